What follows belongs to an exercise in optimizing a design on an open flow for small area; a production flow would make more cautious choices.
Only simulation tests tie the RTL to the original design; equivalence was not proved.
Runs are listed by start time; runs that overlapped did not see each other's results, and the first one shown may already differ from the original design.
Not every run is shown, and edits may drop behaviour that the tests do not exercise.
Power is estimated from default activity; no workload was simulated.

**flow/config.mk**
```make
export PLATFORM = sky130hd
export DESIGN_NAME = piano
export DESIGN_NICKNAME = piano
export VERILOG_FILES = /design/flow/design.v
export SDC_FILE = /design/flow/constraint.sdc
export NUM_CORES = 4
export LEC_CHECK = 0
export CAP_MARGIN = 20
export CORE_MARGIN = 2
export CORE_UTILIZATION = 40
export SLEW_MARGIN = 20
export SYNTH_MEMORY_MAX_BITS = 65536
```
**flow/run.sh**
```bash
#!/bin/bash
# synth_recipe.tcl (not shown) runs the flow's synth.tcl, then flattens the netlist and writes it again
# the make line also repeats each setting of config.mk as NAME=value (left out here)
make -C /OpenROAD-flow-scripts/flow DESIGN_CONFIG=/design/flow/config.mk WORK_HOME=/design/flow/orfs CLKGATE_MAP_FILE= SYNTH_SCRIPT=/design/flow/synth_recipe.tcl finish
```
**flow/music.mem**
```
00BC
00C1
3A41
003C
06C5
3F45
41BC
00C1
3F41
003C
01C5
3F45
41BC
00C1
3F41
003C
01C5
3F45
01B9
00BC
00C1
7341
003C
0039
0DC1
1D41
03C3
1D43
03C5
1D45
03C1
1D41
03C8
5648
0AC5
1D45
03C3
3F43
01C8
3F48
01C3
3F43
01C1
2041
00BE
203E
00C5
5F45
01C1
2041
00C0
7F40
01C0
3F40
01BE
3F3E
01C0
3F40
01C1
1D41
03C3
1D43
03BC
3A3C
06C1
3A41
06C3
1D43
03C5
1D45
03C6
3A46
06C6
1D46
03C5
1D45
03C3
1D43
03C1
1D41
03C3
7343
0DC1
1D41
03C3
2043
00C5
2045
00C1
2041
00C8
5F48
01C5
2045
00C0
00C3
3F43
0040
01C8
3A48
06C3
3A43
06C1
1D41
03BE
1D3E
03BE
3A3E
06C0
1D40
03C1
1D41
03BC
733C
2DBC
203C
00BE
3F3E
01C0
3F40
01C1
2041
00C3
2043
00BC
3F3C
01C1
3F41
01C3
2043
00C5
2045
00BE
00C1
00C6
3A46
0041
003E
06C6
1D46
03C5
1D45
03C3
1D43
03C1
1D41
03C1
FA41
46C5
1D45
03C6
2046
00C5
00C8
3F48
0045
01C3
00C8
3F48
0043
01C1
00C8
3F48
0041
01C0
00C8
3F48
0040
01C8
2048
00CA
204A
00C8
2048
00C6
2046
00C1
00C5
3A45
0041
06C0
00C5
3A45
0040
06BE
00C5
3A45
003E
06BC
00C5
3A45
003C
06C5
1D45
03C6
2046
00C5
2045
00C3
2043
00C1
3F41
01C1
3F41
01C1
2041
00C0
2040
00BE
3F3E
01C0
3A40
06C0
1D40
03C1
1D41
03C3
3A43
06C3
1D43
03C5
1D45
03C3
1D43
03C5
1D45
03C0
00C3
7343
0040
0DC1
00C5
1D45
0041
03C3
00C6
1D46
0043
03C5
00C8
3A48
0045
06C3
00C8
3A48
0043
06C1
00C8
3A48
0041
06C0
00C8
3A48
0040
06C8
1D48
03CA
1D4A
03C8
1D48
03C6
1D46
03C1
00C5
3A45
0041
06C0
00C5
3A45
0040
06BE
00C5
3A45
003E
06BC
00C5
1D45
003C
03C6
1D46
03C5
1D45
03C3
1D43
03C1
1D41
03C0
1D40
03BE
3A3E
06BE
1D3E
03C0
1D40
03C1
1D41
03C3
1D43
03BC
3A3C
06C1
3A41
06C3
1D43
03C5
1D45
03C3
5643
0AC3
1D43
03C3
1D43
03C1
1D41
03C1
FF41
8DCD
204D
00CF
204F
00D1
2051
00CD
204D
00D4
5F54
01D1
2051
00CF
3F4F
01D4
3A54
06CF
3A4F
06CD
074D
01CF
084F
00CD
104D
00CA
204A
00D1
5F51
01CD
204D
00C8
00CC
7F4C
0048
01CD
204D
00CC
204C
00CA
3F4A
01CC
3F4C
01CD
1D4D
03CF
1D4F
03C8
3A48
06CD
3A4D
06CF
1D4F
03D1
1D51
03D2
3A52
06D2
1D52
03D1
1D51
03CF
1D4F
03CD
1D4D
03CC
00CF
734F
004C
0DCD
204D
00CF
204F
00D1
2051
00CD
204D
00D4
5F54
01D1
1D51
03CF
3A4F
06D4
3A54
06CF
3A4F
06CD
074D
01CF
084F
00CD
0E4D
02CA
1D4A
03CA
3A4A
06CC
1D4C
03CD
1D4D
03C8
7348
0DC8
3F48
01C6
00CA
3F4A
0046
01CC
3F4C
01CD
204D
00CF
204F
00C8
3F48
01CD
3F4D
01CF
204F
00D1
2051
08D2
39D2
0752
1952
00D1
2051
00CF
204F
00CD
204D
00CD
FF4D
8DC5
2045
00C6
2046
00C8
2048
20C8
2048
20C8
3A48
06C8
2048
20C8
1048
10CA
104A
10C8
2048
00C6
2046
00C5
2045
20C5
2045
20C5
3A45
06C5
2045
20C5
1045
10C6
1046
10C5
2045
00C3
2043
00C1
2041
20C1
2041
20C1
2041
00C0
2040
00BE
3A3E
06C0
2040
20C0
2040
00C1
2041
00C3
2043
20C3
2043
00C5
2045
00C3
2043
00C5
2045
00C3
3A43
46C5
2045
00C6
2046
00C8
2048
20C8
2048
20C8
2048
20C8
2048
20C8
1048
10CA
104A
10C8
20C6
1D46
0348
00C5
2045
20C5
2045
20C5
3A45
06C5
1045
10C6
1046
10C5
1045
10C3
1043
10C1
1041
10C0
1040
50BE
1D3E
03C0
1D40
03C1
1D41
03C3
1D43
03BC
3A3C
06C1
3A41
06C3
1D43
03C5
1D45
03C3
7343
0DC3
1D43
03C1
1D41
03C1
FF41
CDC1
2041
00C3
2043
00C5
2045
00C8
2048
00CD
1D4D
03CF
1D4F
03D1
2051
00CD
204D
00D4
5F54
01D1
2051
00CF
3F4F
01D4
3A54
06CF
3A4F
06C5
00CD
1D4D
0045
03CA
1D4A
03D1
5651
0ACD
1D4D
03CC
734C
0DCC
3F4C
01CA
3F4A
01CC
3F4C
01CD
204D
00CF
204F
00C8
3F48
01CD
3F4D
01CF
204F
00D1
2051
00CA
02CD
02D2
3C4A
01D2
014D
0252
1D52
00D1
2051
00CF
204F
00CD
204D
00C8
00CC
00CF
7F4F
004C
0048
01CD
204D
00CF
204F
00D1
2051
00CD
204D
00D4
5F54
01D1
2051
00CF
3F4F
01D4
3F54
01CF
3F4F
01CD
074D
01CF
084F
00CD
104D
00CA
204A
00CA
3F4A
01CC
204C
00CD
204D
00C8
7F48
21C8
2048
00CA
3F4A
01CC
3F4C
01CD
1D4D
03CF
1D4F
03C8
3A48
06CD
3A4D
06CF
1D4F
03D1
1D51
03CA
02CD
02D2
364A
024D
0252
03D2
1D52
03D1
1D51
03CF
1D4F
03CD
1D4D
03CD
FA4D
46D1
2051
00D2
2052
00D1
00D4
3F54
0051
01CF
00D4
3F54
004F
01CD
00D4
3A54
004D
06CC
00D4
3A54
004C
06CC
00D4
1D54
004C
03CD
00D6
1D56
004D
03CC
00D4
1D54
004C
03CA
00D2
1D52
004A
03CD
00D1
3A51
004D
06CC
00D1
3A51
004C
06CA
00D1
3A51
004A
06C8
00CC
00D1
3A51
004C
0048
06C8
00CC
00D1
2051
004C
0048
00CA
00D2
2052
004A
00C8
00D1
2051
0048
00C6
00CF
204F
0046
00CD
3F4D
01CD
3A4D
06CD
1D4D
03CC
1D4C
03CA
3A4A
06CC
3A4C
06CC
1D4C
03CD
1D4D
07CF
3A4F
03CF
1D4F
03D1
1D51
03CF
1D4F
03D1
1D51
03C8
00CC
00CF
734F
004C
0048
0DD1
1D51
03D2
1D52
03D1
00D4
3F54
0051
01CF
00D4
3F54
004F
01CD
00D4
3F54
004D
01CC
00D4
3F54
004C
01D4
2054
00D6
1D56
03D4
1D54
03D2
1D52
03CD
00D1
3A51
004D
06CC
00D1
3A51
004C
06CA
00D1
3A51
004A
06D1
1D51
03D2
1D52
03D1
1D51
03CF
1D4F
03CD
1D4D
03CC
1D4C
03CA
3F4A
01CA
204A
00CC
204C
00CD
204D
00CF
204F
00C8
3F48
01CD
3F4D
01CF
1D4F
03D1
1D51
03CA
02CD
02D2
534A
024D
0252
06D1
1D51
03CF
1D4F
03CD
1D4D
03C5
02C8
02CD
B045
0248
024D
09C1
2041
00C3
2043
00C5
2045
00C8
2048
00CD
204D
00CF
204F
00D1
5F51
01D4
2054
00D9
2059
00DB
205B
00E0
7360
0DC1
2041
00C3
2043
00C5
2045
00C1
2041
00C8
5F48
01C5
1D45
03C3
3A43
06C8
3A48
06C3
3A43
0AC1
1CBE
0141
1C3E
03C5
5645
0AC1
1D41
03BC
00C0
7340
003C
0DC1
1D41
03C0
1D40
03BE
3F3E
01C0
3F40
01C1
1D41
03C3
1D43
03BC
3A3C
06C1
3A41
06C3
1D43
03C5
1D45
07C6
3A46
02C6
1D46
03C5
1D45
03C3
1D43
03C1
1D41
03BC
02C0
02C3
703C
0240
0243
09C1
1D41
03C3
2043
00C5
2045
00C1
2041
00C8
5F48
01C5
1D45
03C3
3F43
01C8
3F48
01C3
3F43
01C1
2041
00BE
203E
00BE
3F3E
01C0
2040
00C1
2041
00BC
7F3C
01BC
3F3C
01BA
00BE
3F3E
003A
01C0
3F40
01C1
2041
00C3
2043
00BC
3F3C
01C1
3F41
21C0
1D40
03BA
00BE
3F3E
003A
01C0
3F40
01C1
2041
00C3
2043
00BC
7F3C
01C1
2041
00C0
2040
00BA
00BE
3F3E
003A
01C0
3F40
01C1
1D41
03C3
1D43
03BC
3A3C
06C1
3A41
06C3
1D43
03C5
1D45
03BE
02C1
02C6
353E
0241
0246
02C6
1D46
03C5
1D45
03C3
1D43
03C1
1D41
03C1
B341
0DC1
1D41
03C3
1D43
03C5
1D45
03C8
1D48
03CD
1D4D
03CF
1D4F
03CF
02D1
02D4
6F4F
0251
0254
49C1
2041
00C3
2043
00C5
2045
00C8
2048
00CD
00D1
2051
004D
00CF
00D2
2052
004F
00D1
00D4
3F54
0051
01CF
00D4
3F54
004F
01CD
00D4
3F54
004D
01CC
00CF
00D4
3F54
004F
004C
01CC
00D4
2054
004C
00CD
00D6
2056
004D
00D4
2054
00D2
2052
00CD
00D1
3F51
004D
01CC
00D1
3F51
004C
01CA
00D1
3F51
004A
01C8
00D1
3F51
0048
01C8
00D1
2051
0048
00CA
00D2
2052
004A
00C8
00D1
2051
0048
00C6
00CF
204F
0046
00CA
00CD
3F4D
004A
01CA
00CD
3F4D
004A
01CA
00CD
204D
004A
00C8
00CC
204C
0048
00C6
00CA
3F4A
0046
01C8
00CC
3F4C
0048
01C8
00CC
204C
0048
00CA
00CD
204D
004A
00C6
00CA
00CF
3A4F
004A
0046
06CF
1D4F
03D1
1D51
03CF
1D4F
03D1
1D51
03C8
00CC
00CF
734F
004C
0048
0DCD
00D1
2051
004D
00CF
00D2
2052
004F
00D1
00D4
3F54
0051
01CF
00D4
3A54
004F
06CD
00D4
3A54
004D
06CC
00CF
00D4
3A54
004F
004C
06CC
00CF
00D4
1D54
004F
004C
03CD
00D6
1D56
004D
03CC
00D4
1D54
004C
03CA
00D2
1D52
004A
03CD
00D1
3A51
004D
06CC
00D1
3A51
004C
06D1
3A51
06C8
00D1
2051
0048
00CA
00D2
2052
004A
00C8
00D1
2051
0048
00C6
00CF
204F
0046
00C5
00CD
204D
0045
00C3
00CC
204C
0043
00C1
00CA
3F4A
0041
01CA
204A
00CC
204C
00CD
1D4D
03CF
1D4F
03C8
3A48
06CD
3A4D
06CF
1D4F
03D1
1D51
03C6
03CA
02CF
6E46
034A
024F
08C6
03CF
1A46
034F
00CD
1D4D
03C5
03C8
02CD
AE45
0348
024D
08C1
1D41
03C3
2043
00C5
2045
00C8
2048
00CD
204D
00CF
204F
C0C1
1D41
03C3
2043
00C5
2045
00C8
2048
00CD
204D
00D4
2054
00CF
03D1
02D4
02D9
AC4F
0351
0254
0259
```
**flow/design.v**
```verilog
module clkdiv (input wire clk,              
               input wire rst,              
               input wire [31:0] divx,
               output reg clk_out,          
               output wire rise);           
    reg [31:0] cnt;
    wire wrap = (cnt >= (divx >> 1));
    assign rise = wrap & ~clk_out;
    always @(posedge clk or posedge rst) begin
        if (rst) begin
            cnt     <= 32'd0;
            clk_out <= 1'b0;
        end
        else if (wrap) begin
            cnt     <= 32'd0;
            clk_out <= ~clk_out;
        end
        else begin
            cnt <= cnt + 1'b1;
        end
    end
endmodule
module div (input wire clk,
            input wire rst,
            input wire [31:0] m,
            input wire [31:0] n,
            output reg [31:0] ans);
    reg [31:0] last_m;
    reg [31:0] last_n;
    reg [31:0] m_cache;
    reg [31:0] n_cache;
    reg [31:0] ans_cache;
    always @(posedge clk or posedge rst) begin
        if (rst) begin
            last_m    <= 0;
            last_n    <= 0;
            m_cache   <= 0;
            n_cache   <= 0;
            ans_cache <= 0;
            ans       <= 0;
        end
        else if (m_cache != 0) begin
            if (m_cache > n_cache) begin
                m_cache   <= m_cache - n_cache;
                ans_cache <= ans_cache + 1;
            end
            else begin
                m_cache <= 0;
                ans     <= ans_cache;
            end
        end
        else if (m != last_m || n != last_n) begin
            ans_cache <= 0;
            m_cache   <= m;
            n_cache   <= n;
            last_m    <= m;
            last_n    <= n;
        end
    end
endmodule
module dac #(parameter CLK_FREQ = 120_000_000,
             parameter AM_WIDTH = 8,
             parameter PWM_FREQ = 500_000)
            (input wire clk,                    
             input wire rst,                    
             input wire [AM_WIDTH-1:0] am,      
             output reg pwm);                   
    localparam ARR = CLK_FREQ / PWM_FREQ - 1;
    reg [31:0] cnt;
    reg [31:0] ccr;
    always @(posedge clk or posedge rst) begin
        if (rst) begin
            cnt <= 1'b0;
            ccr <= 1'b0;
        end
        else begin
            if (cnt >= ARR) begin
                cnt <= 1'b0;
                ccr <= (am * ARR) >> AM_WIDTH;
            end
            else
                cnt <= cnt + 1'b1;
        end
    end
    always @(posedge clk or posedge rst) begin
        if (rst)
            pwm <= 1'b0;
        else
            pwm <= cnt > ccr;
    end
endmodule
module dds #(parameter PLAYER_NUM = 3,
             parameter THETA_WIDTH = 8,
             parameter AM_WIDTH = 8)
            (input wire [THETA_WIDTH*PLAYER_NUM-1:0] theta,
             output wire [AM_WIDTH*PLAYER_NUM-1:0] am);
    reg [AM_WIDTH-1:0] wave_rom [0:(1<<THETA_WIDTH)-1];
    initial $readmemh("dds.mem", wave_rom);
    genvar i;
    generate
    for (i=0; i<PLAYER_NUM; i=i+1)
        assign am[AM_WIDTH*i+:AM_WIDTH] = wave_rom[theta[THETA_WIDTH*i+:THETA_WIDTH]];
    endgenerate
endmodule
module noteid2freq(input wire clk,
                   input wire rst,
                   input wire [7:0] noteid,
                   output reg [15:0] freq);
    localparam C0X1024    = 8372;
    localparam RATIOX1024 = 1085;
    reg [7:0] last_noteid;
    reg [7:0] noteid_cache;
    reg [31:0] freq_cache;
    reg [15:0] i;
    always @(posedge clk or posedge rst) begin
        if (rst) begin
            freq         <= 1'b0;
            last_noteid  <= 1'b0;
            noteid_cache <= 1'b0;
            freq_cache   <= 1'b0;
            i            <= 1'b0;
        end
        else begin
            if (i == 1'b0) begin
                if (noteid != last_noteid) begin
                    if (noteid == 0)
                        freq <= 1'b0;
                    else begin
                        noteid_cache <= noteid;
                        freq_cache   <= C0X1024;
                        i            <= 1'b1;
                    end
                    last_noteid <= noteid;
                end
            end
            else begin
                if (i <= noteid_cache) begin
                    freq_cache <= (freq_cache * RATIOX1024) >> 10;
                    i          <= i + 1'b1;
                end
                else begin
                    freq <= freq_cache >> 10;
                    i    <= 1'b0;
                end
            end
        end
    end
endmodule
module note #(parameter CLK_FREQ = 120_000_000,
              parameter THETA_WIDTH = 8,
              parameter AM_WIDTH = 8)
             (input wire clk,
              input wire rst,
              input wire [7:0] noteid,
              input wire signed [AM_WIDTH-1:0] dds_am,
              output reg [THETA_WIDTH-1:0] theta,
              output reg signed [AM_WIDTH-1:0] am);
    wire [15:0] freq;
    wire [31:0] div_n = (noteid == 0 || freq == 0) ? (CLK_FREQ + 1) : (freq << THETA_WIDTH);
    wire [31:0] clk_theta_divx;
    wire clk_theta_level;
    wire theta_en;
    reg [7:0] last_noteid;
    noteid2freq noteid2freq_u (clk, rst, noteid, freq);
    div div_u (clk, rst, CLK_FREQ, div_n, clk_theta_divx);
    clkdiv clkdiv_u (clk, rst, clk_theta_divx, clk_theta_level, theta_en);
    always @(posedge clk or posedge rst) begin
        if (rst)
            theta <= 1'b0;
        else if (theta_en) begin
            if (theta == (1<<AM_WIDTH)-1)
                theta <= 1'b0;
            else
                theta <= theta + 1'b1;
        end
    end
    always @(posedge clk or posedge rst) begin
        if (rst) begin
            am          <= 1'b0;
            last_noteid <= 1'b0;
        end
        else if (theta_en) begin
            if (noteid != last_noteid)
                last_noteid <= noteid;
            else if (noteid != 0 && freq != 0 && clk_theta_divx != 0)
                am <= dds_am;
            else
                am <= 1'b0;
        end
    end
endmodule
module player #(parameter CLK_FREQ = 120_000_000,
                parameter PLAYER_NUM = 3,
                parameter PWM_FREQ = 500_000,
                parameter THETA_WIDTH = 8,
                parameter AM_WIDTH = 8)
               (input wire clk,                    
                input wire rst,                    
                input wire clk_msg,                
                input wire [7:0] msg,              
                output wire wave);                 
    integer i;
    wire [THETA_WIDTH*PLAYER_NUM-1:0] dds_theta;
    wire [AM_WIDTH*PLAYER_NUM-1:0] dds_am;
    wire signed [AM_WIDTH-1:0] ams [PLAYER_NUM-1:0];
    reg signed [31:0] am_sum;
    wire [31:0] am_div;
    wire [7:0] am = am_div[7:0];
    reg clk_msg_last;
    reg [1:0] sta;
    reg [7:0] handle_note;
    reg [PLAYER_NUM-1:0] handle_i;
    reg [7:0] noteids [PLAYER_NUM-1:0];
    dds dds_u (dds_theta, dds_am);
    genvar g;
    generate
    for(g=0; g<PLAYER_NUM; g=g+1) begin : voice
        note #(.CLK_FREQ(CLK_FREQ)) note_u (clk, rst, noteids[g], dds_am[AM_WIDTH*g+:AM_WIDTH], dds_theta[THETA_WIDTH*g+:THETA_WIDTH], ams[g]);
    end
    endgenerate
    div div_u (clk, rst, am_sum, PLAYER_NUM, am_div);
    dac #(.CLK_FREQ(CLK_FREQ), .PWM_FREQ(PWM_FREQ)) dac_u (clk, rst, am, wave);
    always @(*) begin
        am_sum = ams[0];
        for(i = 1; i<PLAYER_NUM; i = i+1) begin
            am_sum = am_sum + ams[i];
        end
        am_sum = am_sum + (1<<(AM_WIDTH-1)) * PLAYER_NUM;
    end
    always @(posedge clk or posedge rst) begin
        if (rst) begin
            clk_msg_last <= 1'b0;
            sta          <= 2'b00;
            handle_note  <= 1'b0;
            handle_i     <= 1'b0;
            for (i = 0; i<PLAYER_NUM; i = i+1)
                noteids[i] <= 8'b0;
        end
        else begin
            case (sta)
                2'b00: begin
                    if (~clk_msg_last & clk_msg) begin
                        handle_note <= msg[6:0];
                        handle_i    <= 1'b0;
                        if (msg[7:7])
                            sta <= 2'b01;
                        else
                            sta <= 2'b10;
                    end
                    clk_msg_last <= clk_msg;
                end
                2'b01: begin  
                    if (noteids[handle_i] == 8'b0) begin
                        noteids[handle_i] <= handle_note;
                        sta               <= 2'b00;
                    end
                    else if (handle_i == PLAYER_NUM-1)
                        sta <= 2'b00;
                    else
                        handle_i <= handle_i + 1'b1;
                end
                2'b10: begin  
                    if (noteids[handle_i] == handle_note) begin
                        noteids[handle_i] <= 8'b0;
                        sta               <= 2'b00;
                    end
                    else if (handle_i == PLAYER_NUM-1)
                        sta <= 2'b00;
                    else
                        handle_i <= handle_i + 1'b1;
                end
                default: ;
            endcase
        end
    end
endmodule
module keyboard #(parameter CLK_FREQ = 120_000_000,
                  parameter MIN_SHIFT = 3,
                  parameter MAX_SHIFT = 6,
                  parameter SCAN_FREQ = 100)
                 (input wire clk,                    
                  input wire rst,                    
                  input wire [12:0] key,             
                  input wire [1:0] pitch,            
                  output reg clk_msg,                
                  output reg [7:0] msg);             
    wire clk_scan_level, scan_en;
    wire clk_scan_13x_level, scan13_en;
    reg [1:0] sta;
    reg [7:0] scan_i;
    reg [12:0] key_last_sta;
    reg [4:0] shift;
    reg [1:0] pitch_last_sta;
    clkdiv clkdiv_u1 (clk, rst, CLK_FREQ / SCAN_FREQ, clk_scan_level, scan_en);
    clkdiv clkdiv_u2 (clk, rst, CLK_FREQ / (SCAN_FREQ*13), clk_scan_13x_level, scan13_en);
    wire [7:0] msg_num = (shift+1)*12+scan_i;
    wire [7:0] msg_n   = {~key[scan_i], msg_num[6:0]};
    wire [4:0] shift_dn = ((pitch_last_sta[0] & ~pitch[0]) && shift > MIN_SHIFT) ? shift - 1'b1 : shift;
    wire [4:0] shift_n  = ((pitch_last_sta[1] & ~pitch[1]) && shift_dn < MAX_SHIFT) ? shift_dn + 1'b1 : shift_dn;
    always @(posedge clk or posedge rst) begin
        if (rst) begin
            clk_msg      <= 1'b0;
            msg          <= 1'b0;
            sta          <= 0;
            scan_i       <= 1'b0;
            key_last_sta <= 13'b1_111_111_111_111;
        end
        else if (scan13_en) begin
            case (sta)
                2'b00: begin
                    if (key_last_sta[scan_i] != key[scan_i]) begin
                        msg                  <= msg_n;
                        key_last_sta[scan_i] <= key[scan_i];
                        sta                  <= 2'b01;
                    end
                    if (scan_i == 12)
                        scan_i <= 1'b0;
                    else
                        scan_i <= scan_i + 1'b1;
                end
                2'b01: begin
                    clk_msg <= 1'b1;
                    sta     <= 2'b10;
                end
                2'b10: begin
                    clk_msg <= 1'b0;
                    sta     <= 2'b00;
                end
                default: ;
            endcase
        end
    end
    always @(posedge clk or posedge rst) begin
        if (rst) begin
            shift          <= 5'd4;
            pitch_last_sta <= 2'b11;
        end
        else if (scan_en) begin
            shift          <= shift_n;
            pitch_last_sta <= pitch;
        end
    end
endmodule
module autoplay #(parameter CLK_FREQ = 120_000_000,
                  parameter TICK_FREQ = 1000,
                  parameter MUSIC_LEN = 1394,
                  parameter MS_PER_BEATX64 = 9)
                 (input wire clk,
                  input wire rst,
                  input wire en,
                  output reg clk_msg,
                  output reg [7:0] msg);
    wire clk_tick_level, tick_rise;
    wire play_en = en & tick_rise;
    reg [15:0] music [0:MUSIC_LEN-1];
    initial $readmemh("music.mem", music);
    reg [1:0] sta;
    reg [15:0] ms;
    reg [15:0] i;
    clkdiv clkdiv_u (clk, rst, CLK_FREQ / TICK_FREQ, clk_tick_level, tick_rise);
    wire [15:0] entry  = music[i];
    wire [15:0] ms_inc = ms + 1'b1;
    always @(posedge clk or posedge rst) begin
        if (rst) begin
            clk_msg <= 1'b0;
            msg     <= 1'b0;
            sta     <= 2'b00;
            ms      <= 1'b0;
            i       <= 1'b0;
        end
        else if (play_en) begin
            ms <= ms_inc;
            case (sta)
                2'b00: begin
                    if (ms_inc > entry[15:8] * MS_PER_BEATX64) begin
                        msg <= entry[7:0];
                        i   <= (i == MUSIC_LEN-1) ? 1'b0 : i + 1'b1;
                        ms  <= 1'b0;
                        sta <= 2'b01;
                    end
                end
                2'b01: begin
                    clk_msg <= 1'b1;
                    sta     <= 2'b11;
                end
                2'b11: begin
                    clk_msg <= 1'b0;
                    sta     <= 2'b00;
                end
                default: ;
            endcase
        end
    end
endmodule
module segment (input wire [7:0] noteid,
                output wire [8:0] seg1,
                output wire [8:0] seg2);
    function [8:0] mask;
        input [31:0] d;
        begin
            case (d)
                0: mask = 9'h3f;
                1: mask = 9'h06;
                2: mask = 9'h5b;
                3: mask = 9'h4f;
                4: mask = 9'h66;
                5: mask = 9'h6d;
                6: mask = 9'h7d;
                7: mask = 9'h07;
                8: mask = 9'h7f;
                9: mask = 9'h6f;
                default: mask = 9'h00;
            endcase
        end
    endfunction
    assign seg1 = (noteid == 0) ? 9'b0 : mask((noteid*103)>>10);  
    assign seg2 = (noteid == 0) ? 9'b0 : mask(noteid%10);         
endmodule
module piano #(parameter CLK_FREQ  = 120_000_000,
               parameter SCAN_FREQ = 10_000,
               parameter TICK_FREQ = 6_000_000)
              (input wire clk,                       
               input wire rst_n,                     
               input wire [12:0] key,                
               input wire [1:0] pitch,               
               input wire switch_sel,                    
               input wire autoplay_n,                
               output wire buzzer,                   
               output wire speaker,                  
               output wire [8:0] seg1,               
               output wire [8:0] seg2);              
    wire rst = ~rst_n;
    wire wave;
    assign buzzer  = ~switch_sel ? wave : 1'b0;
    assign speaker = switch_sel ? wave : 1'b0;
    reg mode;
    wire clk_msg1;
    wire [7:0] msg1;
    keyboard #(.CLK_FREQ(CLK_FREQ), .SCAN_FREQ(SCAN_FREQ)) keyboard_u (clk, rst, key, pitch, clk_msg1, msg1);
    wire clk_msg2;
    wire [7:0] msg2;
    autoplay #(.CLK_FREQ(CLK_FREQ), .TICK_FREQ(TICK_FREQ)) autoplay_u (clk, rst, mode, clk_msg2, msg2);
    wire clk_msg   = mode ? clk_msg2 : clk_msg1;
    wire [7:0] msg = mode ? msg2 : msg1;
    player #(.CLK_FREQ(CLK_FREQ)) player_u (clk, rst, clk_msg, msg, wave);
    always @(posedge clk or posedge rst) begin
        if (rst)
            mode <= 1'b0;
        else if (~autoplay_n)
            mode <= 1'b1;
    end
    reg [7:0] noteid;
    reg clk_msg_q;
    segment segment_u (noteid, seg1, seg2);
    always @(posedge clk or posedge rst) begin
        if (rst) begin
            noteid    <= 1'b0;
            clk_msg_q <= 1'b0;
        end
        else begin
            clk_msg_q <= clk_msg;
            if (clk_msg & ~clk_msg_q & msg[7])
                noteid <= msg[6:0];
        end
    end
endmodule
```
**flow/dds.mem**
```
00
0E
1C
28
34
3F
48
4F
55
59
5C
5E
60
60
61
61
61
62
63
64
65
66
67
69
6A
6B
6C
6D
6E
6F
70
72
73
74
76
77
79
7B
7C
7D
7E
7F
7F
7F
7E
7D
7C
7B
79
78
77
75
74
73
73
72
72
71
71
70
70
6F
6E
6D
6C
6B
6A
69
68
66
65
64
62
60
5F
5C
5A
58
55
52
4F
4C
49
46
43
40
3D
3B
39
37
35
34
33
32
31
31
30
30
2F
2F
2F
2E
2D
2C
2B
2A
28
26
23
21
1E
1A
17
13
10
0C
09
05
03
00
FE
FD
FC
FC
FC
FD
FE
FF
00
01
02
03
04
04
04
03
02
00
FD
FB
F7
F4
F0
ED
E9
E6
E2
DF
DD
DA
D8
D6
D5
D4
D3
D2
D1
D1
D1
D0
D0
CF
CF
CE
CD
CC
CB
C9
C7
C5
C3
C0
BD
BA
B7
B4
B1
AE
AB
A8
A6
A4
A1
A0
9E
9C
9B
9A
98
97
96
95
94
93
92
91
90
90
8F
8F
8E
8E
8D
8D
8C
8B
89
88
87
85
84
83
82
81
81
81
82
83
84
85
87
89
8A
8C
8D
8E
90
91
92
93
94
95
96
97
99
9A
9B
9C
9D
9E
9F
9F
9F
A0
A0
A2
A4
A7
AB
B1
B8
C1
CC
D8
E4
F2
```
**flow/constraint.sdc**
```tcl
create_clock -name core_clock -period 10.0 [get_ports {clk}]
set_input_delay 2.0000 -clock core_clock [delete_from_list [all_inputs] [get_ports {clk}]]
set_output_delay 2.0000 -clock core_clock [all_outputs]
set_load 0.01 [all_outputs]
```
==> notes.md, run 1 <==
Run status
The run finished with no timing, DRC or antenna violations.

Critical path
The master of the slowest instance on the critical path is sky130_fd_sc_hd__dfrtp_2. The largest single stage delay on the critical path is 0.77 ns. The worst register-to-register path has a depth of 31. The critical path start-end classification is reg2reg.

Tracing the worst setup path back leads to its startpoint at autoplay_u.i[0]. The biggest fanout along the worst timing path is 21. For the worst setup path, the data arrival time is 9.61 ns. The register-to-register setup slack is 1.01 ns.

STA classifies the critical path startpoint as a flop. The startpoint identified for the worst register-to-register timing path is autoplay_u.i[0]. The critical path ends at autoplay_u.i[14]. The endpoint of the lowest-slack register-to-register path is autoplay_u.i[14]. Among the stages of the critical path, the cell type that occurs most often is sky130_fd_sc_hd__o21ai_0. STA classifies the critical path endpoint as a flop. For the worst setup path, the data required time is 10.62 ns.

Global route
The initial antenna violation count is 24. The total overflow reported by the global router is 0. Across every metal layer, demand over resource in global routing totals 31.38%. The number of global-route vias before repair is 78,767. The maximum number of pins on one net before global-route repair is 142. The global-route wire length before repair is 518,300 um.

Floorplanning
For this configuration, the core starts out at a cell density of 40.27%. The number of placed I/O pins is 39. The die covers 0.2174 sq mm.

Measured along the y axis, the die boundary spans 466.3 um. The core region area is 0.2123 sq mm. From left edge to right edge, the die measures 466.3 um.

The placement row count is 169.

Power
The leakage power is 42.65 nW. IR analysis of the VDD net gives a maximum drop of 0.6435 mV. Power spread over the standard cell area amounts to 291.0 mW/mm^2.

STA
The worst pin sits at a relative slew slack of 13.99%. Counting I/O delays and the setup requirement, the final critical path takes 8.987 ns. The slew at the pin closest to its max-slew limit is 1.280 ns.

The final count of pins violating max slew was 0. Dividing the final minimum period by the clock period gives 89.87%. The clock skew is 0.09693 ns.

Setup violations remaining at the end of the flow were counted as 0. The setup total negative slack is 0 ns. Derived from the worst setup path, the maximum achievable clock frequency is 0.1113 GHz. The worst slack on hold paths is 0.4497 ns.

Setup repair after global routing left no endpoint under its margin. The final hold violation count is 0.

Routing
The post-detailed-route via-to-cell ratio is 6.194. The routed wire length is 346,600 um. The remaining routing DRC violations is 0.

The total vias in the final route is 79,955. Before antenna repair, the detailed router went through 7 iterations. The count of nets left with antenna violations once routing finished came out at 0. The routed length per placed instance is 26.85 um. The count of routing violations after the opening detailed-route iteration is 9,027.

CTS
The tree is rooted in a sky130_fd_sc_hd__clkbuf_16. Clock-pin slew was measured on the worst setup and hold paths at 0.06 ns. The clock net sink count is 1,028. The clock network latency to the later pin of the worst-skew pair is 0.79 ns. For this design, the CTS-stage hold fixing added 0 buffers. The number of levels in the clock H-tree is 3. TritonCTS built the clock tree. The post-CTS repair timing setup buffer count is 0.

The number of instances resized during post-cts repair is 0. The clock tree buffer depth is 3. The number of clock buffers added by TritonCTS is 119.

Placement
The placed wire-length estimate after detailed placement is 247,000 um. The count of buffers added on input and output ports is 34. The global placement routability congestion is 1.088.

Yosys
In this run the mean area of a mapped cell was 8.521 sq um. The async set-reset flop share out of synthesis is 100.0%. The sequential element share of the synthesized area is 30.12%. Synthesis instantiated 119 different standard cells from the library. The most used flip-flop cell after synthesis is sky130_fd_sc_hd__dfrtp_1. The number of warning messages in the yosys log is 13. The count of state elements after synthesis is 1,028. The number of synthesized flops with an enable pin is 0. The synthesized netlist occupies a cell area of 0.08548 sq mm. The post-synthesis instance total is 10,032.

Run
Max-cap violations in this run came to 0.

Finish
The number of nets at the end of the flow is 11,067. In the layout the commonest cells are 1,004 x sky130_fd_sc_hd__nand2_1, 1,000 x sky130_fd_sc_hd__dfrtp_1, 936 x sky130_fd_sc_hd__nor2_1. The ratio of cells with drive above 1 in the final layout is 8.067%. The area growth from synthesis to layout is 10.32%.

The most common library cell in the layout ignoring fill and taps is sky130_fd_sc_hd__nand2_1.

Min path
The worst min-delay path category is reg2reg.
## report_power, final
group / switching (W) / internal, W / leakage [nW] / total, W
Sequential: 0.000865 / 0.00485 / 13.3 / 0.00571
Clock: 0.00194 / 0.00272 / 2.02 / 0.00466
Combinational: 0.0109 / 0.00618 / 27.3 / 0.0171
## synth_stat cells, types with 44 or more instances
| library cell | n | area (sq um) |
|---|---|---|
| sky130_fd_sc_hd__a211oi_1 | 131 | 983.4 |
| sky130_fd_sc_hd__a21o_1 | 132 | 991.0 |
| sky130_fd_sc_hd__a21oi_1 | 646 | 3233 |
| sky130_fd_sc_hd__a221oi_1 | 55 | 481.7 |
| sky130_fd_sc_hd__a22o_1 | 61 | 534.3 |
| sky130_fd_sc_hd__a311oi_1 | 53 | 464.2 |
| sky130_fd_sc_hd__a31oi_1 | 130 | 813.3 |
| sky130_fd_sc_hd__and2_1 | 49 | 306.5 |
| sky130_fd_sc_hd__and3_1 | 102 | 638.1 |
| sky130_fd_sc_hd__buf_1 | 99 | 371.6 |
| sky130_fd_sc_hd__clkbuf_1 | 507 | 1903 |
| sky130_fd_sc_hd__dfrtp_1 | 1012 | 25320 |
| sky130_fd_sc_hd__fa_1 | 267 | 5345 |
| sky130_fd_sc_hd__ha_1 | 806 | 10080 |
| sky130_fd_sc_hd__inv_1 | 570 | 2140 |
| sky130_fd_sc_hd__mux2_2 | 129 | 1453 |
| sky130_fd_sc_hd__nand2_1 | 1009 | 3787 |
| sky130_fd_sc_hd__nand2b_1 | 79 | 494.2 |
| sky130_fd_sc_hd__nand3_1 | 246 | 1231 |
| sky130_fd_sc_hd__nand4_1 | 118 | 738.2 |
| sky130_fd_sc_hd__nor2_1 | 952 | 3573 |
| sky130_fd_sc_hd__nor2b_1 | 80 | 500.5 |
| sky130_fd_sc_hd__nor3_1 | 229 | 1146 |
| sky130_fd_sc_hd__nor4_1 | 130 | 813.3 |
| sky130_fd_sc_hd__o211ai_1 | 95 | 713.2 |
| sky130_fd_sc_hd__o21a_1 | 58 | 435.4 |
| sky130_fd_sc_hd__o21ai_0 | 861 | 4309 |
| sky130_fd_sc_hd__o221ai_1 | 51 | 446.7 |
| sky130_fd_sc_hd__o22ai_1 | 68 | 425.4 |
| sky130_fd_sc_hd__o311ai_0 | 44 | 385.4 |
| sky130_fd_sc_hd__o31ai_1 | 68 | 510.5 |
| sky130_fd_sc_hd__or3_1 | 56 | 350.3 |
| sky130_fd_sc_hd__xnor2_1 | 279 | 2444 |
| sky130_fd_sc_hd__xor2_1 | 216 | 1892 |
## area by class of cell
cell class | instances | area (sq um)
Fill cell | 20974 | 118000
Multi-Input combinational cell | 7917 | 55800
Sequential cell | 1028 | 25770
Tap cell | 2821 | 3530
Clock buffer | 159 | 3329
Timing Repair Buffer | 328 | 2769
Inverter | 581 | 2182
Clock inverter | 65 | 898.4
Antenna cell | 9 | 22.52
## critical path, delay by kind of cell, from the launching register on
kind	cells	cell delay, ns
XOR/XNOR	2	0.27
flip-flops	1	0.77
buffers and inverters	3	1.18
AND/OR/NAND/NOR	7	1.79
adder cells (fa/ha/maj)	4	1.58
multiplexers	1	0.27
AO/OA/AOI/OAI	14	2.89
## per-layer routing
| layer | global-route usage (%) | part of all wire, % | vias to the layer above | wire length, um |
|---|---|---|---|---|
| li1 | - | - | 35664 | - |
| met1 | 39.92 | 40 | 39424 | 139300 |
| met2 | 47.93 | 43 | 3724 | 150600 |
| met3 | 7.522 | 8.9 | 1119 | 30830 |
| met4 | 19.57 | 7.4 | 24 | 25710 |
| met5 | 0 | 0.045 | - | 156 |
## per-stage QoR
stage          setup slack, ns  cell area [sq um]  instances  power [W]  utilization (%)
4_1_cts                  1.183              94220      12896    0.02707            44.38
5_1_grt                 0.6864              94300      12903    0.02913            44.42
6_report                 1.013              94310      12908    0.02744            44.42
2_1_floorplan            2.621              85940      10153    0.01613                -
3_5_place_dp             1.415              89990      12672    0.02222            42.39
3_3_place_gp             1.172              89980      12672    0.02220            42.38
## kinds of logic (layout without fill, tap and decap cells)
| logic type | count (synthesis) | count (layout) | share of synthesized area (%) |
|---|---|---|---|
| mux | 191 | 191 | 2.879 |
| flops | 1028 | 1028 | 30.12 |
| xor+xnor | 499 | 499 | 5.162 |
| other cells | 1 | 131 | 0.004387 |
| simple gates | 3207 | 3207 | 17.34 |
| compound gates | 2824 | 2824 | 21.06 |
| fa+ha+maj | 1074 | 1074 | 18.06 |
| buf+inv | 1208 | 1133 | 5.369 |
## worst min-delay path by stage
stage	from	endpoint	slack, ns	cells past startpoint
detailed placement	keyboard_u.clkdiv_u1.clk_out	keyboard_u.clkdiv_u1.clk_out	0.46	1
floorplan	player_u.voice[0].note_u.div_u.last_m[9]	player_u.voice[0].note_u.div_u.last_m[9]	0.44	1
global placement	keyboard_u.clkdiv_u1.clk_out	keyboard_u.clkdiv_u1.clk_out	0.46	1
global route	autoplay_u.sta[1]	autoplay_u.sta[0]	0.45	1
CTS	autoplay_u.sta[1]	autoplay_u.sta[0]	0.44	1
finish	autoplay_u.sta[1]	autoplay_u.sta[0]	0.45	1
## registers in the layout, summed over array words and instances, names as in the netlist, 21 cells and up
signal,count
player_u.voice.note_u.div_u.n_cache,39
player_u.voice.note_u.noteid2freq_u.i,48
player_u.voice.note_u.theta,24
player_u.voice.note_u.div_u.m_cache,96
player_u.voice.note_u.noteid2freq_u.last_noteid,21
player_u.voice.note_u.noteid2freq_u.freq_cache,66
player_u.voice.note_u.div_u.ans_cache,96
player_u.voice.note_u.div_u.ans,96
player_u.div_u.m_cache,32
player_u.voice.note_u.clkdiv_u.cnt,96
player_u.dac_u.cnt,32
player_u.voice.note_u.noteid2freq_u.freq,36
keyboard_u.clkdiv_u1.cnt,32
player_u.voice.note_u.noteid2freq_u.noteid_cache,21
autoplay_u.clkdiv_u.cnt,32
player_u.div_u.last_m,24
keyboard_u.clkdiv_u2.cnt,32
player_u.voice.note_u.last_noteid,21
player_u.noteids,21
player_u.voice.note_u.am,24
==> run 2: changes to the inputs <==
==> flow/design.v (replaced) <==
module timebase (input wire clk,
                 input wire rst,
                 output wire tick_en,
                 output wire scan13_en,
                 output wire scan_en);
    reg [4:0] c22;
    reg [5:0] c42;
    reg [12:0] c6001;
    assign tick_en   = (c22 == 5'd10);
    assign scan13_en = (c22 == 5'd21) && (c42 == 6'd20);
    assign scan_en   = (c6001 == 13'd6000) && !c22[0];
    always @(posedge clk or posedge rst) begin
        if (rst) begin
            c22   <= 5'd0;
            c42   <= 6'd0;
            c6001 <= 13'd0;
        end
        else begin
            if (c22 == 5'd21) begin
                c22 <= 5'd0;
                c42 <= (c42 == 6'd41) ? 6'd0 : c42 + 1'b1;
            end
            else
                c22 <= c22 + 1'b1;
            c6001 <= (c6001 == 13'd6000) ? 13'd0 : c6001 + 1'b1;
        end
    end
endmodule
module div3 (input wire clk,
             input wire rst,
             input wire [9:0] m,
             output reg [7:0] ans);
    reg [9:0] lastm;
    reg [9:0] mc;
    reg [7:0] ac;
    always @(posedge clk or posedge rst) begin
        if (rst) begin
            lastm <= 10'd0;
            mc    <= 10'd0;
            ans   <= 8'd0;
        end
        else if (mc != 10'd0) begin
            if (mc > 10'd3)
                mc <= mc - 10'd3;
            else begin
                mc  <= 10'd0;
                ans <= ac;
            end
        end
        else if (m != lastm) begin
            mc    <= m;
            lastm <= m;
        end
    end
    always @(posedge clk) begin
        if (mc != 10'd0)
            ac <= ac + 1'b1;
        else
            ac <= 8'd0;
    end
endmodule
module dac (input wire clk,
            input wire rst,
            input wire [7:0] am,
            output reg pwm);
    reg [7:0] cnt;
    reg [7:0] ccr;
    wire [15:0] prod = am * 8'd239;
    always @(posedge clk or posedge rst) begin
        if (rst) begin
            cnt <= 8'd0;
            ccr <= 8'd0;
            pwm <= 1'b0;
        end
        else begin
            if (cnt == 8'd239) begin
                cnt <= 8'd0;
                ccr <= prod[15:8];
            end
            else
                cnt <= cnt + 1'b1;
            pwm <= cnt > ccr;
        end
    end
endmodule
module wrom (input wire [6:0] a, output reg [7:0] d);
    always @(*) begin
        case (a)
            7'd0: d = 8'd0;
            7'd1: d = 8'd14;
            7'd2: d = 8'd28;
            7'd3: d = 8'd40;
            7'd4: d = 8'd52;
            7'd5: d = 8'd63;
            7'd6: d = 8'd72;
            7'd7: d = 8'd79;
            7'd8: d = 8'd85;
            7'd9: d = 8'd89;
            7'd10: d = 8'd92;
            7'd11: d = 8'd94;
            7'd12: d = 8'd96;
            7'd13: d = 8'd96;
            7'd14: d = 8'd97;
            7'd15: d = 8'd97;
            7'd16: d = 8'd97;
            7'd17: d = 8'd98;
            7'd18: d = 8'd99;
            7'd19: d = 8'd100;
            7'd20: d = 8'd101;
            7'd21: d = 8'd102;
            7'd22: d = 8'd103;
            7'd23: d = 8'd105;
            7'd24: d = 8'd106;
            7'd25: d = 8'd107;
            7'd26: d = 8'd108;
            7'd27: d = 8'd109;
            7'd28: d = 8'd110;
            7'd29: d = 8'd111;
            7'd30: d = 8'd112;
            7'd31: d = 8'd114;
            7'd32: d = 8'd115;
            7'd33: d = 8'd116;
            7'd34: d = 8'd118;
            7'd35: d = 8'd119;
            7'd36: d = 8'd121;
            7'd37: d = 8'd123;
            7'd38: d = 8'd124;
            7'd39: d = 8'd125;
            7'd40: d = 8'd126;
            7'd41: d = 8'd127;
            7'd42: d = 8'd127;
            7'd43: d = 8'd127;
            7'd44: d = 8'd126;
            7'd45: d = 8'd125;
            7'd46: d = 8'd124;
            7'd47: d = 8'd123;
            7'd48: d = 8'd121;
            7'd49: d = 8'd120;
            7'd50: d = 8'd119;
            7'd51: d = 8'd117;
            7'd52: d = 8'd116;
            7'd53: d = 8'd115;
            7'd54: d = 8'd115;
            7'd55: d = 8'd114;
            7'd56: d = 8'd114;
            7'd57: d = 8'd113;
            7'd58: d = 8'd113;
            7'd59: d = 8'd112;
            7'd60: d = 8'd112;
            7'd61: d = 8'd111;
            7'd62: d = 8'd110;
            7'd63: d = 8'd109;
            7'd64: d = 8'd108;
            7'd65: d = 8'd107;
            7'd66: d = 8'd106;
            7'd67: d = 8'd105;
            7'd68: d = 8'd104;
            7'd69: d = 8'd102;
            7'd70: d = 8'd101;
            7'd71: d = 8'd100;
            7'd72: d = 8'd98;
            7'd73: d = 8'd96;
            7'd74: d = 8'd95;
            7'd75: d = 8'd92;
            7'd76: d = 8'd90;
            7'd77: d = 8'd88;
            7'd78: d = 8'd85;
            7'd79: d = 8'd82;
            7'd80: d = 8'd79;
            7'd81: d = 8'd76;
            7'd82: d = 8'd73;
            7'd83: d = 8'd70;
            7'd84: d = 8'd67;
            7'd85: d = 8'd64;
            7'd86: d = 8'd61;
            7'd87: d = 8'd59;
            7'd88: d = 8'd57;
            7'd89: d = 8'd55;
            7'd90: d = 8'd53;
            7'd91: d = 8'd52;
            7'd92: d = 8'd51;
            7'd93: d = 8'd50;
            7'd94: d = 8'd49;
            7'd95: d = 8'd49;
            7'd96: d = 8'd48;
            7'd97: d = 8'd48;
            7'd98: d = 8'd47;
            7'd99: d = 8'd47;
            7'd100: d = 8'd47;
            7'd101: d = 8'd46;
            7'd102: d = 8'd45;
            7'd103: d = 8'd44;
            7'd104: d = 8'd43;
            7'd105: d = 8'd42;
            7'd106: d = 8'd40;
            7'd107: d = 8'd38;
            7'd108: d = 8'd35;
            7'd109: d = 8'd33;
            7'd110: d = 8'd30;
            7'd111: d = 8'd26;
            7'd112: d = 8'd23;
            7'd113: d = 8'd19;
            7'd114: d = 8'd16;
            7'd115: d = 8'd12;
            7'd116: d = 8'd9;
            7'd117: d = 8'd5;
            7'd118: d = 8'd3;
            7'd119: d = 8'd0;
            7'd120: d = 8'd254;
            7'd121: d = 8'd253;
            7'd122: d = 8'd252;
            7'd123: d = 8'd252;
            7'd124: d = 8'd252;
            7'd125: d = 8'd253;
            7'd126: d = 8'd254;
            7'd127: d = 8'd255;
            default: d = 8'd0;
        endcase
    end
endmodule
module qrom (input wire [5:0] a, output reg [11:0] d);
    always @(*) begin
        case (a)
            6'd1: d = 12'd3578;
            6'd2: d = 12'd3372;
            6'd3: d = 12'd3188;
            6'd4: d = 12'd3004;
            6'd5: d = 12'd2840;
            6'd6: d = 12'd2678;
            6'd7: d = 12'd2533;
            6'd8: d = 12'd2391;
            6'd9: d = 12'd2253;
            6'd10: d = 12'd2121;
            6'd11: d = 12'd2003;
            6'd12: d = 12'd1890;
            6'd13: d = 12'd1789;
            6'd14: d = 12'd1686;
            6'd15: d = 12'd1588;
            6'd16: d = 12'd1502;
            6'd17: d = 12'd1416;
            6'd18: d = 12'd1335;
            6'd19: d = 12'd1260;
            6'd20: d = 12'd1189;
            6'd21: d = 12'd1124;
            6'd22: d = 12'd1060;
            6'd23: d = 12'd999;
            6'd24: d = 12'd945;
            6'd25: d = 12'd891;
            6'd26: d = 12'd841;
            6'd27: d = 12'd793;
            6'd28: d = 12'd748;
            6'd29: d = 12'd707;
            6'd30: d = 12'd666;
            6'd31: d = 12'd629;
            6'd32: d = 12'd594;
            6'd33: d = 12'd560;
            6'd34: d = 12'd529;
            6'd35: d = 12'd499;
            6'd36: d = 12'd471;
            6'd37: d = 12'd444;
            6'd38: d = 12'd419;
            6'd39: d = 12'd396;
            6'd40: d = 12'd373;
            6'd41: d = 12'd352;
            6'd42: d = 12'd332;
            6'd43: d = 12'd314;
            6'd44: d = 12'd296;
            6'd45: d = 12'd279;
            6'd46: d = 12'd264;
            6'd47: d = 12'd249;
            6'd48: d = 12'd235;
            6'd49: d = 12'd222;
            default: d = 12'd0;
        endcase
    end
endmodule
module note (input wire clk,
             input wire rst,
             input wire [5:0] nid,
             output reg signed [7:0] am);
    reg [5:0] lastn;
    reg [5:0] fcode;
    reg [6:0] k;
    always @(posedge clk or posedge rst) begin
        if (rst) begin
            lastn <= 6'd0;
            fcode <= 6'd0;
            k     <= 7'd0;
        end
        else if (k == 7'd0) begin
            if (nid != lastn) begin
                if (nid == 6'd0)
                    fcode <= 6'd0;
                else
                    k <= {1'b0, nid} + 7'd48;
                lastn <= nid;
            end
        end
        else begin
            k <= k - 1'b1;
            if (k == 7'd1)
                fcode <= lastn;
        end
    end
    wire [5:0] ncode = (nid == 6'd0) ? 6'd0 : fcode;
    reg [5:0] lastc;
    reg busy;
    reg [11:0] acnt;
    reg [10:0] hdiv;           
    wire [11:0] qv;
    qrom qrom_u (lastc, qv);
    always @(posedge clk or posedge rst) begin
        if (rst) begin
            lastc <= 6'd0;
            busy  <= 1'b0;
            hdiv  <= 11'd0;
        end
        else if (busy) begin
            if (acnt == qv) begin
                busy <= 1'b0;
                hdiv <= acnt[11:1];
            end
        end
        else if (ncode != lastc) begin
            busy  <= 1'b1;
            lastc <= ncode;
        end
    end
    always @(posedge clk) begin
        if (busy)
            acnt <= acnt + 1'b1;
        else
            acnt <= 12'd0;
    end
    reg [10:0] cnt;
    reg clk_out;
    wire wrap = (cnt >= hdiv);
    wire theta_en = wrap & ~clk_out;
    always @(posedge clk or posedge rst) begin
        if (rst) begin
            cnt     <= 11'd0;
            clk_out <= 1'b0;
        end
        else if (wrap) begin
            cnt     <= 11'd0;
            clk_out <= ~clk_out;
        end
        else
            cnt <= cnt + 1'b1;
    end
    reg [7:0] theta;
    reg [5:0] lastid;
    wire [6:0] waddr = theta[7] ? (7'd0 - theta[6:0]) : theta[6:0];
    wire [7:0] wv;
    wrom wrom_u (waddr, wv);
    wire [7:0] sample = theta[7] ? (8'd0 - wv) : wv;
    always @(posedge clk or posedge rst) begin
        if (rst) begin
            theta  <= 8'd0;
            am     <= 8'd0;
            lastid <= 6'd0;
        end
        else if (theta_en) begin
            theta <= theta + 1'b1;
            if (nid != lastid)
                lastid <= nid;
            else if (nid != 6'd0 && fcode != 6'd0 && hdiv != 11'd0)
                am <= sample;
            else
                am <= 8'd0;
        end
    end
endmodule
module autoplay (input wire clk,
                 input wire rst,
                 input wire play_en,
                 output wire strobe,
                 output wire on,
                 output wire [5:0] code);
    reg [1:0] sta;
    reg [7:0] q;
    reg [3:0] r;
    reg [10:0] i;
    wire [14:0] entry;
    srom srom_u (i, entry);
    assign strobe = sta[1];
    assign on     = entry[6];
    assign code   = entry[5:0];
    always @(posedge clk or posedge rst) begin
        if (rst) begin
            sta <= 2'd0;
            q   <= 8'd0;
            r   <= 4'd0;
            i   <= 11'd0;
        end
        else if (play_en) begin
            if (r == 4'd8) begin
                r <= 4'd0;
                q <= q + 1'b1;
            end
            else
                r <= r + 1'b1;
            case (sta)
                2'd0: if (q == entry[14:7]) begin
                    q   <= 8'd0;
                    r   <= 4'd0;
                    sta <= 2'd1;
                end
                2'd1: sta <= 2'd3;
                default: begin
                    sta <= 2'd0;
                    i   <= (i == 11'd1393) ? 11'd0 : i + 1'b1;
                end
            endcase
        end
    end
endmodule
module player (input wire clk,
               input wire rst,
               input wire rise,            
               input wire mode,            
               input wire kon,
               input wire [5:0] kcode,
               input wire aon,
               input wire [5:0] acode,
               output wire wave);
    reg [1:0] pos;             
    reg src;
    reg [5:0] nid0, nid1, nid2;
    wire on = src ? aon : kon;
    wire [5:0] code = src ? acode : kcode;
    wire [5:0] cur = (pos == 2'd1) ? nid0 : (pos == 2'd2) ? nid1 : nid2;
    wire hit = on ? (cur == 6'd0) : (cur == code);
    wire [5:0] wval = on ? code : 6'd0;
    always @(posedge clk or posedge rst) begin
        if (rst) begin
            pos  <= 2'd0;
            src  <= 1'b0;
            nid0 <= 6'd0;
            nid1 <= 6'd0;
            nid2 <= 6'd0;
        end
        else if (pos == 2'd0) begin
            if (rise) begin
                pos <= 2'd1;
                src <= mode;
            end
        end
        else begin
            if (hit) begin
                pos <= 2'd0;
                case (pos)
                    2'd1: nid0 <= wval;
                    2'd2: nid1 <= wval;
                    default: nid2 <= wval;
                endcase
            end
            else
                pos <= (pos == 2'd3) ? 2'd0 : pos + 1'b1;
        end
    end
    wire signed [7:0] am0, am1, am2;
    note voice0 (clk, rst, nid0, am0);
    note voice1 (clk, rst, nid1, am1);
    note voice2 (clk, rst, nid2, am2);
    wire [9:0] am_sum = {{2{am0[7]}}, am0} + {{2{am1[7]}}, am1} + {{2{am2[7]}}, am2} + 10'd384;
    wire [7:0] am;
    div3 div3_u (clk, rst, am_sum, am);
    dac dac_u (clk, rst, am, wave);
endmodule
module keyboard (input wire clk,
                 input wire rst,
                 input wire scan13_en,
                 input wire scan_en,
                 input wire [12:0] key,
                 input wire [1:0] pitch,
                 output wire strobe,
                 output reg on,
                 output reg [5:0] code);
    reg [1:0] sta;
    reg [3:0] scan_i;
    reg [12:0] key_last;
    reg [1:0] shift;           
    reg [1:0] pitch_last;
    assign strobe = sta[1];
    wire [1:0] shift_dn = ((pitch_last[0] & ~pitch[0]) && shift != 2'd0) ? shift - 1'b1 : shift;
    wire [1:0] shift_n  = ((pitch_last[1] & ~pitch[1]) && shift_dn != 2'd3) ? shift_dn + 1'b1 : shift_dn;
    always @(posedge clk or posedge rst) begin
        if (rst) begin
            sta      <= 2'd0;
            scan_i   <= 4'd0;
            key_last <= 13'h1fff;
        end
        else if (scan13_en) begin
            case (sta)
                2'd0: begin
                    if (key_last[scan_i] != key[scan_i]) begin
                        key_last[scan_i] <= key[scan_i];
                        sta              <= 2'd1;
                    end
                    scan_i <= (scan_i == 4'd12) ? 4'd0 : scan_i + 1'b1;
                end
                2'd1: sta <= 2'd2;
                default: sta <= 2'd0;
            endcase
        end
    end
    always @(posedge clk) begin
        if (scan13_en && sta == 2'd0 && key_last[scan_i] != key[scan_i]) begin
            on   <= ~key[scan_i];
            code <= {shift, 2'b00} * 3 + scan_i + 1'b1;
        end
    end
    always @(posedge clk or posedge rst) begin
        if (rst) begin
            shift      <= 2'd1;
            pitch_last <= 2'b11;
        end
        else if (scan_en) begin
            shift      <= shift_n;
            pitch_last <= pitch;
        end
    end
endmodule
module srom (input wire [10:0] a, output reg [14:0] d);
    always @(*) begin
        case (a)
            11'd0: d = 15'd77;
            11'd1: d = 15'd82;
            11'd2: d = 15'd7442;
            11'd3: d = 15'd13;
            11'd4: d = 15'd854;
            11'd5: d = 15'd8086;
            11'd6: d = 15'd8397;
            11'd7: d = 15'd82;
            11'd8: d = 15'd8082;
            11'd9: d = 15'd13;
            11'd10: d = 15'd214;
            11'd11: d = 15'd8086;
            11'd12: d = 15'd8397;
            11'd13: d = 15'd82;
            11'd14: d = 15'd8082;
            11'd15: d = 15'd13;
            11'd16: d = 15'd214;
            11'd17: d = 15'd8086;
            11'd18: d = 15'd202;
            11'd19: d = 15'd77;
            11'd20: d = 15'd82;
            11'd21: d = 15'd14738;
            11'd22: d = 15'd13;
            11'd23: d = 15'd10;
            11'd24: d = 15'd1746;
            11'd25: d = 15'd3730;
            11'd26: d = 15'd468;
            11'd27: d = 15'd3732;
            11'd28: d = 15'd470;
            11'd29: d = 15'd3734;
            11'd30: d = 15'd466;
            11'd31: d = 15'd3730;
            11'd32: d = 15'd473;
            11'd33: d = 15'd11033;
            11'd34: d = 15'd1366;
            11'd35: d = 15'd3734;
            11'd36: d = 15'd468;
            11'd37: d = 15'd8084;
            11'd38: d = 15'd217;
            11'd39: d = 15'd8089;
            11'd40: d = 15'd212;
            11'd41: d = 15'd8084;
            11'd42: d = 15'd210;
            11'd43: d = 15'd4114;
            11'd44: d = 15'd79;
            11'd45: d = 15'd4111;
            11'd46: d = 15'd86;
            11'd47: d = 15'd12182;
            11'd48: d = 15'd210;
            11'd49: d = 15'd4114;
            11'd50: d = 15'd81;
            11'd51: d = 15'd16273;
            11'd52: d = 15'd209;
            11'd53: d = 15'd8081;
            11'd54: d = 15'd207;
            11'd55: d = 15'd8079;
            11'd56: d = 15'd209;
            11'd57: d = 15'd8081;
            11'd58: d = 15'd210;
            11'd59: d = 15'd3730;
            11'd60: d = 15'd468;
            11'd61: d = 15'd3732;
            11'd62: d = 15'd461;
            11'd63: d = 15'd7437;
            11'd64: d = 15'd850;
            11'd65: d = 15'd7442;
            11'd66: d = 15'd852;
            11'd67: d = 15'd3732;
            11'd68: d = 15'd470;
            11'd69: d = 15'd3734;
            11'd70: d = 15'd471;
            11'd71: d = 15'd7447;
            11'd72: d = 15'd855;
            11'd73: d = 15'd3735;
            11'd74: d = 15'd470;
            11'd75: d = 15'd3734;
            11'd76: d = 15'd468;
            11'd77: d = 15'd3732;
            11'd78: d = 15'd466;
            11'd79: d = 15'd3730;
            11'd80: d = 15'd468;
            11'd81: d = 15'd14740;
            11'd82: d = 15'd1746;
            11'd83: d = 15'd3730;
            11'd84: d = 15'd468;
            11'd85: d = 15'd4116;
            11'd86: d = 15'd86;
            11'd87: d = 15'd4118;
            11'd88: d = 15'd82;
            11'd89: d = 15'd4114;
            11'd90: d = 15'd89;
            11'd91: d = 15'd12185;
            11'd92: d = 15'd214;
            11'd93: d = 15'd4118;
            11'd94: d = 15'd81;
            11'd95: d = 15'd84;
            11'd96: d = 15'd8084;
            11'd97: d = 15'd17;
            11'd98: d = 15'd217;
            11'd99: d = 15'd7449;
            11'd100: d = 15'd852;
            11'd101: d = 15'd7444;
            11'd102: d = 15'd850;
            11'd103: d = 15'd3730;
            11'd104: d = 15'd463;
            11'd105: d = 15'd3727;
            11'd106: d = 15'd463;
            11'd107: d = 15'd7439;
            11'd108: d = 15'd849;
            11'd109: d = 15'd3729;
            11'd110: d = 15'd466;
            11'd111: d = 15'd3730;
            11'd112: d = 15'd461;
            11'd113: d = 15'd14733;
            11'd114: d = 15'd5837;
            11'd115: d = 15'd4109;
            11'd116: d = 15'd79;
            11'd117: d = 15'd8079;
            11'd118: d = 15'd209;
            11'd119: d = 15'd8081;
            11'd120: d = 15'd210;
            11'd121: d = 15'd4114;
            11'd122: d = 15'd84;
            11'd123: d = 15'd4116;
            11'd124: d = 15'd77;
            11'd125: d = 15'd8077;
            11'd126: d = 15'd210;
            11'd127: d = 15'd8082;
            11'd128: d = 15'd212;
            11'd129: d = 15'd4116;
            11'd130: d = 15'd86;
            11'd131: d = 15'd4118;
            11'd132: d = 15'd79;
            11'd133: d = 15'd82;
            11'd134: d = 15'd87;
            11'd135: d = 15'd7447;
            11'd136: d = 15'd18;
            11'd137: d = 15'd15;
            11'd138: d = 15'd855;
            11'd139: d = 15'd3735;
            11'd140: d = 15'd470;
            11'd141: d = 15'd3734;
            11'd142: d = 15'd468;
            11'd143: d = 15'd3732;
            11'd144: d = 15'd466;
            11'd145: d = 15'd3730;
            11'd146: d = 15'd466;
            11'd147: d = 15'd32018;
            11'd148: d = 15'd9046;
            11'd149: d = 15'd3734;
            11'd150: d = 15'd471;
            11'd151: d = 15'd4119;
            11'd152: d = 15'd86;
            11'd153: d = 15'd89;
            11'd154: d = 15'd8089;
            11'd155: d = 15'd22;
            11'd156: d = 15'd212;
            11'd157: d = 15'd89;
            11'd158: d = 15'd8089;
            11'd159: d = 15'd20;
            11'd160: d = 15'd210;
            11'd161: d = 15'd89;
            11'd162: d = 15'd8089;
            11'd163: d = 15'd18;
            11'd164: d = 15'd209;
            11'd165: d = 15'd89;
            11'd166: d = 15'd8089;
            11'd167: d = 15'd17;
            11'd168: d = 15'd217;
            11'd169: d = 15'd4121;
            11'd170: d = 15'd91;
            11'd171: d = 15'd4123;
            11'd172: d = 15'd89;
            11'd173: d = 15'd4121;
            11'd174: d = 15'd87;
            11'd175: d = 15'd4119;
            11'd176: d = 15'd82;
            11'd177: d = 15'd86;
            11'd178: d = 15'd7446;
            11'd179: d = 15'd18;
            11'd180: d = 15'd849;
            11'd181: d = 15'd86;
            11'd182: d = 15'd7446;
            11'd183: d = 15'd17;
            11'd184: d = 15'd847;
            11'd185: d = 15'd86;
            11'd186: d = 15'd7446;
            11'd187: d = 15'd15;
            11'd188: d = 15'd845;
            11'd189: d = 15'd86;
            11'd190: d = 15'd7446;
            11'd191: d = 15'd13;
            11'd192: d = 15'd854;
            11'd193: d = 15'd3734;
            11'd194: d = 15'd471;
            11'd195: d = 15'd4119;
            11'd196: d = 15'd86;
            11'd197: d = 15'd4118;
            11'd198: d = 15'd84;
            11'd199: d = 15'd4116;
            11'd200: d = 15'd82;
            11'd201: d = 15'd8082;
            11'd202: d = 15'd210;
            11'd203: d = 15'd8082;
            11'd204: d = 15'd210;
            11'd205: d = 15'd4114;
            11'd206: d = 15'd81;
            11'd207: d = 15'd4113;
            11'd208: d = 15'd79;
            11'd209: d = 15'd8079;
            11'd210: d = 15'd209;
            11'd211: d = 15'd7441;
            11'd212: d = 15'd849;
            11'd213: d = 15'd3729;
            11'd214: d = 15'd466;
            11'd215: d = 15'd3730;
            11'd216: d = 15'd468;
            11'd217: d = 15'd7444;
            11'd218: d = 15'd852;
            11'd219: d = 15'd3732;
            11'd220: d = 15'd470;
            11'd221: d = 15'd3734;
            11'd222: d = 15'd468;
            11'd223: d = 15'd3732;
            11'd224: d = 15'd470;
            11'd225: d = 15'd3734;
            11'd226: d = 15'd465;
            11'd227: d = 15'd84;
            11'd228: d = 15'd14740;
            11'd229: d = 15'd17;
            11'd230: d = 15'd1746;
            11'd231: d = 15'd86;
            11'd232: d = 15'd3734;
            11'd233: d = 15'd18;
            11'd234: d = 15'd468;
            11'd235: d = 15'd87;
            11'd236: d = 15'd3735;
            11'd237: d = 15'd20;
            11'd238: d = 15'd470;
            11'd239: d = 15'd89;
            11'd240: d = 15'd7449;
            11'd241: d = 15'd22;
            11'd242: d = 15'd852;
            11'd243: d = 15'd89;
            11'd244: d = 15'd7449;
            11'd245: d = 15'd20;
            11'd246: d = 15'd850;
            11'd247: d = 15'd89;
            11'd248: d = 15'd7449;
            11'd249: d = 15'd18;
            11'd250: d = 15'd849;
            11'd251: d = 15'd89;
            11'd252: d = 15'd7449;
            11'd253: d = 15'd17;
            11'd254: d = 15'd857;
            11'd255: d = 15'd3737;
            11'd256: d = 15'd475;
            11'd257: d = 15'd3739;
            11'd258: d = 15'd473;
            11'd259: d = 15'd3737;
            11'd260: d = 15'd471;
            11'd261: d = 15'd3735;
            11'd262: d = 15'd466;
            11'd263: d = 15'd86;
            11'd264: d = 15'd7446;
            11'd265: d = 15'd18;
            11'd266: d = 15'd849;
            11'd267: d = 15'd86;
            11'd268: d = 15'd7446;
            11'd269: d = 15'd17;
            11'd270: d = 15'd847;
            11'd271: d = 15'd86;
            11'd272: d = 15'd7446;
            11'd273: d = 15'd15;
            11'd274: d = 15'd845;
            11'd275: d = 15'd86;
            11'd276: d = 15'd3734;
            11'd277: d = 15'd13;
            11'd278: d = 15'd471;
            11'd279: d = 15'd3735;
            11'd280: d = 15'd470;
            11'd281: d = 15'd3734;
            11'd282: d = 15'd468;
            11'd283: d = 15'd3732;
            11'd284: d = 15'd466;
            11'd285: d = 15'd3730;
            11'd286: d = 15'd465;
            11'd287: d = 15'd3729;
            11'd288: d = 15'd463;
            11'd289: d = 15'd7439;
            11'd290: d = 15'd847;
            11'd291: d = 15'd3727;
            11'd292: d = 15'd465;
            11'd293: d = 15'd3729;
            11'd294: d = 15'd466;
            11'd295: d = 15'd3730;
            11'd296: d = 15'd468;
            11'd297: d = 15'd3732;
            11'd298: d = 15'd461;
            11'd299: d = 15'd7437;
            11'd300: d = 15'd850;
            11'd301: d = 15'd7442;
            11'd302: d = 15'd852;
            11'd303: d = 15'd3732;
            11'd304: d = 15'd470;
            11'd305: d = 15'd3734;
            11'd306: d = 15'd468;
            11'd307: d = 15'd11028;
            11'd308: d = 15'd1364;
            11'd309: d = 15'd3732;
            11'd310: d = 15'd468;
            11'd311: d = 15'd3732;
            11'd312: d = 15'd466;
            11'd313: d = 15'd3730;
            11'd314: d = 15'd466;
            11'd315: d = 15'd32658;
            11'd316: d = 15'd18142;
            11'd317: d = 15'd4126;
            11'd318: d = 15'd96;
            11'd319: d = 15'd4128;
            11'd320: d = 15'd98;
            11'd321: d = 15'd4130;
            11'd322: d = 15'd94;
            11'd323: d = 15'd4126;
            11'd324: d = 15'd101;
            11'd325: d = 15'd12197;
            11'd326: d = 15'd226;
            11'd327: d = 15'd4130;
            11'd328: d = 15'd96;
            11'd329: d = 15'd8096;
            11'd330: d = 15'd229;
            11'd331: d = 15'd7461;
            11'd332: d = 15'd864;
            11'd333: d = 15'd7456;
            11'd334: d = 15'd862;
            11'd335: d = 15'd926;
            11'd336: d = 15'd224;
            11'd337: d = 15'd1056;
            11'd338: d = 15'd94;
            11'd339: d = 15'd2078;
            11'd340: d = 15'd91;
            11'd341: d = 15'd4123;
            11'd342: d = 15'd98;
            11'd343: d = 15'd12194;
            11'd344: d = 15'd222;
            11'd345: d = 15'd4126;
            11'd346: d = 15'd89;
            11'd347: d = 15'd93;
            11'd348: d = 15'd16285;
            11'd349: d = 15'd25;
            11'd350: d = 15'd222;
            11'd351: d = 15'd4126;
            11'd352: d = 15'd93;
            11'd353: d = 15'd4125;
            11'd354: d = 15'd91;
            11'd355: d = 15'd8091;
            11'd356: d = 15'd221;
            11'd357: d = 15'd8093;
            11'd358: d = 15'd222;
            11'd359: d = 15'd3742;
            11'd360: d = 15'd480;
            11'd361: d = 15'd3744;
            11'd362: d = 15'd473;
            11'd363: d = 15'd7449;
            11'd364: d = 15'd862;
            11'd365: d = 15'd7454;
            11'd366: d = 15'd864;
            11'd367: d = 15'd3744;
            11'd368: d = 15'd482;
            11'd369: d = 15'd3746;
            11'd370: d = 15'd483;
            11'd371: d = 15'd7459;
            11'd372: d = 15'd867;
            11'd373: d = 15'd3747;
            11'd374: d = 15'd482;
            11'd375: d = 15'd3746;
            11'd376: d = 15'd480;
            11'd377: d = 15'd3744;
            11'd378: d = 15'd478;
            11'd379: d = 15'd3742;
            11'd380: d = 15'd477;
            11'd381: d = 15'd96;
            11'd382: d = 15'd14752;
            11'd383: d = 15'd29;
            11'd384: d = 15'd1758;
            11'd385: d = 15'd4126;
            11'd386: d = 15'd96;
            11'd387: d = 15'd4128;
            11'd388: d = 15'd98;
            11'd389: d = 15'd4130;
            11'd390: d = 15'd94;
            11'd391: d = 15'd4126;
            11'd392: d = 15'd101;
            11'd393: d = 15'd12197;
            11'd394: d = 15'd226;
            11'd395: d = 15'd3746;
            11'd396: d = 15'd480;
            11'd397: d = 15'd7456;
            11'd398: d = 15'd869;
            11'd399: d = 15'd7461;
            11'd400: d = 15'd864;
            11'd401: d = 15'd7456;
            11'd402: d = 15'd862;
            11'd403: d = 15'd926;
            11'd404: d = 15'd224;
            11'd405: d = 15'd1056;
            11'd406: d = 15'd94;
            11'd407: d = 15'd1822;
            11'd408: d = 15'd347;
            11'd409: d = 15'd3739;
            11'd410: d = 15'd475;
            11'd411: d = 15'd7451;
            11'd412: d = 15'd861;
            11'd413: d = 15'd3741;
            11'd414: d = 15'd478;
            11'd415: d = 15'd3742;
            11'd416: d = 15'd473;
            11'd417: d = 15'd14745;
            11'd418: d = 15'd1753;
            11'd419: d = 15'd8089;
            11'd420: d = 15'd215;
            11'd421: d = 15'd91;
            11'd422: d = 15'd8091;
            11'd423: d = 15'd23;
            11'd424: d = 15'd221;
            11'd425: d = 15'd8093;
            11'd426: d = 15'd222;
            11'd427: d = 15'd4126;
            11'd428: d = 15'd96;
            11'd429: d = 15'd4128;
            11'd430: d = 15'd89;
            11'd431: d = 15'd8089;
            11'd432: d = 15'd222;
            11'd433: d = 15'd8094;
            11'd434: d = 15'd224;
            11'd435: d = 15'd4128;
            11'd436: d = 15'd98;
            11'd437: d = 15'd4130;
            11'd438: d = 15'd1123;
            11'd439: d = 15'd7395;
            11'd440: d = 15'd931;
            11'd441: d = 15'd3235;
            11'd442: d = 15'd98;
            11'd443: d = 15'd4130;
            11'd444: d = 15'd96;
            11'd445: d = 15'd4128;
            11'd446: d = 15'd94;
            11'd447: d = 15'd4126;
            11'd448: d = 15'd94;
            11'd449: d = 15'd32670;
            11'd450: d = 15'd18134;
            11'd451: d = 15'd4118;
            11'd452: d = 15'd87;
            11'd453: d = 15'd4119;
            11'd454: d = 15'd89;
            11'd455: d = 15'd4121;
            11'd456: d = 15'd4185;
            11'd457: d = 15'd4121;
            11'd458: d = 15'd4185;
            11'd459: d = 15'd7449;
            11'd460: d = 15'd857;
            11'd461: d = 15'd4121;
            11'd462: d = 15'd4185;
            11'd463: d = 15'd2073;
            11'd464: d = 15'd2139;
            11'd465: d = 15'd2075;
            11'd466: d = 15'd2137;
            11'd467: d = 15'd4121;
            11'd468: d = 15'd87;
            11'd469: d = 15'd4119;
            11'd470: d = 15'd86;
            11'd471: d = 15'd4118;
            11'd472: d = 15'd4182;
            11'd473: d = 15'd4118;
            11'd474: d = 15'd4182;
            11'd475: d = 15'd7446;
            11'd476: d = 15'd854;
            11'd477: d = 15'd4118;
            11'd478: d = 15'd4182;
            11'd479: d = 15'd2070;
            11'd480: d = 15'd2135;
            11'd481: d = 15'd2071;
            11'd482: d = 15'd2134;
            11'd483: d = 15'd4118;
            11'd484: d = 15'd84;
            11'd485: d = 15'd4116;
            11'd486: d = 15'd82;
            11'd487: d = 15'd4114;
            11'd488: d = 15'd4178;
            11'd489: d = 15'd4114;
            11'd490: d = 15'd4178;
            11'd491: d = 15'd4114;
            11'd492: d = 15'd81;
            11'd493: d = 15'd4113;
            11'd494: d = 15'd79;
            11'd495: d = 15'd7439;
            11'd496: d = 15'd849;
            11'd497: d = 15'd4113;
            11'd498: d = 15'd4177;
            11'd499: d = 15'd4113;
            11'd500: d = 15'd82;
            11'd501: d = 15'd4114;
            11'd502: d = 15'd84;
            11'd503: d = 15'd4116;
            11'd504: d = 15'd4180;
            11'd505: d = 15'd4116;
            11'd506: d = 15'd86;
            11'd507: d = 15'd4118;
            11'd508: d = 15'd84;
            11'd509: d = 15'd4116;
            11'd510: d = 15'd86;
            11'd511: d = 15'd4118;
            11'd512: d = 15'd84;
            11'd513: d = 15'd7444;
            11'd514: d = 15'd9046;
            11'd515: d = 15'd4118;
            11'd516: d = 15'd87;
            11'd517: d = 15'd4119;
            11'd518: d = 15'd89;
            11'd519: d = 15'd4121;
            11'd520: d = 15'd4185;
            11'd521: d = 15'd4121;
            11'd522: d = 15'd4185;
            11'd523: d = 15'd4121;
            11'd524: d = 15'd4185;
            11'd525: d = 15'd4121;
            11'd526: d = 15'd4185;
            11'd527: d = 15'd2073;
            11'd528: d = 15'd2139;
            11'd529: d = 15'd2075;
            11'd530: d = 15'd2137;
            11'd531: d = 15'd4183;
            11'd532: d = 15'd3735;
            11'd533: d = 15'd409;
            11'd534: d = 15'd86;
            11'd535: d = 15'd4118;
            11'd536: d = 15'd4182;
            11'd537: d = 15'd4118;
            11'd538: d = 15'd4182;
            11'd539: d = 15'd7446;
            11'd540: d = 15'd854;
            11'd541: d = 15'd2070;
            11'd542: d = 15'd2135;
            11'd543: d = 15'd2071;
            11'd544: d = 15'd2134;
            11'd545: d = 15'd2070;
            11'd546: d = 15'd2132;
            11'd547: d = 15'd2068;
            11'd548: d = 15'd2130;
            11'd549: d = 15'd2066;
            11'd550: d = 15'd2129;
            11'd551: d = 15'd2065;
            11'd552: d = 15'd10319;
            11'd553: d = 15'd3727;
            11'd554: d = 15'd465;
            11'd555: d = 15'd3729;
            11'd556: d = 15'd466;
            11'd557: d = 15'd3730;
            11'd558: d = 15'd468;
            11'd559: d = 15'd3732;
            11'd560: d = 15'd461;
            11'd561: d = 15'd7437;
            11'd562: d = 15'd850;
            11'd563: d = 15'd7442;
            11'd564: d = 15'd852;
            11'd565: d = 15'd3732;
            11'd566: d = 15'd470;
            11'd567: d = 15'd3734;
            11'd568: d = 15'd468;
            11'd569: d = 15'd14740;
            11'd570: d = 15'd1748;
            11'd571: d = 15'd3732;
            11'd572: d = 15'd466;
            11'd573: d = 15'd3730;
            11'd574: d = 15'd466;
            11'd575: d = 15'd32658;
            11'd576: d = 15'd26322;
            11'd577: d = 15'd4114;
            11'd578: d = 15'd84;
            11'd579: d = 15'd4116;
            11'd580: d = 15'd86;
            11'd581: d = 15'd4118;
            11'd582: d = 15'd89;
            11'd583: d = 15'd4121;
            11'd584: d = 15'd94;
            11'd585: d = 15'd3742;
            11'd586: d = 15'd480;
            11'd587: d = 15'd3744;
            11'd588: d = 15'd482;
            11'd589: d = 15'd4130;
            11'd590: d = 15'd94;
            11'd591: d = 15'd4126;
            11'd592: d = 15'd101;
            11'd593: d = 15'd12197;
            11'd594: d = 15'd226;
            11'd595: d = 15'd4130;
            11'd596: d = 15'd96;
            11'd597: d = 15'd8096;
            11'd598: d = 15'd229;
            11'd599: d = 15'd7461;
            11'd600: d = 15'd864;
            11'd601: d = 15'd7456;
            11'd602: d = 15'd854;
            11'd603: d = 15'd94;
            11'd604: d = 15'd3742;
            11'd605: d = 15'd22;
            11'd606: d = 15'd475;
            11'd607: d = 15'd3739;
            11'd608: d = 15'd482;
            11'd609: d = 15'd11042;
            11'd610: d = 15'd1374;
            11'd611: d = 15'd3742;
            11'd612: d = 15'd477;
            11'd613: d = 15'd14749;
            11'd614: d = 15'd1757;
            11'd615: d = 15'd8093;
            11'd616: d = 15'd219;
            11'd617: d = 15'd8091;
            11'd618: d = 15'd221;
            11'd619: d = 15'd8093;
            11'd620: d = 15'd222;
            11'd621: d = 15'd4126;
            11'd622: d = 15'd96;
            11'd623: d = 15'd4128;
            11'd624: d = 15'd89;
            11'd625: d = 15'd8089;
            11'd626: d = 15'd222;
            11'd627: d = 15'd8094;
            11'd628: d = 15'd224;
            11'd629: d = 15'd4128;
            11'd630: d = 15'd98;
            11'd631: d = 15'd4130;
            11'd632: d = 15'd91;
            11'd633: d = 15'd350;
            11'd634: d = 15'd355;
            11'd635: d = 15'd7707;
            11'd636: d = 15'd227;
            11'd637: d = 15'd158;
            11'd638: d = 15'd291;
            11'd639: d = 15'd3747;
            11'd640: d = 15'd98;
            11'd641: d = 15'd4130;
            11'd642: d = 15'd96;
            11'd643: d = 15'd4128;
            11'd644: d = 15'd94;
            11'd645: d = 15'd4126;
            11'd646: d = 15'd89;
            11'd647: d = 15'd93;
            11'd648: d = 15'd96;
            11'd649: d = 15'd16288;
            11'd650: d = 15'd29;
            11'd651: d = 15'd25;
            11'd652: d = 15'd222;
            11'd653: d = 15'd4126;
            11'd654: d = 15'd96;
            11'd655: d = 15'd4128;
            11'd656: d = 15'd98;
            11'd657: d = 15'd4130;
            11'd658: d = 15'd94;
            11'd659: d = 15'd4126;
            11'd660: d = 15'd101;
            11'd661: d = 15'd12197;
            11'd662: d = 15'd226;
            11'd663: d = 15'd4130;
            11'd664: d = 15'd96;
            11'd665: d = 15'd8096;
            11'd666: d = 15'd229;
            11'd667: d = 15'd8101;
            11'd668: d = 15'd224;
            11'd669: d = 15'd8096;
            11'd670: d = 15'd222;
            11'd671: d = 15'd926;
            11'd672: d = 15'd224;
            11'd673: d = 15'd1056;
            11'd674: d = 15'd94;
            11'd675: d = 15'd2078;
            11'd676: d = 15'd91;
            11'd677: d = 15'd4123;
            11'd678: d = 15'd91;
            11'd679: d = 15'd8091;
            11'd680: d = 15'd221;
            11'd681: d = 15'd4125;
            11'd682: d = 15'd94;
            11'd683: d = 15'd4126;
            11'd684: d = 15'd89;
            11'd685: d = 15'd16281;
            11'd686: d = 15'd4313;
            11'd687: d = 15'd4121;
            11'd688: d = 15'd91;
            11'd689: d = 15'd8091;
            11'd690: d = 15'd221;
            11'd691: d = 15'd8093;
            11'd692: d = 15'd222;
            11'd693: d = 15'd3742;
            11'd694: d = 15'd480;
            11'd695: d = 15'd3744;
            11'd696: d = 15'd473;
            11'd697: d = 15'd7449;
            11'd698: d = 15'd862;
            11'd699: d = 15'd7454;
            11'd700: d = 15'd864;
            11'd701: d = 15'd3744;
            11'd702: d = 15'd482;
            11'd703: d = 15'd3746;
            11'd704: d = 15'd475;
            11'd705: d = 15'd350;
            11'd706: d = 15'd355;
            11'd707: d = 15'd6939;
            11'd708: d = 15'd286;
            11'd709: d = 15'd291;
            11'd710: d = 15'd483;
            11'd711: d = 15'd3747;
            11'd712: d = 15'd482;
            11'd713: d = 15'd3746;
            11'd714: d = 15'd480;
            11'd715: d = 15'd3744;
            11'd716: d = 15'd478;
            11'd717: d = 15'd3742;
            11'd718: d = 15'd478;
            11'd719: d = 15'd32030;
            11'd720: d = 15'd9058;
            11'd721: d = 15'd4130;
            11'd722: d = 15'd99;
            11'd723: d = 15'd4131;
            11'd724: d = 15'd98;
            11'd725: d = 15'd101;
            11'd726: d = 15'd8101;
            11'd727: d = 15'd34;
            11'd728: d = 15'd224;
            11'd729: d = 15'd101;
            11'd730: d = 15'd8101;
            11'd731: d = 15'd32;
            11'd732: d = 15'd222;
            11'd733: d = 15'd101;
            11'd734: d = 15'd7461;
            11'd735: d = 15'd30;
            11'd736: d = 15'd861;
            11'd737: d = 15'd101;
            11'd738: d = 15'd7461;
            11'd739: d = 15'd29;
            11'd740: d = 15'd861;
            11'd741: d = 15'd101;
            11'd742: d = 15'd3749;
            11'd743: d = 15'd29;
            11'd744: d = 15'd478;
            11'd745: d = 15'd103;
            11'd746: d = 15'd3751;
            11'd747: d = 15'd30;
            11'd748: d = 15'd477;
            11'd749: d = 15'd101;
            11'd750: d = 15'd3749;
            11'd751: d = 15'd29;
            11'd752: d = 15'd475;
            11'd753: d = 15'd99;
            11'd754: d = 15'd3747;
            11'd755: d = 15'd27;
            11'd756: d = 15'd478;
            11'd757: d = 15'd98;
            11'd758: d = 15'd7458;
            11'd759: d = 15'd30;
            11'd760: d = 15'd861;
            11'd761: d = 15'd98;
            11'd762: d = 15'd7458;
            11'd763: d = 15'd29;
            11'd764: d = 15'd859;
            11'd765: d = 15'd98;
            11'd766: d = 15'd7458;
            11'd767: d = 15'd27;
            11'd768: d = 15'd857;
            11'd769: d = 15'd93;
            11'd770: d = 15'd98;
            11'd771: d = 15'd7458;
            11'd772: d = 15'd29;
            11'd773: d = 15'd25;
            11'd774: d = 15'd857;
            11'd775: d = 15'd93;
            11'd776: d = 15'd98;
            11'd777: d = 15'd4130;
            11'd778: d = 15'd29;
            11'd779: d = 15'd25;
            11'd780: d = 15'd91;
            11'd781: d = 15'd99;
            11'd782: d = 15'd4131;
            11'd783: d = 15'd27;
            11'd784: d = 15'd89;
            11'd785: d = 15'd98;
            11'd786: d = 15'd4130;
            11'd787: d = 15'd25;
            11'd788: d = 15'd87;
            11'd789: d = 15'd96;
            11'd790: d = 15'd4128;
            11'd791: d = 15'd23;
            11'd792: d = 15'd94;
            11'd793: d = 15'd8094;
            11'd794: d = 15'd222;
            11'd795: d = 15'd7454;
            11'd796: d = 15'd862;
            11'd797: d = 15'd3742;
            11'd798: d = 15'd477;
            11'd799: d = 15'd3741;
            11'd800: d = 15'd475;
            11'd801: d = 15'd7451;
            11'd802: d = 15'd861;
            11'd803: d = 15'd7453;
            11'd804: d = 15'd861;
            11'd805: d = 15'd3741;
            11'd806: d = 15'd478;
            11'd807: d = 15'd3742;
            11'd808: d = 15'd992;
            11'd809: d = 15'd7456;
            11'd810: d = 15'd480;
            11'd811: d = 15'd3744;
            11'd812: d = 15'd482;
            11'd813: d = 15'd3746;
            11'd814: d = 15'd480;
            11'd815: d = 15'd3744;
            11'd816: d = 15'd482;
            11'd817: d = 15'd3746;
            11'd818: d = 15'd473;
            11'd819: d = 15'd93;
            11'd820: d = 15'd96;
            11'd821: d = 15'd14752;
            11'd822: d = 15'd29;
            11'd823: d = 15'd25;
            11'd824: d = 15'd1762;
            11'd825: d = 15'd3746;
            11'd826: d = 15'd483;
            11'd827: d = 15'd3747;
            11'd828: d = 15'd482;
            11'd829: d = 15'd101;
            11'd830: d = 15'd8101;
            11'd831: d = 15'd34;
            11'd832: d = 15'd224;
            11'd833: d = 15'd101;
            11'd834: d = 15'd8101;
            11'd835: d = 15'd32;
            11'd836: d = 15'd222;
            11'd837: d = 15'd101;
            11'd838: d = 15'd8101;
            11'd839: d = 15'd30;
            11'd840: d = 15'd221;
            11'd841: d = 15'd101;
            11'd842: d = 15'd8101;
            11'd843: d = 15'd29;
            11'd844: d = 15'd229;
            11'd845: d = 15'd4133;
            11'd846: d = 15'd103;
            11'd847: d = 15'd3751;
            11'd848: d = 15'd485;
            11'd849: d = 15'd3749;
            11'd850: d = 15'd483;
            11'd851: d = 15'd3747;
            11'd852: d = 15'd478;
            11'd853: d = 15'd98;
            11'd854: d = 15'd7458;
            11'd855: d = 15'd30;
            11'd856: d = 15'd861;
            11'd857: d = 15'd98;
            11'd858: d = 15'd7458;
            11'd859: d = 15'd29;
            11'd860: d = 15'd859;
            11'd861: d = 15'd98;
            11'd862: d = 15'd7458;
            11'd863: d = 15'd27;
            11'd864: d = 15'd866;
            11'd865: d = 15'd3746;
            11'd866: d = 15'd483;
            11'd867: d = 15'd3747;
            11'd868: d = 15'd482;
            11'd869: d = 15'd3746;
            11'd870: d = 15'd480;
            11'd871: d = 15'd3744;
            11'd872: d = 15'd478;
            11'd873: d = 15'd3742;
            11'd874: d = 15'd477;
            11'd875: d = 15'd3741;
            11'd876: d = 15'd475;
            11'd877: d = 15'd8091;
            11'd878: d = 15'd219;
            11'd879: d = 15'd4123;
            11'd880: d = 15'd93;
            11'd881: d = 15'd4125;
            11'd882: d = 15'd94;
            11'd883: d = 15'd4126;
            11'd884: d = 15'd96;
            11'd885: d = 15'd4128;
            11'd886: d = 15'd89;
            11'd887: d = 15'd8089;
            11'd888: d = 15'd222;
            11'd889: d = 15'd8094;
            11'd890: d = 15'd224;
            11'd891: d = 15'd3744;
            11'd892: d = 15'd482;
            11'd893: d = 15'd3746;
            11'd894: d = 15'd475;
            11'd895: d = 15'd350;
            11'd896: d = 15'd355;
            11'd897: d = 15'd10651;
            11'd898: d = 15'd286;
            11'd899: d = 15'd291;
            11'd900: d = 15'd866;
            11'd901: d = 15'd3746;
            11'd902: d = 15'd480;
            11'd903: d = 15'd3744;
            11'd904: d = 15'd478;
            11'd905: d = 15'd3742;
            11'd906: d = 15'd470;
            11'd907: d = 15'd345;
            11'd908: d = 15'd350;
            11'd909: d = 15'd22550;
            11'd910: d = 15'd281;
            11'd911: d = 15'd286;
            11'd912: d = 15'd1234;
            11'd913: d = 15'd4114;
            11'd914: d = 15'd84;
            11'd915: d = 15'd4116;
            11'd916: d = 15'd86;
            11'd917: d = 15'd4118;
            11'd918: d = 15'd89;
            11'd919: d = 15'd4121;
            11'd920: d = 15'd94;
            11'd921: d = 15'd4126;
            11'd922: d = 15'd96;
            11'd923: d = 15'd4128;
            11'd924: d = 15'd98;
            11'd925: d = 15'd12194;
            11'd926: d = 15'd229;
            11'd927: d = 15'd4133;
            11'd928: d = 15'd106;
            11'd929: d = 15'd4138;
            11'd930: d = 15'd108;
            11'd931: d = 15'd4140;
            11'd932: d = 15'd113;
            11'd933: d = 15'd14769;
            11'd934: d = 15'd1746;
            11'd935: d = 15'd4114;
            11'd936: d = 15'd84;
            11'd937: d = 15'd4116;
            11'd938: d = 15'd86;
            11'd939: d = 15'd4118;
            11'd940: d = 15'd82;
            11'd941: d = 15'd4114;
            11'd942: d = 15'd89;
            11'd943: d = 15'd12185;
            11'd944: d = 15'd214;
            11'd945: d = 15'd3734;
            11'd946: d = 15'd468;
            11'd947: d = 15'd7444;
            11'd948: d = 15'd857;
            11'd949: d = 15'd7449;
            11'd950: d = 15'd852;
            11'd951: d = 15'd7444;
            11'd952: d = 15'd1362;
            11'd953: d = 15'd3663;
            11'd954: d = 15'd146;
            11'd955: d = 15'd3599;
            11'd956: d = 15'd470;
            11'd957: d = 15'd11030;
            11'd958: d = 15'd1362;
            11'd959: d = 15'd3730;
            11'd960: d = 15'd461;
            11'd961: d = 15'd81;
            11'd962: d = 15'd14737;
            11'd963: d = 15'd13;
            11'd964: d = 15'd1746;
            11'd965: d = 15'd3730;
            11'd966: d = 15'd465;
            11'd967: d = 15'd3729;
            11'd968: d = 15'd463;
            11'd969: d = 15'd8079;
            11'd970: d = 15'd209;
            11'd971: d = 15'd8081;
            11'd972: d = 15'd210;
            11'd973: d = 15'd3730;
            11'd974: d = 15'd468;
            11'd975: d = 15'd3732;
            11'd976: d = 15'd461;
            11'd977: d = 15'd7437;
            11'd978: d = 15'd850;
            11'd979: d = 15'd7442;
            11'd980: d = 15'd852;
            11'd981: d = 15'd3732;
            11'd982: d = 15'd470;
            11'd983: d = 15'd3734;
            11'd984: d = 15'd983;
            11'd985: d = 15'd7447;
            11'd986: d = 15'd343;
            11'd987: d = 15'd3735;
            11'd988: d = 15'd470;
            11'd989: d = 15'd3734;
            11'd990: d = 15'd468;
            11'd991: d = 15'd3732;
            11'd992: d = 15'd466;
            11'd993: d = 15'd3730;
            11'd994: d = 15'd461;
            11'd995: d = 15'd337;
            11'd996: d = 15'd340;
            11'd997: d = 15'd14349;
            11'd998: d = 15'd273;
            11'd999: d = 15'd276;
            11'd1000: d = 15'd1234;
            11'd1001: d = 15'd3730;
            11'd1002: d = 15'd468;
            11'd1003: d = 15'd4116;
            11'd1004: d = 15'd86;
            11'd1005: d = 15'd4118;
            11'd1006: d = 15'd82;
            11'd1007: d = 15'd4114;
            11'd1008: d = 15'd89;
            11'd1009: d = 15'd12185;
            11'd1010: d = 15'd214;
            11'd1011: d = 15'd3734;
            11'd1012: d = 15'd468;
            11'd1013: d = 15'd8084;
            11'd1014: d = 15'd217;
            11'd1015: d = 15'd8089;
            11'd1016: d = 15'd212;
            11'd1017: d = 15'd8084;
            11'd1018: d = 15'd210;
            11'd1019: d = 15'd4114;
            11'd1020: d = 15'd79;
            11'd1021: d = 15'd4111;
            11'd1022: d = 15'd79;
            11'd1023: d = 15'd8079;
            11'd1024: d = 15'd209;
            11'd1025: d = 15'd4113;
            11'd1026: d = 15'd82;
            11'd1027: d = 15'd4114;
            11'd1028: d = 15'd77;
            11'd1029: d = 15'd16269;
            11'd1030: d = 15'd205;
            11'd1031: d = 15'd8077;
            11'd1032: d = 15'd203;
            11'd1033: d = 15'd79;
            11'd1034: d = 15'd8079;
            11'd1035: d = 15'd11;
            11'd1036: d = 15'd209;
            11'd1037: d = 15'd8081;
            11'd1038: d = 15'd210;
            11'd1039: d = 15'd4114;
            11'd1040: d = 15'd84;
            11'd1041: d = 15'd4116;
            11'd1042: d = 15'd77;
            11'd1043: d = 15'd8077;
            11'd1044: d = 15'd210;
            11'd1045: d = 15'd8082;
            11'd1046: d = 15'd4305;
            11'd1047: d = 15'd3729;
            11'd1048: d = 15'd459;
            11'd1049: d = 15'd79;
            11'd1050: d = 15'd8079;
            11'd1051: d = 15'd11;
            11'd1052: d = 15'd209;
            11'd1053: d = 15'd8081;
            11'd1054: d = 15'd210;
            11'd1055: d = 15'd4114;
            11'd1056: d = 15'd84;
            11'd1057: d = 15'd4116;
            11'd1058: d = 15'd77;
            11'd1059: d = 15'd16269;
            11'd1060: d = 15'd210;
            11'd1061: d = 15'd4114;
            11'd1062: d = 15'd81;
            11'd1063: d = 15'd4113;
            11'd1064: d = 15'd75;
            11'd1065: d = 15'd79;
            11'd1066: d = 15'd8079;
            11'd1067: d = 15'd11;
            11'd1068: d = 15'd209;
            11'd1069: d = 15'd8081;
            11'd1070: d = 15'd210;
            11'd1071: d = 15'd3730;
            11'd1072: d = 15'd468;
            11'd1073: d = 15'd3732;
            11'd1074: d = 15'd461;
            11'd1075: d = 15'd7437;
            11'd1076: d = 15'd850;
            11'd1077: d = 15'd7442;
            11'd1078: d = 15'd852;
            11'd1079: d = 15'd3732;
            11'd1080: d = 15'd470;
            11'd1081: d = 15'd3734;
            11'd1082: d = 15'd463;
            11'd1083: d = 15'd338;
            11'd1084: d = 15'd343;
            11'd1085: d = 15'd6799;
            11'd1086: d = 15'd274;
            11'd1087: d = 15'd279;
            11'd1088: d = 15'd343;
            11'd1089: d = 15'd3735;
            11'd1090: d = 15'd470;
            11'd1091: d = 15'd3734;
            11'd1092: d = 15'd468;
            11'd1093: d = 15'd3732;
            11'd1094: d = 15'd466;
            11'd1095: d = 15'd3730;
            11'd1096: d = 15'd466;
            11'd1097: d = 15'd22930;
            11'd1098: d = 15'd1746;
            11'd1099: d = 15'd3730;
            11'd1100: d = 15'd468;
            11'd1101: d = 15'd3732;
            11'd1102: d = 15'd470;
            11'd1103: d = 15'd3734;
            11'd1104: d = 15'd473;
            11'd1105: d = 15'd3737;
            11'd1106: d = 15'd478;
            11'd1107: d = 15'd3742;
            11'd1108: d = 15'd480;
            11'd1109: d = 15'd3744;
            11'd1110: d = 15'd480;
            11'd1111: d = 15'd354;
            11'd1112: d = 15'd357;
            11'd1113: d = 15'd14240;
            11'd1114: d = 15'd290;
            11'd1115: d = 15'd293;
            11'd1116: d = 15'd9426;
            11'd1117: d = 15'd4114;
            11'd1118: d = 15'd84;
            11'd1119: d = 15'd4116;
            11'd1120: d = 15'd86;
            11'd1121: d = 15'd4118;
            11'd1122: d = 15'd89;
            11'd1123: d = 15'd4121;
            11'd1124: d = 15'd94;
            11'd1125: d = 15'd98;
            11'd1126: d = 15'd4130;
            11'd1127: d = 15'd30;
            11'd1128: d = 15'd96;
            11'd1129: d = 15'd99;
            11'd1130: d = 15'd4131;
            11'd1131: d = 15'd32;
            11'd1132: d = 15'd98;
            11'd1133: d = 15'd101;
            11'd1134: d = 15'd8101;
            11'd1135: d = 15'd34;
            11'd1136: d = 15'd224;
            11'd1137: d = 15'd101;
            11'd1138: d = 15'd8101;
            11'd1139: d = 15'd32;
            11'd1140: d = 15'd222;
            11'd1141: d = 15'd101;
            11'd1142: d = 15'd8101;
            11'd1143: d = 15'd30;
            11'd1144: d = 15'd221;
            11'd1145: d = 15'd96;
            11'd1146: d = 15'd101;
            11'd1147: d = 15'd8101;
            11'd1148: d = 15'd32;
            11'd1149: d = 15'd29;
            11'd1150: d = 15'd221;
            11'd1151: d = 15'd101;
            11'd1152: d = 15'd4133;
            11'd1153: d = 15'd29;
            11'd1154: d = 15'd94;
            11'd1155: d = 15'd103;
            11'd1156: d = 15'd4135;
            11'd1157: d = 15'd30;
            11'd1158: d = 15'd101;
            11'd1159: d = 15'd4133;
            11'd1160: d = 15'd99;
            11'd1161: d = 15'd4131;
            11'd1162: d = 15'd94;
            11'd1163: d = 15'd98;
            11'd1164: d = 15'd8098;
            11'd1165: d = 15'd30;
            11'd1166: d = 15'd221;
            11'd1167: d = 15'd98;
            11'd1168: d = 15'd8098;
            11'd1169: d = 15'd29;
            11'd1170: d = 15'd219;
            11'd1171: d = 15'd98;
            11'd1172: d = 15'd8098;
            11'd1173: d = 15'd27;
            11'd1174: d = 15'd217;
            11'd1175: d = 15'd98;
            11'd1176: d = 15'd8098;
            11'd1177: d = 15'd25;
            11'd1178: d = 15'd217;
            11'd1179: d = 15'd98;
            11'd1180: d = 15'd4130;
            11'd1181: d = 15'd25;
            11'd1182: d = 15'd91;
            11'd1183: d = 15'd99;
            11'd1184: d = 15'd4131;
            11'd1185: d = 15'd27;
            11'd1186: d = 15'd89;
            11'd1187: d = 15'd98;
            11'd1188: d = 15'd4130;
            11'd1189: d = 15'd25;
            11'd1190: d = 15'd87;
            11'd1191: d = 15'd96;
            11'd1192: d = 15'd4128;
            11'd1193: d = 15'd23;
            11'd1194: d = 15'd91;
            11'd1195: d = 15'd94;
            11'd1196: d = 15'd8094;
            11'd1197: d = 15'd27;
            11'd1198: d = 15'd219;
            11'd1199: d = 15'd94;
            11'd1200: d = 15'd8094;
            11'd1201: d = 15'd27;
            11'd1202: d = 15'd219;
            11'd1203: d = 15'd94;
            11'd1204: d = 15'd4126;
            11'd1205: d = 15'd27;
            11'd1206: d = 15'd89;
            11'd1207: d = 15'd93;
            11'd1208: d = 15'd4125;
            11'd1209: d = 15'd25;
            11'd1210: d = 15'd87;
            11'd1211: d = 15'd91;
            11'd1212: d = 15'd8091;
            11'd1213: d = 15'd23;
            11'd1214: d = 15'd217;
            11'd1215: d = 15'd93;
            11'd1216: d = 15'd8093;
            11'd1217: d = 15'd25;
            11'd1218: d = 15'd217;
            11'd1219: d = 15'd93;
            11'd1220: d = 15'd4125;
            11'd1221: d = 15'd25;
            11'd1222: d = 15'd91;
            11'd1223: d = 15'd94;
            11'd1224: d = 15'd4126;
            11'd1225: d = 15'd27;
            11'd1226: d = 15'd87;
            11'd1227: d = 15'd91;
            11'd1228: d = 15'd96;
            11'd1229: d = 15'd7456;
            11'd1230: d = 15'd27;
            11'd1231: d = 15'd23;
            11'd1232: d = 15'd864;
            11'd1233: d = 15'd3744;
            11'd1234: d = 15'd482;
            11'd1235: d = 15'd3746;
            11'd1236: d = 15'd480;
            11'd1237: d = 15'd3744;
            11'd1238: d = 15'd482;
            11'd1239: d = 15'd3746;
            11'd1240: d = 15'd473;
            11'd1241: d = 15'd93;
            11'd1242: d = 15'd96;
            11'd1243: d = 15'd14752;
            11'd1244: d = 15'd29;
            11'd1245: d = 15'd25;
            11'd1246: d = 15'd1758;
            11'd1247: d = 15'd98;
            11'd1248: d = 15'd4130;
            11'd1249: d = 15'd30;
            11'd1250: d = 15'd96;
            11'd1251: d = 15'd99;
            11'd1252: d = 15'd4131;
            11'd1253: d = 15'd32;
            11'd1254: d = 15'd98;
            11'd1255: d = 15'd101;
            11'd1256: d = 15'd8101;
            11'd1257: d = 15'd34;
            11'd1258: d = 15'd224;
            11'd1259: d = 15'd101;
            11'd1260: d = 15'd7461;
            11'd1261: d = 15'd32;
            11'd1262: d = 15'd862;
            11'd1263: d = 15'd101;
            11'd1264: d = 15'd7461;
            11'd1265: d = 15'd30;
            11'd1266: d = 15'd861;
            11'd1267: d = 15'd96;
            11'd1268: d = 15'd101;
            11'd1269: d = 15'd7461;
            11'd1270: d = 15'd32;
            11'd1271: d = 15'd29;
            11'd1272: d = 15'd861;
            11'd1273: d = 15'd96;
            11'd1274: d = 15'd101;
            11'd1275: d = 15'd3749;
            11'd1276: d = 15'd32;
            11'd1277: d = 15'd29;
            11'd1278: d = 15'd478;
            11'd1279: d = 15'd103;
            11'd1280: d = 15'd3751;
            11'd1281: d = 15'd30;
            11'd1282: d = 15'd477;
            11'd1283: d = 15'd101;
            11'd1284: d = 15'd3749;
            11'd1285: d = 15'd29;
            11'd1286: d = 15'd475;
            11'd1287: d = 15'd99;
            11'd1288: d = 15'd3747;
            11'd1289: d = 15'd27;
            11'd1290: d = 15'd478;
            11'd1291: d = 15'd98;
            11'd1292: d = 15'd7458;
            11'd1293: d = 15'd30;
            11'd1294: d = 15'd861;
            11'd1295: d = 15'd98;
            11'd1296: d = 15'd7458;
            11'd1297: d = 15'd29;
            11'd1298: d = 15'd866;
            11'd1299: d = 15'd7458;
            11'd1300: d = 15'd857;
            11'd1301: d = 15'd98;
            11'd1302: d = 15'd4130;
            11'd1303: d = 15'd25;
            11'd1304: d = 15'd91;
            11'd1305: d = 15'd99;
            11'd1306: d = 15'd4131;
            11'd1307: d = 15'd27;
            11'd1308: d = 15'd89;
            11'd1309: d = 15'd98;
            11'd1310: d = 15'd4130;
            11'd1311: d = 15'd25;
            11'd1312: d = 15'd87;
            11'd1313: d = 15'd96;
            11'd1314: d = 15'd4128;
            11'd1315: d = 15'd23;
            11'd1316: d = 15'd86;
            11'd1317: d = 15'd94;
            11'd1318: d = 15'd4126;
            11'd1319: d = 15'd22;
            11'd1320: d = 15'd84;
            11'd1321: d = 15'd93;
            11'd1322: d = 15'd4125;
            11'd1323: d = 15'd20;
            11'd1324: d = 15'd82;
            11'd1325: d = 15'd91;
            11'd1326: d = 15'd8091;
            11'd1327: d = 15'd18;
            11'd1328: d = 15'd219;
            11'd1329: d = 15'd4123;
            11'd1330: d = 15'd93;
            11'd1331: d = 15'd4125;
            11'd1332: d = 15'd94;
            11'd1333: d = 15'd3742;
            11'd1334: d = 15'd480;
            11'd1335: d = 15'd3744;
            11'd1336: d = 15'd473;
            11'd1337: d = 15'd7449;
            11'd1338: d = 15'd862;
            11'd1339: d = 15'd7454;
            11'd1340: d = 15'd864;
            11'd1341: d = 15'd3744;
            11'd1342: d = 15'd482;
            11'd1343: d = 15'd3746;
            11'd1344: d = 15'd471;
            11'd1345: d = 15'd475;
            11'd1346: d = 15'd352;
            11'd1347: d = 15'd14103;
            11'd1348: d = 15'd411;
            11'd1349: d = 15'd288;
            11'd1350: d = 15'd1111;
            11'd1351: d = 15'd480;
            11'd1352: d = 15'd3351;
            11'd1353: d = 15'd416;
            11'd1354: d = 15'd94;
            11'd1355: d = 15'd3742;
            11'd1356: d = 15'd470;
            11'd1357: d = 15'd473;
            11'd1358: d = 15'd350;
            11'd1359: d = 15'd22294;
            11'd1360: d = 15'd409;
            11'd1361: d = 15'd286;
            11'd1362: d = 15'd1106;
            11'd1363: d = 15'd3730;
            11'd1364: d = 15'd468;
            11'd1365: d = 15'd4116;
            11'd1366: d = 15'd86;
            11'd1367: d = 15'd4118;
            11'd1368: d = 15'd89;
            11'd1369: d = 15'd4121;
            11'd1370: d = 15'd94;
            11'd1371: d = 15'd4126;
            11'd1372: d = 15'd96;
            11'd1373: d = 15'd4128;
            11'd1374: d = 15'd24658;
            11'd1375: d = 15'd3730;
            11'd1376: d = 15'd468;
            11'd1377: d = 15'd4116;
            11'd1378: d = 15'd86;
            11'd1379: d = 15'd4118;
            11'd1380: d = 15'd89;
            11'd1381: d = 15'd4121;
            11'd1382: d = 15'd94;
            11'd1383: d = 15'd4126;
            11'd1384: d = 15'd101;
            11'd1385: d = 15'd4133;
            11'd1386: d = 15'd96;
            11'd1387: d = 15'd482;
            11'd1388: d = 15'd357;
            11'd1389: d = 15'd362;
            11'd1390: d = 15'd22048;
            11'd1391: d = 15'd418;
            11'd1392: d = 15'd293;
            11'd1393: d = 15'd298;
            default: d = 15'd0;
        endcase
    end
endmodule
module segrom (input wire [5:0] a, output reg [17:0] d);
    always @(*) begin
        case (a)
            6'd1: d = 18'd52351;
            6'd2: d = 18'd52335;
            6'd3: d = 18'd55871;
            6'd4: d = 18'd55814;
            6'd5: d = 18'd55899;
            6'd6: d = 18'd55887;
            6'd7: d = 18'd55910;
            6'd8: d = 18'd55917;
            6'd9: d = 18'd55933;
            6'd10: d = 18'd55815;
            6'd11: d = 18'd55935;
            6'd12: d = 18'd55919;
            6'd13: d = 18'd64063;
            6'd14: d = 18'd64006;
            6'd15: d = 18'd64091;
            6'd16: d = 18'd64079;
            6'd17: d = 18'd64102;
            6'd18: d = 18'd64109;
            6'd19: d = 18'd64125;
            6'd20: d = 18'd64007;
            6'd21: d = 18'd64127;
            6'd22: d = 18'd64111;
            6'd23: d = 18'd3647;
            6'd24: d = 18'd3590;
            6'd25: d = 18'd3675;
            6'd26: d = 18'd3663;
            6'd27: d = 18'd3686;
            6'd28: d = 18'd3693;
            6'd29: d = 18'd3709;
            6'd30: d = 18'd3591;
            6'd31: d = 18'd3711;
            6'd32: d = 18'd3695;
            6'd33: d = 18'd65087;
            6'd34: d = 18'd65030;
            6'd35: d = 18'd65115;
            6'd36: d = 18'd65103;
            6'd37: d = 18'd65126;
            6'd38: d = 18'd65133;
            6'd39: d = 18'd65149;
            6'd40: d = 18'd65031;
            6'd41: d = 18'd65151;
            6'd42: d = 18'd65135;
            6'd43: d = 18'd56895;
            6'd44: d = 18'd56838;
            6'd45: d = 18'd56923;
            6'd46: d = 18'd56911;
            6'd47: d = 18'd56934;
            6'd48: d = 18'd56941;
            6'd49: d = 18'd56957;
            default: d = 18'd0;
        endcase
    end
endmodule
module piano (input wire clk,
              input wire rst_n,
              input wire [12:0] key,
              input wire [1:0] pitch,
              input wire switch_sel,
              input wire autoplay_n,
              output wire buzzer,
              output wire speaker,
              output wire [8:0] seg1,
              output wire [8:0] seg2);
    wire rst = ~rst_n;
    wire tick_en, scan13_en, scan_en;
    timebase timebase_u (clk, rst, tick_en, scan13_en, scan_en);
    reg mode;
    always @(posedge clk or posedge rst) begin
        if (rst)
            mode <= 1'b0;
        else if (~autoplay_n)
            mode <= 1'b1;
    end
    wire kstrobe, kon;
    wire [5:0] kcode;
    keyboard keyboard_u (clk, rst, scan13_en, scan_en, key, pitch, kstrobe, kon, kcode);
    wire astrobe, aon;
    wire [5:0] acode;
    autoplay autoplay_u (clk, rst, mode & tick_en, astrobe, aon, acode);
    wire strobe = mode ? astrobe : kstrobe;
    wire mon = mode ? aon : kon;
    wire [5:0] mcode = mode ? acode : kcode;
    reg strobe_q;
    wire rise = strobe & ~strobe_q;
    reg [5:0] disp;
    always @(posedge clk or posedge rst) begin
        if (rst) begin
            disp     <= 6'd0;
            strobe_q <= 1'b0;
        end
        else begin
            strobe_q <= strobe;
            if (rise & mon)
                disp <= mcode;
        end
    end
    segrom segrom_u (disp, {seg1, seg2});
    wire wave;
    player player_u (clk, rst, rise, mode, kon, kcode, aon, acode, wave);
    assign buzzer  = ~switch_sel & wave;
    assign speaker = switch_sel & wave;
endmodule
removed: flow/dds.mem
removed: flow/music.mem
==> notes.md, run 2 <==
CTS
The hold-fix buffer count after cts is 0. The number of levels in the clock H-tree is 2. Clock latency on the worst-skew pair, taken at its later pin, is 0.68 ns.

Clock tree synthesis selected as its root buffer the cell sky130_fd_sc_hd__clkbuf_16. Gates resized during post-CTS repair numbered 0. The clock drives 410 sinks. Counting the buffers created by CTS gives 51. The post-CTS repair timing setup buffer count is 0. The TritonCTS clock tree is done. The clock tree buffer depth is 3. The clock input transition at the sequential cells of the worst setup and hold paths is 0.07 ns.

Critical path
For the worst flop-to-flop path, the logic depth is 16. The data required time at the worst endpoint is 10.51 ns. The nature of the critical path startpoint is a flop. The master of the slowest instance on the critical path is sky130_fd_sc_hd__ha_1.

In this run the critical register-to-register path is launched from autoplay_u.i[0]. The cell repeated most along the worst path is sky130_fd_sc_hd__buf_4. The delay contributed by the slowest stage of the critical path is 0.93 ns.

The register-to-register setup slack is 3.44 ns. The critical path endpoint category is a flop. The endpoint of the lowest-slack register-to-register path is autoplay_u.r[1]. Traced cell by cell, the critical path runs through clkinv_1, buf_4, ha_1, buf_4, nor3b_1, buf_4, a21oi_1, o21ai_0, nand3_1, o41a_1, a221oi_1, o21ai_0, a21oi_2, nand4_1, nor3_2, a211oi_1. Together, buffers and inverters on the worst path number 4.

STA puts the critical path data arrival time at 7.06 ns. The biggest fanout along the worst timing path is 26. The critical path start-end classification is reg2reg.

Grouping stages by cell kind, the critical path spends the most delay in compound AO/OA/AOI/OAI gates.

Yosys
The cell area that synthesis handed to floorplanning was 0.04585 sq mm. Sorting the synthesized cells by how often they occur yields 526 x sky130_fd_sc_hd__nand2_1, 495 x sky130_fd_sc_hd__o21ai_0, 466 x sky130_fd_sc_hd__nor2_1, 430 x sky130_fd_sc_hd__a21oi_1, 343 x sky130_fd_sc_hd__dfrtp_1. The post-synthesis instance total is 5,999. In this run the mean area of a mapped cell was 7.643 sq um. The synthesized netlist devotes 6.219% of its cell area to XOR and XNOR gates. The post-synthesis compound-gate area fraction is 29.61%. Yosys mapped a number of flops with a built-in enable equal to 7. The number of distinct library cell variants in the gate-level netlist after synthesis is 121.

The synthesized design devotes to its leading area cell type 18.72% of total area. The largest family of logic cells by synthesized area is compound AO/OA/AOI/OAI gates. The sequential element share of the synthesized area is 22.02%. Yosys printed 12 warnings. By area the synthesized netlist is led by sky130_fd_sc_hd__dfrtp_1 19%, sky130_fd_sc_hd__ha_1 7.1%, sky130_fd_sc_hd__o21ai_0 5.4%, sky130_fd_sc_hd__a21oi_1 4.7%, sky130_fd_sc_hd__nand2_1 4.3%. The portion of netlist area occupied by mux cells is 4.743%. The cell type with the highest aggregate area in the netlist is sky130_fd_sc_hd__dfrtp_1. Among all cell types in the netlist, the one instantiated most often is sky130_fd_sc_hd__nand2_1. The synthesized netlist devotes 20.79% of its cell area to simple gates.

After synthesis, the share of flip-flops with an asynchronous set or reset is 87.56%. The synthesized design contains 410 register bits. The area share of fa/ha/maj cells after synthesis is 8.405%. The commonest register cell after synthesis is sky130_fd_sc_hd__dfrtp_1.

Global route
The maximum number of pins on one net before global-route repair is 174. For this run the aggregate overflow at the end of global routing stands at 0. The number of global-route vias before repair is 47,615. The global-route wire length before repair is 357,000 um. The initial antenna violation count came to 39. The overall track demand over capacity in global routing is 41.68%.

Placement
Once detailed placement completed, the half-perimeter wirelength came to 171,000 um. The number of buffers added on ports is 34. The global placement routability congestion is 1.130.

Routing
In this run the remaining antenna-violating nets after routing total 0. The remaining routing DRC violations is 0. Using the TritonRoute via totals, the vias-per-cell ratio works out to 7.143.

The first detailed-routing pass ran for 17 iterations. Summing over every cut layer, the via total after detailed routing is 52,254. The first routing iteration left 8,734 violations. Summed over all layers, the routed wires come to 252,400 um. The routed length per placed instance is 34.50 um.

STA
The final count of pins violating max slew was 0. Summed over all failing endpoints, the final setup total negative slack is 0 ns. Final hold analysis gives a worst-case slack of 0.4676 ns. Setup repair after global routing left no endpoint under its margin. Setup violations remaining at the end of the flow were counted as 0. The achievable frequency is 0.1525 GHz. The minimum clock period is 6.556 ns. Across the routed clock network, the largest skew measured is 0.04769 ns. The final cycle utilization of the critical path is 65.56%. For the pin with the worst max-slew slack, the measured transition is 1.391 ns. The final hold violation count is 0. The worst relative slew slack is 7.300%.

Floorplanning
After floorplanning, the core was divided into 124 placement rows. For this design the top-level I/O count stands at 39. The vertical die dimension is 342.6 um. For this configuration, the core starts out at a cell density of 40.21%. The overall die area is 0.1174 sq mm. The core region area is 0.1140 sq mm. From left edge to right edge, the die measures 342.6 um.

Min path
The path class of the tightest hold or removal check is reg2reg. The worst hold path startpoint is keyboard_u.key_last[8]. The terminating pin of the worst hold path is keyboard_u.key_last[8]. The worst hold path passes through 2 cells.

Finish
The ratio of cells with drive above 1 in the final layout is 9.404%. The number of nets at the end of the flow is 6,019. The growth of design area from synthesis to finish is 6.901%. The fraction of the core area covered by cells at the end of the flow is 42.98%. In the layout the commonest cells are 523 x sky130_fd_sc_hd__nand2_1, 494 x sky130_fd_sc_hd__o21ai_0, 459 x sky130_fd_sc_hd__nor2_1.

The largest registers in the layout are keyboard_u.key_last (13), timebase_u.c6001 (13). Leaving out fill and tap cells, the most frequent cell in the layout is sky130_fd_sc_hd__nand2_1. The number of filler cells placed in the layout is 11,622.

Run
The number of maximum-capacitance constraint violations is 0.

Run status
The run finished with no timing, DRC or antenna violations.
-- run 2: cell types whose count changed after synthesis, moves of 87 or more --
cell and delta:
sky130_fd_sc_hd__nor3_1 -92, sky130_fd_sc_hd__nor4_1 -87, sky130_fd_sc_hd__dfrtp_1 -669, sky130_fd_sc_hd__xnor2_1 -117
sky130_fd_sc_hd__inv_1 -336, sky130_fd_sc_hd__fa_1 -238, sky130_fd_sc_hd__a21o_1 -96, sky130_fd_sc_hd__ha_1 -546
sky130_fd_sc_hd__nand2_1 -483, sky130_fd_sc_hd__a21oi_1 -216, sky130_fd_sc_hd__buf_2 +115, sky130_fd_sc_hd__o21ai_0 -366
sky130_fd_sc_hd__nor2_1 -486, sky130_fd_sc_hd__clkbuf_1 -190
-- run 2: layer usage --
layer	track usage, %	vias up	wire [um]
met2	54.46	4138	94790
li1	-	21611	-
met1	52.63	25040	98120
met4	27.67	24	22480
met3	21.25	1441	36610
met5	2.163	-	351
-- run 2: tightest hold or removal path: cells and delay by family (launching register included) --
family / cells / cell delay (ns)
flip-flops: 1 / 0.36
multiplexers: 1 / 0.06
buffers and inverters: 1 / 0.04
-- run 2: area by class of cell --
type | count | area, sq um | area share (%)
Antenna cell | 50 | 125.1 | 0.2553
Clock buffer | 75 | 1538 | 3.137
Timing Repair Buffer | 232 | 1928 | 3.934
Tap cell | 1512 | 1892 | 3.860
Multi-Input combinational cell | 4770 | 32210 | 65.71
Inverter | 246 | 925.9 | 1.889
Sequential cell | 410 | 10110 | 20.64
Clock inverter | 20 | 282.8 | 0.5769
-- run 2: logic make-up after synthesis --
| logic type | count (synthesis) |
|---|---|
| AO/OA/AOI/OAI | 2034 |
| AND/OR/NAND/NOR | 1947 |
| buffers and inverters | 822 |
| flip-flops | 410 |
| XOR/XNOR | 324 |
| adder cells (fa/ha/maj) | 291 |
| multiplexers | 170 |
| other | 1 |
-- run 2: worst max path at each step --
stage                          startpoint          endpoint  slack (ns)  cells past startpoint
after global placement    autoplay_u.i[3]   autoplay_u.r[1]        3.70                     12
after floorplan           autoplay_u.i[1]  player_u.nid0[0]        5.00                     17
after global routing      autoplay_u.i[0]   autoplay_u.r[1]        3.50                     16
after CTS                 autoplay_u.i[1]   autoplay_u.r[1]        3.78                     15
after detailed placement  autoplay_u.i[1]   autoplay_u.r[1]        3.82                     15
final                     autoplay_u.i[0]   autoplay_u.r[1]        3.44                     16
-- run 2: stage by stage --
| stage | cells | cell area [sq um] | worst slack, ns |
|---|---|---|---|
| 2_1_floorplan | 6002 | 45860 | 4.996 |
| 3_3_place_gp | 7163 | 46940 | 3.700 |
| 3_5_place_dp | 7165 | 46980 | 3.815 |
| 4_1_cts | 7260 | 48800 | 3.782 |
| 5_1_grt | 7269 | 48900 | 3.501 |
| 6_report | 7315 | 49010 | 3.444 |
Power of run 2 is not shown: the default activity estimate is doubtful for this run.
==> run 3: changes to the inputs <==
==> flow/design.v (replaced) <==
module timebase (input wire clk,
                 input wire rst,
                 output wire tick_en,
                 output wire scan13_en,
                 output wire scan_en);
    reg [4:0] c22;
    reg [5:0] c42;
    reg [12:0] c6001;
    wire [5:0] c42_n = {c42[4:0], c42[5] ^ c42[4]};
    wire [12:0] c6001_n = {c6001[11:0], c6001[12] ^ c6001[3] ^ c6001[2] ^ c6001[0]};
    assign tick_en   = (c22 == 5'd10);
    assign scan13_en = (c22 == 5'd21) && (c42 == 6'd61);
    assign scan_en   = (c6001 == 13'd3320) && !c22[0];
    always @(posedge clk or posedge rst) begin
        if (rst) begin
            c22   <= 5'd0;
            c42   <= 6'd1;
            c6001 <= 13'd1;
        end
        else begin
            if (c22 == 5'd21) begin
                c22 <= 5'd0;
                c42 <= (c42 == 6'd29) ? 6'd1 : c42_n;
            end
            else
                c22 <= c22 + 1'b1;
            c6001 <= (c6001 == 13'd3320) ? 13'd1 : c6001_n;
        end
    end
endmodule
module div3 (input wire clk,
             input wire rst,
             input wire [9:0] m,
             output reg [7:0] ans);
    reg [9:0] lastm;
    reg busy;
    reg [7:0] ac;
    wire [9:0] ac3 = {1'b0, ac, 1'b1} + {2'b00, ac} + 10'd2;    
    always @(posedge clk or posedge rst) begin
        if (rst) begin
            lastm <= 10'd0;
            busy  <= 1'b0;
            ans   <= 8'd0;
        end
        else if (busy) begin
            if (ac3 >= lastm) begin
                busy <= 1'b0;
                ans  <= ac;
            end
        end
        else if (m != lastm) begin
            busy  <= (m != 10'd0);
            lastm <= m;
        end
    end
    always @(posedge clk) begin
        if (busy)
            ac <= ac + 1'b1;
        else
            ac <= 8'd0;
    end
endmodule
module dac (input wire clk,
            input wire rst,
            input wire [7:0] am,
            output reg pwm);
    reg [8:0] u;
    reg [7:0] amq;
    wire wrap = u[8];                  
    wire skip = (u % 9'd15) == 9'd0;
    always @(posedge clk or posedge rst) begin
        if (rst) begin
            u   <= 9'd0;
            amq <= 8'd0;
            pwm <= 1'b0;
        end
        else begin
            if (wrap) begin
                u   <= 9'd0;
                amq <= am;
            end
            else
                u <= u + (skip ? 9'd2 : 9'd1);
            pwm <= {1'b0, amq} < u;
        end
    end
endmodule
module wrom (input wire [6:0] a, output reg [7:0] d);
    always @(*) begin
        case (a)
            7'd0: d = 8'd0;
            7'd1: d = 8'd14;
            7'd2: d = 8'd28;
            7'd3: d = 8'd40;
            7'd4: d = 8'd52;
            7'd5: d = 8'd63;
            7'd6: d = 8'd72;
            7'd7: d = 8'd79;
            7'd8: d = 8'd85;
            7'd9: d = 8'd89;
            7'd10: d = 8'd92;
            7'd11: d = 8'd94;
            7'd12: d = 8'd96;
            7'd13: d = 8'd96;
            7'd14: d = 8'd97;
            7'd15: d = 8'd97;
            7'd16: d = 8'd97;
            7'd17: d = 8'd98;
            7'd18: d = 8'd99;
            7'd19: d = 8'd100;
            7'd20: d = 8'd101;
            7'd21: d = 8'd102;
            7'd22: d = 8'd103;
            7'd23: d = 8'd105;
            7'd24: d = 8'd106;
            7'd25: d = 8'd107;
            7'd26: d = 8'd108;
            7'd27: d = 8'd109;
            7'd28: d = 8'd110;
            7'd29: d = 8'd111;
            7'd30: d = 8'd112;
            7'd31: d = 8'd114;
            7'd32: d = 8'd115;
            7'd33: d = 8'd116;
            7'd34: d = 8'd118;
            7'd35: d = 8'd119;
            7'd36: d = 8'd121;
            7'd37: d = 8'd123;
            7'd38: d = 8'd124;
            7'd39: d = 8'd125;
            7'd40: d = 8'd126;
            7'd41: d = 8'd127;
            7'd42: d = 8'd127;
            7'd43: d = 8'd127;
            7'd44: d = 8'd126;
            7'd45: d = 8'd125;
            7'd46: d = 8'd124;
            7'd47: d = 8'd123;
            7'd48: d = 8'd121;
            7'd49: d = 8'd120;
            7'd50: d = 8'd119;
            7'd51: d = 8'd117;
            7'd52: d = 8'd116;
            7'd53: d = 8'd115;
            7'd54: d = 8'd115;
            7'd55: d = 8'd114;
            7'd56: d = 8'd114;
            7'd57: d = 8'd113;
            7'd58: d = 8'd113;
            7'd59: d = 8'd112;
            7'd60: d = 8'd112;
            7'd61: d = 8'd111;
            7'd62: d = 8'd110;
            7'd63: d = 8'd109;
            7'd64: d = 8'd108;
            7'd65: d = 8'd107;
            7'd66: d = 8'd106;
            7'd67: d = 8'd105;
            7'd68: d = 8'd104;
            7'd69: d = 8'd102;
            7'd70: d = 8'd101;
            7'd71: d = 8'd100;
            7'd72: d = 8'd98;
            7'd73: d = 8'd96;
            7'd74: d = 8'd95;
            7'd75: d = 8'd92;
            7'd76: d = 8'd90;
            7'd77: d = 8'd88;
            7'd78: d = 8'd85;
            7'd79: d = 8'd82;
            7'd80: d = 8'd79;
            7'd81: d = 8'd76;
            7'd82: d = 8'd73;
            7'd83: d = 8'd70;
            7'd84: d = 8'd67;
            7'd85: d = 8'd64;
            7'd86: d = 8'd61;
            7'd87: d = 8'd59;
            7'd88: d = 8'd57;
            7'd89: d = 8'd55;
            7'd90: d = 8'd53;
            7'd91: d = 8'd52;
            7'd92: d = 8'd51;
            7'd93: d = 8'd50;
            7'd94: d = 8'd49;
            7'd95: d = 8'd49;
            7'd96: d = 8'd48;
            7'd97: d = 8'd48;
            7'd98: d = 8'd47;
            7'd99: d = 8'd47;
            7'd100: d = 8'd47;
            7'd101: d = 8'd46;
            7'd102: d = 8'd45;
            7'd103: d = 8'd44;
            7'd104: d = 8'd43;
            7'd105: d = 8'd42;
            7'd106: d = 8'd40;
            7'd107: d = 8'd38;
            7'd108: d = 8'd35;
            7'd109: d = 8'd33;
            7'd110: d = 8'd30;
            7'd111: d = 8'd26;
            7'd112: d = 8'd23;
            7'd113: d = 8'd19;
            7'd114: d = 8'd16;
            7'd115: d = 8'd12;
            7'd116: d = 8'd9;
            7'd117: d = 8'd5;
            7'd118: d = 8'd3;
            7'd119: d = 8'd0;
            7'd120: d = 8'd254;
            7'd121: d = 8'd253;
            7'd122: d = 8'd252;
            7'd123: d = 8'd252;
            7'd124: d = 8'd252;
            7'd125: d = 8'd253;
            7'd126: d = 8'd254;
            7'd127: d = 8'd255;
            default: d = 8'd0;
        endcase
    end
endmodule
module qrom (input wire [5:0] a, output reg [11:0] d);
    always @(*) begin
        case (a)
            6'd1: d = 12'd3578;
            6'd2: d = 12'd3372;
            6'd3: d = 12'd3188;
            6'd4: d = 12'd3004;
            6'd5: d = 12'd2840;
            6'd6: d = 12'd2678;
            6'd7: d = 12'd2533;
            6'd8: d = 12'd2391;
            6'd9: d = 12'd2253;
            6'd10: d = 12'd2121;
            6'd11: d = 12'd2003;
            6'd12: d = 12'd1890;
            6'd13: d = 12'd1789;
            6'd14: d = 12'd1686;
            6'd15: d = 12'd1588;
            6'd16: d = 12'd1502;
            6'd17: d = 12'd1416;
            6'd18: d = 12'd1335;
            6'd19: d = 12'd1260;
            6'd20: d = 12'd1189;
            6'd21: d = 12'd1124;
            6'd22: d = 12'd1060;
            6'd23: d = 12'd999;
            6'd24: d = 12'd945;
            6'd25: d = 12'd891;
            6'd26: d = 12'd841;
            6'd27: d = 12'd793;
            6'd28: d = 12'd748;
            6'd29: d = 12'd707;
            6'd30: d = 12'd666;
            6'd31: d = 12'd629;
            6'd32: d = 12'd594;
            6'd33: d = 12'd560;
            6'd34: d = 12'd529;
            6'd35: d = 12'd499;
            6'd36: d = 12'd471;
            6'd37: d = 12'd444;
            6'd38: d = 12'd419;
            6'd39: d = 12'd396;
            6'd40: d = 12'd373;
            6'd41: d = 12'd352;
            6'd42: d = 12'd332;
            6'd43: d = 12'd314;
            6'd44: d = 12'd296;
            6'd45: d = 12'd279;
            6'd46: d = 12'd264;
            6'd47: d = 12'd249;
            6'd48: d = 12'd235;
            6'd49: d = 12'd222;
            default: d = 12'd0;
        endcase
    end
endmodule
module note (input wire clk,
             input wire rst,
             input wire [5:0] nid,
             input wire my_slot,       
             input wire [7:0] sample,  
             input wire [1:0] qdist,   
             output reg [5:0] lastc,
             output reg [11:0] acnt,
             output reg [7:0] theta,
             output reg signed [7:0] am);
    reg [5:0] lastn;
    reg [5:0] fcode;
    reg [6:0] k;
    always @(posedge clk or posedge rst) begin
        if (rst) begin
            lastn <= 6'd0;
            fcode <= 6'd0;
            k     <= 7'd0;
        end
        else if (k == 7'd0) begin
            if (nid != lastn) begin
                if (nid == 6'd0)
                    fcode <= 6'd0;
                else
                    k <= {1'b1, nid};      
                lastn <= nid;
            end
        end
        else begin
            if (k == 7'd17) begin
                k     <= 7'd0;
                fcode <= lastn;
            end
            else
                k <= k - 1'b1;
        end
    end
    wire [5:0] ncode = (nid == 6'd0) ? 6'd0 : fcode;
    reg busy;
    reg [10:0] hdiv;           
    reg [1:0] ecnt;
    wire done = (lastc == 6'd0) | (my_slot ? (qdist == 2'd0) : (ecnt == 2'd1));
    always @(posedge clk or posedge rst) begin
        if (rst) begin
            lastc <= 6'd0;
            busy  <= 1'b0;
            hdiv  <= 11'd0;
            ecnt  <= 2'd0;
        end
        else if (busy) begin
            if (my_slot) begin
                if (qdist == 2'd1 || qdist == 2'd2)
                    ecnt <= qdist;
            end
            else if (ecnt != 2'd0)
                ecnt <= ecnt - 1'b1;
            if (done) begin
                busy <= 1'b0;
                hdiv <= acnt[11:1];
            end
        end
        else if (ncode != lastc) begin
            busy  <= 1'b1;
            lastc <= ncode;
        end
    end
    always @(posedge clk) begin
        if (busy)
            acnt <= acnt + 1'b1;
        else
            acnt <= 12'd0;
    end
    reg [10:0] cnt;
    reg clk_out;
    wire wrap = (cnt >= hdiv);
    wire theta_en = wrap & ~clk_out;
    always @(posedge clk or posedge rst) begin
        if (rst) begin
            cnt     <= 11'd0;
            clk_out <= 1'b0;
        end
        else if (wrap) begin
            cnt     <= 11'd0;
            clk_out <= ~clk_out;
        end
        else
            cnt <= cnt + 1'b1;
    end
    reg [5:0] lastid;
    reg [7:0] nx;
    always @(posedge clk)
        if (my_slot)
            nx <= sample;
    always @(posedge clk or posedge rst) begin
        if (rst) begin
            theta  <= 8'd0;
            am     <= 8'd0;
            lastid <= 6'd0;
        end
        else if (theta_en) begin
            theta <= theta + 1'b1;
            if (nid != lastid)
                lastid <= nid;
            else if (nid != 6'd0 && fcode != 6'd0 && hdiv != 11'd0)
                am <= nx;
            else
                am <= 8'd0;
        end
    end
endmodule
module autoplay (input wire clk,
                 input wire rst,
                 input wire play_en,
                 output wire strobe,
                 output wire on,
                 output wire [5:0] code);
    reg [1:0] sta;
    reg [7:0] q;
    reg [3:0] r;
    reg [10:0] i;
    wire [10:0] entry;
    wire [7:0] delay;
    srom srom_u (i, entry);
    sdrom sdrom_u ({entry[5], entry[10:6]}, delay);
    snrom snrom_u (entry[4:0], code);
    assign strobe = sta[1];
    assign on     = entry[5];
    always @(posedge clk or posedge rst) begin
        if (rst) begin
            sta <= 2'd0;
            q   <= 8'd0;
            r   <= 4'd0;
            i   <= 11'd0;
        end
        else if (play_en) begin
            if (r == 4'd8) begin
                r <= 4'd0;
                q <= q + 1'b1;
            end
            else
                r <= r + 1'b1;
            case (sta)
                2'd0: if (q == delay) begin
                    q   <= 8'd0;
                    r   <= 4'd0;
                    sta <= 2'd1;
                end
                2'd1: sta <= 2'd3;
                default: begin
                    sta <= 2'd0;
                    i   <= (i == 11'd1393) ? 11'd0 : i + 1'b1;
                end
            endcase
        end
    end
endmodule
module player (input wire clk,
               input wire rst,
               input wire rise,            
               input wire mode,            
               input wire kon,
               input wire [5:0] kcode,
               input wire aon,
               input wire [5:0] acode,
               output wire wave);
    reg [1:0] pos;             
    reg src;
    reg [5:0] nid0, nid1, nid2;
    wire on = src ? aon : kon;
    wire [5:0] code = src ? acode : kcode;
    wire [5:0] cur = (pos == 2'd1) ? nid0 : (pos == 2'd2) ? nid1 : nid2;
    wire hit = on ? (cur == 6'd0) : (cur == code);
    wire [5:0] wval = on ? code : 6'd0;
    always @(posedge clk or posedge rst) begin
        if (rst) begin
            pos  <= 2'd0;
            src  <= 1'b0;
            nid0 <= 6'd0;
            nid1 <= 6'd0;
            nid2 <= 6'd0;
        end
        else if (pos == 2'd0) begin
            if (rise) begin
                pos <= 2'd1;
                src <= mode;
            end
        end
        else begin
            if (hit) begin
                pos <= 2'd0;
                case (pos)
                    2'd1: nid0 <= wval;
                    2'd2: nid1 <= wval;
                    default: nid2 <= wval;
                endcase
            end
            else
                pos <= (pos == 2'd3) ? 2'd0 : pos + 1'b1;
        end
    end
    reg [1:0] slot;
    always @(posedge clk or posedge rst) begin
        if (rst)
            slot <= 2'd0;
        else
            slot <= (slot == 2'd2) ? 2'd0 : slot + 1'b1;
    end
    wire [7:0] th0, th1, th2;
    wire [7:0] theta = (slot == 2'd0) ? th0 : (slot == 2'd1) ? th1 : th2;
    wire [6:0] waddr = theta[7] ? (7'd0 - theta[6:0]) : theta[6:0];
    wire [7:0] wv;
    wrom wrom_u (waddr, wv);
    wire [7:0] sample = theta[7] ? (8'd0 - wv) : wv;
    wire [5:0] lc0, lc1, lc2;
    wire [11:0] ac0, ac1, ac2;
    wire [5:0] lastc = (slot == 2'd0) ? lc0 : (slot == 2'd1) ? lc1 : lc2;
    wire [11:0] acnt = (slot == 2'd0) ? ac0 : (slot == 2'd1) ? ac1 : ac2;
    wire [11:0] qv;
    qrom qrom_u (lastc, qv);
    wire [11:0] qd = qv - acnt;
    wire [1:0] qdist = (qd[11:2] == 10'd0) ? qd[1:0] : 2'd3;
    wire signed [7:0] am0, am1, am2;
    note voice0 (clk, rst, nid0, slot == 2'd0, sample, qdist, lc0, ac0, th0, am0);
    note voice1 (clk, rst, nid1, slot == 2'd1, sample, qdist, lc1, ac1, th1, am1);
    note voice2 (clk, rst, nid2, slot == 2'd2, sample, qdist, lc2, ac2, th2, am2);
    wire [9:0] am_sum = {2'b00, ~am0[7], am0[6:0]} + {2'b00, ~am1[7], am1[6:0]} + {2'b00, ~am2[7], am2[6:0]};
    wire [7:0] am;
    div3 div3_u (clk, rst, am_sum, am);
    dac dac_u (clk, rst, am, wave);
endmodule
module keyboard (input wire clk,
                 input wire rst,
                 input wire scan13_en,
                 input wire scan_en,
                 input wire [12:0] key,
                 input wire [1:0] pitch,
                 output wire strobe,
                 output wire on,
                 output wire [5:0] code);
    reg [1:0] sta;
    reg [3:0] scan_i;
    reg [12:0] key_last;       
    reg [1:0] shift;           
    reg [1:0] shift_c;         
    reg [1:0] pitch_last;
    assign strobe = sta[1];
    assign on     = ~key_last[12];
    assign code   = {shift_c, 2'b00} * 3 + ((scan_i == 4'd0) ? 4'd13 : scan_i);
    wire cur = key[scan_i];
    wire [1:0] shift_dn = ((pitch_last[0] & ~pitch[0]) && shift != 2'd0) ? shift - 1'b1 : shift;
    wire [1:0] shift_n  = ((pitch_last[1] & ~pitch[1]) && shift_dn != 2'd3) ? shift_dn + 1'b1 : shift_dn;
    always @(posedge clk or posedge rst) begin
        if (rst) begin
            sta      <= 2'd0;
            scan_i   <= 4'd0;
            key_last <= 13'h1fff;
        end
        else if (scan13_en) begin
            case (sta)
                2'd0: begin
                    if (key_last[0] != cur)
                        sta <= 2'd1;
                    key_last <= {cur, key_last[12:1]};
                    scan_i   <= (scan_i == 4'd12) ? 4'd0 : scan_i + 1'b1;
                end
                2'd1: sta <= 2'd2;
                default: sta <= 2'd0;
            endcase
        end
    end
    always @(posedge clk) begin
        if (scan13_en && sta == 2'd0 && key_last[0] != cur)
            shift_c <= shift;
    end
    always @(posedge clk or posedge rst) begin
        if (rst) begin
            shift      <= 2'd1;
            pitch_last <= 2'b11;
        end
        else if (scan_en) begin
            shift      <= shift_n;
            pitch_last <= pitch;
        end
    end
endmodule
module srom (input wire [10:0] a, output reg [10:0] d);
    always @(*) begin
        case (a)
            11'd0: d = 11'd39;
            11'd1: d = 11'd44;
            11'd2: d = 11'd268;
            11'd3: d = 11'd135;
            11'd4: d = 11'd239;
            11'd5: d = 11'd207;
            11'd6: d = 11'd743;
            11'd7: d = 11'd44;
            11'd8: d = 11'd204;
            11'd9: d = 11'd135;
            11'd10: d = 11'd175;
            11'd11: d = 11'd207;
            11'd12: d = 11'd743;
            11'd13: d = 11'd44;
            11'd14: d = 11'd204;
            11'd15: d = 11'd135;
            11'd16: d = 11'd175;
            11'd17: d = 11'd207;
            11'd18: d = 11'd162;
            11'd19: d = 11'd39;
            11'd20: d = 11'd44;
            11'd21: d = 11'd460;
            11'd22: d = 11'd135;
            11'd23: d = 11'd130;
            11'd24: d = 11'd428;
            11'd25: d = 11'd76;
            11'd26: d = 11'd109;
            11'd27: d = 11'd77;
            11'd28: d = 11'd111;
            11'd29: d = 11'd79;
            11'd30: d = 11'd108;
            11'd31: d = 11'd76;
            11'd32: d = 11'd106;
            11'd33: d = 11'd714;
            11'd34: d = 11'd559;
            11'd35: d = 11'd79;
            11'd36: d = 11'd109;
            11'd37: d = 11'd205;
            11'd38: d = 11'd170;
            11'd39: d = 11'd202;
            11'd40: d = 11'd173;
            11'd41: d = 11'd205;
            11'd42: d = 11'd172;
            11'd43: d = 11'd12;
            11'd44: d = 11'd37;
            11'd45: d = 11'd5;
            11'd46: d = 11'd47;
            11'd47: d = 11'd527;
            11'd48: d = 11'd172;
            11'd49: d = 11'd12;
            11'd50: d = 11'd36;
            11'd51: d = 11'd580;
            11'd52: d = 11'd164;
            11'd53: d = 11'd196;
            11'd54: d = 11'd165;
            11'd55: d = 11'd197;
            11'd56: d = 11'd164;
            11'd57: d = 11'd196;
            11'd58: d = 11'd172;
            11'd59: d = 11'd76;
            11'd60: d = 11'd109;
            11'd61: d = 11'd77;
            11'd62: d = 11'd103;
            11'd63: d = 11'd263;
            11'd64: d = 11'd236;
            11'd65: d = 11'd268;
            11'd66: d = 11'd237;
            11'd67: d = 11'd77;
            11'd68: d = 11'd111;
            11'd69: d = 11'd79;
            11'd70: d = 11'd110;
            11'd71: d = 11'd270;
            11'd72: d = 11'd238;
            11'd73: d = 11'd78;
            11'd74: d = 11'd111;
            11'd75: d = 11'd79;
            11'd76: d = 11'd109;
            11'd77: d = 11'd77;
            11'd78: d = 11'd108;
            11'd79: d = 11'd76;
            11'd80: d = 11'd109;
            11'd81: d = 11'd461;
            11'd82: d = 11'd428;
            11'd83: d = 11'd76;
            11'd84: d = 11'd109;
            11'd85: d = 11'd13;
            11'd86: d = 11'd47;
            11'd87: d = 11'd15;
            11'd88: d = 11'd44;
            11'd89: d = 11'd12;
            11'd90: d = 11'd42;
            11'd91: d = 11'd522;
            11'd92: d = 11'd175;
            11'd93: d = 11'd15;
            11'd94: d = 11'd36;
            11'd95: d = 11'd45;
            11'd96: d = 11'd205;
            11'd97: d = 11'd132;
            11'd98: d = 11'd170;
            11'd99: d = 11'd266;
            11'd100: d = 11'd237;
            11'd101: d = 11'd269;
            11'd102: d = 11'd236;
            11'd103: d = 11'd76;
            11'd104: d = 11'd101;
            11'd105: d = 11'd69;
            11'd106: d = 11'd101;
            11'd107: d = 11'd261;
            11'd108: d = 11'd228;
            11'd109: d = 11'd68;
            11'd110: d = 11'd108;
            11'd111: d = 11'd76;
            11'd112: d = 11'd103;
            11'd113: d = 11'd455;
            11'd114: d = 11'd1063;
            11'd115: d = 11'd7;
            11'd116: d = 11'd37;
            11'd117: d = 11'd197;
            11'd118: d = 11'd164;
            11'd119: d = 11'd196;
            11'd120: d = 11'd172;
            11'd121: d = 11'd12;
            11'd122: d = 11'd45;
            11'd123: d = 11'd13;
            11'd124: d = 11'd39;
            11'd125: d = 11'd199;
            11'd126: d = 11'd172;
            11'd127: d = 11'd204;
            11'd128: d = 11'd173;
            11'd129: d = 11'd13;
            11'd130: d = 11'd47;
            11'd131: d = 11'd15;
            11'd132: d = 11'd37;
            11'd133: d = 11'd44;
            11'd134: d = 11'd46;
            11'd135: d = 11'd270;
            11'd136: d = 11'd140;
            11'd137: d = 11'd133;
            11'd138: d = 11'd238;
            11'd139: d = 11'd78;
            11'd140: d = 11'd111;
            11'd141: d = 11'd79;
            11'd142: d = 11'd109;
            11'd143: d = 11'd77;
            11'd144: d = 11'd108;
            11'd145: d = 11'd76;
            11'd146: d = 11'd108;
            11'd147: d = 11'd972;
            11'd148: d = 11'd623;
            11'd149: d = 11'd79;
            11'd150: d = 11'd110;
            11'd151: d = 11'd14;
            11'd152: d = 11'd47;
            11'd153: d = 11'd42;
            11'd154: d = 11'd202;
            11'd155: d = 11'd143;
            11'd156: d = 11'd173;
            11'd157: d = 11'd42;
            11'd158: d = 11'd202;
            11'd159: d = 11'd141;
            11'd160: d = 11'd172;
            11'd161: d = 11'd42;
            11'd162: d = 11'd202;
            11'd163: d = 11'd140;
            11'd164: d = 11'd164;
            11'd165: d = 11'd42;
            11'd166: d = 11'd202;
            11'd167: d = 11'd132;
            11'd168: d = 11'd170;
            11'd169: d = 11'd10;
            11'd170: d = 11'd43;
            11'd171: d = 11'd11;
            11'd172: d = 11'd42;
            11'd173: d = 11'd10;
            11'd174: d = 11'd46;
            11'd175: d = 11'd14;
            11'd176: d = 11'd44;
            11'd177: d = 11'd47;
            11'd178: d = 11'd271;
            11'd179: d = 11'd140;
            11'd180: d = 11'd228;
            11'd181: d = 11'd47;
            11'd182: d = 11'd271;
            11'd183: d = 11'd132;
            11'd184: d = 11'd229;
            11'd185: d = 11'd47;
            11'd186: d = 11'd271;
            11'd187: d = 11'd133;
            11'd188: d = 11'd231;
            11'd189: d = 11'd47;
            11'd190: d = 11'd271;
            11'd191: d = 11'd135;
            11'd192: d = 11'd239;
            11'd193: d = 11'd79;
            11'd194: d = 11'd110;
            11'd195: d = 11'd14;
            11'd196: d = 11'd47;
            11'd197: d = 11'd15;
            11'd198: d = 11'd45;
            11'd199: d = 11'd13;
            11'd200: d = 11'd44;
            11'd201: d = 11'd204;
            11'd202: d = 11'd172;
            11'd203: d = 11'd204;
            11'd204: d = 11'd172;
            11'd205: d = 11'd12;
            11'd206: d = 11'd36;
            11'd207: d = 11'd4;
            11'd208: d = 11'd37;
            11'd209: d = 11'd197;
            11'd210: d = 11'd164;
            11'd211: d = 11'd260;
            11'd212: d = 11'd228;
            11'd213: d = 11'd68;
            11'd214: d = 11'd108;
            11'd215: d = 11'd76;
            11'd216: d = 11'd109;
            11'd217: d = 11'd269;
            11'd218: d = 11'd237;
            11'd219: d = 11'd77;
            11'd220: d = 11'd111;
            11'd221: d = 11'd79;
            11'd222: d = 11'd109;
            11'd223: d = 11'd77;
            11'd224: d = 11'd111;
            11'd225: d = 11'd79;
            11'd226: d = 11'd100;
            11'd227: d = 11'd45;
            11'd228: d = 11'd461;
            11'd229: d = 11'd132;
            11'd230: d = 11'd428;
            11'd231: d = 11'd47;
            11'd232: d = 11'd79;
            11'd233: d = 11'd140;
            11'd234: d = 11'd109;
            11'd235: d = 11'd46;
            11'd236: d = 11'd78;
            11'd237: d = 11'd141;
            11'd238: d = 11'd111;
            11'd239: d = 11'd42;
            11'd240: d = 11'd266;
            11'd241: d = 11'd143;
            11'd242: d = 11'd237;
            11'd243: d = 11'd42;
            11'd244: d = 11'd266;
            11'd245: d = 11'd141;
            11'd246: d = 11'd236;
            11'd247: d = 11'd42;
            11'd248: d = 11'd266;
            11'd249: d = 11'd140;
            11'd250: d = 11'd228;
            11'd251: d = 11'd42;
            11'd252: d = 11'd266;
            11'd253: d = 11'd132;
            11'd254: d = 11'd234;
            11'd255: d = 11'd74;
            11'd256: d = 11'd107;
            11'd257: d = 11'd75;
            11'd258: d = 11'd106;
            11'd259: d = 11'd74;
            11'd260: d = 11'd110;
            11'd261: d = 11'd78;
            11'd262: d = 11'd108;
            11'd263: d = 11'd47;
            11'd264: d = 11'd271;
            11'd265: d = 11'd140;
            11'd266: d = 11'd228;
            11'd267: d = 11'd47;
            11'd268: d = 11'd271;
            11'd269: d = 11'd132;
            11'd270: d = 11'd229;
            11'd271: d = 11'd47;
            11'd272: d = 11'd271;
            11'd273: d = 11'd133;
            11'd274: d = 11'd231;
            11'd275: d = 11'd47;
            11'd276: d = 11'd79;
            11'd277: d = 11'd135;
            11'd278: d = 11'd110;
            11'd279: d = 11'd78;
            11'd280: d = 11'd111;
            11'd281: d = 11'd79;
            11'd282: d = 11'd109;
            11'd283: d = 11'd77;
            11'd284: d = 11'd108;
            11'd285: d = 11'd76;
            11'd286: d = 11'd100;
            11'd287: d = 11'd68;
            11'd288: d = 11'd101;
            11'd289: d = 11'd261;
            11'd290: d = 11'd229;
            11'd291: d = 11'd69;
            11'd292: d = 11'd100;
            11'd293: d = 11'd68;
            11'd294: d = 11'd108;
            11'd295: d = 11'd76;
            11'd296: d = 11'd109;
            11'd297: d = 11'd77;
            11'd298: d = 11'd103;
            11'd299: d = 11'd263;
            11'd300: d = 11'd236;
            11'd301: d = 11'd268;
            11'd302: d = 11'd237;
            11'd303: d = 11'd77;
            11'd304: d = 11'd111;
            11'd305: d = 11'd79;
            11'd306: d = 11'd109;
            11'd307: d = 11'd717;
            11'd308: d = 11'd557;
            11'd309: d = 11'd77;
            11'd310: d = 11'd109;
            11'd311: d = 11'd77;
            11'd312: d = 11'd108;
            11'd313: d = 11'd76;
            11'd314: d = 11'd108;
            11'd315: d = 11'd844;
            11'd316: d = 11'd808;
            11'd317: d = 11'd8;
            11'd318: d = 11'd56;
            11'd319: d = 11'd24;
            11'd320: d = 11'd57;
            11'd321: d = 11'd25;
            11'd322: d = 11'd40;
            11'd323: d = 11'd8;
            11'd324: d = 11'd58;
            11'd325: d = 11'd538;
            11'd326: d = 11'd185;
            11'd327: d = 11'd25;
            11'd328: d = 11'd56;
            11'd329: d = 11'd216;
            11'd330: d = 11'd186;
            11'd331: d = 11'd282;
            11'd332: d = 11'd248;
            11'd333: d = 11'd280;
            11'd334: d = 11'd232;
            11'd335: d = 11'd776;
            11'd336: d = 11'd184;
            11'd337: d = 11'd920;
            11'd338: d = 11'd40;
            11'd339: d = 11'd392;
            11'd340: d = 11'd43;
            11'd341: d = 11'd11;
            11'd342: d = 11'd57;
            11'd343: d = 11'd537;
            11'd344: d = 11'd168;
            11'd345: d = 11'd8;
            11'd346: d = 11'd42;
            11'd347: d = 11'd41;
            11'd348: d = 11'd585;
            11'd349: d = 11'd138;
            11'd350: d = 11'd168;
            11'd351: d = 11'd8;
            11'd352: d = 11'd41;
            11'd353: d = 11'd9;
            11'd354: d = 11'd43;
            11'd355: d = 11'd203;
            11'd356: d = 11'd169;
            11'd357: d = 11'd201;
            11'd358: d = 11'd168;
            11'd359: d = 11'd72;
            11'd360: d = 11'd120;
            11'd361: d = 11'd88;
            11'd362: d = 11'd106;
            11'd363: d = 11'd266;
            11'd364: d = 11'd232;
            11'd365: d = 11'd264;
            11'd366: d = 11'd248;
            11'd367: d = 11'd88;
            11'd368: d = 11'd121;
            11'd369: d = 11'd89;
            11'd370: d = 11'd123;
            11'd371: d = 11'd283;
            11'd372: d = 11'd251;
            11'd373: d = 11'd91;
            11'd374: d = 11'd121;
            11'd375: d = 11'd89;
            11'd376: d = 11'd120;
            11'd377: d = 11'd88;
            11'd378: d = 11'd104;
            11'd379: d = 11'd72;
            11'd380: d = 11'd105;
            11'd381: d = 11'd56;
            11'd382: d = 11'd472;
            11'd383: d = 11'd137;
            11'd384: d = 11'd424;
            11'd385: d = 11'd8;
            11'd386: d = 11'd56;
            11'd387: d = 11'd24;
            11'd388: d = 11'd57;
            11'd389: d = 11'd25;
            11'd390: d = 11'd40;
            11'd391: d = 11'd8;
            11'd392: d = 11'd58;
            11'd393: d = 11'd538;
            11'd394: d = 11'd185;
            11'd395: d = 11'd89;
            11'd396: d = 11'd120;
            11'd397: d = 11'd280;
            11'd398: d = 11'd250;
            11'd399: d = 11'd282;
            11'd400: d = 11'd248;
            11'd401: d = 11'd280;
            11'd402: d = 11'd232;
            11'd403: d = 11'd776;
            11'd404: d = 11'd184;
            11'd405: d = 11'd920;
            11'd406: d = 11'd40;
            11'd407: d = 11'd1096;
            11'd408: d = 11'd299;
            11'd409: d = 11'd75;
            11'd410: d = 11'd107;
            11'd411: d = 11'd267;
            11'd412: d = 11'd233;
            11'd413: d = 11'd73;
            11'd414: d = 11'd104;
            11'd415: d = 11'd72;
            11'd416: d = 11'd106;
            11'd417: d = 11'd458;
            11'd418: d = 11'd426;
            11'd419: d = 11'd202;
            11'd420: d = 11'd174;
            11'd421: d = 11'd43;
            11'd422: d = 11'd203;
            11'd423: d = 11'd142;
            11'd424: d = 11'd169;
            11'd425: d = 11'd201;
            11'd426: d = 11'd168;
            11'd427: d = 11'd8;
            11'd428: d = 11'd56;
            11'd429: d = 11'd24;
            11'd430: d = 11'd42;
            11'd431: d = 11'd202;
            11'd432: d = 11'd168;
            11'd433: d = 11'd200;
            11'd434: d = 11'd184;
            11'd435: d = 11'd24;
            11'd436: d = 11'd57;
            11'd437: d = 11'd25;
            11'd438: d = 11'd699;
            11'd439: d = 11'd1147;
            11'd440: d = 11'd795;
            11'd441: d = 11'd1179;
            11'd442: d = 11'd57;
            11'd443: d = 11'd25;
            11'd444: d = 11'd56;
            11'd445: d = 11'd24;
            11'd446: d = 11'd40;
            11'd447: d = 11'd8;
            11'd448: d = 11'd40;
            11'd449: d = 11'd840;
            11'd450: d = 11'd815;
            11'd451: d = 11'd15;
            11'd452: d = 11'd46;
            11'd453: d = 11'd14;
            11'd454: d = 11'd42;
            11'd455: d = 11'd10;
            11'd456: d = 11'd362;
            11'd457: d = 11'd10;
            11'd458: d = 11'd362;
            11'd459: d = 11'd266;
            11'd460: d = 11'd234;
            11'd461: d = 11'd10;
            11'd462: d = 11'd362;
            11'd463: d = 11'd394;
            11'd464: d = 11'd491;
            11'd465: d = 11'd395;
            11'd466: d = 11'd490;
            11'd467: d = 11'd10;
            11'd468: d = 11'd46;
            11'd469: d = 11'd14;
            11'd470: d = 11'd47;
            11'd471: d = 11'd15;
            11'd472: d = 11'd367;
            11'd473: d = 11'd15;
            11'd474: d = 11'd367;
            11'd475: d = 11'd271;
            11'd476: d = 11'd239;
            11'd477: d = 11'd15;
            11'd478: d = 11'd367;
            11'd479: d = 11'd399;
            11'd480: d = 11'd494;
            11'd481: d = 11'd398;
            11'd482: d = 11'd495;
            11'd483: d = 11'd15;
            11'd484: d = 11'd45;
            11'd485: d = 11'd13;
            11'd486: d = 11'd44;
            11'd487: d = 11'd12;
            11'd488: d = 11'd364;
            11'd489: d = 11'd12;
            11'd490: d = 11'd364;
            11'd491: d = 11'd12;
            11'd492: d = 11'd36;
            11'd493: d = 11'd4;
            11'd494: d = 11'd37;
            11'd495: d = 11'd261;
            11'd496: d = 11'd228;
            11'd497: d = 11'd4;
            11'd498: d = 11'd356;
            11'd499: d = 11'd4;
            11'd500: d = 11'd44;
            11'd501: d = 11'd12;
            11'd502: d = 11'd45;
            11'd503: d = 11'd13;
            11'd504: d = 11'd365;
            11'd505: d = 11'd13;
            11'd506: d = 11'd47;
            11'd507: d = 11'd15;
            11'd508: d = 11'd45;
            11'd509: d = 11'd13;
            11'd510: d = 11'd47;
            11'd511: d = 11'd15;
            11'd512: d = 11'd45;
            11'd513: d = 11'd269;
            11'd514: d = 11'd623;
            11'd515: d = 11'd15;
            11'd516: d = 11'd46;
            11'd517: d = 11'd14;
            11'd518: d = 11'd42;
            11'd519: d = 11'd10;
            11'd520: d = 11'd362;
            11'd521: d = 11'd10;
            11'd522: d = 11'd362;
            11'd523: d = 11'd10;
            11'd524: d = 11'd362;
            11'd525: d = 11'd10;
            11'd526: d = 11'd362;
            11'd527: d = 11'd394;
            11'd528: d = 11'd491;
            11'd529: d = 11'd395;
            11'd530: d = 11'd490;
            11'd531: d = 11'd366;
            11'd532: d = 11'd78;
            11'd533: d = 11'd650;
            11'd534: d = 11'd47;
            11'd535: d = 11'd15;
            11'd536: d = 11'd367;
            11'd537: d = 11'd15;
            11'd538: d = 11'd367;
            11'd539: d = 11'd271;
            11'd540: d = 11'd239;
            11'd541: d = 11'd399;
            11'd542: d = 11'd494;
            11'd543: d = 11'd398;
            11'd544: d = 11'd495;
            11'd545: d = 11'd399;
            11'd546: d = 11'd493;
            11'd547: d = 11'd397;
            11'd548: d = 11'd492;
            11'd549: d = 11'd396;
            11'd550: d = 11'd484;
            11'd551: d = 11'd388;
            11'd552: d = 11'd1189;
            11'd553: d = 11'd69;
            11'd554: d = 11'd100;
            11'd555: d = 11'd68;
            11'd556: d = 11'd108;
            11'd557: d = 11'd76;
            11'd558: d = 11'd109;
            11'd559: d = 11'd77;
            11'd560: d = 11'd103;
            11'd561: d = 11'd263;
            11'd562: d = 11'd236;
            11'd563: d = 11'd268;
            11'd564: d = 11'd237;
            11'd565: d = 11'd77;
            11'd566: d = 11'd111;
            11'd567: d = 11'd79;
            11'd568: d = 11'd109;
            11'd569: d = 11'd461;
            11'd570: d = 11'd429;
            11'd571: d = 11'd77;
            11'd572: d = 11'd108;
            11'd573: d = 11'd76;
            11'd574: d = 11'd108;
            11'd575: d = 11'd844;
            11'd576: d = 11'd1260;
            11'd577: d = 11'd12;
            11'd578: d = 11'd45;
            11'd579: d = 11'd13;
            11'd580: d = 11'd47;
            11'd581: d = 11'd15;
            11'd582: d = 11'd42;
            11'd583: d = 11'd10;
            11'd584: d = 11'd40;
            11'd585: d = 11'd72;
            11'd586: d = 11'd120;
            11'd587: d = 11'd88;
            11'd588: d = 11'd121;
            11'd589: d = 11'd25;
            11'd590: d = 11'd40;
            11'd591: d = 11'd8;
            11'd592: d = 11'd58;
            11'd593: d = 11'd538;
            11'd594: d = 11'd185;
            11'd595: d = 11'd25;
            11'd596: d = 11'd56;
            11'd597: d = 11'd216;
            11'd598: d = 11'd186;
            11'd599: d = 11'd282;
            11'd600: d = 11'd248;
            11'd601: d = 11'd280;
            11'd602: d = 11'd239;
            11'd603: d = 11'd40;
            11'd604: d = 11'd72;
            11'd605: d = 11'd143;
            11'd606: d = 11'd107;
            11'd607: d = 11'd75;
            11'd608: d = 11'd121;
            11'd609: d = 11'd729;
            11'd610: d = 11'd552;
            11'd611: d = 11'd72;
            11'd612: d = 11'd105;
            11'd613: d = 11'd457;
            11'd614: d = 11'd425;
            11'd615: d = 11'd201;
            11'd616: d = 11'd171;
            11'd617: d = 11'd203;
            11'd618: d = 11'd169;
            11'd619: d = 11'd201;
            11'd620: d = 11'd168;
            11'd621: d = 11'd8;
            11'd622: d = 11'd56;
            11'd623: d = 11'd24;
            11'd624: d = 11'd42;
            11'd625: d = 11'd202;
            11'd626: d = 11'd168;
            11'd627: d = 11'd200;
            11'd628: d = 11'd184;
            11'd629: d = 11'd24;
            11'd630: d = 11'd57;
            11'd631: d = 11'd25;
            11'd632: d = 11'd43;
            11'd633: d = 11'd296;
            11'd634: d = 11'd315;
            11'd635: d = 11'd1227;
            11'd636: d = 11'd187;
            11'd637: d = 11'd1032;
            11'd638: d = 11'd347;
            11'd639: d = 11'd91;
            11'd640: d = 11'd57;
            11'd641: d = 11'd25;
            11'd642: d = 11'd56;
            11'd643: d = 11'd24;
            11'd644: d = 11'd40;
            11'd645: d = 11'd8;
            11'd646: d = 11'd42;
            11'd647: d = 11'd41;
            11'd648: d = 11'd56;
            11'd649: d = 11'd600;
            11'd650: d = 11'd137;
            11'd651: d = 11'd138;
            11'd652: d = 11'd168;
            11'd653: d = 11'd8;
            11'd654: d = 11'd56;
            11'd655: d = 11'd24;
            11'd656: d = 11'd57;
            11'd657: d = 11'd25;
            11'd658: d = 11'd40;
            11'd659: d = 11'd8;
            11'd660: d = 11'd58;
            11'd661: d = 11'd538;
            11'd662: d = 11'd185;
            11'd663: d = 11'd25;
            11'd664: d = 11'd56;
            11'd665: d = 11'd216;
            11'd666: d = 11'd186;
            11'd667: d = 11'd218;
            11'd668: d = 11'd184;
            11'd669: d = 11'd216;
            11'd670: d = 11'd168;
            11'd671: d = 11'd776;
            11'd672: d = 11'd184;
            11'd673: d = 11'd920;
            11'd674: d = 11'd40;
            11'd675: d = 11'd392;
            11'd676: d = 11'd43;
            11'd677: d = 11'd11;
            11'd678: d = 11'd43;
            11'd679: d = 11'd203;
            11'd680: d = 11'd169;
            11'd681: d = 11'd9;
            11'd682: d = 11'd40;
            11'd683: d = 11'd8;
            11'd684: d = 11'd42;
            11'd685: d = 11'd586;
            11'd686: d = 11'd874;
            11'd687: d = 11'd10;
            11'd688: d = 11'd43;
            11'd689: d = 11'd203;
            11'd690: d = 11'd169;
            11'd691: d = 11'd201;
            11'd692: d = 11'd168;
            11'd693: d = 11'd72;
            11'd694: d = 11'd120;
            11'd695: d = 11'd88;
            11'd696: d = 11'd106;
            11'd697: d = 11'd266;
            11'd698: d = 11'd232;
            11'd699: d = 11'd264;
            11'd700: d = 11'd248;
            11'd701: d = 11'd88;
            11'd702: d = 11'd121;
            11'd703: d = 11'd89;
            11'd704: d = 11'd107;
            11'd705: d = 11'd296;
            11'd706: d = 11'd315;
            11'd707: d = 11'd1291;
            11'd708: d = 11'd328;
            11'd709: d = 11'd347;
            11'd710: d = 11'd123;
            11'd711: d = 11'd91;
            11'd712: d = 11'd121;
            11'd713: d = 11'd89;
            11'd714: d = 11'd120;
            11'd715: d = 11'd88;
            11'd716: d = 11'd104;
            11'd717: d = 11'd72;
            11'd718: d = 11'd104;
            11'd719: d = 11'd968;
            11'd720: d = 11'd633;
            11'd721: d = 11'd25;
            11'd722: d = 11'd59;
            11'd723: d = 11'd27;
            11'd724: d = 11'd57;
            11'd725: d = 11'd58;
            11'd726: d = 11'd218;
            11'd727: d = 11'd153;
            11'd728: d = 11'd184;
            11'd729: d = 11'd58;
            11'd730: d = 11'd218;
            11'd731: d = 11'd152;
            11'd732: d = 11'd168;
            11'd733: d = 11'd58;
            11'd734: d = 11'd282;
            11'd735: d = 11'd136;
            11'd736: d = 11'd233;
            11'd737: d = 11'd58;
            11'd738: d = 11'd282;
            11'd739: d = 11'd137;
            11'd740: d = 11'd233;
            11'd741: d = 11'd58;
            11'd742: d = 11'd90;
            11'd743: d = 11'd137;
            11'd744: d = 11'd104;
            11'd745: d = 11'd62;
            11'd746: d = 11'd94;
            11'd747: d = 11'd136;
            11'd748: d = 11'd105;
            11'd749: d = 11'd58;
            11'd750: d = 11'd90;
            11'd751: d = 11'd137;
            11'd752: d = 11'd107;
            11'd753: d = 11'd59;
            11'd754: d = 11'd91;
            11'd755: d = 11'd139;
            11'd756: d = 11'd104;
            11'd757: d = 11'd57;
            11'd758: d = 11'd281;
            11'd759: d = 11'd136;
            11'd760: d = 11'd233;
            11'd761: d = 11'd57;
            11'd762: d = 11'd281;
            11'd763: d = 11'd137;
            11'd764: d = 11'd235;
            11'd765: d = 11'd57;
            11'd766: d = 11'd281;
            11'd767: d = 11'd139;
            11'd768: d = 11'd234;
            11'd769: d = 11'd41;
            11'd770: d = 11'd57;
            11'd771: d = 11'd281;
            11'd772: d = 11'd137;
            11'd773: d = 11'd138;
            11'd774: d = 11'd234;
            11'd775: d = 11'd41;
            11'd776: d = 11'd57;
            11'd777: d = 11'd25;
            11'd778: d = 11'd137;
            11'd779: d = 11'd138;
            11'd780: d = 11'd43;
            11'd781: d = 11'd59;
            11'd782: d = 11'd27;
            11'd783: d = 11'd139;
            11'd784: d = 11'd42;
            11'd785: d = 11'd57;
            11'd786: d = 11'd25;
            11'd787: d = 11'd138;
            11'd788: d = 11'd46;
            11'd789: d = 11'd56;
            11'd790: d = 11'd24;
            11'd791: d = 11'd142;
            11'd792: d = 11'd40;
            11'd793: d = 11'd200;
            11'd794: d = 11'd168;
            11'd795: d = 11'd264;
            11'd796: d = 11'd232;
            11'd797: d = 11'd72;
            11'd798: d = 11'd105;
            11'd799: d = 11'd73;
            11'd800: d = 11'd107;
            11'd801: d = 11'd267;
            11'd802: d = 11'd233;
            11'd803: d = 11'd265;
            11'd804: d = 11'd233;
            11'd805: d = 11'd73;
            11'd806: d = 11'd104;
            11'd807: d = 11'd72;
            11'd808: d = 11'd952;
            11'd809: d = 11'd280;
            11'd810: d = 11'd120;
            11'd811: d = 11'd88;
            11'd812: d = 11'd121;
            11'd813: d = 11'd89;
            11'd814: d = 11'd120;
            11'd815: d = 11'd88;
            11'd816: d = 11'd121;
            11'd817: d = 11'd89;
            11'd818: d = 11'd106;
            11'd819: d = 11'd41;
            11'd820: d = 11'd56;
            11'd821: d = 11'd472;
            11'd822: d = 11'd137;
            11'd823: d = 11'd138;
            11'd824: d = 11'd441;
            11'd825: d = 11'd89;
            11'd826: d = 11'd123;
            11'd827: d = 11'd91;
            11'd828: d = 11'd121;
            11'd829: d = 11'd58;
            11'd830: d = 11'd218;
            11'd831: d = 11'd153;
            11'd832: d = 11'd184;
            11'd833: d = 11'd58;
            11'd834: d = 11'd218;
            11'd835: d = 11'd152;
            11'd836: d = 11'd168;
            11'd837: d = 11'd58;
            11'd838: d = 11'd218;
            11'd839: d = 11'd136;
            11'd840: d = 11'd169;
            11'd841: d = 11'd58;
            11'd842: d = 11'd218;
            11'd843: d = 11'd137;
            11'd844: d = 11'd186;
            11'd845: d = 11'd26;
            11'd846: d = 11'd62;
            11'd847: d = 11'd94;
            11'd848: d = 11'd122;
            11'd849: d = 11'd90;
            11'd850: d = 11'd123;
            11'd851: d = 11'd91;
            11'd852: d = 11'd104;
            11'd853: d = 11'd57;
            11'd854: d = 11'd281;
            11'd855: d = 11'd136;
            11'd856: d = 11'd233;
            11'd857: d = 11'd57;
            11'd858: d = 11'd281;
            11'd859: d = 11'd137;
            11'd860: d = 11'd235;
            11'd861: d = 11'd57;
            11'd862: d = 11'd281;
            11'd863: d = 11'd139;
            11'd864: d = 11'd249;
            11'd865: d = 11'd89;
            11'd866: d = 11'd123;
            11'd867: d = 11'd91;
            11'd868: d = 11'd121;
            11'd869: d = 11'd89;
            11'd870: d = 11'd120;
            11'd871: d = 11'd88;
            11'd872: d = 11'd104;
            11'd873: d = 11'd72;
            11'd874: d = 11'd105;
            11'd875: d = 11'd73;
            11'd876: d = 11'd107;
            11'd877: d = 11'd203;
            11'd878: d = 11'd171;
            11'd879: d = 11'd11;
            11'd880: d = 11'd41;
            11'd881: d = 11'd9;
            11'd882: d = 11'd40;
            11'd883: d = 11'd8;
            11'd884: d = 11'd56;
            11'd885: d = 11'd24;
            11'd886: d = 11'd42;
            11'd887: d = 11'd202;
            11'd888: d = 11'd168;
            11'd889: d = 11'd200;
            11'd890: d = 11'd184;
            11'd891: d = 11'd88;
            11'd892: d = 11'd121;
            11'd893: d = 11'd89;
            11'd894: d = 11'd107;
            11'd895: d = 11'd296;
            11'd896: d = 11'd315;
            11'd897: d = 11'd1355;
            11'd898: d = 11'd328;
            11'd899: d = 11'd347;
            11'd900: d = 11'd249;
            11'd901: d = 11'd89;
            11'd902: d = 11'd120;
            11'd903: d = 11'd88;
            11'd904: d = 11'd104;
            11'd905: d = 11'd72;
            11'd906: d = 11'd111;
            11'd907: d = 11'd298;
            11'd908: d = 11'd296;
            11'd909: d = 11'd1423;
            11'd910: d = 11'd330;
            11'd911: d = 11'd328;
            11'd912: d = 11'd1004;
            11'd913: d = 11'd12;
            11'd914: d = 11'd45;
            11'd915: d = 11'd13;
            11'd916: d = 11'd47;
            11'd917: d = 11'd15;
            11'd918: d = 11'd42;
            11'd919: d = 11'd10;
            11'd920: d = 11'd40;
            11'd921: d = 11'd8;
            11'd922: d = 11'd56;
            11'd923: d = 11'd24;
            11'd924: d = 11'd57;
            11'd925: d = 11'd537;
            11'd926: d = 11'd186;
            11'd927: d = 11'd26;
            11'd928: d = 11'd63;
            11'd929: d = 11'd31;
            11'd930: d = 11'd61;
            11'd931: d = 11'd29;
            11'd932: d = 11'd60;
            11'd933: d = 11'd476;
            11'd934: d = 11'd428;
            11'd935: d = 11'd12;
            11'd936: d = 11'd45;
            11'd937: d = 11'd13;
            11'd938: d = 11'd47;
            11'd939: d = 11'd15;
            11'd940: d = 11'd44;
            11'd941: d = 11'd12;
            11'd942: d = 11'd42;
            11'd943: d = 11'd522;
            11'd944: d = 11'd175;
            11'd945: d = 11'd79;
            11'd946: d = 11'd109;
            11'd947: d = 11'd269;
            11'd948: d = 11'd234;
            11'd949: d = 11'd266;
            11'd950: d = 11'd237;
            11'd951: d = 11'd269;
            11'd952: d = 11'd556;
            11'd953: d = 11'd1317;
            11'd954: d = 11'd1036;
            11'd955: d = 11'd1477;
            11'd956: d = 11'd111;
            11'd957: d = 11'd719;
            11'd958: d = 11'd556;
            11'd959: d = 11'd76;
            11'd960: d = 11'd103;
            11'd961: d = 11'd36;
            11'd962: d = 11'd452;
            11'd963: d = 11'd135;
            11'd964: d = 11'd428;
            11'd965: d = 11'd76;
            11'd966: d = 11'd100;
            11'd967: d = 11'd68;
            11'd968: d = 11'd101;
            11'd969: d = 11'd197;
            11'd970: d = 11'd164;
            11'd971: d = 11'd196;
            11'd972: d = 11'd172;
            11'd973: d = 11'd76;
            11'd974: d = 11'd109;
            11'd975: d = 11'd77;
            11'd976: d = 11'd103;
            11'd977: d = 11'd263;
            11'd978: d = 11'd236;
            11'd979: d = 11'd268;
            11'd980: d = 11'd237;
            11'd981: d = 11'd77;
            11'd982: d = 11'd111;
            11'd983: d = 11'd79;
            11'd984: d = 11'd942;
            11'd985: d = 11'd270;
            11'd986: d = 11'd302;
            11'd987: d = 11'd78;
            11'd988: d = 11'd111;
            11'd989: d = 11'd79;
            11'd990: d = 11'd109;
            11'd991: d = 11'd77;
            11'd992: d = 11'd108;
            11'd993: d = 11'd76;
            11'd994: d = 11'd103;
            11'd995: d = 11'd292;
            11'd996: d = 11'd301;
            11'd997: d = 11'd1543;
            11'd998: d = 11'd324;
            11'd999: d = 11'd333;
            11'd1000: d = 11'd1004;
            11'd1001: d = 11'd76;
            11'd1002: d = 11'd109;
            11'd1003: d = 11'd13;
            11'd1004: d = 11'd47;
            11'd1005: d = 11'd15;
            11'd1006: d = 11'd44;
            11'd1007: d = 11'd12;
            11'd1008: d = 11'd42;
            11'd1009: d = 11'd522;
            11'd1010: d = 11'd175;
            11'd1011: d = 11'd79;
            11'd1012: d = 11'd109;
            11'd1013: d = 11'd205;
            11'd1014: d = 11'd170;
            11'd1015: d = 11'd202;
            11'd1016: d = 11'd173;
            11'd1017: d = 11'd205;
            11'd1018: d = 11'd172;
            11'd1019: d = 11'd12;
            11'd1020: d = 11'd37;
            11'd1021: d = 11'd5;
            11'd1022: d = 11'd37;
            11'd1023: d = 11'd197;
            11'd1024: d = 11'd164;
            11'd1025: d = 11'd4;
            11'd1026: d = 11'd44;
            11'd1027: d = 11'd12;
            11'd1028: d = 11'd39;
            11'd1029: d = 11'd583;
            11'd1030: d = 11'd167;
            11'd1031: d = 11'd199;
            11'd1032: d = 11'd166;
            11'd1033: d = 11'd37;
            11'd1034: d = 11'd197;
            11'd1035: d = 11'd134;
            11'd1036: d = 11'd164;
            11'd1037: d = 11'd196;
            11'd1038: d = 11'd172;
            11'd1039: d = 11'd12;
            11'd1040: d = 11'd45;
            11'd1041: d = 11'd13;
            11'd1042: d = 11'd39;
            11'd1043: d = 11'd199;
            11'd1044: d = 11'd172;
            11'd1045: d = 11'd204;
            11'd1046: d = 11'd868;
            11'd1047: d = 11'd68;
            11'd1048: d = 11'd102;
            11'd1049: d = 11'd37;
            11'd1050: d = 11'd197;
            11'd1051: d = 11'd134;
            11'd1052: d = 11'd164;
            11'd1053: d = 11'd196;
            11'd1054: d = 11'd172;
            11'd1055: d = 11'd12;
            11'd1056: d = 11'd45;
            11'd1057: d = 11'd13;
            11'd1058: d = 11'd39;
            11'd1059: d = 11'd583;
            11'd1060: d = 11'd172;
            11'd1061: d = 11'd12;
            11'd1062: d = 11'd36;
            11'd1063: d = 11'd4;
            11'd1064: d = 11'd38;
            11'd1065: d = 11'd37;
            11'd1066: d = 11'd197;
            11'd1067: d = 11'd134;
            11'd1068: d = 11'd164;
            11'd1069: d = 11'd196;
            11'd1070: d = 11'd172;
            11'd1071: d = 11'd76;
            11'd1072: d = 11'd109;
            11'd1073: d = 11'd77;
            11'd1074: d = 11'd103;
            11'd1075: d = 11'd263;
            11'd1076: d = 11'd236;
            11'd1077: d = 11'd268;
            11'd1078: d = 11'd237;
            11'd1079: d = 11'd77;
            11'd1080: d = 11'd111;
            11'd1081: d = 11'd79;
            11'd1082: d = 11'd101;
            11'd1083: d = 11'd300;
            11'd1084: d = 11'd302;
            11'd1085: d = 11'd1605;
            11'd1086: d = 11'd332;
            11'd1087: d = 11'd334;
            11'd1088: d = 11'd302;
            11'd1089: d = 11'd78;
            11'd1090: d = 11'd111;
            11'd1091: d = 11'd79;
            11'd1092: d = 11'd109;
            11'd1093: d = 11'd77;
            11'd1094: d = 11'd108;
            11'd1095: d = 11'd76;
            11'd1096: d = 11'd108;
            11'd1097: d = 11'd1676;
            11'd1098: d = 11'd428;
            11'd1099: d = 11'd76;
            11'd1100: d = 11'd109;
            11'd1101: d = 11'd77;
            11'd1102: d = 11'd111;
            11'd1103: d = 11'd79;
            11'd1104: d = 11'd106;
            11'd1105: d = 11'd74;
            11'd1106: d = 11'd104;
            11'd1107: d = 11'd72;
            11'd1108: d = 11'd120;
            11'd1109: d = 11'd88;
            11'd1110: d = 11'd120;
            11'd1111: d = 11'd313;
            11'd1112: d = 11'd314;
            11'd1113: d = 11'd1752;
            11'd1114: d = 11'd345;
            11'd1115: d = 11'd346;
            11'd1116: d = 11'd1388;
            11'd1117: d = 11'd12;
            11'd1118: d = 11'd45;
            11'd1119: d = 11'd13;
            11'd1120: d = 11'd47;
            11'd1121: d = 11'd15;
            11'd1122: d = 11'd42;
            11'd1123: d = 11'd10;
            11'd1124: d = 11'd40;
            11'd1125: d = 11'd57;
            11'd1126: d = 11'd25;
            11'd1127: d = 11'd136;
            11'd1128: d = 11'd56;
            11'd1129: d = 11'd59;
            11'd1130: d = 11'd27;
            11'd1131: d = 11'd152;
            11'd1132: d = 11'd57;
            11'd1133: d = 11'd58;
            11'd1134: d = 11'd218;
            11'd1135: d = 11'd153;
            11'd1136: d = 11'd184;
            11'd1137: d = 11'd58;
            11'd1138: d = 11'd218;
            11'd1139: d = 11'd152;
            11'd1140: d = 11'd168;
            11'd1141: d = 11'd58;
            11'd1142: d = 11'd218;
            11'd1143: d = 11'd136;
            11'd1144: d = 11'd169;
            11'd1145: d = 11'd56;
            11'd1146: d = 11'd58;
            11'd1147: d = 11'd218;
            11'd1148: d = 11'd152;
            11'd1149: d = 11'd137;
            11'd1150: d = 11'd169;
            11'd1151: d = 11'd58;
            11'd1152: d = 11'd26;
            11'd1153: d = 11'd137;
            11'd1154: d = 11'd40;
            11'd1155: d = 11'd62;
            11'd1156: d = 11'd30;
            11'd1157: d = 11'd136;
            11'd1158: d = 11'd58;
            11'd1159: d = 11'd26;
            11'd1160: d = 11'd59;
            11'd1161: d = 11'd27;
            11'd1162: d = 11'd40;
            11'd1163: d = 11'd57;
            11'd1164: d = 11'd217;
            11'd1165: d = 11'd136;
            11'd1166: d = 11'd169;
            11'd1167: d = 11'd57;
            11'd1168: d = 11'd217;
            11'd1169: d = 11'd137;
            11'd1170: d = 11'd171;
            11'd1171: d = 11'd57;
            11'd1172: d = 11'd217;
            11'd1173: d = 11'd139;
            11'd1174: d = 11'd170;
            11'd1175: d = 11'd57;
            11'd1176: d = 11'd217;
            11'd1177: d = 11'd138;
            11'd1178: d = 11'd170;
            11'd1179: d = 11'd57;
            11'd1180: d = 11'd25;
            11'd1181: d = 11'd138;
            11'd1182: d = 11'd43;
            11'd1183: d = 11'd59;
            11'd1184: d = 11'd27;
            11'd1185: d = 11'd139;
            11'd1186: d = 11'd42;
            11'd1187: d = 11'd57;
            11'd1188: d = 11'd25;
            11'd1189: d = 11'd138;
            11'd1190: d = 11'd46;
            11'd1191: d = 11'd56;
            11'd1192: d = 11'd24;
            11'd1193: d = 11'd142;
            11'd1194: d = 11'd43;
            11'd1195: d = 11'd40;
            11'd1196: d = 11'd200;
            11'd1197: d = 11'd139;
            11'd1198: d = 11'd171;
            11'd1199: d = 11'd40;
            11'd1200: d = 11'd200;
            11'd1201: d = 11'd139;
            11'd1202: d = 11'd171;
            11'd1203: d = 11'd40;
            11'd1204: d = 11'd8;
            11'd1205: d = 11'd139;
            11'd1206: d = 11'd42;
            11'd1207: d = 11'd41;
            11'd1208: d = 11'd9;
            11'd1209: d = 11'd138;
            11'd1210: d = 11'd46;
            11'd1211: d = 11'd43;
            11'd1212: d = 11'd203;
            11'd1213: d = 11'd142;
            11'd1214: d = 11'd170;
            11'd1215: d = 11'd41;
            11'd1216: d = 11'd201;
            11'd1217: d = 11'd138;
            11'd1218: d = 11'd170;
            11'd1219: d = 11'd41;
            11'd1220: d = 11'd9;
            11'd1221: d = 11'd138;
            11'd1222: d = 11'd43;
            11'd1223: d = 11'd40;
            11'd1224: d = 11'd8;
            11'd1225: d = 11'd139;
            11'd1226: d = 11'd46;
            11'd1227: d = 11'd43;
            11'd1228: d = 11'd56;
            11'd1229: d = 11'd280;
            11'd1230: d = 11'd139;
            11'd1231: d = 11'd142;
            11'd1232: d = 11'd248;
            11'd1233: d = 11'd88;
            11'd1234: d = 11'd121;
            11'd1235: d = 11'd89;
            11'd1236: d = 11'd120;
            11'd1237: d = 11'd88;
            11'd1238: d = 11'd121;
            11'd1239: d = 11'd89;
            11'd1240: d = 11'd106;
            11'd1241: d = 11'd41;
            11'd1242: d = 11'd56;
            11'd1243: d = 11'd472;
            11'd1244: d = 11'd137;
            11'd1245: d = 11'd138;
            11'd1246: d = 11'd424;
            11'd1247: d = 11'd57;
            11'd1248: d = 11'd25;
            11'd1249: d = 11'd136;
            11'd1250: d = 11'd56;
            11'd1251: d = 11'd59;
            11'd1252: d = 11'd27;
            11'd1253: d = 11'd152;
            11'd1254: d = 11'd57;
            11'd1255: d = 11'd58;
            11'd1256: d = 11'd218;
            11'd1257: d = 11'd153;
            11'd1258: d = 11'd184;
            11'd1259: d = 11'd58;
            11'd1260: d = 11'd282;
            11'd1261: d = 11'd152;
            11'd1262: d = 11'd232;
            11'd1263: d = 11'd58;
            11'd1264: d = 11'd282;
            11'd1265: d = 11'd136;
            11'd1266: d = 11'd233;
            11'd1267: d = 11'd56;
            11'd1268: d = 11'd58;
            11'd1269: d = 11'd282;
            11'd1270: d = 11'd152;
            11'd1271: d = 11'd137;
            11'd1272: d = 11'd233;
            11'd1273: d = 11'd56;
            11'd1274: d = 11'd58;
            11'd1275: d = 11'd90;
            11'd1276: d = 11'd152;
            11'd1277: d = 11'd137;
            11'd1278: d = 11'd104;
            11'd1279: d = 11'd62;
            11'd1280: d = 11'd94;
            11'd1281: d = 11'd136;
            11'd1282: d = 11'd105;
            11'd1283: d = 11'd58;
            11'd1284: d = 11'd90;
            11'd1285: d = 11'd137;
            11'd1286: d = 11'd107;
            11'd1287: d = 11'd59;
            11'd1288: d = 11'd91;
            11'd1289: d = 11'd139;
            11'd1290: d = 11'd104;
            11'd1291: d = 11'd57;
            11'd1292: d = 11'd281;
            11'd1293: d = 11'd136;
            11'd1294: d = 11'd233;
            11'd1295: d = 11'd57;
            11'd1296: d = 11'd281;
            11'd1297: d = 11'd137;
            11'd1298: d = 11'd249;
            11'd1299: d = 11'd281;
            11'd1300: d = 11'd234;
            11'd1301: d = 11'd57;
            11'd1302: d = 11'd25;
            11'd1303: d = 11'd138;
            11'd1304: d = 11'd43;
            11'd1305: d = 11'd59;
            11'd1306: d = 11'd27;
            11'd1307: d = 11'd139;
            11'd1308: d = 11'd42;
            11'd1309: d = 11'd57;
            11'd1310: d = 11'd25;
            11'd1311: d = 11'd138;
            11'd1312: d = 11'd46;
            11'd1313: d = 11'd56;
            11'd1314: d = 11'd24;
            11'd1315: d = 11'd142;
            11'd1316: d = 11'd47;
            11'd1317: d = 11'd40;
            11'd1318: d = 11'd8;
            11'd1319: d = 11'd143;
            11'd1320: d = 11'd45;
            11'd1321: d = 11'd41;
            11'd1322: d = 11'd9;
            11'd1323: d = 11'd141;
            11'd1324: d = 11'd44;
            11'd1325: d = 11'd43;
            11'd1326: d = 11'd203;
            11'd1327: d = 11'd140;
            11'd1328: d = 11'd171;
            11'd1329: d = 11'd11;
            11'd1330: d = 11'd41;
            11'd1331: d = 11'd9;
            11'd1332: d = 11'd40;
            11'd1333: d = 11'd72;
            11'd1334: d = 11'd120;
            11'd1335: d = 11'd88;
            11'd1336: d = 11'd106;
            11'd1337: d = 11'd266;
            11'd1338: d = 11'd232;
            11'd1339: d = 11'd264;
            11'd1340: d = 11'd248;
            11'd1341: d = 11'd88;
            11'd1342: d = 11'd121;
            11'd1343: d = 11'd89;
            11'd1344: d = 11'd110;
            11'd1345: d = 11'd107;
            11'd1346: d = 11'd312;
            11'd1347: d = 11'd1806;
            11'd1348: d = 11'd651;
            11'd1349: d = 11'd344;
            11'd1350: d = 11'd686;
            11'd1351: d = 11'd120;
            11'd1352: d = 11'd1870;
            11'd1353: d = 11'd664;
            11'd1354: d = 11'd40;
            11'd1355: d = 11'd72;
            11'd1356: d = 11'd111;
            11'd1357: d = 11'd106;
            11'd1358: d = 11'd296;
            11'd1359: d = 11'd1935;
            11'd1360: d = 11'd650;
            11'd1361: d = 11'd328;
            11'd1362: d = 11'd684;
            11'd1363: d = 11'd76;
            11'd1364: d = 11'd109;
            11'd1365: d = 11'd13;
            11'd1366: d = 11'd47;
            11'd1367: d = 11'd15;
            11'd1368: d = 11'd42;
            11'd1369: d = 11'd10;
            11'd1370: d = 11'd40;
            11'd1371: d = 11'd8;
            11'd1372: d = 11'd56;
            11'd1373: d = 11'd24;
            11'd1374: d = 11'd1452;
            11'd1375: d = 11'd76;
            11'd1376: d = 11'd109;
            11'd1377: d = 11'd13;
            11'd1378: d = 11'd47;
            11'd1379: d = 11'd15;
            11'd1380: d = 11'd42;
            11'd1381: d = 11'd10;
            11'd1382: d = 11'd40;
            11'd1383: d = 11'd8;
            11'd1384: d = 11'd58;
            11'd1385: d = 11'd26;
            11'd1386: d = 11'd56;
            11'd1387: d = 11'd121;
            11'd1388: d = 11'd314;
            11'd1389: d = 11'd319;
            11'd1390: d = 11'd2008;
            11'd1391: d = 11'd665;
            11'd1392: d = 11'd346;
            11'd1393: d = 11'd351;
            default: d = 11'd0;
        endcase
    end
endmodule
module sdrom (input wire [5:0] a, output reg [7:0] d);
    always @(*) begin
        case (a)
            6'd0: d = 8'd32;
            6'd1: d = 8'd29;
            6'd2: d = 8'd0;
            6'd3: d = 8'd63;
            6'd4: d = 8'd58;
            6'd5: d = 8'd2;
            6'd6: d = 8'd16;
            6'd7: d = 8'd115;
            6'd8: d = 8'd95;
            6'd9: d = 8'd127;
            6'd10: d = 8'd3;
            6'd11: d = 8'd86;
            6'd12: d = 8'd7;
            6'd13: d = 8'd255;
            6'd14: d = 8'd8;
            6'd15: d = 8'd250;
            6'd16: d = 8'd1;
            6'd17: d = 8'd14;
            6'd18: d = 8'd25;
            6'd19: d = 8'd60;
            6'd20: d = 8'd54;
            6'd21: d = 8'd83;
            6'd22: d = 8'd176;
            6'd23: d = 8'd28;
            6'd24: d = 8'd112;
            6'd25: d = 8'd53;
            6'd26: d = 8'd179;
            6'd27: d = 8'd111;
            6'd28: d = 8'd110;
            6'd29: d = 8'd26;
            6'd30: d = 8'd174;
            6'd31: d = 8'd172;
            6'd32: d = 8'd0;
            6'd33: d = 8'd3;
            6'd34: d = 8'd1;
            6'd35: d = 8'd6;
            6'd36: d = 8'd2;
            6'd37: d = 8'd32;
            6'd38: d = 8'd13;
            6'd39: d = 8'd16;
            6'd40: d = 8'd10;
            6'd41: d = 8'd70;
            6'd42: d = 8'd8;
            6'd43: d = 8'd65;
            6'd44: d = 8'd141;
            6'd45: d = 8'd33;
            6'd46: d = 8'd7;
            6'd47: d = 8'd9;
            6'd48: d = 8'd45;
            6'd49: d = 8'd57;
            6'd50: d = 8'd80;
            6'd51: d = 8'd205;
            6'd52: d = 8'd28;
            6'd53: d = 8'd73;
            6'd54: d = 8'd192;
            default: d = 8'd0;
        endcase
    end
endmodule
module snrom (input wire [4:0] a, output reg [5:0] d);
    always @(*) begin
        case (a)
            5'd2: d = 6'd10;
            5'd4: d = 6'd17;
            5'd5: d = 6'd15;
            5'd6: d = 6'd11;
            5'd7: d = 6'd13;
            5'd8: d = 6'd30;
            5'd9: d = 6'd29;
            5'd10: d = 6'd25;
            5'd11: d = 6'd27;
            5'd12: d = 6'd18;
            5'd13: d = 6'd20;
            5'd14: d = 6'd23;
            5'd15: d = 6'd22;
            5'd24: d = 6'd32;
            5'd25: d = 6'd34;
            5'd26: d = 6'd37;
            5'd27: d = 6'd35;
            5'd28: d = 6'd49;
            5'd29: d = 6'd44;
            5'd30: d = 6'd39;
            5'd31: d = 6'd42;
            default: d = 6'd0;
        endcase
    end
endmodule
module segrom (input wire [5:0] a, output reg [17:0] d);
    always @(*) begin
        case (a)
            6'd1: d = 18'd52351;
            6'd2: d = 18'd52335;
            6'd3: d = 18'd55871;
            6'd4: d = 18'd55814;
            6'd5: d = 18'd55899;
            6'd6: d = 18'd55887;
            6'd7: d = 18'd55910;
            6'd8: d = 18'd55917;
            6'd9: d = 18'd55933;
            6'd10: d = 18'd55815;
            6'd11: d = 18'd55935;
            6'd12: d = 18'd55919;
            6'd13: d = 18'd64063;
            6'd14: d = 18'd64006;
            6'd15: d = 18'd64091;
            6'd16: d = 18'd64079;
            6'd17: d = 18'd64102;
            6'd18: d = 18'd64109;
            6'd19: d = 18'd64125;
            6'd20: d = 18'd64007;
            6'd21: d = 18'd64127;
            6'd22: d = 18'd64111;
            6'd23: d = 18'd3647;
            6'd24: d = 18'd3590;
            6'd25: d = 18'd3675;
            6'd26: d = 18'd3663;
            6'd27: d = 18'd3686;
            6'd28: d = 18'd3693;
            6'd29: d = 18'd3709;
            6'd30: d = 18'd3591;
            6'd31: d = 18'd3711;
            6'd32: d = 18'd3695;
            6'd33: d = 18'd65087;
            6'd34: d = 18'd65030;
            6'd35: d = 18'd65115;
            6'd36: d = 18'd65103;
            6'd37: d = 18'd65126;
            6'd38: d = 18'd65133;
            6'd39: d = 18'd65149;
            6'd40: d = 18'd65031;
            6'd41: d = 18'd65151;
            6'd42: d = 18'd65135;
            6'd43: d = 18'd56895;
            6'd44: d = 18'd56838;
            6'd45: d = 18'd56923;
            6'd46: d = 18'd56911;
            6'd47: d = 18'd56934;
            6'd48: d = 18'd56941;
            6'd49: d = 18'd56957;
            default: d = 18'd0;
        endcase
    end
endmodule
module piano (input wire clk,
              input wire rst_n,
              input wire [12:0] key,
              input wire [1:0] pitch,
              input wire switch_sel,
              input wire autoplay_n,
              output wire buzzer,
              output wire speaker,
              output wire [8:0] seg1,
              output wire [8:0] seg2);
    wire rst = ~rst_n;
    wire tick_en, scan13_en, scan_en;
    timebase timebase_u (clk, rst, tick_en, scan13_en, scan_en);
    reg mode;
    always @(posedge clk or posedge rst) begin
        if (rst)
            mode <= 1'b0;
        else if (~autoplay_n)
            mode <= 1'b1;
    end
    wire kstrobe, kon;
    wire [5:0] kcode;
    keyboard keyboard_u (clk, rst, scan13_en, scan_en, key, pitch, kstrobe, kon, kcode);
    wire astrobe, aon;
    wire [5:0] acode;
    autoplay autoplay_u (clk, rst, mode & tick_en, astrobe, aon, acode);
    wire strobe = mode ? astrobe : kstrobe;
    wire mon = mode ? aon : kon;
    wire [5:0] mcode = mode ? acode : kcode;
    reg strobe_q;
    wire rise = strobe & ~strobe_q;
    reg [5:0] disp;
    always @(posedge clk or posedge rst) begin
        if (rst) begin
            disp     <= 6'd0;
            strobe_q <= 1'b0;
        end
        else begin
            strobe_q <= strobe;
            if (rise & mon)
                disp <= mcode;
        end
    end
    segrom segrom_u (disp, {seg1, seg2});
    wire wave;
    player player_u (clk, rst, rise, mode, kon, kcode, aon, acode, wave);
    assign buzzer  = ~switch_sel & wave;
    assign speaker = switch_sel & wave;
endmodule
==> flow/flow/run.sh (new file) <==
#!/bin/bash
# Own layout flow: the standard synthesis, then the combinational logic
# between the (unchanged) registers is re-mapped by ABC for area, then the standard flow's
# standard layout from floorplan to finish on that netlist.
set -euo pipefail
R=orfs/results/${FLOW_PLATFORM}/piano/base
LIB=${FLOW_HOME}/platforms/${FLOW_PLATFORM}/lib/sky130_fd_sc_hd__tt_025C_1v80.lib
YOSYS=$(command -v yosys || echo ${FLOW_HOME}/../tools/install/yosys/bin/yosys)

# 1. standard synthesis (register names and cell types come from here)
bash standard.sh synth > 1_standard_synth.log 2>&1
cp ${R}/1_2_yosys.v 1_2_yosys_standard.v

# 2. re-map the combinational logic; sequential and tie cells stay as they are
SEQ=$(grep -oE 'sky130_fd_sc_hd__(df|edf|dl|sdf|conb)[a-z0-9_]*' 1_2_yosys_standard.v | sort -u | tr '\n' ' ')
cat > resyn.abc <<EOA
strash
dch -f
map -a
strash
dch -f
amap
strash
dch -f
amap
topo
EOA
cat > resyn.ys <<EOY
read_liberty -ignore_miss_func ${LIB}
blackbox ${SEQ}
read_verilog 1_2_yosys_standard.v
hierarchy -top ${FLOW_TOP}
flatten
opt_clean
abc -liberty ${LIB} -dont_use sky130_fd_sc_hd__probe* -dont_use sky130_fd_sc_hd__lpflow_* -script resyn.abc
opt_clean -purge
hilomap -singleton -hicell sky130_fd_sc_hd__conb_1 HI -locell sky130_fd_sc_hd__conb_1 LO
splitnets
opt_clean -purge
tee -o resyn_stat.txt stat -liberty ${LIB}
write_verilog -noattr -nohex -nodec 1_2_yosys_resyn.v
EOY
${YOSYS} -s resyn.ys > 2_resyn.log 2>&1
cp 1_2_yosys_resyn.v ${R}/1_2_yosys.v
rm -f ${R}/1_synth.odb ${R}/1_synth.sdc

# 3. standard layout on the re-mapped netlist
bash standard.sh finish > 3_standard_finish.log 2>&1
==> flow/standard.sh (new file) <==
#!/bin/bash
# synth_recipe.tcl (not shown) runs the flow's synth.tcl, then flattens the netlist and writes it again
# the make line also repeats each setting of config.mk as NAME=value (left out here)
make -C /OpenROAD-flow-scripts/flow DESIGN_CONFIG=/design/flow/config.mk WORK_HOME=/design/flow/orfs CLKGATE_MAP_FILE= SYNTH_SCRIPT=/design/flow/synth_recipe.tcl "${@:-finish}"
--- a/flow/config.mk
+++ b/flow/config.mk
@@ -8,5 +8,10 @@
 export CAP_MARGIN = 20
 export CORE_MARGIN = 2
-export CORE_UTILIZATION = 40
+export CORE_UTILIZATION = 30
+export CTS_BUF_LIST = sky130_fd_sc_hd__clkbuf_8 sky130_fd_sc_hd__clkbuf_16
+export CTS_CLUSTER_DIAMETER = 100
+export CTS_CLUSTER_SIZE = 20
+export GPL_TIMING_DRIVEN = 0
+export PLACE_DENSITY = 0.4
 export SLEW_MARGIN = 20
 export SYNTH_MEMORY_MAX_BITS = 65536
removed: flow/run.sh
==> notes.md, run 3 <==
Finish
After the last flow step, the layout net total stands at 4,300. Compared with the post-synthesis result, the final layout area differs by 14.50%. The summed area of non-filler cells in the final layout is 0.03373 sq mm. The largest registers in the layout are keyboard_u.key_last (13), timebase_u.c6001 (13). The number of filler cells placed in the layout is 10,668.

Once layout is complete, the utilization of the core stands at 34.78%. In the layout the commonest cells are 918 x sky130_fd_sc_hd__nor2_1, 563 x sky130_fd_sc_hd__clkinv_1, 332 x sky130_fd_sc_hd__nand2_1. Leaving out fill and tap cells, the most frequent cell in the layout is sky130_fd_sc_hd__nor2_1. In the final layout, the share of cells above drive strength 1 is 5.554%.

Critical path
The critical path endpoint category is a flop. In this run the worst path has a maximum fanout of 30. Tracing the worst setup path back leads to its startpoint at autoplay_u.i[0].

The delay contributed by the slowest stage of the critical path is 1.02 ns. By startpoint and endpoint, the worst setup path is classified as reg2reg. The worst setup path is launched from a flop. The data required time at the worst endpoint is 10.54 ns.

The data arrival time at the worst-slack endpoint is 10.66 ns. In this run the critical register-to-register path is launched from autoplay_u.i[0]. The cell repeated most along the worst path is sky130_fd_sc_hd__clkinv_1. The master of the slowest instance on the critical path is sky130_fd_sc_hd__o41ai_1.

STA
Static timing analysis puts the maximum clock frequency at 0.09889 GHz. Setup repair after global routing left no endpoint under its margin. Final hold analysis gives a worst-case slack of 0.3796 ns. The least setup slack across all paths after layout is -0.1118 ns. The slew at the pin closest to its max-slew limit is 1.231 ns. The clock skew is 0.04956 ns. The final hold violation count is 0. The final count of pins violating max slew is 0. The final cycle utilization of the critical path is 101.1%. In this run the tightest slew margin relative to its limit is 17.60%.

The final setup violation count is 15. The minimum clock period is 10.11 ns. The setup total negative slack is -0.7047 ns.

Routing
After detailed routing, the average wire length per cell comes to 32.52 um. Once detail routing completed, the nets flagged for antenna violations numbered 0. The total vias in the final route is 35,754. The count of TritonRoute iterations in the first routing pass is 6. The post-detailed-route via-to-cell ratio is 6.390. After the first detailed-routing iteration, the DRC count stood at 4,742. The remaining routing DRC violations is 0. The final layout contains routed wiring with a total length of 182,000 um.

CTS
The clock net sink count is 429. The clock tree buffer depth is 3. The clock root buffer master is sky130_fd_sc_hd__clkbuf_16. The total clock buffers created by CTS is 28.

After clock tree synthesis, the flow added hold-fix buffers numbering 0. The clock input transition at the sequential cells of the worst setup and hold paths is 0.09 ns. TritonCTS built the clock tree. The clock network latency to the later pin of the worst-skew pair is 0.63 ns. CTS built an H-tree with a depth of 1.

Placement
Summing all placed instances gives a cell area of 0.03257 sq mm. Once detailed placement completed, the half-perimeter wirelength came to 134,800 um. Routability-driven placement finished with a final weighted congestion of 1.128. The number of buffers added on ports is 34.

Floorplanning
The overall die area is 0.1007 sq mm. The core region area is 0.09699 sq mm. The width of the chip is 317.4 um. The vertical die dimension is 317.4 um.

The effective utilization at floorplan is 30.37%. The placement row count is 114. The number of placed I/O pins is 39.

Yosys
The number of warning messages in the yosys log is 14. The post-synthesis instance total is 4,155. In this run the cell area of the synthesized design comes to 0.02946 sq mm. The mean cell area of the mapped netlist is 7.090 sq um.

Global route
The overall track demand over capacity in global routing is 35.34%. The total overflow reported by the global router is 0. The number of global-route vias before repair is 33,048. The global-route wire length before repair is 253,400 um. Entering global routing, the biggest net connects 91 pins.

The initial antenna violation count came to 13.

Run
Across the run, the number of max-cap violations was 0.

Min path
The worst hold path startpoint is timebase_u.c6001[9]. The path class of the tightest hold or removal check is reg2reg.

Run status
The checks that failed were negative setup slack. The run finished, with violations left.
## run 3: cell types whose count changed in the layout (fill, tap and decap cells not counted), moves of 75 or more
cell | previous run | this run
sky130_fd_sc_hd__a21oi_1 | 428 | 272
sky130_fd_sc_hd__buf_4 | 187 | 6
sky130_fd_sc_hd__clkinv_1 | 5 | 563
sky130_fd_sc_hd__ha_1 | 257 | 0
sky130_fd_sc_hd__inv_1 | 233 | 12
sky130_fd_sc_hd__nand2_1 | 523 | 332
sky130_fd_sc_hd__nand2b_1 | 102 | 4
sky130_fd_sc_hd__nand3_1 | 231 | 42
sky130_fd_sc_hd__nor2_1 | 459 | 918
sky130_fd_sc_hd__o211ai_1 | 90 | 15
sky130_fd_sc_hd__o21ai_0 | 494 | 311
sky130_fd_sc_hd__o22ai_1 | 52 | 234
sky130_fd_sc_hd__xnor2_1 | 156 | 1
sky130_fd_sc_hd__xor2_1 | 160 | 1
## run 3: final cells by class
cell class	count	area, sq um	share of cell area (%)
repair buffers	93	1171	3.472
flip-flops and latches	429	10700	31.71
inverters	580	2228	6.607
diodes	16	40.04	0.1187
clock inverters	21	162.7	0.4822
multi-input cells	3149	17070	50.61
clock buffers	31	764.5	2.266
well taps	1276	1597	4.733
## run 3: final timing paths
| kind | end | slack (ns) | cells past startpoint |
|---|---|---|---|
| setup / recovery | player_u.nid2[0] | -0.11 | 28 |
| hold / removal | timebase_u.c6001[10] | 0.38 | 0 |
| setup reg to reg | player_u.nid2[0] | -0.11 | 28 |
| hold reg to reg | timebase_u.c6001[10] | 0.38 | 0 |
| max in group asynchronous | player_u.slot[1] | 7.54 | 3 |
| min in group asynchronous | player_u.dac_u.u[5] | 1.29 | 1 |
## run 3: metrics by stage
stage	worst slack, ns	cells
global route	0.03383	5583
detailed placement	-1.848	5523
floorplan	1.039	4158
global placement	-10.27	5468
finish	-0.1118	5595
CTS	0.01443	5576
## run 3: critical path: cells and delay by family (launching register included)
| kind | cells | cell delay (ns) |
|---|---|---|
| compound gates | 13 | 3.89 |
| simple gates | 8 | 3.05 |
| flops | 1 | 0.59 |
| buf+inv | 7 | 2.37 |
## run 3: per-layer routing
metal / up-vias / wire [um] / track usage, % / share of wire (%)
li1: 15586 / - / - / -
met4: 20 / 12960 / 19.61 / 7.1
met1: 17159 / 76590 / 46.80 / 42
met3: 647 / 22040 / 14.47 / 12
met5: - / 304 / 0.6155 / 0.17
met2: 2342 / 70070 / 48.15 / 39
## run 3: timing repair
action	CTS	global route
pin swaps	1	1
setup buffers	1	2
resized for setup	18	21
endpoints found under the setup margin	81	73
Power of run 3 is not shown: the default activity estimate is doubtful for this run.
==> run 4: changes to the inputs <==
--- a/flow/design.v
+++ b/flow/design.v
@@ -397,7 +397,10 @@
     reg [3:0] r;
     reg [10:0] i;
-    wire [10:0] entry;
+    wire [10:0] rom_out;
+    reg [10:0] entry;
     wire [7:0] delay;
-    srom srom_u (i, entry);
+    srom srom_u (i, rom_out);
+    always @(posedge clk)
+        entry <= rom_out;
     sdrom sdrom_u ({entry[5], entry[10:6]}, delay);
     snrom snrom_u (entry[4:0], code);
--- a/flow/config.mk
+++ b/flow/config.mk
@@ -14,4 +14,5 @@
 export GPL_TIMING_DRIVEN = 0
 export PLACE_DENSITY = 0.4
+export SETUP_SLACK_MARGIN = 0.3
 export SLEW_MARGIN = 20
 export SYNTH_MEMORY_MAX_BITS = 65536
==> notes.md, run 4 <==
Placement
The placed wire-length estimate after detailed placement is 124,100 um. At the end of routability-driven placement, the weighted congestion stood at 1.107. Summing all placed instances gives a cell area of 0.03282 sq mm.

The number of buffers added on ports is 34. The number of placed instances with taps included is 5,596.

Critical path
Tracing the worst setup path back leads to its startpoint at player_u.slot[1]. The critical path ends at player_u.voice2.hdiv[2]. In this run the number of cells on the critical path is 29. For flop-to-flop paths, the worst setup slack is 1.03 ns. The count of buffer and inverter cells on the critical path is 7. The endpoint of the lowest-slack register-to-register path is player_u.voice2.hdiv[2]. The delay contributed by the slowest stage of the critical path is 0.69 ns. The launching point of the worst reg2reg path is player_u.slot[1]. For the worst flop-to-flop path, the logic depth is 29.

The slowest stage of the critical path belongs to the cell sky130_fd_sc_hd__dfrtp_4. The data arrival time at the worst-slack endpoint is 9.51 ns. The biggest fanout along the worst timing path is 26. The critical path start-end classification is reg2reg. Data on the critical path is required at its endpoint by 10.54 ns. The cell class contributing the biggest share of worst-path delay is compound AO/OA/AOI/OAI gates. The worst setup path is captured at a flop. The nature of the critical path startpoint is a flop.

CTS
The clock net sink count is 440. In this run, CTS created clock tree buffers numbering 29. In this run the clock root is driven by a sky130_fd_sc_hd__clkbuf_16. The post-CTS repair timing setup buffer count is 0. CTS built an H-tree with a depth of 1. Clock-pin slew was measured on the worst setup and hold paths at 0.09 ns. The clock tree buffer depth is 3.

The TritonCTS clock tree is done. Hold repair after CTS inserted 0 buffers. At the later pin of the worst-skew pair, clock insertion delay measures 0.65 ns.

Routing
In the routed design, unresolved DRC markers number 0. The total vias in the final route is 35,650. After detailed routing, the total wire length is 171,700 um. Using the TritonRoute via totals, the vias-per-cell ratio works out to 6.300.

The number of nets with antenna violations after routing is 0. The count of routing violations after the opening detailed-route iteration is 5,323. For this run, the detailed router's first-pass iteration total came to 10. The routed length per placed instance is 30.35 um.

Floorplanning
The vertical die dimension is 319.6 um. The width of the chip is 319.6 um. The overall die area is 0.1021 sq mm.

The initialized floorplan defines 115 standard-cell rows. For this configuration, the core starts out at a cell density of 30.31%. The core region is 0.09856 sq mm. During I/O placement, the number of pins put on the boundary was 39.

STA
The final count of pins violating max slew is 0. At the pin with the least slew margin, the transition time is 1.394 ns. The worst relative slew slack is 7.100%. The final cycle utilization of the critical path is 89.65%. Between clock sinks in the finished design, the worst skew comes to 0.04765 ns.

Setup repair after global routing left no endpoint under its margin. The final setup violation count is 0. The final hold violation count is 0.

The achievable frequency is 0.1115 GHz. The smallest clock period supported by the final layout is computed as 8.965 ns.

Global route
For this run the aggregate overflow at the end of global routing stands at 0. Entering global routing, the biggest net connects 86 pins. The number of global-route vias before repair is 32,943. The initial antenna violation count is 18. Global routing consumed, over all layers together, 32.50% of the routing resources.

The first global-routing pass estimated 242,200 um of wire.

Min path
The worst hold path belongs to the class reg2reg.

Finish
The growth of design area from synthesis to finish is 13.02%. The largest registers in the layout are keyboard_u.key_last (13), timebase_u.c6001 (13). Fill cells in the final layout number 10,785. After routing the design area is 0.03376 sq mm. In the layout the commonest cells are 934 x sky130_fd_sc_hd__nor2_1, 599 x sky130_fd_sc_hd__clkinv_1, 332 x sky130_fd_sc_hd__dfrtp_1. The number of standard cells in the final layout excluding fillers is 5,659. For this run, the post-layout net count is 4,359. The library cell used most frequently in the layout, excluding fill and tap cells, is sky130_fd_sc_hd__nor2_1. Summing all flip-flop and latch instances after layout gives 0.01091 sq mm.

The ratio of cells with drive above 1 in the final layout is 3.965%. In the final layout, the multi-input gates occupy 0.01691 sq mm.

Yosys
The post-synthesis instance total is 4,218. The cell area after synthesis is 0.02988 sq mm. The mean cell area of the mapped netlist is 7.083 sq um. For this run, the number of Yosys warnings is 14.

Run status
The flow ran to the end and the layout has no timing, DRC or antenna violations.

Run
The tool flagged a number of max-cap violations equal to 0.
==> run 4: changes by cell type in the layout (fill, tap and decap cells not counted), moves of 16 or more <==
cell	before	now
sky130_fd_sc_hd__o22a_1	26	10
sky130_fd_sc_hd__o21a_1	23	39
sky130_fd_sc_hd__nor2_2	47	22
sky130_fd_sc_hd__clkinv_1	563	599
sky130_fd_sc_hd__o22ai_1	234	266
sky130_fd_sc_hd__nor3_1	181	222
sky130_fd_sc_hd__a211oi_1	93	74
sky130_fd_sc_hd__a31oi_1	69	87
sky130_fd_sc_hd__nor2_1	918	934
sky130_fd_sc_hd__a21oi_1	272	256
==> run 4: metrics by stage <==
step	TNS, ns	hold slack [ns]	utilization (%)	setup slack, ns
after global routing	0	0.4002	34.24	0.4088
after CTS	0	0.3894	34.21	0.4917
after detailed placement	0	0.3878	33.29	0.5456
final	0	0.3883	34.26	1.035
after floorplan	0	0.3609	-	1.705
after global placement	-3780.88	0.3859	32.30	-10.37
==> run 4: what timing repair did <==
item,in CTS,in global routing
resized for setup,0,4
endpoints found under the setup margin,0,26
hold endpoints to repair,0,0
==> run 4: worst register-to-register path, delay by kind of cell (launching register included) <==
family	cells	cell delay [ns]
simple gates	10	2.40
flops	1	0.69
compound gates	12	3.70
buf+inv	7	2.07
==> run 4: final cells by class <==
class	count	share of cell area, %
diodes	9	0.06670
clock buffers	29	2.149
multi-input cells	3173	50.09
clock inverters	25	0.5114
well taps	1287	4.769
repair buffers	88	3.279
flip-flops and latches	440	32.31
inverters	608	6.826
==> run 4: how the worst min path moves through the flow <==
stage | from | end | cells past startpoint
floorplan | timebase_u.c6001[2] | timebase_u.c6001[3] | 0
global placement | timebase_u.c6001[2] | timebase_u.c6001[3] | 0
detailed placement | timebase_u.c6001[2] | timebase_u.c6001[3] | 0
CTS | timebase_u.c6001[2] | timebase_u.c6001[3] | 0
global route | timebase_u.c6001[0] | timebase_u.c6001[1] | 0
finish | timebase_u.c6001[2] | timebase_u.c6001[3] | 0
==> run 4: layer usage <==
| metal | up-vias | share of wire (%) | global-route usage (%) |
|---|---|---|---|
| met5 | - | 0.10 | 0.8038 |
| met4 | 12 | 7.1 | 18.55 |
| met3 | 683 | 12 | 12.23 |
| met2 | 2283 | 40 | 46.07 |
| li1 | 15791 | - | - |
| met1 | 16881 | 41 | 42.00 |
Power of run 4 is not shown: the default activity estimate is doubtful for this run.
==> run 5: changes to the inputs <==
--- a/flow/config.mk
+++ b/flow/config.mk
@@ -12,5 +12,5 @@
 export CTS_CLUSTER_DIAMETER = 100
 export CTS_CLUSTER_SIZE = 20
-export GPL_TIMING_DRIVEN = 0
+export GPL_TIMING_DRIVEN = 1
 export PLACE_DENSITY = 0.4
 export SETUP_SLACK_MARGIN = 0.3
==> notes.md, run 5 <==
STA
The final hold violation count was 0. The slew at the pin closest to its max-slew limit is 1.387 ns. The worst relative slew slack is 7.181%.

Setup violations remaining at the end of the flow were counted as 0. The clock skew is 0.02341 ns. Setup repair after global routing left no endpoint under its margin. Derived from the worst setup path, the maximum achievable clock frequency is 0.1129 GHz. Dividing the final minimum period by the clock period gives 88.59%. After routing, the total negative slack on setup checks comes to 0 ns. The final count of pins violating max slew is 0. The minimum clock period is 8.859 ns.

Finish
The growth of design area from synthesis to finish is 13.70%. The library cell used most frequently in the layout, excluding fill and tap cells, is sky130_fd_sc_hd__nor2_1. The number of filler cells placed in the layout is 10,821. Cells with a size suffix above 1 make up 5.184% of the layout.

The number of nets at the end of the flow is 4,453. In the layout the commonest cells are 948 x sky130_fd_sc_hd__nor2_1, 605 x sky130_fd_sc_hd__clkinv_1, 338 x sky130_fd_sc_hd__dfrtp_1. The largest registers in the layout are keyboard_u.key_last (13), timebase_u.c6001 (13).

Yosys
The post-synthesis instance total is 4,218. The number of warning messages in the yosys log is 14. The mean cell area of the mapped netlist is 7.083 sq um. The synthesized netlist occupies a cell area of 0.02988 sq mm.

Critical path
In this run the critical register-to-register path is launched from player_u.slot[1]. The worst setup path is captured at a flop. In this run the register-to-register setup slack is 1.14 ns.

STA puts the critical path data arrival time at 9.37 ns. The critical path start-end classification is reg2reg. The worst reg2reg path depth is 28. The delay contributed by the slowest stage of the critical path is 0.94 ns. For this design, the slowest cell found on the critical path is sky130_fd_sc_hd__a2111oi_0.

The worst setup path is launched from a flop. The worst register-to-register path ends at player_u.voice1.hdiv[0]. In this run the worst path has a maximum fanout of 22. Data on the critical path is required at its endpoint by 10.51 ns.

Min path
Along the worst hold path, the cell count comes to 0. The terminating pin of the worst hold path is timebase_u.c6001[3]. The worst hold path startpoint is timebase_u.c6001[2]. The worst min-delay path category is reg2reg.

CTS
Clock-pin slew was measured on the worst setup and hold paths at 0.09 ns. The TritonCTS clock tree is done. The clock net sink count is 440. The clock root buffer master is sky130_fd_sc_hd__clkbuf_16. For the worst-skew pair, the clock arrives at the later sink with an insertion delay of 0.62 ns.

The number of instances resized during post-cts repair is 0. Buffers inserted to repair hold after CTS numbered 0. No sink is reached through more buffers than the 3 on the longest clock path. The total clock buffers created by CTS is 29.

The number of levels in the clock H-tree is 1. In this run the post-CTS setup repair buffer count came out at 0.

Global route
The initial antenna violation count was 21. The overall track demand over capacity in global routing is 33.69%. The global-route wire length before repair is 250,500 um. Summed over all layers, the global routing overflow is 0.

Entering global routing, the biggest net connects 127 pins. The number of global-route vias before repair is 33,536.

Floorplanning
For this configuration, the core starts out at a cell density of 30.31%. The number of placed I/O pins is 39. The overall die area is 0.1021 sq mm. The region available for standard cell placement spans 0.09856 sq mm. The vertical die dimension is 319.6 um. From left edge to right edge, the die measures 319.6 um.

The placement row count is 115.

Placement
The global placement routability congestion is 1.087. The placed wire-length estimate after detailed placement is 130,900 um. Port buffering added 34 buffers.

Routing
Dividing the detail-routed wire length by the instance count gives 30.82 um. The remaining routing DRC violations is 0. For this block, the initial DRC count from the detailed router was 5,191. The routed wire length is 177,400 um.

The count of TritonRoute iterations in the first routing pass is 8. The detail route stage leaves a number of antenna-violating nets equal to 0. The post-detailed-route via-to-cell ratio is 6.304. The total vias in the final route is 36,300.

Run
The number of maximum-capacitance constraint violations is 0.

Run status
The flow ran to the end and the layout has no timing, DRC or antenna violations.
## run 5: cell types whose count changed in the layout (fill, tap and decap cells not counted), moves of 7 or more
cell                     change
sky130_fd_sc_hd__nor2_2      -7
sky130_fd_sc_hd__nor2_1     +14
sky130_fd_sc_hd__buf_4     +142
sky130_fd_sc_hd__buf_2      -17
sky130_fd_sc_hd__nor2_4      -7
sky130_fd_sc_hd__buf_16     -12
## run 5: cell type report
cell class | instances | area (sq um) | share of cell area, %
inverters | 608 | 2282 | 6.718
repair buffers | 182 | 1469 | 4.324
flip-flops and latches | 440 | 10890 | 32.06
well taps | 1287 | 1610 | 4.740
clock inverters | 24 | 157.7 | 0.4641
diodes | 15 | 37.54 | 0.1105
multi-input cells | 3173 | 16800 | 49.44
clock buffers | 29 | 725.7 | 2.136
## run 5: worst max-delay path by stage
stage | to | slack [ns] | start
after floorplan | player_u.voice2.hdiv[2] | 1.71 | player_u.slot[1]
after global placement | player_u.voice1.hdiv[1] | 1.11 | player_u.slot[1]
after detailed placement | player_u.voice1.hdiv[4] | 1.25 | player_u.slot[1]
after CTS | player_u.voice1.hdiv[0] | 1.19 | player_u.slot[1]
after global routing | player_u.voice1.hdiv[1] | 0.40 | player_u.slot[1]
final | player_u.voice1.hdiv[0] | 1.14 | player_u.slot[1]
## run 5: routing by layer
metal | track usage [%] | up-vias | wire length (um)
met3 | 11.59 | 693 | 21110
met4 | 19.09 | 16 | 12440
met2 | 47.15 | 2365 | 70540
met1 | 44.81 | 17264 | 73250
met5 | 0 | - | 99
li1 | - | 15962 | -
## run 5: critical path, delay by kind of cell (launching register included)
kind                   cells  cell delay [ns]
AO/OA/AOI/OAI             12             3.61
flip-flops                 1             0.63
buffers and inverters      6             2.05
AND/OR/NAND/NOR           10             2.45
## run 5: metrics by stage
stage	instances	worst slack, ns	area (sq um)	utilization (%)	hold WS (ns)
after CTS	5743	1.188	33930	34.42	0.3907
after detailed placement	5690	1.246	33040	33.53	0.3693
final	5758	1.141	33970	34.47	0.3869
after floorplan	4221	1.705	29890	-	0.3609
after global routing	5743	0.3966	33930	34.43	0.4039
after global placement	5690	1.113	33040	33.52	0.3686
Power of run 5 is not shown: the default activity estimate is doubtful for this run.
==> run 6: changes to the inputs <==
--- a/flow/design.v
+++ b/flow/design.v
@@ -68,5 +68,11 @@
     reg [7:0] amq;
     wire wrap = u[8];                  
-    wire skip = (u % 9'd15) == 9'd0;
+    reg skip;                          
+    always @(*)
+        case (u)
+            9'd0, 9'd15, 9'd30, 9'd45, 9'd60, 9'd75, 9'd90, 9'd105, 9'd120,
+            9'd135, 9'd150, 9'd165, 9'd180, 9'd195, 9'd210, 9'd225, 9'd240: skip = 1'b1;
+            default: skip = 1'b0;
+        endcase
     always @(posedge clk or posedge rst) begin
         if (rst) begin
@@ -521,10 +527,10 @@
     reg [1:0] sta;
     reg [3:0] scan_i;
-    reg [12:0] key_last;       
+    reg [12:0] key_up;         
     reg [1:0] shift;           
     reg [1:0] shift_c;         
     reg [1:0] pitch_last;
     assign strobe = sta[1];
-    assign on     = ~key_last[12];
+    assign on     = key_up[12];
     assign code   = {shift_c, 2'b00} * 3 + ((scan_i == 4'd0) ? 4'd13 : scan_i);
     wire cur = key[scan_i];
@@ -535,12 +541,12 @@
             sta      <= 2'd0;
             scan_i   <= 4'd0;
-            key_last <= 13'h1fff;
+            key_up   <= 13'h0000;
         end
         else if (scan13_en) begin
             case (sta)
                 2'd0: begin
-                    if (key_last[0] != cur)
+                    if (key_up[0] == cur)
                         sta <= 2'd1;
-                    key_last <= {cur, key_last[12:1]};
+                    key_up   <= {~cur, key_up[12:1]};
                     scan_i   <= (scan_i == 4'd12) ? 4'd0 : scan_i + 1'b1;
                 end
@@ -551,5 +557,5 @@
     end
     always @(posedge clk) begin
-        if (scan13_en && sta == 2'd0 && key_last[0] != cur)
+        if (scan13_en && sta == 2'd0 && key_up[0] == cur)
             shift_c <= shift;
     end
--- a/flow/config.mk
+++ b/flow/config.mk
@@ -12,5 +12,5 @@
 export CTS_CLUSTER_DIAMETER = 100
 export CTS_CLUSTER_SIZE = 20
-export GPL_TIMING_DRIVEN = 1
+export GPL_TIMING_DRIVEN = 0
 export PLACE_DENSITY = 0.4
 export SETUP_SLACK_MARGIN = 0.3
==> notes.md, run 6 <==
Routing
The routed length per placed instance is 31.62 um. Wires add up to 177,600 um. The remaining routing DRC violations is 0. Once detail routing completed, the nets flagged for antenna violations numbered 0. The routed layout has 35,361 vias. In the routed layout, each cell is associated on average with a via count of 6.295. The first detailed-routing pass took 10 iterations. The first routing iteration left 5,234 violations.

STA
The worst path meets setup with 1.255 ns of slack. The minimum clock period is 8.745 ns. The final cycle utilization of the critical path is 87.45%. Setup repair after global routing left no endpoint under its margin. The achievable frequency is 0.1144 GHz.

The final count of pins violating max slew is 0. At the pin with the least slew margin, the transition time is 1.358 ns. The final hold violation count is 0. Headroom to the max-slew limit came out at 9.147%. Across the routed clock network, the largest skew measured is 0.04040 ns. Setup violations remaining at the end of the flow were counted as 0.

Critical path
The register-to-register setup slack is 1.26 ns. The delay contributed by the slowest stage of the critical path is 0.78 ns. The cell class contributing the biggest share of worst-path delay is compound AO/OA/AOI/OAI gates. The largest individual stage delay along the critical path comes from the cell sky130_fd_sc_hd__dfrtp_2.

The data required time at the worst endpoint is 10.54 ns. The data arrival time at the worst-slack endpoint is 9.28 ns. The critical path endpoint category is a flop. The worst setup path is launched from a flop.

The biggest fanout along the worst timing path is 26. The critical path start-end classification is reg2reg. The number of buffers and inverters on the critical path is 7.

Placement
The number of buffers added on ports is 34. Once placement finished, the instance area stood at 0.03283 sq mm. The setup slack at placement is 0.5348 ns. Summed over all nets, the half-perimeter wirelength after detailed placement is 129,500 um.

In this run, placement finished with an instance count of 5,548. The global placement routability congestion is 1.076.

Finish
Of the cells placed in the final design, the portion with a size suffix greater than 1 is 4.471%. In the final layout, the registers with the most flip-flops are keyboard_u.key_up (13), timebase_u.c6001 (13). Leaving out filler cells and counting taps, the final layout contains 5,617. In the layout the commonest cells are 906 x sky130_fd_sc_hd__nor2_1, 564 x sky130_fd_sc_hd__clkinv_1, 344 x sky130_fd_sc_hd__dfrtp_1. The number of filler cells placed in the layout is 10,753. The library cell used most frequently in the layout, excluding fill and tap cells, is sky130_fd_sc_hd__nor2_1. The number of nets at the end of the flow is 4,313. The growth of design area from synthesis to finish is 14.12%. The summed area of non-filler cells in the final layout is 0.03381 sq mm.

Yosys
The number of warning messages in the yosys log is 14. After technology mapping, the gate count stands at 4,161. The mean cell area of the mapped netlist is 7.119 sq um. The cell area after synthesis is 0.02962 sq mm.

Floorplanning
The overall die area is 0.1013 sq mm. The initial utilization of the core area, before any placement, comes to 30.19%. The number of placed I/O pins is 39.

The floorplan has 115 rows. The die is 318.2 um wide. The vertical die dimension is 318.2 um. The core region area is 0.09813 sq mm.

CTS
The number of setup buffers added after CTS is 0. The clock net sink count is 440. The total clock buffers created by CTS is 29. The number of levels in the clock H-tree is 1. After clock tree synthesis, the clock-pin slew on the worst setup and hold paths is 0.09 ns. The clock tree buffer depth is 3. TritonCTS built the clock tree.

The number of gates resized after CTS was 0. CTS placed an instance of sky130_fd_sc_hd__clkbuf_16 at the clock tree root. Clock latency on the worst-skew pair, taken at its later pin, is 0.66 ns. In this run, post-CTS hold repair placed 0 buffers.

Min path
The path class of the tightest hold or removal check is reg2reg.

Global route
The initial antenna violation count was 17. The global-route wire length before repair is 250,700 um. The overall track demand over capacity in global routing is 34.09%.

The number of global-route vias before repair is 33,138. The maximum number of pins on one net before global-route repair is 92. Global routing finished with a remaining overflow of 0.

Run
Max-cap violations in this run came to 0.

Run status
The flow ran to the end and the layout has no timing, DRC or antenna violations.
-- run 6: stage by stage --
| stage | utilization, % | setup TNS [ns] | hold slack (ns) |
|---|---|---|---|
| detailed placement | 33.46 | 0 | 0.3685 |
| finish | 34.45 | 0 | 0.3755 |
| global placement | 32.19 | -3935.63 | 0.3637 |
| floorplan | - | 0 | 0.3545 |
| CTS | 34.38 | 0 | 0.3822 |
| global route | 34.42 | 0 | 0.3909 |
-- run 6: layout make-up --
class	instances	area, sq um	share of cell area, %
multi-input cells	3147	16890	49.96
flip-flops and latches	440	10900	32.23
inverters	577	2193	6.488
well taps	1287	1610	4.763
repair buffers	99	1277	3.779
clock buffers	30	739.5	2.187
clock inverters	24	166.4	0.4922
diodes	13	32.53	0.09623
-- run 6: final timing paths --
check                                         start                       end  depth (start not counted)
worst max-delay path               player_u.slot[1]   player_u.voice2.hdiv[4]                         31
worst min-delay path            timebase_u.c6001[8]       timebase_u.c6001[9]                          0
worst max register to register     player_u.slot[1]   player_u.voice2.hdiv[4]                         31
worst min register to register  timebase_u.c6001[8]       timebase_u.c6001[9]                          0
max in group asynchronous                     rst_n           autoplay_u.i[8]                          4
min in group asynchronous                     rst_n  player_u.voice0.hdiv[10]                          1
-- run 6: worst register-to-register path, delay by kind of cell, from the launching register on --
family / cells / cell delay [ns]
AOI/OAI and AO/OA: 17 / 3.97
buffers and inverters: 7 / 1.85
DFF: 1 / 0.78
and+or+nand+nor: 7 / 2.07
-- run 6: metal layers --
layer	global-route usage, %	routed length [um]	share of wire (%)	vias to the layer above
li1	-	-	-	15649
met1	43.27	72200	41	16856
met2	49.33	72560	41	2136
met3	11.51	18740	11	706
met4	21.72	13990	7.9	14
met5	0	138	0.078	-
Power of run 6 is not shown: the default activity estimate is doubtful for this run.

## static timing again, ports no longer ideal
In the flow no input, the clock included, has a driving cell. The finished layouts below were timed again as built, in two steps.
Step 1: set_driving_cell puts a clkbuf_16 on clk and a buf_2 on each other input, an assumption about the parent block.
Step 2, shift: input delay + t, output delay - t, t = (earliest + latest rising clock arrival at the registers) / 2. This alone moves slack from input paths to output paths.
a / b / c = ideal ports / drivers / drivers and shift; a / b = the first two.
| run | t, ns | setup slack, ns | hold WS [ns] | worst slew at a driven data input, ns |
|---|---|---|---|---|
| run 1 | 0.824 | 1.013 / 1.013 / 1.013 | 0.450 / 0.450 / 0.450 | 0.18 |
| run 2 | 0.734 | 3.444 / 3.444 / 3.444 | 0.468 / 0.468 / 0.468 | 0.05 |
| run 3 | 0.681 | -0.112 / -0.112 / -0.112 | 0.380 / 0.380 / 0.380 | 0.06 |
| run 4 | 0.695 | 1.035 / 1.035 / 1.035 | 0.388 / 0.388 / 0.388 | 0.05 |
| run 5 | 0.679 | 1.141 / 1.141 / 1.141 | 0.387 / 0.387 / 0.387 | 0.05 |
| run 6 | 0.721 | 1.255 / 1.255 / 1.255 | 0.376 / 0.376 / 0.376 | 0.05 |
